Context: an optimization exercise on an open-source flow, tuned for small area. The choices shown serve that exercise and are no tape-out recipe.
At most, simulation tests tie the RTL to the original design; equivalence was not proved.
Runs are listed by start time; runs that overlapped did not see each other's results, and the first one shown may already differ from the original design.
Some runs may be left out. An edit can pass the tests and still lose a function that they never use.
For runs 16, 20, 29 and 30, only the layout was checked, not whether the RTL still works.
Power is estimated from default activity; no workload was simulated.

File: flow/config.mk
export PLATFORM = sky130hd
export DESIGN_NAME = alu_6_bit
export DESIGN_NICKNAME = alu_6_bit
export VERILOG_FILES = /design/flow/design.v
export SDC_FILE = /design/flow/constraint.sdc
export NUM_CORES = 4
export LEC_CHECK = 0
export CAP_MARGIN = 20
export CORE_MARGIN = 2
export CORE_UTILIZATION = 40
export SLEW_MARGIN = 20
File: flow/constraint.sdc
create_clock -name core_clock -period 10.0 [get_ports {CLK_I}]
set_input_delay 2.0000 -clock core_clock [delete_from_list [all_inputs] [get_ports {CLK_I}]]
set_output_delay 2.0000 -clock core_clock [all_outputs]
set_load 0.01 [all_outputs]
File: flow/design.v
`timescale 1ns / 1ps
module alu_6_bit(            input          CLK_I                                   ,
                             input          RST_N_I                                 ,
                             input  [5:0]   DATA_IN_1_I                             ,
                             input  [5:0]   DATA_IN_2_I                             ,
                             input  [5:0]   CONTROL_I                               ,
                             input          EN_I                                    ,
                             output [11:0]  DATA_OUT_O                              ,
                             output         DONE_O                                  ,
                             output         BUSY_O                                 );
reg   [3:0]                                 alu_state_machine                       ;
reg   [5:0]                                 reg_a_r                                 ;
reg   [5:0]                                 reg_b_r                                 ;
reg   [5:0]                                 control_r                               ;
reg   [11:0]                                data_out_r                              ;
reg                                         busy_r                                  ;
reg                                         done_r                                  ;
reg                                         pre_en_r                                ;
localparam                   IDLE_S                   = 6'd0                        ,
                             ADDITION_S               = 6'd1                        ,
                             SUBSTRUCTION_S           = 6'd2                        ,
                             MULTIPLICATION_S         = 6'd3                        ,
                             DIVISION_S               = 6'd4                        ,
                             AND_S                    = 6'd5                        ,
                             OR_S                     = 6'd6                        ,
                             NOT_S                    = 6'd7                        ,
                             XOR_S                    = 6'd8                        ,
                             SHIFT_LEFT_S             = 6'd9                        ,
                             SHIFT_RIGHT_S            = 6'd10                       ,
                             ROTATE_RIGHT_S           = 6'd11                       ,
                             ROTATE_LEFT_S            = 6'd12                       ,
                             SELECT_OPERATION_S       = 6'd13                       ;
wire                                        en_w                                    ;
wire  [2:0]                                 rot_amt_w                               ;
wire  [11:0]                                rot_r_ext_w                             ;
wire  [11:0]                                rot_l_ext_w                             ;
wire  [5:0]                                 rot_right_w                             ;
wire  [5:0]                                 rot_left_w                              ;
assign   en_w                                         = EN_I                        ;
assign   rot_amt_w                                    = reg_b_r % 6'd6              ;
assign   rot_r_ext_w                                  = {reg_a_r,reg_a_r} >> rot_amt_w;
assign   rot_l_ext_w                                  = {reg_a_r,reg_a_r} << rot_amt_w;
assign   rot_right_w                                  = rot_r_ext_w[5:0]            ;
assign   rot_left_w                                   = rot_l_ext_w[11:6]           ;
assign   BUSY_O                                       = busy_r                      ;
assign   DONE_O                                       = done_r                      ;
assign   DATA_OUT_O                                   = data_out_r                  ;
always @(posedge CLK_I) begin
  if(!RST_N_I) begin
    reg_a_r                                           <= 0                          ;
    reg_b_r                                           <= 0                          ;
    control_r                                         <= 0                          ;
    busy_r                                            <= 0                          ;
    done_r                                            <= 0                          ;
    pre_en_r                                          <= 0                          ;
    data_out_r                                        <= 0                          ;
    alu_state_machine                                 <= IDLE_S                     ;
  end
  else begin
    pre_en_r                                          <= EN_I                       ;
    case(alu_state_machine)
    IDLE_S : begin
      if(!pre_en_r && en_w) begin
        reg_a_r                                       <= DATA_IN_1_I                ;
        reg_b_r                                       <= DATA_IN_2_I                ;
        control_r                                     <= CONTROL_I                  ;
        done_r                                        <= 0                          ;
        busy_r                                        <= 1                          ;
        alu_state_machine                             <= SELECT_OPERATION_S         ;
      end
      else begin
        reg_a_r                                       <= 0                          ;
        reg_b_r                                       <= 0                          ;
        control_r                                     <= 0                          ;
        done_r                                        <= 1                          ;
        data_out_r                                    <= 0                          ;
        busy_r                                        <= 0                          ;
        alu_state_machine                             <= IDLE_S                     ;
      end
    end
    SELECT_OPERATION_S : begin
      case(control_r) 
      ADDITION_S             : alu_state_machine      <= ADDITION_S                 ;
      SUBSTRUCTION_S         : alu_state_machine      <= SUBSTRUCTION_S             ;
      MULTIPLICATION_S       : alu_state_machine      <= MULTIPLICATION_S           ;
      DIVISION_S             : alu_state_machine      <= DIVISION_S                 ;
      AND_S                  : alu_state_machine      <= AND_S                      ;
      OR_S                   : alu_state_machine      <= OR_S                       ;
      NOT_S                  : alu_state_machine      <= NOT_S                      ;
      XOR_S                  : alu_state_machine      <= XOR_S                      ;
      SHIFT_LEFT_S           : begin
        reg_a_r                                       <= reg_a_r << reg_b_r         ;
        alu_state_machine                             <= SHIFT_LEFT_S               ;
      end
      SHIFT_RIGHT_S          : begin
        reg_a_r                                       <= reg_a_r >> reg_b_r         ;
        alu_state_machine                             <= SHIFT_RIGHT_S              ;
      end
      ROTATE_RIGHT_S         : begin
        reg_a_r                                       <= rot_right_w                ;
        alu_state_machine                             <= ROTATE_RIGHT_S             ;
      end
      ROTATE_LEFT_S          : begin
        reg_a_r                                       <= rot_left_w                 ;
        alu_state_machine                             <= ROTATE_LEFT_S              ;
      end
      default                : alu_state_machine      <= IDLE_S                     ;
      endcase
    end
    ADDITION_S : begin
      data_out_r                                      <= reg_a_r + reg_b_r          ;
      done_r                                          <= 1                          ;
      busy_r                                          <= 0                          ;
      alu_state_machine                               <= IDLE_S                     ;
    end
    SUBSTRUCTION_S : begin
      data_out_r                                      <= reg_a_r - reg_b_r          ;
      done_r                                          <= 1                          ;
      busy_r                                          <= 0                          ;
      alu_state_machine                               <= IDLE_S                     ;
    end
    MULTIPLICATION_S : begin
      data_out_r                                      <= reg_a_r * reg_b_r          ;
      done_r                                          <= 1                          ;
      busy_r                                          <= 0                          ;
      alu_state_machine                               <= IDLE_S                     ;
    end
    DIVISION_S : begin
      data_out_r                                      <= (reg_b_r == 6'd0) ? 12'd63 : {6'd0, reg_a_r / reg_b_r};
      done_r                                          <= 1                          ;
      busy_r                                          <= 0                          ;
      alu_state_machine                               <= IDLE_S                     ;
    end
    AND_S : begin
      data_out_r                                      <= reg_a_r & reg_b_r          ;
      done_r                                          <= 1                          ;
      busy_r                                          <= 0                          ;
      alu_state_machine                               <= IDLE_S                     ;
    end
    OR_S : begin
      data_out_r                                      <= reg_a_r | reg_b_r          ;
      done_r                                          <= 1                          ;
      busy_r                                          <= 0                          ;
      alu_state_machine                               <= IDLE_S                     ;
    end
    NOT_S : begin
      data_out_r                                      <= ~ reg_a_r                  ;
      done_r                                          <= 1                          ;
      busy_r                                          <= 0                          ;
      alu_state_machine                               <= IDLE_S                     ;
    end
    XOR_S : begin
      data_out_r                                      <= reg_a_r ^ reg_b_r          ;
      done_r                                          <= 1                          ;
      busy_r                                          <= 0                          ;
      alu_state_machine                               <= IDLE_S                     ;
    end
    SHIFT_LEFT_S : begin
      data_out_r                                      <= reg_a_r                    ;
      done_r                                          <= 1                          ;
      busy_r                                          <= 0                          ;
      alu_state_machine                               <= IDLE_S                     ;
    end
    SHIFT_RIGHT_S : begin
      data_out_r                                      <= reg_a_r                    ;
      done_r                                          <= 1                          ;
      busy_r                                          <= 0                          ;
      alu_state_machine                               <= IDLE_S                     ;
    end
    ROTATE_LEFT_S : begin
      data_out_r                                      <= reg_a_r                    ;
      done_r                                          <= 1                          ;
      busy_r                                          <= 0                          ;
      alu_state_machine                               <= IDLE_S                     ;
    end
    ROTATE_RIGHT_S : begin
      data_out_r                                      <= reg_a_r                    ;
      done_r                                          <= 1                          ;
      busy_r                                          <= 0                          ;
      alu_state_machine                               <= IDLE_S                     ;
    end
    default : alu_state_machine                       <= IDLE_S                     ; 
    endcase
  end
end
endmodule
File: flow/run.sh
#!/bin/bash
# synth_recipe.tcl (not shown) runs the flow's synth.tcl, then flattens the netlist and writes it again
# the make line also repeats each setting of config.mk as NAME=value (left out here)
make -C /OpenROAD-flow-scripts/flow DESIGN_CONFIG=/design/flow/config.mk WORK_HOME=/design/flow/orfs CLKGATE_MAP_FILE= SYNTH_SCRIPT=/design/flow/synth_recipe.tcl finish
==> results of run 1 <==
worst max-delay path by stage:
stage / slack (ps) / endpoint / depth (start not counted)
after floorplan: 2710 / data_out_r[0]$_SDFFE_PN0P_ / 35
after CTS: 2390 / data_out_r[0]$_SDFFE_PN0P_ / 33
after detailed placement: 2410 / data_out_r[0]$_SDFFE_PN0P_ / 33
after global placement: 2640 / data_out_r[0]$_SDFFE_PN0P_ / 33
after global routing: 1730 / data_out_r[0]$_SDFFE_PN0P_ / 33
final: 2330 / data_out_r[0]$_SDFFE_PN0P_ / 33
area by class of cell:
cell class / count / area (um2)
fill: 1320 / 7231
timing repair buffer: 42 / 400.4
clock inverter: 2 / 37.54
tap: 176 / 220.2
inverter: 54 / 202.7
sequential: 37 / 740.7
multi-input combinational: 558 / 4219
clock buffer: 6 / 138.9
registers in the layout, summed over array words and instances, names as in the netlist:
signal	flops
control_r	6
data_out_r	12
busy_r	1
alu_state_machine	4
pre_en_r	1
reg_a_r	6
reg_b_r	6
done_r	1
stage by stage:
step                      util (%)  setup slack, ps  total power (uW)  hold slack, ps  std cells
after floorplan                  -             2709             537.5           480.4        691
after global placement       43.84             2640             632.7           446.1        867
after detailed placement     43.84             2411             644.0           456.3        867
after CTS                    45.18             2392             848.9           470.8        875
after global routing         45.18             1734             915.8           495.1        875
final                        45.18             2334             850.5           467.2        875
kinds of logic (layout without fill, tap and decap cells):
| logic type | count (synthesis) | count (layout) | synth area share, % |
|---|---|---|---|
| buffers and inverters | 96 | 104 | 7.706 |
| DFF | 37 | 37 | 13.78 |
| and+or+nand+nor | 225 | 225 | 22.10 |
| adders and majority gates | 82 | 82 | 21.75 |
| xor gates and xnor gates | 10 | 10 | 1.630 |
| AOI/OAI and AO/OA | 214 | 214 | 27.36 |
| muxes | 27 | 27 | 5.681 |
synth_stat cells, types with 5 or more instances:
library cell and n:
xnor2_1 6, nand2b_1 10, and3_1 7, a221oi_1 6, nand3b_1 5, a2111oi_0 5, inv_1 51, fa_1 19
nor3_1 17, mux2_2 6, ha_1 63, clkbuf_1 25, a22o_1 11, nor2b_1 9, o211ai_1 10, nand2_1 61
a21oi_1 52, o21a_1 16, a22oi_1 5, nor2_1 45, a211oi_1 8, dfxtp_1 37, mux2i_1 17, a21o_1 8
buf_6 5, nand4_1 6, buf_2 7, o31ai_1 7, nand3_1 21, o21ai_0 35, a31oi_1 12, or3_1 7
metal layers:
metal  vias to the layer above  track usage, %
met1                      2600           31.47
met5                         -               0
met2                       240           41.30
met3                        36           4.183
li1                       2549               -
met4                         0           10.15
power by group:
group	internal, uW	total (uW)	switching, uW
clock network	125	203	77.7
logic	222	469	247
registers	158	179	21.6
total	504	850	346
layout by cell type, fill, tap and decap left out, types with 5 or more instances in the layout:
cell	instances
a2111oi_0	5
a211oi_1	8
a21o_1	8
a21oi_1	52
a221oi_1	6
a22o_1	11
a22oi_1	5
a31oi_1	12
and3_1	7
buf_4	8
clkbuf_16	5
clkdlybuf4s50_1	34
dfxtp_1	37
fa_1	19
ha_1	63
inv_1	51
mux2_2	6
mux2i_1	17
nand2_1	61
nand2b_1	10
nand3_1	21
nand3b_1	5
nand4_1	6
nor2_1	45
nor2b_1	9
nor3_1	17
o211ai_1	10
o21a_1	16
o21ai_0	35
o31ai_1	7
or3_1	7
xnor2_1	6
critical path, delay by kind of cell, from the launching register on:
kind / cells / cell delay [ps]
AO/OA/AOI/OAI: 21 / 4060
adder cells (fa/ha/maj): 5 / 1290
multiplexers: 4 / 1180
flip-flops: 1 / 680
AND/OR/NAND/NOR: 2 / 290
buffers and inverters: 1 / 60
==> out/qor.yml, run 1 <==
wl_um: 17400
first_pass_iters: 6
wl_met2_um: 8074
setup_viol: 0
antenna_left: 0
period_needed_ps: 7666
cts_tree: "built"
crit_path_max_fanout: 16
drt-wirelength-per-cell_um: 19.89
max_slew_margin_pct: 32.03
gr-usage-all-layers_pct: 24.70
cts_buffers: 5
worst_slew_pin_slew_ps: 1005
die_x_um: 119.9
avgSynthCellArea_um2: 7.777
crit_path_end_kind: "flop"
grt_pass1_wl_um: 27960
ys.flop_type: "dfxtp_1"
fp.dieH_um: 119.9
arrival_ps: 7860
vias: 5425
hold_viol: 0
holdPathStages: 2
rr_endpoint: "data_out_r[0]$_SDFFE_PN0P_"
cts_sinks: 37
r2r_cells: 33
gp_congestion: 0.9660
p_leak_uw: 0.002365
die-area_um2: 14380
met1Wirelength_um: 7526
cp_common_cell: "o21a_1"
startpoint_type: "flop"
maxCapViolations: 0
grt_max_degree: 30
clk_pin_slew_worst_paths_ps: 70
crit_type: "reg -> reg"
synthArstFlopShare_pct: 0
nNetsFinal: 801
top_layer_used: "met4"
r2r_start: "reg_b_r[3]$_SDFFE_PN0P_"
netlist.area_leader.share_pct: 14.67
power.density_nw_per_um2: 142.7
r2r_setup_slack_ps: 2330
h-tree-depth: 2
synth_edf_count: 0
stdcell_area_um2: 5959
fin_skew_ps: 7.847
min-delay-start: "done_r$_SDFFE_PN0P_"
drc: 0
ys_seq_area_share_pct: 13.78
cp-startpoint: "reg_b_r[3]$_SDFFE_PN0P_"
rsz0062_at_grt: "no"
syn_inst: 691
vdd_drop_max_mv: 0.07682
ctsLongestPathBuffers: 2
yosysTopAreaCell: "ha_1"
overflow: 0
antenna_found_initial: 0
syn_to_final_growth_pct: 10.90
slowest_delay_ps: 680
portBuffers: 34
slowest_stage: "dfxtp_1"
maxSlewViolCount: 0
post_cts_resized: 0
insertion_delay_ps: 300
clock.fmax_mhz: 130.4
holdCritPathClass: "reg -> reg"
ys_seq_elements: 37
synth.top_cells.by_area: "ha_1, dfxtp_1, fa_1"
synth_cell_types: 76
grt_pass1_vias: 5360
via_per_inst: 6.200
drive_gt1_share_pct: 6.009
syn_nets: 794
synth_area_um2: 5374
fin_crit_sh_pct: 76.66
hold_buffers: 0
placed_area_um2: 5783
final.setup.tns_ps: 0
cts-root-buf: "clkbuf_16"
coreArea_um2: 13190
row_count: 42
diodes: 0
ios: 35
cp.required_ps: 10200
hold_end: "done_r$_SDFFE_PN0P_"
status: "complete, no violations"
post-cts-setup-buffer-count: 0
routed-wl-met3_um: 1196
start_util_pct: 40.74
drt_iter0_markers: 365
yosys_warnings: 1
hpwlAfterDp_um: 13150
==> run 2: changes to the inputs <==
==> flow/design.v (replaced) <==
module alu_6_bit(
  input         CLK_I,
  input         RST_N_I,
  input  [5:0]  DATA_IN_1_I,
  input  [5:0]  DATA_IN_2_I,
  input  [5:0]  CONTROL_I,
  input         EN_I,
  output [11:0] DATA_OUT_O,
  output        DONE_O,
  output        BUSY_O
);
reg  [2:0]  st_r;
reg         pre_en_r;
reg  [11:0] res_r;
reg  [11:0] data_out_r;
wire [5:0] a = DATA_IN_1_I;
wire [5:0] b = DATA_IN_2_I;
wire [5:0] c = CONTROL_I;
wire idle  = ~st_r[2] | (st_r[1] & st_r[0]);
wire sel   = st_r[2] & ~st_r[1];
wire exec  = st_r[2] & st_r[1] & ~st_r[0];
wire start = idle & EN_I & ~pre_en_r;
wire valid = (c[5:4] == 2'b00) && (c[3:0] != 4'd0) && (c[3:0] <= 4'd12);
wire op_add = c[3:0] == 4'd1;
wire op_sub = c[3:0] == 4'd2;
wire op_mul = c[3:0] == 4'd3;
wire op_div = c[3:0] == 4'd4;
wire op_and = c[3:0] == 4'd5;
wire op_or  = c[3:0] == 4'd6;
wire op_not = c[3:0] == 4'd7;
wire op_xor = c[3:0] == 4'd8;
wire op_shl = c[3:0] == 4'd9;
wire op_shr = c[3:0] == 4'd10;
wire op_rr  = c[3:0] == 4'd11;
wire op_rl  = c[3:0] == 4'd12;
wire op_sh  = op_shl | op_shr | op_rr | op_rl;
wire [2:0] bm6 = b % 6'd6;
wire       left = op_shl | op_rl;
wire [2:0] ramt = op_sh & ~op_rr & ~op_rl & (b >= 6'd6) ? 3'd7 : (op_shl | op_shr) ? b[2:0] : bm6;
wire [2:0] damt = left ? ramt : ((ramt == 3'd0) ? 3'd0 : 3'd6 - ramt);
wire [5:0] onehot = (ramt == 3'd7) ? 6'd0 : (6'd1 << damt);
wire [5:0] m = op_sh ? onehot : b;
wire [5:0] pp [0:5];
wire [5:0] s  [0:5];
wire [5:0] cc [0:5];
wire [11:0] p;
genvar i, j;
generate
  for (i = 0; i < 6; i = i + 1) begin : g_pp
    for (j = 0; j < 6; j = j + 1) begin : g_pj
      assign pp[i][j] = a[j] & m[i];
    end
  end
  assign s[0]  = pp[0];
  assign cc[0] = 6'd0;
  for (i = 1; i < 6; i = i + 1) begin : g_row
    for (j = 0; j < 6; j = j + 1) begin : g_col
      wire x = pp[i][j];
      wire y = (j < 5) ? s[i-1][j+1] : 1'b0;
      wire z = cc[i-1][j];
      assign s[i][j]  = x ^ y ^ z;
      assign cc[i][j] = (x & y) | (z & (x ^ y));
    end
  end
  for (i = 0; i < 6; i = i + 1) begin : g_lo
    assign p[i] = s[i][0];
  end
endgenerate
wire [5:0] fc;
assign fc[0] = 1'b0;
generate
  for (j = 0; j < 5; j = j + 1) begin : g_fin
    wire x = s[5][j+1];
    wire z = cc[5][j];
    assign p[6+j]  = x ^ z ^ fc[j];
    assign fc[j+1] = (x & z) | (fc[j] & (x ^ z));
  end
endgenerate
assign p[11] = fc[5] ^ cc[5][5];
wire [5:0] q;
wire [5:0] bz;    
assign bz[0] = 1'b1;
generate
  for (i = 1; i < 6; i = i + 1) begin : g_bz
    assign bz[i] = bz[i-1] & ~b[6-i];
  end
endgenerate
wire [5:0] rm [0:6];
assign rm[6] = 6'd0;
generate
  for (i = 5; i >= 0; i = i - 1) begin : g_div
    localparam integer W = 6 - i;           
    wire [W-1:0] r = {rm[i+1][W-2 >= 0 ? W-2 : 0:0], a[i]};
    wire [W:0]   bw;                       
    wire [W-1:0] d;
    assign bw[0] = 1'b0;
    for (j = 0; j < W; j = j + 1) begin : g_b
      assign d[j]    = r[j] ^ b[j] ^ bw[j];
      assign bw[j+1] = (~r[j] & b[j]) | (bw[j] & ~(r[j] ^ b[j]));
    end
    assign q[i] = bz[W-1 < 5 ? 6 - W : 0] & ~bw[W];
    if (W < 6) begin : g_r
      wire [W-1:0] nr = q[i] ? d : r;
      assign rm[i] = {{(6-W){1'b0}}, nr};
    end else begin : g_r0
      assign rm[i] = 6'd0;
    end
  end
endgenerate
wire [5:0] bx = b ^ {6{op_sub}};
wire [6:0] ac;
wire [5:0] as;
assign ac[0] = op_sub;
generate
  for (j = 0; j < 6; j = j + 1) begin : g_add
    assign as[j]   = a[j] ^ bx[j] ^ ac[j];
    assign ac[j+1] = (a[j] & bx[j]) | (ac[j] & (a[j] ^ bx[j]));
  end
endgenerate
wire [5:0] logic_r = op_and ? (a & b) : op_or ? (a | b) : op_xor ? (a ^ b) : ~a;
wire use_hi = op_shr | op_rr | op_rl;
wire use_lo = op_shl | op_rr | op_rl | (op_shr & (b == 6'd0));
wire [5:0] sh_r = (p[5:0] & {6{use_lo}}) | (p[11:6] & {6{use_hi}});
reg [11:0] alu;
always @* begin
  if (op_mul)      alu = p;
  else if (op_div) alu = {6'd0, q};
  else if (op_add) alu = {5'd0, ac[6], as};
  else if (op_sub) alu = {{6{~ac[6]}}, as};
  else if (op_sh)  alu = {6'd0, sh_r};
  else if (op_not) alu = {6'h3f, ~a};
  else             alu = {6'd0, logic_r};
end
always @(posedge CLK_I) begin
  pre_en_r <= RST_N_I & EN_I;
  if (~sel) res_r <= alu;
  if (~RST_N_I)
    st_r <= 3'b000;
  else if (start)
    st_r <= {2'b10, ~valid};
  else if (sel)
    st_r <= {2'b11, st_r[0]};
  else
    st_r <= 3'b001;
  if (~RST_N_I | (idle & ~start))
    data_out_r <= 12'd0;
  else if (exec)
    data_out_r <= res_r;
end
assign DATA_OUT_O = data_out_r;
assign BUSY_O     = st_r[2];
assign DONE_O     = ~st_r[2] & st_r[0];
endmodule
--- a/flow/config.mk
+++ b/flow/config.mk
@@ -5,6 +5,7 @@
 export SDC_FILE = /design/flow/constraint.sdc
 export NUM_CORES = 4
 export LEC_CHECK = 0
+export ABC_AREA = 1
 export CAP_MARGIN = 20
 export CORE_MARGIN = 2
 export CORE_UTILIZATION = 40
==> run 2 against run 1 <==
Net effect: first-iteration DRC count fell by 58%; sequential power fell by 22%; sequential share of layout area rose by 3.3 points; non-clock buffer count rose by 7; design area fell by 28%; routed wire length fell by 47%; still clean.
==> out/qor.yml, run 2 <==
final.setup.tns_ps: 0  # unchanged
period_needed_ps: 9377  # +1711 ps
ys.flop_type: "dfxtp_1"
grt_pass1_vias: 3304  # -38%
slowest_delay_ps: 490  # -190 ps
slowest_stage: "clkdlybuf4s50_1"
clkPwrFrac_pct: 15.1  # -8.7 points
most-common-layout-cells: "nand2_1, nor2_1, inv_1"
gr-usage-all-layers_pct: 19.88  # -4.8 points
clk_pin_slew_worst_paths_ps: 90  # +20 ps
hpwlAfterDp_um: 7846  # -40%
drc: 0  # unchanged
cp.required_ps: 10040  # -160 ps
synthArstFlopShare_pct: 0  # unchanged
antenna_found_initial: 0  # unchanged
seq_power_share_pct: 30.7  # +9.6 points
ys_seq_area_share_pct: 18.40  # +4.6 points
r2r_cells: 9  # -73%
dp_cells: 640  # -26%
cts_tree: "built"
crit_type: "in -> reg"
synth.top_cells.by_area: "fa_1, nand2_1, edfxtp_1"
crit_path_end_kind: "flop"
cp_common_cell: "fa_1"
synth_area_um2: 3699  # -31%
placed_area_um2: 4253  # -26%
avgSynthCellArea_um2: 7.563  # -2.7%
setup_viol: 0  # unchanged
holdCritPathClass: "reg -> reg"
vias: 3299  # -39%
coreArea_um2: 9109  # -31%
drt-wirelength-per-cell_um: 14.40  # -28%
fin_crit_sh_pct: 93.77  # +17 points
cts_sinks: 28  # -24%
clock.fmax_mhz: 106.6  # -18%
antenna_left: 0  # unchanged
arrival_ps: 9410  # +1550 ps
rsz0062_at_grt: "no"
largestRegisters: "data_out_r (12), res_r (12), st_r (3)"
ios: 35  # unchanged
ctsLongestPathBuffers: 2  # unchanged
holdPathStages: 2  # unchanged
status: "complete, no violations"
worst_slew_pin_slew_ps: 869.8  # -135.6 ps
crit_path_max_fanout: 6  # -10
fin_skew_ps: 3.779  # -4.068 ps
syn_inst: 489  # -29%
diodes: 0  # unchanged
max_slew_margin_pct: 42.02  # +10 points
drive_gt1_share_pct: 15.20  # +9.2 points
switching_power_uw: 184.2  # -47%
wl_um: 9271  # -47%
portBuffers: 34  # unchanged
h-tree-depth: 1  # -1
yosysTopAreaCell: "fa_1"
synth_common_cells: "nand2_1, nor2_1, inv_1"
grt_max_degree: 16  # -47%
p_int_uw: 267.1  # -47%
die_x_um: 100.2  # -16%
row_count: 35  # -17%
fp.dieH_um: 100.2  # -16%
die-area_um2: 10030  # -30%
netlist.area_leader.share_pct: 21.11  # +6.4 points
maxSlewViolCount: 0  # unchanged
hold_viol: 0  # unchanged
power.density_nw_per_um2: 104.5  # -27%
post-cts-setup-buffer-count: 0  # unchanged
syn_to_final_growth_pct: 16.81
gp_congestion: 0.8903  # -7.8%
stdcell_area_um2: 4320  # -28%
p_leak_uw: 0.001959  # -17%
final_cells: 644  # -26%
ys_seq_elements: 28  # -24%
netSwitchingFraction_pct: 40.82  # +0.087 points
final_common_cell: "nand2_1"
vdd_drop_max_mv: 0.04463  # -42%
grt_pass1_wl_um: 15980  # -43%
whs_ps: 464.6  # -2.599 ps
syn_nets: 577  # -27%
yosys_warnings: 1  # unchanged
drt_iter0_markers: 154  # -58%
first_pass_iters: 4  # -2
synth_cell_types: 38  # -50%
nNetsFinal: 622  # -22%
combPwrFrac_pct: 54.2  # -0.9 points
cts-root-buf: "clkbuf_8"
overflow: 0  # unchanged
startpoint_type: "primary input"
synth_edf_count: 12  # +12
start_util_pct: 40.60  # -0.14 points
cts_buffers: 3  # -2
final_core_util_pct: 47.43  # +2.3 points
yosysMostFrequentCell: "nand2_1"
maxCapViolations: 0  # unchanged
insertion_delay_ps: 270  # -30 ps
via_per_inst: 5.123  # -17%
## run 2: changes by cell type in the layout (fill, tap and decap cells not counted), sizes merged, moves of 12 or more
cell | previous run | this run
nand2 | 61 | 116
ha | 63 | 28
nor2 | 46 | 73
a21oi | 52 | 31
dfxtp | 37 | 16
fa | 19 | 39
mux2i | 17 | 0
nor3 | 18 | 2
o21a | 16 | 0
edfxtp | 0 | 12
inv | 52 | 64
## run 2: path summary, 6_finish.rpt
kind                                                  from                         end  slack, ps
worst max-delay path                        DATA_IN_2_I[4]          res_r[0]$_DFFE_PN_        620
worst min-delay path            data_out_r[2]$_SDFFE_PP0P_  data_out_r[2]$_SDFFE_PP0P_        460
worst max register to register          st_r[2]$_SDFF_PN0_  data_out_r[8]$_SDFFE_PP0P_       7630
worst min register to register  data_out_r[2]$_SDFFE_PP0P_  data_out_r[2]$_SDFFE_PP0P_        460
## run 2: power groups by stage
stage	clock network [uW]	logic, uW	registers [uW]
2_1_floorplan	0	169	140
3_3_place_gp	0	241	141
3_5_place_dp	0	246	141
4_1_cts	70.4	247	139
5_1_grt	74.5	279	140
6_report	68.2	244	139
## run 2: what timing repair did
item / 4_1_cts / 5_1_grt
endpoints found under the setup margin: 0 / 1
hold buffers: 0 / 0
resized for setup: 0 / 5
## run 2: worst max-delay path, delay by kind of cell
| kind | cells | cell delay (ps) |
|---|---|---|
| fa+ha+maj | 11 | 4390 |
| buf+inv | 5 | 810 |
| simple gates | 16 | 1480 |
| compound gates | 7 | 750 |
## run 2: per-layer routing
layer | track usage [%] | up-vias | wire (um)
li1 | - | 1677 | -
met1 | 26.00 | 1534 | 4087
met4 | 4.320 | 0 | 131
met3 | 1.253 | 11 | 384
met2 | 36.14 | 77 | 4667
met5 | 0 | - | 0
## run 2: final cells by class
class / count / area, um2
Multi-Input combinational cell: 388 / 2750
Sequential cell: 28 / 680.7
Inverter: 64 / 242.7
Fill cell: 947 / 4788
Clock buffer: 4 / 55.05
Tap cell: 111 / 138.9
Timing Repair Buffer: 49 / 452.9
## run 2: stage by stage
| stage | setup slack [ps] | total power (uW) |
|---|---|---|
| 2_1_floorplan | 820.1 | 308.7 |
| 3_3_place_gp | 292.8 | 382.3 |
| 3_5_place_dp | 4.676 | 387.3 |
| 4_1_cts | 284.9 | 456.3 |
| 5_1_grt | 17.32 | 493.8 |
| 6_report | 623.0 | 451.4 |
## run 2: kinds of logic (layout without fill, tap and decap cells)
| logic type | count (synthesis) | after routing | synth area share, % |
|---|---|---|---|
| and+or+nand+nor | 227 | 227 | 28.01 |
| AOI/OAI and AO/OA | 89 | 89 | 14.24 |
| buffers and inverters | 73 | 117 | 7.578 |
| adders and majority gates | 67 | 67 | 30.58 |
| DFF | 28 | 28 | 18.40 |
| xor gates and xnor gates | 5 | 5 | 1.184 |
==> run 3: changes to the inputs <==
--- a/flow/config.mk
+++ b/flow/config.mk
@@ -8,5 +8,5 @@
 export ABC_AREA = 1
 export CAP_MARGIN = 20
 export CORE_MARGIN = 2
-export CORE_UTILIZATION = 40
+export CORE_UTILIZATION = 75
 export SLEW_MARGIN = 20
==> run 3 against run 2 <==
Net effect: via count grew 11%; area after synthesis is the same; critical path type unchanged; final cell count shrank 6.8%; critical endpoint unchanged; synthesized cell count is the same; combinational power grew 4%; clock skew is essentially flat; sequential share of layout area grew 0.15 points; hold slack gained 8.9 ps; global-route usage grew 17 points; routed wire length grew 7.4%; largest cell class unchanged; maximum frequency shrank 1.9%.
==> out/qor.yml, run 3 <==
largestRegisters: "data_out_r (12), res_r (12), st_r (3)"
syn_nets: 577  # unchanged
drt_iter0_markers: 397  # +160%
insertion_delay_ps: 280  # about the same
vdd_drop_max_mv: 0.07454  # +67%
synthAdderAreaFrac_pct: 30.58  # unchanged
fin_crit_sh_pct: 95.55  # +1.8 points
status: "complete, no violations"
synth_mux_area_share_pct: 0  # unchanged
portBuffers: 34  # unchanged
ys_seq_area_share_pct: 18.40  # unchanged
fin_skew_ps: 4.275  # +0.4965 ps
drive_gt1_share_pct: 15.38  # +0.19 points
start_util_pct: 77.79  # +37 points
avgSynthCellArea_um2: 7.563  # unchanged
via_per_inst: 6.097  # +19%
die-area_um2: 5509  # -45%
maxCapViolations: 0  # unchanged
overflow: 0  # unchanged
synth_edf_count: 12  # unchanged
die_x_um: 74.23  # -26%
slowest_delay_ps: 450  # -40 ps
clk_pin_slew_worst_paths_ps: 100  # about the same
h-tree-depth: 1  # unchanged
fp.dieH_um: 74.23  # -26%
yosys_warnings: 1  # unchanged
synth-xor-area-share_pct: 1.184  # unchanged
yosysMostFrequentCell: "nand2_1"
final_common_cell: "nand2_1"
hold_viol: 0  # unchanged
cp.required_ps: 10150  # +110 ps
setup_viol: 0  # unchanged
worst_slew_pin_slew_ps: 932.2  # +62.42 ps
synthArstFlopShare_pct: 0  # unchanged
holdCritPathClass: "reg -> reg"
ctsLongestPathBuffers: 2  # unchanged
startpoint_type: "primary input"
vias: 3658  # +11%
row_count: 25  # -29%
ios: 35  # unchanged
final.setup.tns_ps: 0  # unchanged
r2r_setup_slack_ps: 7530  # -100 ps
yosysTopAreaCell: "fa_1"
min-delay-start: "data_out_r[10]$_SDFFE_PP0P_"
nNetsFinal: 622  # unchanged
wl_um: 9959  # +7.4%
synth_common_cells: "nand2_1, nor2_1, inv_1"
grt_pass1_wl_um: 15780  # -1.3%
nFillCells: 238  # -75%
p_leak_uw: 0.001965  # +0.29%
gp_congestion: 1.023  # +15%
synth_top_family_by_area: "adder cells"
cts_tree: "built"
cts-root-buf: "clkbuf_8"
gr-usage-all-layers_pct: 37.38  # +17 points
synthSimpleGateAreaFrac_pct: 28.01  # unchanged
first_pass_iters: 5  # +1
most-common-layout-cells: "nand2_1, nor2_1, inv_1"
power.density_nw_per_um2: 112.8  # +8.0%
crit_type: "in -> reg"
max_slew_margin_pct: 37.62  # -4.4 points
crit_path_end_kind: "flop"
antenna_found_initial: 0  # unchanged
grt_max_degree: 17  # +1
synth_cell_types: 38  # unchanged
syn_inst: 489  # unchanged
hold_buffers: 0  # unchanged
synth_area_um2: 3699  # unchanged
cp-startpoint: "DATA_IN_2_I[5]"
synth_compound_area_share_pct: 14.24  # unchanged
diodes: 0  # unchanged
synth.top_cells.by_area: "fa_1, nand2_1, edfxtp_1"
syn_to_final_growth_pct: 15.70
stdcell_area_um2: 4279  # -0.96%
slowest_stage: "clkdlybuf4s50_1"
antenna_left: 0  # unchanged
crit_path_max_fanout: 6  # unchanged
coreArea_um2: 4755  # -48%
placed_area_um2: 4183  # -1.6%
r2r_start: "st_r[2]$_SDFF_PN0_"
hpwlAfterDp_um: 7755  # -1.2%
cp_common_cell: "fa_1"
clock.fmax_mhz: 104.7  # -1.9%
ys.flop_type: "dfxtp_1"
drc: 0  # unchanged
cts_buffers: 3  # unchanged
ys_seq_elements: 28  # unchanged
arrival_ps: 9710  # +300 ps
cts_sinks: 28  # unchanged
maxSlewViolCount: 0  # unchanged
period_needed_ps: 9555  # +178.1 ps
netlist.area_leader.share_pct: 21.11  # unchanged
drt-wirelength-per-cell_um: 16.60  # +15%
grt_pass1_vias: 3483  # +5.4%
## run 3: cell counts after synthesis
Identical to the previous run, type by type.
## run 3: cells by family (layout without fill, tap and decap cells)
family          count (synthesis)  in the layout
buf+inv                        73            117
compound gates                 89             89
fa+ha+maj                      67             67
simple gates                  227            227
flops                          28             28
xor+xnor                        5              5
## run 3: final timing paths
kind | endpoint | cells past startpoint
max | res_r[0]$_DFFE_PN_ | 39
max reg2reg | data_out_r[7]$_SDFFE_PP0P_ | 9
min reg2reg | data_out_r[10]$_SDFFE_PP0P_ | 2
min | data_out_r[10]$_SDFFE_PP0P_ | 2
## run 3: worst max-delay path, delay by kind of cell
kind | cells | cell delay, ps
AOI/OAI and AO/OA | 9 | 1030
adders and majority gates | 11 | 4380
buffers and inverters | 2 | 540
and+or+nand+nor | 17 | 1760
## run 3: per-stage QoR
step	total power (uW)	cells	setup WS, ps	utilization [%]	hold slack [ps]
CTS	469.7	598	246.3	89.47	473.0
global placement	369.6	594	303.8	87.97	447.9
detailed placement	381.8	594	-38.36	87.97	453.0
global route	513.0	600	-30.25	90.00	488.4
floorplan	308.7	489	820.1	-	462.6
finish	482.9	600	444.9	90.00	473.5
## run 3: power by group
group | leakage [uW] | switching, uW | internal [uW]
combinational | 0.00167 | 154 | 99.6
sequential | 0.000260 | 5.06 | 134
clock | 0.0000357 | 35.8 | 53.6
## run 3: timing repair
action | CTS | global route
endpoints found under the setup margin | 0 | 1
resized for setup | 0 | 6
setup buffers | 0 | 2
## run 3: area by class of cell
type                    count  area, um2  share of cell area [%]
multi-input cells         388       2748                   64.21
well taps                  67      83.83                   1.959
repair buffers             49      452.9                   10.58
clock inverters             1      30.03                  0.7018
flip-flops and latches     28      680.7                   15.91
inverters                  64      242.7                   5.673
clock buffers               3      41.29                  0.9649
## run 3: metal layers
layer  routed length (um)  track usage (%)  vias to the layer above
met1                 3612            44.57                     1694
met2                 5139            70.04                      239
li1                     -                -                     1677
met4                  412            14.29                        0
met3                  795            2.981                       48
met5                    0                0                        -
==> run 4: changes to the inputs <==
--- a/flow/design.v
+++ b/flow/design.v
@@ -117,20 +117,17 @@
     assign ac[j+1] = (a[j] & bx[j]) | (ac[j] & (a[j] ^ bx[j]));
   end
 endgenerate
-wire [5:0] logic_r = op_and ? (a & b) : op_or ? (a | b) : op_xor ? (a ^ b) : ~a;
+wire k_and = op_and | op_or;
+wire k_xor = op_or | op_xor;
+wire [5:0] logic_r = (a & b & {6{k_and}}) | ((a ^ b) & {6{k_xor}}) | (~a & {6{op_not}});
 wire use_hi = op_shr | op_rr | op_rl;
 wire use_lo = op_shl | op_rr | op_rl | (op_shr & (b == 6'd0));
-wire [5:0] sh_r = (p[5:0] & {6{use_lo}}) | (p[11:6] & {6{use_hi}});
-reg [11:0] alu;
-always @* begin
-  if (op_mul)      alu = p;
-  else if (op_div) alu = {6'd0, q};
-  else if (op_add) alu = {5'd0, ac[6], as};
-  else if (op_sub) alu = {{6{~ac[6]}}, as};
-  else if (op_sh)  alu = {6'd0, sh_r};
-  else if (op_not) alu = {6'h3f, ~a};
-  else             alu = {6'd0, logic_r};
-end
+wire fill   = op_not | (op_sub & ~ac[6]);
+wire [11:0] alu;
+assign alu[5:0]  = (p[5:0] & {6{op_mul | use_lo}}) | (p[11:6] & {6{use_hi}}) |
+                   (q & {6{op_div}}) | (as & {6{op_add | op_sub}}) | logic_r;
+assign alu[6]    = (p[6] & op_mul) | (ac[6] & op_add) | fill;
+assign alu[11:7] = (p[11:7] & {5{op_mul}}) | {5{fill}};
 always @(posedge CLK_I) begin
   pre_en_r <= RST_N_I & EN_I;
   if (~sel) res_r <= alu;
==> flow/flow/run.sh (new file) <==
#!/bin/bash
# The standard layout, with plain buffers (buf_1) on the ports instead of
# the delay cells the standard flow picks. The full output of the flow goes to
# standard.log in this folder.
export BUFFER_PORTS_ARGS="-buffer_cell sky130_fd_sc_hd__buf_1"
bash standard.sh > standard.log 2>&1
==> flow/standard.sh (new file) <==
#!/bin/bash
# synth_recipe.tcl (not shown) runs the flow's synth.tcl, then flattens the netlist and writes it again
# the make line also repeats each setting of config.mk as NAME=value (left out here)
make -C /OpenROAD-flow-scripts/flow DESIGN_CONFIG=/design/flow/config.mk WORK_HOME=/design/flow/orfs CLKGATE_MAP_FILE= SYNTH_SCRIPT=/design/flow/synth_recipe.tcl "${@:-finish}"
--- a/flow/config.mk
+++ b/flow/config.mk
@@ -8,5 +8,5 @@
 export ABC_AREA = 1
 export CAP_MARGIN = 20
 export CORE_MARGIN = 2
-export CORE_UTILIZATION = 75
+export CORE_UTILIZATION = 40
 export SLEW_MARGIN = 20
removed: flow/run.sh
==> run 4 against run 3 <==
Net effect: maximum frequency up 1.8%; area after synthesis is 9.0% lower; flip-flop and latch count unchanged; critical endpoint unchanged.
==> out/qor.yml, run 4 <==
status: "complete, no violations"
fin_skew_ps: 4.030  # -0.2448 ps
holdCritPathClass: "reg -> reg"
slowest_delay_ps: 460  # about the same
h-tree-depth: 1  # unchanged
maxSlewViolCount: 0  # unchanged
vdd_drop_max_mv: 0.04482  # -40%
max_slew_margin_pct: 41.55  # +3.9 points
crit_path_end_kind: "flop"
yosys_warnings: 1  # unchanged
avgSynthCellArea_um2: 7.717  # +2.0%
ys_seq_elements: 28  # unchanged
cp.required_ps: 10030  # -120 ps
cp_common_cell: "fa_1"
clock.fmax_mhz: 106.5  # +1.8%
synth_area_um2: 3364  # -9.0%
diodes: 0  # unchanged
die_x_um: 95.71  # +29%
syn_inst: 436  # -11%
drive_gt1_share_pct: 6.709  # -8.7 points
yosysTopAreaCell: "fa_1"
synth_cell_types: 44  # +16%
cts-root-buf: "clkbuf_8"
wl_um: 8534  # -14%
syn_nets: 518  # -10%
ios: 35  # unchanged
final_core_util_pct: 45.36  # -45 points
post-cts-setup-buffer-count: 0  # unchanged
stdcell_area_um2: 3709  # -13%
synth.top_cells.by_area: "fa_1, nand2_1, edfxtp_1"
vias: 3015  # -18%
worst_slew_pin_slew_ps: 876.8  # -55.37 ps
synthArstFlopShare_pct: 0  # unchanged
cts_buffers: 3  # unchanged
hpwlAfterDp_um: 7120  # -8.2%
rsz0062_at_grt: "no"
synth_common_cells: "nand2_1, inv_1, nor2_1"
nFillCells: 873  # +270%
grt_pass1_wl_um: 14060  # -11%
cts_tree: "built"
hold_viol: 0  # unchanged
ys.flop_type: "dfxtp_1"
drt_iter0_markers: 152  # -62%
ys_seq_area_share_pct: 20.23  # +1.8 points
portBuffers: 34  # unchanged
finalPower_uw: 428.4  # -11%
first_pass_iters: 4  # -1
largestRegisters: "data_out_r (12), res_r (12), st_r (3)"
cts_sinks: 28  # unchanged
overflow: 0  # unchanged
die-area_um2: 9160  # +66%
slowest_stage: "fa_1"
final.setup.tns_ps: 0  # unchanged
via_per_inst: 5.180  # -15%
synth_edf_count: 12  # unchanged
clk_pin_slew_worst_paths_ps: 90  # about the same
nNetsFinal: 560  # -10%
antenna_left: 0  # unchanged
fp.dieH_um: 95.71  # +29%
p_leak_uw: 0.001701  # -13%
most-common-layout-cells: "nand2_1, inv_1, nor2_1"
ctsLongestPathBuffers: 2  # unchanged
crit_path_max_fanout: 6  # unchanged
drt-wirelength-per-cell_um: 14.66  # -12%
fin_crit_sh_pct: 93.87  # -1.7 points
start_util_pct: 41.15  # -37 points
insertion_delay_ps: 270  # about the same
grt_pass1_vias: 2987  # -14%
power.density_nw_per_um2: 115.5  # +2.4%
gp_congestion: 0.8950  # -13%
netlist.area_leader.share_pct: 23.21  # +2.1 points
coreArea_um2: 8175  # +72%
row_count: 33  # +32%
gr-usage-all-layers_pct: 19.71  # -18 points
yosysMostFrequentCell: "nand2_1"
startpoint_type: "primary input"
setup_viol: 0  # unchanged
final_common_cell: "nand2_1"
arrival_ps: 9420  # -290 ps
syn_to_final_growth_pct: 10.23
antenna_found_initial: 0  # unchanged
period_needed_ps: 9387  # -167.8 ps
maxCapViolations: 0  # unchanged
drc: 0  # unchanged
whs_ps: 463.1  # -10.41 ps
placed_area_um2: 3661  # -12%
crit_type: "in -> reg"
grt_max_degree: 16  # -1
-- run 4: changes by cell type after synthesis, moves of 7 or more --
cell,change
a21oi_1,+7
inv_1,+9
inv_2,-12
nand2_2,-13
nor2_1,-7
nor2_2,-10
o21ai_0,-17
-- run 4: final timing paths --
check                              from                    endpoint  slack (ps)  cells past startpoint
max                      DATA_IN_2_I[5]          res_r[0]$_DFFE_PN_         610                     39
min          data_out_r[2]$_SDFFE_PP0P_  data_out_r[2]$_SDFFE_PP0P_         460                      2
max reg2reg          st_r[2]$_SDFF_PN0_  data_out_r[4]$_SDFFE_PP0P_        7680                      9
min reg2reg  data_out_r[2]$_SDFFE_PP0P_  data_out_r[2]$_SDFFE_PP0P_         460                      2
-- run 4: kinds of logic after synthesis --
family	Yosys count	synth area share, %
and+or+nand+nor	194	24.40
AOI/OAI and AO/OA	79	14.54
buffers and inverters	68	7.810
adders and majority gates	61	31.39
DFF	28	20.23
xor gates and xnor gates	5	1.302
muxes	1	0.3347
-- run 4: final cells by class --
cell class	instances	area, um2	area share [%]
repair buffers	43	195.2	5.263
multi-input cells	340	2424	65.35
well taps	105	131.4	3.543
flip-flops and latches	28	680.7	18.35
clock buffers	4	45.04	1.215
inverters	62	232.7	6.275
-- run 4: worst max-delay path, delay by kind of cell --
kind	cells	cell delay, ps
buf+inv	5	480
simple gates	14	1700
fa+ha+maj	11	4370
compound gates	9	890
-- run 4: repair_timing --
action | 4_1_cts | 5_1_grt
hold buffers | 0 | 0
endpoints found under the setup margin | 0 | 1
gates resized for setup | 0 | 1
-- run 4: metal layers --
metal	vias up	track usage, %	wire (um)
li1	1508	-	-
met2	91	33.62	3914
met4	0	6.548	210
met3	17	1.958	552
met1	1399	26.23	3857
met5	-	0	0
-- run 4: power by group --
part | total [uW] | switching, uW | leakage, uW | internal (uW)
clock | 61.4 | 32.9 | 0.0000228 | 28.5
sequential | 141 | 4.71 | 0.000263 | 136
combinational | 226 | 140 | 0.00142 | 86.3
total | 428 | 177 | 0.00170 | 251
-- run 4: stage by stage --
stage / cells / setup slack, ps
2_1_floorplan: 436 / 864.8
3_3_place_gp: 578 / 636.2
3_5_place_dp: 578 / 300.4
4_1_cts: 582 / 575.3
5_1_grt: 582 / 81.97
6_report: 582 / 612.7
==> run 5: changes to the inputs <==
==> flow/flow/run.sh (replaced) <==
#!/bin/bash
# Layout flow: the standard synthesis, then the combinational cells are
# re-mapped for area with yosys/abc (registers and adder cells are kept with
# their names and cell types), then the standard layout from floorplan on,
# with plain buffers (buf_1) on the ports. Each tool's output goes to its own
# log file in this folder.
set -euo pipefail
here=$(pwd)
export BUFFER_PORTS_ARGS="-buffer_cell sky130_fd_sc_hd__buf_1"
bash standard.sh synth > log_synth.txt 2>&1

res=$(ls -d "$here"/orfs/results/*/alu_6_bit/base)
lib=$FLOW_HOME/platforms/$FLOW_PLATFORM/lib/sky130_fd_sc_hd__tt_025C_1v80.lib
cp "$res/1_2_yosys.v" "$here/std_1_2_yosys.v"
python3 "$here/flow/mkmap.py" "$lib" "$here/comb_map.v" > log_mkmap.txt 2>&1
dontuse=$(sed -n '/DONT_USE_CELLS/,/^$/p' "$FLOW_HOME/platforms/$FLOW_PLATFORM/config.mk" | grep -o 'sky130_fd_sc_hd__[a-z0-9_]*' | sed 's/^/-dont_use /' | tr '\n' ' ')
sed -e "s|{LIB}|$lib|g" -e "s|{NET}|$here/std_1_2_yosys.v|" -e "s|{TOP}|$FLOW_TOP|" \
    -e "s|{MAP}|$here/comb_map.v|" -e "s|{DONTUSE}|$dontuse|" -e "s|{ABC}|$here/flow/resyn.abc|" \
    -e "s|{STAT}|$here/resyn_stat.txt|" -e "s|{OUT}|$here/resyn_1_2_yosys.v|" \
    "$here/flow/resyn.ys" > "$here/resyn_run.ys"
if yosys -s "$here/resyn_run.ys" > log_resyn.txt 2>&1 && [[ -s "$here/resyn_1_2_yosys.v" ]]; then
  cp "$here/resyn_1_2_yosys.v" "$res/1_2_yosys.v"
  rm -f "$res/1_synth.odb" "$res/1_synth.sdc"
else
  echo "re-mapping failed, keeping the standard netlist" >> log_resyn.txt
fi
bash standard.sh > log_layout.txt 2>&1
==> flow/flow/mkmap.py (new file) <==
# Writes a yosys techmap file that turns each single-output combinational cell
# of the liberty file (except the adder cells) back into its boolean function.
import re, sys
lib, out = sys.argv[1], sys.argv[2]
t = open(lib).read()
starts = [(m.group(1), m.end()) for m in re.finditer(r'\n\s*cell\s*\(\s*"?(\w+)"?\s*\)\s*\{', t)]
mods = []
for i, (name, st) in enumerate(starts):
    en = starts[i + 1][1] if i + 1 < len(starts) else len(t)
    body = t[st:en]
    if re.search(r'\b(ff|latch|statetable)\s*\(', body) or '__fa_' in name or '__ha_' in name:
        continue
    ins, outs = [], []
    for pn, pb in re.findall(r'pin\s*\(\s*"?(\w+)"?\s*\)\s*\{(.*?)\n\s{8}\}', body, re.S):
        d = re.search(r'direction\s*:\s*"?(\w+)"?', pb)
        if not d:
            continue
        if d.group(1) == 'input':
            ins.append(pn)
        elif d.group(1) == 'output':
            f = re.search(r'function\s*:\s*"([^"]*)"', pb)
            if f:
                outs.append((pn, f.group(1)))
    if len(outs) != 1:
        continue
    o, f = outs[0]
    f = f.replace('!', '~').replace('*', '&').replace('+', '|')
    mods.append('(* techmap_celltype = "%s" *)\nmodule _tm_%s(%s);\n%s\noutput %s;\nassign %s = %s;\nendmodule\n'
                % (name, name, ', '.join(ins + [o]), '\n'.join('input %s;' % x for x in ins), o, o, f))
open(out, 'w').write('\n'.join(mods))
==> flow/flow/resyn.abc (new file) <==
strash
&get -n
&deepsyn -T 60
&put
dch
map -a
mfs2
strash
dch
map -a
topo
==> flow/flow/resyn.ys (new file) <==
# Re-maps the combinational cells of the standard synthesis for area. The
# flip-flops and the adder cells stay as they are, with their names.
read_liberty -lib {LIB}
read_verilog -defer {NET}
hierarchy -top {TOP}
techmap -map {MAP}
techmap
opt
abc -liberty {LIB} {DONTUSE} -script {ABC}
opt_clean -purge
hilomap -singleton -hicell sky130_fd_sc_hd__conb_1 HI -locell sky130_fd_sc_hd__conb_1 LO
rename -enumerate -pattern _rs%_
tee -o {STAT} stat -liberty {LIB}
write_verilog -noattr -nohex -nodec {OUT}
==> run 5 against run 4 <==
Net effect: still clean on timing, DRC and antenna; die area down 8.7%; area after synthesis down 9.1%; non-clock buffer count rose by 5; global-route usage down 0.89 points; core utilization grew 2.6 points; clock-buffer cell count fell by 1; hold slack improved by 1.4 ps; sequential power barely moved; maximum frequency is 0.75% lower; clock skew up 2.9 ps; largest power group unchanged; highest routed layer unchanged.
==> out/qor.yml, run 5 <==
status: "complete, no violations"
slowest_delay_ps: 430  # -30 ps
drt-wirelength-per-cell_um: 14.01  # -4.4%
portBuffers: 34  # unchanged
coreArea_um2: 7331  # -10%
overflow: 0  # unchanged
period_needed_ps: 9459  # +71.42 ps
row_count: 31  # -6.1%
h-tree-depth: 1  # unchanged
cts_buffers: 3  # unchanged
setup_viol: 0  # unchanged
insertion_delay_ps: 260  # about the same
worst_slew_pin_slew_ps: 901.8  # +24.96 ps
nFillCells: 747  # -14%
syn_to_final_growth_pct: 15.06
crit_path_end_kind: "flop"
final_common_cell: "clkinv_1"
cp.required_ps: 10000  # -30 ps
power.density_nw_per_um2: 109.1  # -5.6%
antenna_left: 0  # unchanged
hold_viol: 0  # unchanged
vdd_drop_max_mv: 0.04832  # +7.8%
dp_cells: 524  # -9.3%
grt_max_degree: 16  # unchanged
largestRegisters: "data_out_r (12), res_r (12), st_r (3)"
via_per_inst: 5.008  # -3.3%
ios: 35  # unchanged
cts_tree: "built"
most-common-layout-cells: "clkinv_1, nor2_1, nand2_1"
arrival_ps: 9460  # +40 ps
whs_ps: 464.5  # +1.382 ps
drive_gt1_share_pct: 7.907  # +1.2 points
start_util_pct: 41.71  # +0.56 points
maxSlewViolCount: 0  # unchanged
gr-usage-all-layers_pct: 18.82  # -0.89 points
clk_pin_slew_worst_paths_ps: 90  # about the same
vias: 2649  # -12%
crit_type: "in -> reg"
cp_common_cell: "fa_1"
crit_path_max_fanout: 6  # unchanged
cts-root-buf: "clkbuf_8"
syn_nets: 460  # -11%
startpoint_type: "primary input"
first_pass_iters: 4  # unchanged
yosys_warnings: 1  # unchanged
gp_congestion: 0.9047  # +1.1%
diodes: 0  # unchanged
avgSynthCellArea_um2: 8.090  # +4.8%
ff_latch_area_um2: 680.7  # unchanged
final_cells: 529  # -9.1%
nNetsFinal: 513  # -8.4%
drc: 0  # unchanged
stdcell_area_um2: 3518  # -5.1%
grt_pass1_wl_um: 12710  # -9.6%
slowest_stage: "fa_1"
syn_inst: 378  # -13%
fin_crit_sh_pct: 94.59  # +0.71 points
antenna_found_initial: 0  # unchanged
wl_um: 7412  # -13%
ctsLongestPathBuffers: 2  # unchanged
clock.fmax_mhz: 105.7  # -0.75%
placed_area_um2: 3407  # -6.9%
fin_skew_ps: 6.907  # +2.877 ps
finalPower_uw: 383.8  # -10%
synth_area_um2: 3058  # -9.1%
hpwlAfterDp_um: 6343  # -11%
maxCapViolations: 0  # unchanged
holdCritPathClass: "reg -> reg"
die_x_um: 91.44  # -4.5%
die-area_um2: 8360  # -8.7%
cts_sinks: 28  # unchanged
max_slew_margin_pct: 39.88  # -1.7 points
drt_iter0_markers: 121  # -20%
fp.dieH_um: 91.44  # -4.5%
grt_pass1_vias: 2754  # -7.8%
p_leak_uw: 0.001402  # -18%
multi_input_comb_area_um2: 2170  # -10%
[run 5: final cells by class]
class / count / area share [%]
Clock buffer: 3 / 1.174
Clock inverter: 1 / 0.1067
Timing Repair Buffer: 48 / 6.615
Inverter: 70 / 7.575
Tap cell: 99 / 3.521
Multi-Input combinational cell: 280 / 61.66
Sequential cell: 28 / 19.35
[run 5: through the flow]
stage | util, % | setup TNS, ps | setup WS, ps
finish | 47.99 | 0 | 541.3
global route | 47.99 | -44.00 | -44.00
CTS | 47.09 | 0 | 157.7
detailed placement | 46.48 | -115.2 | -115.2
global placement | 46.48 | 0 | 206.7
floorplan | - | 0 | 352.6
[run 5: final timing paths]
| path | end | cells past startpoint | slack (ps) | from |
|---|---|---|---|---|
| max | res_r[0]$_DFFE_PN_ | 40 | 540 | DATA_IN_2_I[4] |
| min | data_out_r[5]$_SDFFE_PP0P_ | 2 | 460 | data_out_r[5]$_SDFFE_PP0P_ |
| max reg2reg | data_out_r[3]$_SDFFE_PP0P_ | 6 | 7760 | st_r[2]$_SDFF_PN0_ |
| min reg2reg | data_out_r[5]$_SDFFE_PP0P_ | 2 | 460 | data_out_r[5]$_SDFFE_PP0P_ |
[run 5: per-layer routing]
metal	wire length, um	GRT usage, %
met2	3442	31.56
met5	0	0
met1	3457	25.84
met4	159	5.429
met3	352	1.743
[run 5: critical path: cells and delay by family]
kind	cells	cell delay (ps)
adders and majority gates	11	4180
and+or+nand+nor	10	1070
buffers and inverters	6	620
AOI/OAI and AO/OA	13	1580
[run 5: power breakdown]
part | internal (uW) | total, uW | switching (uW)
combinational | 73.7 | 186 | 113
sequential | 135 | 139 | 4.27
clock | 27.4 | 58.1 | 30.6
[run 5: timing repair]
action,CTS,global route
setup endpoints to repair,0,1
resized for setup,0,18
buffers inserted,0,1
hold buffers,0,0
==> run 6: changes to the inputs <==
==> flow/flow/run.sh (replaced) <==
#!/bin/bash
# Layout flow: the standard synthesis, then the combinational cells are
# re-mapped for area with yosys/abc (registers and adder cells are kept with
# their names and cell types) and the result is proven equivalent to the
# standard netlist, then the standard layout from floorplan on, with plain
# buffers (buf_1) on the ports. Each tool's output goes to its own log file in
# this folder.
set -euo pipefail
here=$(pwd)
export BUFFER_PORTS_ARGS="-buffer_cell sky130_fd_sc_hd__buf_1"
bash standard.sh synth > log_synth.txt 2>&1

res=$(ls -d "$here"/orfs/results/*/alu_6_bit/base)
lib=$FLOW_HOME/platforms/$FLOW_PLATFORM/lib/sky130_fd_sc_hd__tt_025C_1v80.lib
cp "$res/1_2_yosys.v" "$here/std_1_2_yosys.v"
python3 "$here/flow/mkmap.py" "$lib" "$here/comb_map.v" > log_mkmap.txt 2>&1
dontuse=$(sed -n '/DONT_USE_CELLS/,/^$/p' "$FLOW_HOME/platforms/$FLOW_PLATFORM/config.mk" | grep -o 'sky130_fd_sc_hd__[a-z0-9_]*' | sed 's/^/-dont_use /' | tr '\n' ' ')
for f in resyn equiv; do
  sed -e "s|{LIB}|$lib|g" -e "s|{NET}|$here/std_1_2_yosys.v|" -e "s|{TOP}|$FLOW_TOP|g" \
      -e "s|{MAP}|$here/comb_map.v|" -e "s|{SEQ}|$here/flow/cells_seq.v|" -e "s|{DONTUSE}|$dontuse|" \
      -e "s|{ABC}|$here/flow/resyn.abc|" -e "s|{STAT}|$here/resyn_stat.txt|" \
      -e "s|{OUT}|$here/resyn_1_2_yosys.v|" "$here/flow/$f.ys" > "$here/${f}_run.ys"
done
if yosys -s "$here/resyn_run.ys" > log_resyn.txt 2>&1 && [[ -s "$here/resyn_1_2_yosys.v" ]] &&
   timeout 1200 yosys -s "$here/equiv_run.ys" > log_equiv.txt 2>&1; then
  cp "$here/resyn_1_2_yosys.v" "$res/1_2_yosys.v"
  rm -f "$res/1_synth.odb" "$res/1_synth.sdc"
  echo "re-mapped netlist proven equivalent and used" > log_choice.txt
else
  echo "re-mapping failed or not proven, keeping the standard netlist" > log_choice.txt
fi
bash standard.sh > log_layout.txt 2>&1
==> flow/flow/cells_seq.v (new file) <==
(* techmap_celltype = "sky130_fd_sc_hd__fa_1" *)
module _tm_fa(A, B, CIN, COUT, SUM); input A, B, CIN; output COUT, SUM;
assign SUM = A ^ B ^ CIN; assign COUT = (A & B) | (CIN & (A ^ B)); endmodule
(* techmap_celltype = "sky130_fd_sc_hd__ha_1" *)
module _tm_ha(A, B, COUT, SUM); input A, B; output COUT, SUM;
assign SUM = A ^ B; assign COUT = A & B; endmodule
(* techmap_celltype = "sky130_fd_sc_hd__conb_1" *)
module _tm_conb(HI, LO); output HI, LO; assign HI = 1'b1; assign LO = 1'b0; endmodule
(* techmap_celltype = "sky130_fd_sc_hd__dfxtp_1" *)
module _tm_dfxtp(CLK, D, Q); input CLK, D; output reg Q; always @(posedge CLK) Q <= D; endmodule
(* techmap_celltype = "sky130_fd_sc_hd__edfxtp_1" *)
module _tm_edfxtp(CLK, D, DE, Q); input CLK, D, DE; output reg Q; always @(posedge CLK) if (DE) Q <= D; endmodule
==> flow/flow/equiv.ys (new file) <==
# Proves the re-mapped netlist equivalent to the standard synthesis's netlist,
# with the registers paired by name.
read_liberty -lib {LIB}
read_verilog {NET}
rename {TOP} gold
read_verilog {OUT}
rename {TOP} gate
techmap -autoproc -map {MAP} -map {SEQ}
opt_clean
techmap
opt_clean
equiv_make gold gate equiv
hierarchy -top equiv
equiv_simple -seq 2
equiv_induct
equiv_status -assert
--- a/flow/flow/resyn.ys
+++ b/flow/flow/resyn.ys
@@ -10,5 +10,6 @@
 opt_clean -purge
 hilomap -singleton -hicell sky130_fd_sc_hd__conb_1 HI -locell sky130_fd_sc_hd__conb_1 LO
 rename -enumerate -pattern _rs%_
+check -assert -mapped
 tee -o {STAT} stat -liberty {LIB}
 write_verilog -noattr -nohex -nodec {OUT}
--- a/flow/config.mk
+++ b/flow/config.mk
@@ -8,5 +8,5 @@
 export ABC_AREA = 1
 export CAP_MARGIN = 20
 export CORE_MARGIN = 2
-export CORE_UTILIZATION = 40
+export CORE_UTILIZATION = 55
 export SLEW_MARGIN = 20
==> run 6 against run 5 <==
Net effect: still clean on timing, DRC and antenna; maximum frequency increased by 0.48%; flip-flop and latch count unchanged; register-to-register slack improved by 20 ps; critical path depth decreased by 1; clock power increased by 2%; clock skew decreased by 4.5 ps; design area decreased by 0.96%; highest routed layer unchanged.
==> out/qor.yml, run 6 <==
drt_iter0_markers: 125  # +3.3%
setup_viol: 0  # unchanged
arrival_ps: 9420  # -40 ps
die-area_um2: 6172  # -26%
crit_path_max_fanout: 7  # +1
cts_buffers: 3  # unchanged
fin_crit_sh_pct: 94.13  # -0.46 points
antenna_found_initial: 0  # unchanged
drive_gt1_share_pct: 9.070  # +1.2 points
met1Wirelength_um: 3359  # -2.8%
diodes: 0  # unchanged
syn_inst: 378  # unchanged
most-common-layout-cells: "clkinv_1, nor2_1, nand2_1"
via_per_inst: 5.357  # +7.0%
grt_pass1_vias: 2691  # -2.3%
crit_type: "in -> reg"
coreArea_um2: 5439  # -26%
cp.required_ps: 10010  # about the same
largestRegisters: "data_out_r (12), res_r (12), st_r (3)"
first_pass_iters: 4  # unchanged
worst_slew_pin_slew_ps: 919.6  # +17.80 ps
maxSlewViolCount: 0  # unchanged
final_core_util_pct: 64.07  # +16 points
avgSynthCellArea_um2: 8.090  # unchanged
h-tree-depth: 1  # unchanged
grt_max_degree: 16  # unchanged
drc: 0  # unchanged
ctsLongestPathBuffers: 2  # unchanged
period_needed_ps: 9413  # -45.53 ps
clk_pin_slew_worst_paths_ps: 90  # about the same
syn_nets: 460  # unchanged
drt-wirelength-per-cell_um: 14.33  # +2.3%
cts-root-buf: "clkbuf_8"
nFillCells: 519  # -31%
setup_slack_ps: 586.8  # +45.53 ps
gr-usage-all-layers_pct: 25.86  # +7.0 points
top_layer_used: "met4"
overflow: 0  # unchanged
antenna_left: 0  # unchanged
die_x_um: 78.57  # -14%
start_util_pct: 56.22  # +15 points
maxCapViolations: 0  # unchanged
routed-wl-met3_um: 267  # -24%
p_leak_uw: 0.001407  # +0.35%
nNetsFinal: 513  # unchanged
hold_buffers: 0  # unchanged
power.density_nw_per_um2: 110.7  # +1.5%
cts_tree: "built"
syn_to_final_growth_pct: 13.95
status: "complete, no violations"
gp_congestion: 0.9619  # +6.3%
slowest_stage: "fa_1"
startpoint_type: "primary input"
synth_area_um2: 3058  # unchanged
row_count: 27  # -13%
grt_pass1_wl_um: 12650  # -0.49%
hpwlAfterDp_um: 6059  # -4.5%
portBuffers: 34  # unchanged
holdCritPathClass: "reg -> reg"
hold_viol: 0  # unchanged
fp.dieH_um: 78.57  # -14%
ios: 35  # unchanged
yosys_warnings: 1  # unchanged
vias: 2689  # +1.5%
clock.fmax_mhz: 106.2  # +0.48%
cts_sinks: 28  # unchanged
wl_um: 7195  # -2.9%
max_slew_margin_pct: 38.69  # -1.2 points
final_common_cell: "clkinv_1"
crit_path_end_kind: "flop"
dpl_worst_slack_ps: -317.4  # -202.2 ps
insertion_delay_ps: 270  # about the same
fin_skew_ps: 2.443  # -4.464 ps
vdd_drop_max_mv: 0.07927  # +64%
slowest_delay_ps: 410  # -20 ps
wl_met2_um: 3348  # -2.7%
cp_common_cell: "fa_1"
==> run 6: what timing repair did <==
item / in CTS / in global routing
buffers inserted: 0 / 2
setup endpoints to repair: 1 / 1
pin swaps: 0 / 6
gates resized for setup: 1 / 25
==> run 6: worst paths after layout <==
| path | from | endpoint | slack, ps | depth (start not counted) |
|---|---|---|---|---|
| min reg2reg | data_out_r[1]$_SDFFE_PP0P_ | data_out_r[1]$_SDFFE_PP0P_ | 460 | 2 |
| max | DATA_IN_2_I[5] | res_r[0]$_DFFE_PN_ | 590 | 39 |
| max reg2reg | st_r[2]$_SDFF_PN0_ | data_out_r[5]$_SDFFE_PP0P_ | 7780 | 6 |
| min | data_out_r[1]$_SDFFE_PP0P_ | data_out_r[1]$_SDFFE_PP0P_ | 460 | 2 |
==> run 6: through the flow <==
step	TNS, ps	hold WS (ps)	power (uW)	instance area, um2	std cells
global placement	-19.98	435.8	320.2	3366	496
detailed placement	-317.4	443.7	323.7	3366	496
floorplan	0	449.5	265.4	3058	378
finish	0	458.4	385.8	3485	502
CTS	0	466.1	382.7	3413	500
global route	-10.87	479.1	420.9	3485	502
==> run 6: critical path, delay by kind of cell <==
kind	cells	cell delay, ps
adder cells (fa/ha/maj)	11	4130
AO/OA/AOI/OAI	14	1720
AND/OR/NAND/NOR	10	1140
buffers and inverters	4	410
==> run 6: per-layer routing <==
| layer | vias to the layer above | track usage [%] |
|---|---|---|
| met5 | - | 0 |
| met4 | 0 | 6.316 |
| met3 | 16 | 1.494 |
| met2 | 71 | 44.62 |
| met1 | 1259 | 35.78 |
| li1 | 1343 | - |
==> run 6: cell type report <==
| type | instances | area, um2 | share of cell area [%] |
|---|---|---|---|
| clock inverters | 1 | 3.754 | 0.1077 |
| well taps | 72 | 90.09 | 2.585 |
| multi-input cells | 280 | 2172 | 62.33 |
| clock buffers | 3 | 41.29 | 1.185 |
| inverters | 70 | 262.8 | 7.540 |
| repair buffers | 48 | 234.0 | 6.715 |
| flip-flops and latches | 28 | 680.7 | 19.53 |
==> run 6: power by group <==
group / leakage (uW) / total (uW) / switching, uW / internal, uW
registers: 0.000261 / 139 / 4.03 / 135
clock network: 0.0000231 / 59.0 / 31.5 / 27.5
logic: 0.00112 / 188 / 113 / 74.6
==> run 7: changes to the inputs <==
--- a/flow/config.mk
+++ b/flow/config.mk
@@ -8,5 +8,5 @@
 export ABC_AREA = 1
 export CAP_MARGIN = 20
 export CORE_MARGIN = 2
-export CORE_UTILIZATION = 55
+export CORE_UTILIZATION = 70
 export SLEW_MARGIN = 20
==> run 7 against run 6 <==
Net effect: combinational power is 3% higher; design area increased by 0.50%; core utilization up 17 points; via count is 3.9% higher; clock skew is essentially flat; critical endpoint unchanged; largest cell class unchanged; largest power group unchanged; highest routed layer unchanged.
==> out/qor.yml, run 7 <==
wl_um: 7501  # +4.3%
ctsLongestPathBuffers: 2  # unchanged
antenna_left: 0  # unchanged
die-area_um2: 4913  # -20%
startpoint_type: "primary input"
clk_pin_slew_worst_paths_ps: 90  # about the same
cts_sinks: 28  # unchanged
drive_gt1_share_pct: 10.00  # +0.93 points
grt_pass1_vias: 2827  # +5.1%
antenna_found_initial: 0  # unchanged
final.setup.tns_ps: 0  # unchanged
largestRegisters: "data_out_r (12), res_r (12), st_r (3)"
cts-root-buf: "clkbuf_8"
worst_slew_pin_slew_ps: 860.2  # -59.35 ps
grt_pass1_wl_um: 12580  # -0.55%
arrival_ps: 9470  # +50 ps
coreArea_um2: 4294  # -21%
syn_to_final_growth_pct: 14.53
avgSynthCellArea_um2: 8.090  # unchanged
ios: 35  # unchanged
syn_inst: 378  # unchanged
hpwlAfterDp_um: 6024  # -0.57%
row_count: 24  # -11%
hold_viol: 0  # unchanged
synth_area_um2: 3058  # unchanged
vdd_drop_max_mv: 0.05124  # -35%
vias: 2793  # +3.9%
diodes: 0  # unchanged
cts_tree: "built"
overflow: 0  # unchanged
yosys_warnings: 1  # unchanged
hold_buffers: 0  # unchanged
grt_max_degree: 17  # +1
status: "complete, no violations"
max_slew_margin_pct: 42.65  # +4.0 points
cp.required_ps: 10010  # about the same
drc: 0  # unchanged
ff_latch_area_um2: 680.7  # unchanged
setup_slack_ps: 540.5  # -46.35 ps
h-tree-depth: 1  # unchanged
crit_type: "in -> reg"
nFillCells: 296  # -43%
syn_nets: 460  # unchanged
power.density_nw_per_um2: 119.3  # +7.8%
most-common-layout-cells: "clkinv_1, nor2_1, nand2_1"
maxCapViolations: 0  # unchanged
insertion_delay_ps: 270  # about the same
fin_skew_ps: 2.128  # -0.3153 ps
fp.dieH_um: 70.10  # -11%
portBuffers: 34  # unchanged
drt-wirelength-per-cell_um: 15.56  # +8.6%
maxSlewViolCount: 0  # unchanged
start_util_pct: 71.21  # +15 points
clock.fmax_mhz: 105.7  # -0.49%
slowest_delay_ps: 420  # about the same
dpl_worst_slack_ps: -334.1  # -16.77 ps
nNetsFinal: 513  # unchanged
first_pass_iters: 5  # +1
final_common_cell: "clkinv_1"
period_needed_ps: 9460  # +46.35 ps
p_leak_uw: 0.001427  # +1.4%
cp_num_buf_inv: 5  # +1
multi_input_comb_area_um2: 2188  # +0.75%
final_core_util_pct: 81.56  # +17 points
crit_path_end_kind: "flop"
fin_crit_sh_pct: 94.60  # +0.46 points
critPathTopFamily: "adder cells"
die_x_um: 70.10  # -11%
crit_path_max_fanout: 6  # -1
drt_iter0_markers: 236  # +89%
via_per_inst: 5.795  # +8.2%
cts_buffers: 3  # unchanged
holdCritPathClass: "reg -> reg"
slowest_stage: "fa_1"
gp_congestion: 0.9317  # -3.1%
gr-usage-all-layers_pct: 32.15  # +6.3 points
setup_viol: 0  # unchanged
cp_common_cell: "fa_1"
==> run 7: repair_timing <==
item / in CTS / in global routing
resized for setup: 1 / 27
pin swaps: 0 / 6
setup endpoints to repair: 1 / 1
setup buffers: 0 / 3
==> run 7: final timing paths <==
path | cells after the start | endpoint | slack (ps) | from
worst max-delay path | 42 | res_r[0]$_DFFE_PN_ | 540 | DATA_IN_2_I[5]
worst min-delay path | 2 | data_out_r[9]$_SDFFE_PP0P_ | 460 | data_out_r[9]$_SDFFE_PP0P_
worst max register to register | 6 | data_out_r[0]$_SDFFE_PP0P_ | 7820 | st_r[2]$_SDFF_PN0_
worst min register to register | 2 | data_out_r[9]$_SDFFE_PP0P_ | 460 | data_out_r[9]$_SDFFE_PP0P_
==> run 7: through the flow <==
step,instance area (um2),power (uW),cells,hold slack (ps)
5_1_grt,3502,447.2,482,503.2
2_1_floorplan,3058,265.4,378,449.5
6_report,3502,417.8,482,463.0
4_1_cts,3410,408.8,479,467.1
3_3_place_gp,3333,316.0,475,435.7
3_5_place_dp,3333,324.2,475,444.9
==> run 7: power by group <==
group,switching (uW),internal (uW)
Sequential,4.07,135
Clock,31.7,53.5
Combinational,118,75.6
==> run 7: layout make-up <==
class	count	share of cell area [%]
Tap cell	52	1.858
Multi-Input combinational cell	280	62.49
Inverter	70	7.503
Clock buffer	3	1.179
Sequential cell	28	19.44
Timing Repair Buffer	48	6.681
Clock inverter	1	0.8574
==> run 7: metal layers <==
layer  GRT usage (%)  share of wire (%)  vias up
met5               0                  0        -
met4           11.97                2.9        0
met3           1.732                5.2       21
met2           56.40                 50      117
met1           42.33                 42     1309
li1                -                  -     1346
==> run 7: worst reg2reg max path, cell delays in order, from the launching register on <==
cell	delay [ps]
dfxtp_1	360
clkinv_1	90
nor2_1	190
clkinv_1	410
a21oi_1	830
nand2_1	120
o21ai_0	100
==> run 8: changes to the inputs <==
--- a/flow/design.v
+++ b/flow/design.v
@@ -39,7 +39,10 @@
 wire [2:0] ramt = op_sh & ~op_rr & ~op_rl & (b >= 6'd6) ? 3'd7 : (op_shl | op_shr) ? b[2:0] : bm6;
 wire [2:0] damt = left ? ramt : ((ramt == 3'd0) ? 3'd0 : 3'd6 - ramt);
 wire [5:0] onehot = (ramt == 3'd7) ? 6'd0 : (6'd1 << damt);
-wire [5:0] m = op_sh ? onehot : b;
+wire       op_as = op_add | op_sub;
+wire [5:0] m = op_sh ? onehot : op_as ? 6'd1 : b;
+wire [5:0] bx = b ^ {6{op_sub}};
+wire       c0 = op_as & (op_sub ? (a[0] | ~b[0]) : (a[0] & b[0]));
 wire [5:0] pp [0:5];
 wire [5:0] s  [0:5];
 wire [5:0] cc [0:5];
@@ -48,11 +51,17 @@
 generate
   for (i = 0; i < 6; i = i + 1) begin : g_pp
     for (j = 0; j < 6; j = j + 1) begin : g_pj
-      assign pp[i][j] = a[j] & m[i];
+      if (i == 1 && j < 5) begin : g_as
+        assign pp[i][j] = (a[j] & m[i]) | (bx[j+1] & op_as);
+      end else if (i == 0 && j == 0) begin : g_b0
+        assign pp[i][j] = (a[j] & m[i]) ^ (b[0] & op_as);
+      end else begin : g_mul
+        assign pp[i][j] = a[j] & m[i];
+      end
     end
   end
   assign s[0]  = pp[0];
-  assign cc[0] = 6'd0;
+  assign cc[0] = {5'd0, c0};
   for (i = 1; i < 6; i = i + 1) begin : g_row
     for (j = 0; j < 6; j = j + 1) begin : g_col
       wire x = pp[i][j];
@@ -107,30 +116,26 @@
     end
   end
 endgenerate
-wire [5:0] bx = b ^ {6{op_sub}};
-wire [6:0] ac;
-wire [5:0] as;
-assign ac[0] = op_sub;
-generate
-  for (j = 0; j < 6; j = j + 1) begin : g_add
-    assign as[j]   = a[j] ^ bx[j] ^ ac[j];
-    assign ac[j+1] = (a[j] & bx[j]) | (ac[j] & (a[j] ^ bx[j]));
-  end
-endgenerate
-wire k_and = op_and | op_or;
-wire k_xor = op_or | op_xor;
-wire [5:0] logic_r = (a & b & {6{k_and}}) | ((a ^ b) & {6{k_xor}}) | (~a & {6{op_not}});
-wire use_hi = op_shr | op_rr | op_rl;
-wire use_lo = op_shl | op_rr | op_rl | (op_shr & (b == 6'd0));
-wire fill   = op_not | (op_sub & ~ac[6]);
+wire ld = ~sel;
+wire k_and = (op_and | op_or) & ld;
+wire k_xor = (op_or | op_xor) & ld;
+wire k_not = op_not & ld;
+wire e_lo  = (op_mul | op_as | op_shl | op_rr | op_rl | (op_shr & (b == 6'd0))) & ld;
+wire e_hi  = (op_shr | op_rr | op_rl) & ld;
+wire e_div = op_div & ld;
+wire e_mul = (op_mul | op_add) & ld;
+wire e_up  = op_mul & ld;
+wire fill  = k_not | (op_sub & ld & ~p[6]);
+wire [5:0] logic_r = (a & b & {6{k_and}}) | ((a ^ b) & {6{k_xor}}) | (~a & {6{k_not}});
 wire [11:0] alu;
-assign alu[5:0]  = (p[5:0] & {6{op_mul | use_lo}}) | (p[11:6] & {6{use_hi}}) |
-                   (q & {6{op_div}}) | (as & {6{op_add | op_sub}}) | logic_r;
-assign alu[6]    = (p[6] & op_mul) | (ac[6] & op_add) | fill;
-assign alu[11:7] = (p[11:7] & {5{op_mul}}) | {5{fill}};
+wire [11:0] hold = res_r & {12{sel}};
+assign alu[5:0]  = (p[5:0] & {6{e_lo}}) | (p[11:6] & {6{e_hi}}) |
+                   (q & {6{e_div}}) | logic_r | hold[5:0];
+assign alu[6]    = (p[6] & e_mul) | fill | hold[6];
+assign alu[11:7] = (p[11:7] & {5{e_up}}) | {5{fill}} | hold[11:7];
 always @(posedge CLK_I) begin
   pre_en_r <= RST_N_I & EN_I;
-  if (~sel) res_r <= alu;
+  res_r <= alu;
   if (~RST_N_I)
     st_r <= 3'b000;
   else if (start)
--- a/flow/config.mk
+++ b/flow/config.mk
@@ -8,5 +8,5 @@
 export ABC_AREA = 1
 export CAP_MARGIN = 20
 export CORE_MARGIN = 2
-export CORE_UTILIZATION = 70
+export CORE_UTILIZATION = 40
 export SLEW_MARGIN = 20
==> run 8 against run 7 <==
Net effect: clock skew about the same; die area increased by 63%; via count increased by 1.1%; maximum frequency decreased by 0.61%; synthesized cell count increased by 1.3%; clock-buffer cell count unchanged; sequential share of layout area decreased by 2.9 points; combinational power increased by 9%; non-clock buffer count increased by 2; final cell count increased by 11%; critical endpoint is now res_r[0]$_DFF_P_.
==> out/qor.yml, run 8 <==
rr_endpoint: "data_out_r[5]$_SDFFE_PP0P_"
slowest_stage: "fa_1"
drc: 0  # unchanged
cts_buffers: 3  # unchanged
dp_cells: 528  # +11%
antenna_left: 0  # unchanged
die-area_um2: 8026  # +63%
grt_pass1_wl_um: 13540  # +7.6%
max_slew_margin_pct: 41.10  # -1.5 points
start_util_pct: 40.84  # -30 points
syn_nets: 460  # unchanged
worst_slew_pin_slew_ps: 883.4  # +23.22 ps
gp_congestion: 0.9924  # +6.5%
status: "complete, no violations"
r2r_cells: 6  # unchanged
diodes: 0  # unchanged
whs_ps: 462.0  # -0.9640 ps
setup_viol: 0  # unchanged
h-tree-depth: 1  # unchanged
maxCapViolations: 0  # unchanged
cts-root-buf: "clkbuf_8"
vias: 2823  # +1.1%
clock.fmax_mhz: 105.1  # -0.61%
gr-usage-all-layers_pct: 21.60  # -11 points
wl_um: 7988  # +6.5%
startpoint_type: "primary input"
syn_to_final_growth_pct: 15.54
placed_area_um2: 3272  # -1.8%
clk_pin_slew_worst_paths_ps: 90  # about the same
antenna_found_initial: 0  # unchanged
row_count: 31  # +29%
holdCritPathClass: "reg -> reg"
die_x_um: 89.59  # +28%
largestRegisters: "data_out_r (12), res_r (12), st_r (3)"
drive_gt1_share_pct: 6.407  # -3.6 points
cts_tree: "built"
fin_skew_ps: 2.371  # +0.2432 ps
vdd_drop_max_mv: 0.07993  # +56%
grt_max_degree: 17  # unchanged
final_core_util_pct: 47.18  # -34 points
hold_buffers: 0  # unchanged
final_cells: 536  # +11%
grt_pass1_vias: 2842  # +0.53%
r2r_start: "st_r[2]$_SDFF_PN0_"
most-common-layout-cells: "clkinv_1, nand2_1, nor2_1"
power.density_nw_per_um2: 127.5  # +6.8%
drt_iter0_markers: 245  # +3.8%
avgSynthCellArea_um2: 7.651  # -5.4%
cts_sinks: 28  # unchanged
hpwlAfterDp_um: 6782  # +13%
first_pass_iters: 6  # +1
insertion_delay_ps: 270  # about the same
arrival_ps: 9660  # +190 ps
crit_path_end_kind: "flop"
cp_common_cell: "fa_1"
p_leak_uw: 0.001358  # -4.8%
crit_path_max_fanout: 5  # -1
stdcell_area_um2: 3386  # -3.3%
endpoint: "res_r[0]$_DFF_P_"
nNetsFinal: 515  # +0.39%
ctsLongestPathBuffers: 2  # unchanged
fin_crit_sh_pct: 95.17  # +0.58 points
cp-startpoint: "DATA_IN_1_I[5]"
hold_viol: 0  # unchanged
fp.dieH_um: 89.59  # +28%
cp.required_ps: 10150  # +140 ps
synth_area_um2: 2930  # -4.2%
portBuffers: 34  # unchanged
drt-wirelength-per-cell_um: 14.90  # -4.2%
coreArea_um2: 7176  # +67%
overflow: 0  # unchanged
yosys_warnings: 1  # unchanged
syn_inst: 383  # +1.3%
r2r_setup_slack_ps: 7320  # -500 ps
via_per_inst: 5.267  # -9.1%
slowest_delay_ps: 440  # +20 ps
period_needed_ps: 9517  # +57.69 ps
final_common_cell: "clkinv_1"
ios: 35  # unchanged
crit_type: "in -> reg"
maxSlewViolCount: 0  # unchanged
==> run 8: worst min path at each step <==
stage | start | to | cells past startpoint
3_3_place_gp | data_out_r[9]$_SDFFE_PP0P_ | data_out_r[9]$_SDFFE_PP0P_ | 2
3_5_place_dp | data_out_r[1]$_SDFFE_PP0P_ | data_out_r[1]$_SDFFE_PP0P_ | 2
2_1_floorplan | res_r[0]$_DFF_P_ | data_out_r[0]$_SDFFE_PP0P_ | 2
5_1_grt | data_out_r[1]$_SDFFE_PP0P_ | data_out_r[1]$_SDFFE_PP0P_ | 2
4_1_cts | data_out_r[1]$_SDFFE_PP0P_ | data_out_r[1]$_SDFFE_PP0P_ | 2
6_report | data_out_r[11]$_SDFFE_PP0P_ | data_out_r[11]$_SDFFE_PP0P_ | 2
==> run 8: layer usage <==
layer	vias to the layer above	global-route usage (%)	share of wire [%]
met5	-	0	0
met4	0	7.463	2.8
met3	20	1.645	5.9
met2	121	37.17	48
met1	1310	28.63	43
li1	1372	-	-
==> run 8: through the flow <==
stage               total power, uW  setup WS, ps  setup TNS, ps
global route                  471.7        -30.90         -30.90
floorplan                     277.4         772.8              0
detailed placement            347.5         26.41              0
finish                        431.5         482.8              0
CTS                           434.3         288.5              0
global placement              342.7         409.4              0
==> run 8: what timing repair did <==
action / 4_1_cts / 5_1_grt
setup endpoints to repair: 0 / 1
endpoints found under the hold margin: 0 / 0
gates resized for setup: 0 / 4
buffers inserted: 0 / 4
==> run 8: final cells by class <==
| class | count | area, um2 |
|---|---|---|
| Clock buffer | 3 | 41.29 |
| Clock inverter | 1 | 30.03 |
| Fill cell | 747 | 3790 |
| Inverter | 74 | 277.8 |
| Multi-Input combinational cell | 281 | 2105 |
| Sequential cell | 28 | 560.5 |
| Tap cell | 99 | 123.9 |
| Timing Repair Buffer | 50 | 247.7 |
==> run 8: power breakdown <==
group,total [uW],internal (uW),switching (uW)
Sequential,134,128,6.38
Clock,86.5,53.5,33.0
Combinational,211,80.4,130
Total,432,262,170
==> run 8: worst max-delay path: cells and delay by family <==
family                     cells  cell delay (ps)
adders and majority gates     12             4600
buffers and inverters          4              420
and+or+nand+nor                9             1500
AOI/OAI and AO/OA             10             1130
==> run 9: changes to the inputs <==
--- a/flow/config.mk
+++ b/flow/config.mk
@@ -6,7 +6,11 @@
 export NUM_CORES = 4
 export LEC_CHECK = 0
 export ABC_AREA = 1
-export CAP_MARGIN = 20
+export CAP_MARGIN = 0
 export CORE_MARGIN = 2
 export CORE_UTILIZATION = 40
-export SLEW_MARGIN = 20
+export CTS_BUF_LIST = sky130_fd_sc_hd__clkbuf_8
+export CTS_CLUSTER_DIAMETER = 200
+export CTS_CLUSTER_SIZE = 30
+export GPL_TIMING_DRIVEN = 0
+export SLEW_MARGIN = 0
==> run 9 against run 8 <==
Net effect: largest power group unchanged; largest cell class unchanged; hold slack got worse by 1.3 ps; clock skew grew 2.3 ps; combinational power decreased by 4%.
==> out/qor.yml, run 9 <==
status: "complete, no violations"
crit_type: "in -> reg"
netSwitchingFraction_pct: 40.26  # +0.92 points
yosys_warnings: 1  # unchanged
grt_max_degree: 16  # -1
hold_buffers: 0  # unchanged
holdPathStages: 2  # unchanged
setup_slack_ps: 474.9  # -7.867 ps
cts_tree: "built"
ios: 35  # unchanged
period_needed_ps: 9525  # +7.867 ps
synth_area_um2: 2930  # unchanged
gr-usage-all-layers_pct: 20.08  # -1.5 points
fp.dieH_um: 89.59  # unchanged
cp-startpoint: "DATA_IN_1_I[5]"
maxCapViolations: 0  # unchanged
arrival_ps: 9670  # about the same
drc: 0  # unchanged
antenna_found_initial: 0  # unchanged
min-delay-start: "data_out_r[6]$_SDFFE_PP0P_"
setup_viol: 0  # unchanged
start_util_pct: 40.84  # unchanged
die_x_um: 89.59  # unchanged
vias: 2670  # -5.4%
vdd_drop_max_mv: 0.05480  # -31%
r2r_start: "st_r[2]$_SDFF_PN0_"
p_leak_uw: 0.001328  # -2.2%
switching_power_uw: 162.4  # -4.3%
final_common_cell: "clkinv_1"
crit_path_end_kind: "flop"
syn_inst: 383  # unchanged
most-common-layout-cells: "clkinv_1, nand2_1, nor2_1"
hold_viol: 0  # unchanged
antenna_left: 0  # unchanged
via_per_inst: 5.066  # -3.8%
slowest_stage: "fa_1"
die-area_um2: 8026  # unchanged
drive_gt1_share_pct: 6.776  # +0.37 points
cts_buffers: 3  # unchanged
cp.required_ps: 10140  # about the same
seq_power_share_pct: 33.2  # +2.1 points
fin_skew_ps: 4.685  # +2.313 ps
diodes: 0  # unchanged
h-tree-depth: 1  # unchanged
maxSlewViolCount: 0  # unchanged
syn_nets: 460  # unchanged
p_int_uw: 241.0  # -8.0%
power.density_nw_per_um2: 120.8  # -5.2%
dpl_worst_slack_ps: -731.8  # -758.2 ps
clk_pin_slew_worst_paths_ps: 90  # about the same
clock.fmax_mhz: 105.0  # about the same
avgSynthCellArea_um2: 7.651  # unchanged
cts-root-buf: "clkbuf_8"
hpwlAfterDp_um: 6209  # -8.5%
slowest_delay_ps: 440  # about the same
ctsLongestPathBuffers: 2  # unchanged
cts_sinks: 28  # unchanged
drt_iter0_markers: 194  # -21%
clkPwrFrac_pct: 16.8  # -3.2 points
wl_um: 7503  # -6.1%
worst_slew_pin_slew_ps: 875.8  # -7.643 ps
grt_pass1_wl_um: 12420  # -8.3%
grt_pass1_vias: 2475  # -13%
holdCritPathClass: "reg -> reg"
overflow: 0  # unchanged
startpoint_type: "primary input"
max_slew_margin_pct: 41.61  # +0.51 points
crit_path_max_fanout: 7  # +2
portBuffers: 34  # unchanged
syn_to_final_growth_pct: 13.92
gp_congestion: 0.9295  # -6.3%
combPwrFrac_pct: 50.0  # +1.1 points
drt-wirelength-per-cell_um: 14.24  # -4.5%
nNetsFinal: 506  # -1.7%
coreArea_um2: 7176  # unchanged
cp_common_cell: "fa_1"
first_pass_iters: 4  # -2
row_count: 31  # unchanged
insertion_delay_ps: 270  # about the same
fin_crit_sh_pct: 95.25  # about the same
r2r_cells: 6  # unchanged
largestRegisters: "data_out_r (12), res_r (12), st_r (3)"
final_cells: 527  # -1.7%
dp_cells: 516  # -2.3%
run 9: final cells by class:
| type | count | area, um2 |
|---|---|---|
| clock buffer | 4 | 55.05 |
| tap | 99 | 123.9 |
| sequential | 28 | 560.5 |
| timing repair buffer | 41 | 193.9 |
| fill | 766 | 3837 |
| multi-input combinational | 281 | 2123 |
| inverter | 74 | 281.5 |
run 9: critical path: cells and delay by family:
family                   cells  cell delay, ps
AND/OR/NAND/NOR             10            1670
adder cells (fa/ha/maj)     12            4480
buffers and inverters        5             650
AO/OA/AOI/OAI                8             840
run 9: power groups by stage:
stage / Sequential, uW / Combinational, uW / Clock [uW]
after detailed placement: 137 / 199 / 0
final: 134 / 202 / 67.7
after CTS: 134 / 200 / 69.5
after global placement: 137 / 196 / 0
after floorplan: 136 / 141 / 0
after global routing: 136 / 233 / 72.8
run 9: through the flow:
step                hold slack (ps)  utilization (%)  TNS (ps)  cell area [um2]  power [uW]
finish                        460.7            46.52         0             3338       403.4
global route                  486.3            46.52    -17.52             3338       441.9
CTS                           467.4            45.25         0             3247       403.9
detailed placement            444.7            44.34    -776.3             3182       336.1
global placement              438.5            44.34    -753.8             3182       332.6
floorplan                     441.7                -         0             2930       277.4
run 9: path summary, 6_finish.rpt:
| kind | end | slack (ps) |
|---|---|---|
| max | res_r[0]$_DFF_P_ | 470 |
| min | data_out_r[6]$_SDFFE_PP0P_ | 460 |
| max reg2reg | data_out_r[9]$_SDFFE_PP0P_ | 7340 |
| min reg2reg | data_out_r[6]$_SDFFE_PP0P_ | 460 |
run 9: repair_timing:
action,4_1_cts,5_1_grt
hold endpoints to repair,0,0
endpoints found under the setup margin,1,1
setup buffers,0,7
cloned,0,0
pin swaps,0,1
resized for setup,5,13
run 9: routing by layer:
metal  GRT usage, %  share of wire, %  vias up
li1               -                 -     1355
met1          29.82                48     1226
met2          31.95                45       81
met3         0.9141               5.3        8
met4          5.563               1.6        0
met5              0                 0        -
==> run 10: changes to the inputs <==
--- a/flow/config.mk
+++ b/flow/config.mk
@@ -9,8 +9,5 @@
 export CAP_MARGIN = 0
 export CORE_MARGIN = 2
 export CORE_UTILIZATION = 40
-export CTS_BUF_LIST = sky130_fd_sc_hd__clkbuf_8
-export CTS_CLUSTER_DIAMETER = 200
-export CTS_CLUSTER_SIZE = 30
 export GPL_TIMING_DRIVEN = 0
 export SLEW_MARGIN = 0
==> run 10 against run 9 <==
Net effect: highest routed layer unchanged; clock-buffer cell count is the same; area after synthesis is the same; sequential share of layout area is the same; design area is the same.
==> out/qor.yml, run 10 <==
status: "complete, no violations"
clock.fmax_mhz: 105.0  # unchanged
hold_end: "data_out_r[6]$_SDFFE_PP0P_"
insertion_delay_ps: 270  # about the same
grt_pass1_wl_um: 12420  # unchanged
wl_um: 7503  # unchanged
fin_crit_sh_pct: 95.25  # unchanged
coreArea_um2: 7176  # unchanged
most-common-layout-cells: "clkinv_1, nand2_1, nor2_1"
start_util_pct: 40.84  # unchanged
holdCritPathClass: "reg -> reg"
diodes: 0  # unchanged
row_count: 31  # unchanged
avgSynthCellArea_um2: 7.651  # unchanged
vias: 2670  # unchanged
p_leak_uw: 0.001328  # unchanged
startpoint_type: "primary input"
power.density_nw_per_um2: 120.8  # unchanged
ios: 35  # unchanged
synth_area_um2: 2930  # unchanged
yosys_warnings: 1  # unchanged
cts_tree: "built"
antenna_found_initial: 0  # unchanged
nNetsFinal: 506  # unchanged
portBuffers: 34  # unchanged
drc: 0  # unchanged
period_needed_ps: 9525  # unchanged
final_core_util_pct: 46.52  # unchanged
gr-usage-all-layers_pct: 20.08  # unchanged
via_per_inst: 5.066  # unchanged
drt-wirelength-per-cell_um: 14.24  # unchanged
cp_common_cell: "fa_1"
holdPathStages: 2  # unchanged
crit_path_end_kind: "flop"
cts_buffers: 3  # unchanged
slowest_stage: "fa_1"
largestRegisters: "data_out_r (12), res_r (12), st_r (3)"
grt_max_degree: 16  # unchanged
maxSlewViolCount: 0  # unchanged
crit_path_max_fanout: 7  # unchanged
overflow: 0  # unchanged
arrival_ps: 9670  # about the same
maxCapViolations: 0  # unchanged
fp.dieH_um: 89.59  # unchanged
hpwlAfterDp_um: 6209  # unchanged
fin_skew_ps: 4.685  # unchanged
syn_to_final_growth_pct: 13.92  # unchanged
gp_congestion: 0.9295  # unchanged
min-delay-start: "data_out_r[6]$_SDFFE_PP0P_"
h-tree-depth: 1  # unchanged
r2r_start: "st_r[2]$_SDFF_PN0_"
die-area_um2: 8026  # unchanged
vdd_drop_max_mv: 0.05480  # unchanged
crit_type: "in -> reg"
slowest_delay_ps: 440  # about the same
hold_viol: 0  # unchanged
final_common_cell: "clkinv_1"
rr_endpoint: "data_out_r[9]$_SDFFE_PP0P_"
cts_sinks: 28  # unchanged
drive_gt1_share_pct: 6.776  # unchanged
grt_pass1_vias: 2475  # unchanged
syn_nets: 460  # unchanged
r2r_cells: 6  # unchanged
cts-root-buf: "clkbuf_8"
syn_inst: 383  # unchanged
antenna_left: 0  # unchanged
r2r_setup_slack_ps: 7340  # about the same
max_slew_margin_pct: 41.61  # unchanged
dp_cells: 516  # unchanged
worst_slew_pin_slew_ps: 875.8  # unchanged
die_x_um: 89.59  # unchanged
first_pass_iters: 4  # unchanged
setup_viol: 0  # unchanged
clk_pin_slew_worst_paths_ps: 90  # about the same
final_cells: 527  # unchanged
drt_iter0_markers: 194  # unchanged
ctsLongestPathBuffers: 2  # unchanged
cp.required_ps: 10140  # about the same
## run 10: critical path: cells and delay by family
kind	cells	cell delay, ps
AND/OR/NAND/NOR	10	1670
AO/OA/AOI/OAI	8	840
buffers and inverters	5	650
adder cells (fa/ha/maj)	12	4480
## run 10: metrics by stage
step / total power (uW) / setup TNS, ps / setup WS (ps) / cell area (um2) / hold WS, ps
floorplan: 277.4 / 0 / 772.8 / 2930 / 441.7
global placement: 332.6 / -753.8 / -718.8 / 3182 / 438.5
detailed placement: 336.1 / -776.3 / -731.8 / 3182 / 444.7
CTS: 403.9 / 0 / 29.99 / 3247 / 467.4
global route: 441.9 / -17.52 / -17.52 / 3338 / 486.3
finish: 403.4 / 0 / 474.9 / 3338 / 460.7
## run 10: where the power goes
group	switching, uW	internal [uW]	leakage (uW)
Sequential	6.28	128	0.000230
Combinational	124	78.0	0.00107
Clock	32.5	35.2	0.0000288
## run 10: final cells by class
type                    instances  area, um2
repair buffers                 41      193.9
well taps                      99      123.9
flip-flops and latches         28      560.5
fillers                       766       3837
inverters                      74      281.5
multi-input cells             281       2123
clock buffers                   4      55.05
## run 10: repair_timing
action,CTS,global route
buffers inserted,0,7
hold buffers,0,0
resized for setup,5,13
hold endpoints to repair,0,0
endpoints found under the setup margin,1,1
pin swaps,0,1
## run 10: layer usage
metal,vias up,global-route usage (%),wire length (um)
li1,1355,-,-
met1,1226,29.82,3633
met2,81,31.95,3353
met3,8,0.9141,395
met4,0,5.563,121
met5,-,0,0
## run 10: how the worst max path moves through the flow
stage                         startpoint               end  slack, ps  cells after the start
after floorplan           DATA_IN_2_I[5]  res_r[0]$_DFF_P_        770                     34
after global placement    DATA_IN_1_I[5]  res_r[0]$_DFF_P_       -720                     35
after detailed placement  DATA_IN_2_I[1]  res_r[0]$_DFF_P_       -730                     35
after CTS                 DATA_IN_2_I[2]  res_r[0]$_DFF_P_         30                     33
after global routing      DATA_IN_2_I[5]  res_r[0]$_DFF_P_        -20                     36
final                     DATA_IN_1_I[5]  res_r[0]$_DFF_P_        470                     35
==> run 11: changes to the inputs <==
--- a/flow/design.v
+++ b/flow/design.v
@@ -13,14 +13,15 @@
 reg         pre_en_r;
 reg  [11:0] res_r;
 reg  [11:0] data_out_r;
-wire [5:0] a = DATA_IN_1_I;
-wire [5:0] b = DATA_IN_2_I;
-wire [5:0] c = CONTROL_I;
+reg  [3:0]  op_r;
+wire [5:0] a = res_r[11:6];
+wire [5:0] b = res_r[5:0];
+wire [3:0] c = op_r;
 wire idle  = ~st_r[2] | (st_r[1] & st_r[0]);
 wire sel   = st_r[2] & ~st_r[1];
 wire exec  = st_r[2] & st_r[1] & ~st_r[0];
 wire start = idle & EN_I & ~pre_en_r;
-wire valid = (c[5:4] == 2'b00) && (c[3:0] != 4'd0) && (c[3:0] <= 4'd12);
+wire valid = (CONTROL_I[5:4] == 2'b00) && (CONTROL_I[3:0] != 4'd0) && (CONTROL_I[3:0] <= 4'd12);
 wire op_add = c[3:0] == 4'd1;
 wire op_sub = c[3:0] == 4'd2;
 wire op_mul = c[3:0] == 4'd3;
@@ -116,7 +117,7 @@
     end
   end
 endgenerate
-wire ld = ~sel;
+wire ld = sel;
 wire k_and = (op_and | op_or) & ld;
 wire k_xor = (op_or | op_xor) & ld;
 wire k_not = op_not & ld;
@@ -128,13 +129,14 @@
 wire fill  = k_not | (op_sub & ld & ~p[6]);
 wire [5:0] logic_r = (a & b & {6{k_and}}) | ((a ^ b) & {6{k_xor}}) | (~a & {6{k_not}});
 wire [11:0] alu;
-wire [11:0] hold = res_r & {12{sel}};
+wire [11:0] hold = {DATA_IN_1_I, DATA_IN_2_I} & {12{~sel}};
 assign alu[5:0]  = (p[5:0] & {6{e_lo}}) | (p[11:6] & {6{e_hi}}) |
                    (q & {6{e_div}}) | logic_r | hold[5:0];
 assign alu[6]    = (p[6] & e_mul) | fill | hold[6];
 assign alu[11:7] = (p[11:7] & {5{e_up}}) | {5{fill}} | hold[11:7];
 always @(posedge CLK_I) begin
   pre_en_r <= RST_N_I & EN_I;
+  op_r  <= CONTROL_I[3:0];
   res_r <= alu;
   if (~RST_N_I)
     st_r <= 3'b000;
==> run 11 against run 10 <==
Net effect: register-to-register slack got worse by 6400 ps; via count increased by 3.6%; clock skew increased by 1.8 ps; non-clock buffer count decreased by 7; combinational power increased by 150%; sequential share of layout area increased by 2.3 points; design area increased by 0.45%; clock power increased by 100%; routed wire length increased by 11%; area after synthesis increased by 1.5%; sequential power increased by 31%; flip-flop and latch count increased by 4.
==> out/qor.yml, run 11 <==
vdd_drop_max_mv: 0.1132  # +110%
holdCritPathClass: "reg -> reg"
yosys_warnings: 1  # unchanged
start_util_pct: 41.24  # +0.40 points
holdPathStages: 2  # unchanged
ff_latch_area_um2: 640.6  # +14%
post-cts-setup-buffer-count: 0  # unchanged
h-tree-depth: 2  # +1
coreArea_um2: 7214  # +0.54%
slowest_delay_ps: 490  # +50 ps
ctsLongestPathBuffers: 2  # unchanged
drc: 0  # unchanged
setup_viol: 0  # unchanged
hold_buffers: 0  # unchanged
crit_path_max_fanout: 7  # unchanged
wl_um: 8300  # +11%
fp.dieH_um: 90.25  # +0.73%
arrival_ps: 9240  # -430 ps
hpwlAfterDp_um: 6628  # +6.8%
drive_gt1_share_pct: 2.552  # -4.2 points
antenna_left: 0  # unchanged
clk_pin_slew_worst_paths_ps: 70  # -20 ps
drt_iter0_markers: 253  # +30%
cts_tree: "built"
p_leak_uw: 0.001325  # -0.26%
gp_congestion: 0.9573  # +3.0%
via_per_inst: 5.217  # +3.0%
overflow: 0  # unchanged
syn_nets: 466  # +1.3%
die_x_um: 90.25  # +0.73%
die-area_um2: 8144  # +1.5%
grt_pass1_vias: 2821  # +14%
most-common-layout-cells: "nand2_1, nor2_1, clkinv_1"
cts-root-buf: "clkbuf_8"
rsz0062_at_grt: "no"
whs_ps: 455.7  # -4.960 ps
combPwrFrac_pct: 61.3  # +11 points
final_common_cell: "nand2_1"
diodes: 0  # unchanged
syn_to_final_growth_pct: 12.70
status: "complete, no violations"
max_slew_margin_pct: 28.09  # -14 points
fin_crit_sh_pct: 90.11  # -5.1 points
clock.fmax_mhz: 111.0  # +5.7%
r2r_cells: 32  # +26
worst_slew_pin_slew_ps: 1079  # +202.8 ps
multi_input_comb_area_um2: 2102  # -1.0%
grt_max_degree: 20  # +4
maxCapViolations: 0  # unchanged
insertion_delay_ps: 280  # about the same
hold_viol: 0  # unchanged
switching_power_uw: 384.5  # +140%
nNetsFinal: 507  # +0.20%
power.density_nw_per_um2: 241.3  # +100%
clkPwrFrac_pct: 17.1  # +0.3 points
crit_type: "reg -> reg"
antenna_found_initial: 0  # unchanged
gr-usage-all-layers_pct: 21.76  # +1.7 points
cts_sinks: 32  # +14%
grt_pass1_wl_um: 14060  # +13%
ios: 35  # unchanged
row_count: 31  # unchanged
cts_buffers: 5  # +2
portBuffers: 34  # unchanged
cp.required_ps: 10230  # +90 ps
avgSynthCellArea_um2: 7.649  # about the same
final.setup.tns_ps: 0  # unchanged
period_needed_ps: 9011  # -514.2 ps
largestRegisters: "data_out_r (12), res_r (12), op_r (4)"
seq_power_share_pct: 21.6  # -12 points
maxSlewViolCount: 0  # unchanged
vias: 2765  # +3.6%
synth_area_um2: 2975  # +1.5%
first_pass_iters: 5  # +1
nFillCells: 767  # +0.13%
netSwitchingFraction_pct: 47.53  # +7.3 points
fin_skew_ps: 6.505  # +1.820 ps
p_int_uw: 424.5  # +76%
post_cts_resized: 0  # -5
syn_inst: 389  # +1.6%
slowest_stage: "dfxtp_1"
startpoint_type: "flop"
drt-wirelength-per-cell_um: 15.66  # +10%
crit_path_end_kind: "flop"
cp_common_cell: "fa_1"
## run 11: layer usage
layer	track usage (%)	vias up	part of all wire, %
met5	0	-	0
met1	29.02	1327	45
li1	-	1367	-
met4	7.051	0	1.3
met3	3.101	8	4.0
met2	36.47	63	49
## run 11: worst paths after layout
kind,from,to,slack [ps]
max,res_r[11]$_DFF_P_,res_r[0]$_DFF_P_,990
min reg2reg,data_out_r[11]$_SDFFE_PP0P_,data_out_r[11]$_SDFFE_PP0P_,460
max reg2reg,res_r[11]$_DFF_P_,res_r[0]$_DFF_P_,990
min,data_out_r[11]$_SDFFE_PP0P_,data_out_r[11]$_SDFFE_PP0P_,460
## run 11: cell type report
type / count / share of cell area (%)
multi-input combinational: 295 / 62.69
sequential: 32 / 19.10
inverter: 62 / 6.940
timing repair buffer: 34 / 3.806
tap: 99 / 3.694
clock buffer: 7 / 2.873
clock inverter: 1 / 0.8955
## run 11: critical path: cells and delay by family, from the launching register on
family | cells | cell delay (ps)
adder cells (fa/ha/maj) | 12 | 4640
AO/OA/AOI/OAI | 9 | 1480
AND/OR/NAND/NOR | 9 | 1870
buffers and inverters | 2 | 440
flip-flops | 1 | 490
## run 11: power groups by stage
stage	combinational (uW)	clock (uW)	sequential (uW)
final	496	138	175
after floorplan	362	0	164
after global routing	567	146	178
after CTS	495	140	174
after detailed placement	492	0	177
after global placement	475	0	177
## run 11: through the flow
step                      utilization (%)  worst slack (ps)  cell area [um2]  cells  power [uW]
final                               46.48             989.2             3353    530       809.0
after global routing                46.48             451.8             3353    530       891.4
after CTS                           46.48              1088             3353    530       809.6
after detailed placement            44.73              1118             3227    522       669.1
after global placement              44.73              1089             3227    522       652.1
after floorplan                         -              2394             2975    389       526.6
==> run 12: changes to the inputs <==
--- a/flow/design.v
+++ b/flow/design.v
@@ -13,15 +13,14 @@
 reg         pre_en_r;
 reg  [11:0] res_r;
 reg  [11:0] data_out_r;
-reg  [3:0]  op_r;
-wire [5:0] a = res_r[11:6];
-wire [5:0] b = res_r[5:0];
-wire [3:0] c = op_r;
+wire [5:0] a = DATA_IN_1_I;
+wire [5:0] b = DATA_IN_2_I;
+wire [5:0] c = CONTROL_I;
 wire idle  = ~st_r[2] | (st_r[1] & st_r[0]);
 wire sel   = st_r[2] & ~st_r[1];
 wire exec  = st_r[2] & st_r[1] & ~st_r[0];
 wire start = idle & EN_I & ~pre_en_r;
-wire valid = (CONTROL_I[5:4] == 2'b00) && (CONTROL_I[3:0] != 4'd0) && (CONTROL_I[3:0] <= 4'd12);
+wire valid = (c[5:4] == 2'b00) && (c[3:0] != 4'd0) && (c[3:0] <= 4'd12);
 wire op_add = c[3:0] == 4'd1;
 wire op_sub = c[3:0] == 4'd2;
 wire op_mul = c[3:0] == 4'd3;
@@ -117,7 +116,7 @@
     end
   end
 endgenerate
-wire ld = sel;
+wire ld = ~sel;
 wire k_and = (op_and | op_or) & ld;
 wire k_xor = (op_or | op_xor) & ld;
 wire k_not = op_not & ld;
@@ -129,14 +128,13 @@
 wire fill  = k_not | (op_sub & ld & ~p[6]);
 wire [5:0] logic_r = (a & b & {6{k_and}}) | ((a ^ b) & {6{k_xor}}) | (~a & {6{k_not}});
 wire [11:0] alu;
-wire [11:0] hold = {DATA_IN_1_I, DATA_IN_2_I} & {12{~sel}};
+wire [11:0] hold = res_r & {12{sel}};
 assign alu[5:0]  = (p[5:0] & {6{e_lo}}) | (p[11:6] & {6{e_hi}}) |
                    (q & {6{e_div}}) | logic_r | hold[5:0];
 assign alu[6]    = (p[6] & e_mul) | fill | hold[6];
 assign alu[11:7] = (p[11:7] & {5{e_up}}) | {5{fill}} | hold[11:7];
 always @(posedge CLK_I) begin
   pre_en_r <= RST_N_I & EN_I;
-  op_r  <= CONTROL_I[3:0];
   res_r <= alu;
   if (~RST_N_I)
     st_r <= 3'b000;
--- a/flow/flow/run.sh
+++ b/flow/flow/run.sh
@@ -8,6 +8,7 @@
 set -euo pipefail
 here=$(pwd)
 export BUFFER_PORTS_ARGS="-buffer_cell sky130_fd_sc_hd__buf_1"
+export CTS_ARGS="-root_buf sky130_fd_sc_hd__clkbuf_8 -buf_list sky130_fd_sc_hd__clkbuf_8 -dont_use_dummy_load -repair_clock_nets"
 bash standard.sh synth > log_synth.txt 2>&1
 
 res=$(ls -d "$here"/orfs/results/*/alu_6_bit/base)
==> run 12 against run 11 <==
Net effect: first-iteration DRC count fell by 18%; highest routed layer unchanged; worst setup slack lost 510 ps; area after synthesis down 1.5%; combinational power fell by 59%; largest power group unchanged.
==> out/qor.yml, run 12 <==
avgSynthCellArea_um2: 7.651  # about the same
antenna_found_initial: 0  # unchanged
cts_sinks: 28  # -13%
maxCapViolations: 0  # unchanged
syn_nets: 460  # -1.3%
slowest_stage: "fa_1"
p_leak_uw: 0.001321  # -0.28%
cts_tree: "built"
ios: 35  # unchanged
cts-root-buf: "clkbuf_8"
seq_power_share_pct: 34.1  # +13 points
placed_area_um2: 3182  # -1.4%
crit_path_max_fanout: 7  # unchanged
netSwitchingFraction_pct: 40.85  # -6.7 points
drive_gt1_share_pct: 6.557  # +4.0 points
diodes: 0  # unchanged
fp.dieH_um: 89.59  # -0.73%
drc: 0  # unchanged
clock.fmax_mhz: 105.1  # -5.3%
most-common-layout-cells: "clkinv_1, nand2_1, nor2_1"
clk_pin_slew_worst_paths_ps: 90  # +20 ps
vias: 2672  # -3.4%
dpl_worst_slack_ps: -731.8  # -1850 ps
use_met1_pct: 29.71  # +0.69 points
cp.required_ps: 10140  # -90 ps
startpoint_type: "primary input"
arrival_ps: 9650  # +410 ps
grt-busiest-layer: "met2"
yosys_warnings: 1  # unchanged
gr-usage-all-layers_pct: 20.18  # -1.6 points
hold_viol: 0  # unchanged
vdd_drop_max_mv: 0.05498  # -51%
cp_num_buf_inv: 5  # +3
max_slew_margin_pct: 40.76  # +13 points
hpwlAfterDp_um: 6209  # -6.3%
first_pass_iters: 4  # -1
synth_area_um2: 2930  # -1.5%
drt-wirelength-per-cell_um: 14.25  # -9.0%
power.density_nw_per_um2: 118.4  # -51%
status: "complete, no violations"
cts_buffers: 3  # -2
setup_viol: 0  # unchanged
wl_um: 7494  # -9.7%
combPwrFrac_pct: 51.2  # -10 points
grt_max_degree: 16  # -20%
grt_pass1_vias: 2485  # -12%
insertion_delay_ps: 270  # about the same
setup_slack_ps: 482.7  # -506.5 ps
die_x_um: 89.59  # -0.73%
drt_iter0_markers: 207  # -18%
nNetsFinal: 506  # -0.20%
slowest_delay_ps: 440  # -50 ps
fin_skew_ps: 5.669  # -0.8355 ps
gp_congestion: 0.9295  # -2.9%
syn_inst: 383  # -1.5%
holdCritPathClass: "reg -> reg"
clkPwrFrac_pct: 14.7  # -2.4 points
crit_path_end_kind: "flop"
largestRegisters: "data_out_r (12), res_r (12), st_r (3)"
ctsLongestPathBuffers: 2  # unchanged
h-tree-depth: 1  # -1
final_common_cell: "clkinv_1"
hold_buffers: 0  # unchanged
syn_to_final_growth_pct: 13.45
row_count: 31  # unchanged
crit_type: "in -> reg"
grtUsageMet3_pct: 0.9141  # -2.2 points
critPathTopFamily: "adder cells"
p_int_uw: 232.8  # -45%
portBuffers: 34  # unchanged
cp_common_cell: "fa_1"
switching_power_uw: 160.7  # -58%
period_needed_ps: 9517  # +506.5 ps
overflow: 0  # unchanged
grt_util_met2_pct: 32.22  # -4.2 points
fin_crit_sh_pct: 95.17  # +5.1 points
die-area_um2: 8026  # -1.4%
via_per_inst: 5.080  # -2.6%
maxSlewViolCount: 0  # unchanged
antenna_left: 0  # unchanged
stdcell_area_um2: 3324  # -0.86%
grt_pass1_wl_um: 12440  # -12%
worst_slew_pin_slew_ps: 888.7  # -189.9 ps
start_util_pct: 40.84  # -0.40 points
coreArea_um2: 7176  # -0.54%
-- run 12: changes by cell type in the layout (fill, tap and decap cells not counted), sizes merged, moves of 3 or more --
cell,previous run,this run
a22oi,17,7
clkinv,62,73
dfxtp,32,28
mux2,0,3
nand2,71,67
nand3b,0,3
nor2,66,54
o221ai,0,7
-- run 12: worst paths after layout --
| path | slack, ps | start | depth (start not counted) | to |
|---|---|---|---|---|
| max | 480 | DATA_IN_1_I[5] | 35 | res_r[0]$_DFF_P_ |
| min | 460 | data_out_r[6]$_SDFFE_PP0P_ | 2 | data_out_r[6]$_SDFFE_PP0P_ |
| max reg2reg | 7350 | st_r[2]$_SDFF_PN0_ | 6 | data_out_r[9]$_SDFFE_PP0P_ |
| min reg2reg | 460 | data_out_r[6]$_SDFFE_PP0P_ | 2 | data_out_r[6]$_SDFFE_PP0P_ |
-- run 12: final cells by class --
class,count,area [um2]
Tap cell,99,123.9
Sequential cell,28,560.5
Multi-Input combinational cell,281,2123
Clock buffer,3,41.29
Fill cell,767,3851
Timing Repair Buffer,41,193.9
Inverter,74,281.5
-- run 12: repair_timing --
item,4_1_cts,5_1_grt
endpoints found under the setup margin,1,1
buffers inserted,0,7
pin swaps,0,1
resized for setup,5,13
-- run 12: power by group through the flow --
stage | Clock [uW] | Sequential [uW] | Combinational, uW
2_1_floorplan | 0 | 136 | 141
3_3_place_gp | 0 | 137 | 196
3_5_place_dp | 0 | 137 | 199
4_1_cts | 59.5 | 134 | 200
5_1_grt | 63.8 | 136 | 233
6_report | 57.9 | 134 | 201
-- run 12: through the flow --
step	TNS, ps	instances	utilization (%)	power, uW	hold WS, ps
after floorplan	0	383	-	277.4	441.7
after global placement	-753.8	516	44.34	332.6	438.5
after detailed placement	-776.3	516	44.34	336.1	444.7
after CTS	0	519	45.06	393.9	467.4
after global routing	-21.22	526	46.33	432.9	486.3
final	0	526	46.33	393.5	460.8
-- run 12: worst min-delay path: stages, from the launching register on --
cell and delay (ps):
dfxtp_1 330, nand2_1 50, o21ai_0 50
-- run 12: per-layer routing --
metal | vias up | wire [um]
met5 | - | 0
met4 | 0 | 137
met3 | 10 | 377
met2 | 78 | 3364
met1 | 1228 | 3615
li1 | 1356 | -
==> run 13: changes to the inputs <==
--- a/flow/flow/run.sh
+++ b/flow/flow/run.sh
@@ -8,7 +8,7 @@
 set -euo pipefail
 here=$(pwd)
 export BUFFER_PORTS_ARGS="-buffer_cell sky130_fd_sc_hd__buf_1"
-export CTS_ARGS="-root_buf sky130_fd_sc_hd__clkbuf_8 -buf_list sky130_fd_sc_hd__clkbuf_8 -dont_use_dummy_load -repair_clock_nets"
+export CTS_ARGS="-root_buf sky130_fd_sc_hd__clkbuf_16 -buf_list sky130_fd_sc_hd__clkbuf_16 -dont_use_dummy_load -sink_clustering_enable -sink_clustering_size 40 -sink_clustering_max_diameter 300 -sink_buffer_max_cap_derate 1.0 -repair_clock_nets"
 bash standard.sh synth > log_synth.txt 2>&1
 
 res=$(ls -d "$here"/orfs/results/*/alu_6_bit/base)
==> run 13 against run 12 <==
Net effect: total power grew 7.4%; global-route usage is essentially flat; sequential share of layout area down 0.17 points; non-clock buffer count did not move; critical path type unchanged; highest routed layer unchanged.
==> out/qor.yml, run 13 <==
start_util_pct: 40.84  # unchanged
overflow: 0  # unchanged
coreArea_um2: 7176  # unchanged
yosys_warnings: 1  # unchanged
wl_met2_um: 3367  # about the same
cts_sinks: 28  # unchanged
routed-wl-met3_um: 326  # -14%
crit_type: "in -> reg"
avgSynthCellArea_um2: 7.651  # unchanged
max_slew_margin_pct: 41.12  # +0.36 points
grt_pass1_wl_um: 12470  # +0.23%
drt_iter0_markers: 190  # -8.2%
setup_slack_ps: 460.4  # -22.27 ps
hold_buffers: 0  # unchanged
whs_ps: 455.1  # -5.717 ps
drt-wirelength-per-cell_um: 14.30  # +0.35%
fp.dieH_um: 89.59  # unchanged
die-area_um2: 8026  # unchanged
gp_congestion: 0.9295  # unchanged
power.density_nw_per_um2: 125.8  # +6.3%
period_needed_ps: 9540  # +22.26 ps
syn_to_final_growth_pct: 14.60
nNetsFinal: 506  # unchanged
ctsLongestPathBuffers: 2  # unchanged
grt_pass1_vias: 2483  # -0.080%
drc: 0  # unchanged
final_common_cell: "clkinv_1"
maxSlewViolCount: 0  # unchanged
grt_max_degree: 16  # unchanged
row_count: 31  # unchanged
nFillCells: 770  # +0.39%
r2r_setup_slack_ps: 7390  # +40 ps
slowest_stage: "fa_1"
maxCapViolations: 0  # unchanged
vdd_drop_max_mv: 0.05003  # -9.0%
vias: 2661  # -0.41%
cp_common_cell: "fa_1"
status: "complete, no violations"
worst_slew_pin_slew_ps: 883.3  # -5.412 ps
stdcell_area_um2: 3358  # +1.0%
fin_crit_sh_pct: 95.40  # +0.22 points
setup_viol: 0  # unchanged
via_per_inst: 5.059  # -0.41%
fin_skew_ps: 5.351  # -0.3178 ps
drive_gt1_share_pct: 6.557  # unchanged
met1Wirelength_um: 3686  # +2.0%
holdCritPathClass: "reg -> reg"
final.setup.tns_ps: 0  # unchanged
h-tree-depth: 1  # unchanged
cts-root-buf: "clkbuf_16"
hpwlAfterDp_um: 6209  # unchanged
syn_nets: 460  # unchanged
dpl_worst_slack_ps: -731.8  # unchanged
crit_path_end_kind: "flop"
antenna_found_initial: 0  # unchanged
clock.fmax_mhz: 104.8  # -0.23%
arrival_ps: 9660  # about the same
placed_area_um2: 3182  # unchanged
largestRegisters: "data_out_r (12), res_r (12), st_r (3)"
slowest_delay_ps: 440  # about the same
cts_buffers: 3  # unchanged
die_x_um: 89.59  # unchanged
ios: 35  # unchanged
top_layer_used: "met4"
cts_tree: "built"
cp.required_ps: 10120  # -20 ps
synth_area_um2: 2930  # unchanged
antenna_left: 0  # unchanged
wl_um: 7520  # +0.35%
p_leak_uw: 0.001336  # +1.2%
hold_viol: 0  # unchanged
final_core_util_pct: 46.80  # +0.47 points
insertion_delay_ps: 260  # about the same
gr-usage-all-layers_pct: 20.22  # +0.038 points
most-common-layout-cells: "clkinv_1, nand2_1, nor2_1"
portBuffers: 34  # unchanged
syn_inst: 383  # unchanged
diodes: 0  # unchanged
startpoint_type: "primary input"
clk_pin_slew_worst_paths_ps: 60  # -30 ps
first_pass_iters: 4  # unchanged
crit_path_max_fanout: 7  # unchanged
==> run 13: layout make-up <==
class                   instances  area, um2  share of cell area (%)
clock buffers                   3      75.07                   2.235
repair buffers                 41      193.9                   5.775
flip-flops and latches         28      560.5                   16.69
well taps                      99      123.9                   3.689
multi-input cells             281       2123                   63.23
inverters                      74      281.5                   8.383
==> run 13: worst paths after layout <==
check	startpoint	to	cells after the start
worst max-delay path	DATA_IN_1_I[5]	res_r[0]$_DFF_P_	35
worst max register to register	st_r[2]$_SDFF_PN0_	data_out_r[5]$_SDFFE_PP0P_	6
worst min register to register	data_out_r[6]$_SDFFE_PP0P_	data_out_r[6]$_SDFFE_PP0P_	2
worst min-delay path	data_out_r[6]$_SDFFE_PP0P_	data_out_r[6]$_SDFFE_PP0P_	2
==> run 13: stage by stage <==
| stage | cells | power, uW |
|---|---|---|
| 2_1_floorplan | 383 | 277.4 |
| 3_3_place_gp | 516 | 332.6 |
| 3_5_place_dp | 516 | 336.1 |
| 4_1_cts | 519 | 423.7 |
| 5_1_grt | 526 | 461.7 |
| 6_report | 526 | 422.5 |
==> run 13: where the power goes <==
| group | internal (uW) | switching [uW] | total (uW) |
|---|---|---|---|
| clock network | 52.9 | 33.5 | 86.5 |
| logic | 78.0 | 124 | 202 |
| registers | 128 | 6.34 | 134 |
| total | 259 | 164 | 423 |
==> run 13: repair_timing <==
| item | in CTS | in global routing |
|---|---|---|
| cloned | 0 | 0 |
| gates resized for setup | 5 | 13 |
| setup buffers | 0 | 7 |
| pin swaps | 0 | 1 |
| setup endpoints to repair | 1 | 1 |
==> run 13: per-layer routing <==
layer	global-route usage (%)	vias to the layer above
met3	0.9141	11
met1	29.88	1223
met4	5.970	0
li1	-	1354
met5	0	-
met2	32.15	73
==> run 13: worst max-delay path, delay by kind of cell <==
family | cells | cell delay, ps
buffers and inverters | 5 | 650
AOI/OAI and AO/OA | 8 | 840
adders and majority gates | 12 | 4490
and+or+nand+nor | 10 | 1660
==> run 14: changes to the inputs <==
==> flow/flow/run.sh (replaced) <==
#!/bin/bash
# Layout flow: the standard synthesis; then the combinational cells are
# re-mapped for area with yosys/abc in a few variants (registers keep their
# cells and names), the smallest variant is proven equivalent to the standard
# netlist and replaces it; then the standard layout from floorplan on,
# with plain buffers (buf_1) on the ports and a clock tree without dummy
# loads. Each tool's output goes to its own log file in this folder.
set -euo pipefail
here=$(pwd)
export BUFFER_PORTS_ARGS="-buffer_cell sky130_fd_sc_hd__buf_1"
export CTS_ARGS="-root_buf sky130_fd_sc_hd__clkbuf_8 -buf_list sky130_fd_sc_hd__clkbuf_8 -dont_use_dummy_load -repair_clock_nets"
bash standard.sh synth > log_synth.txt 2>&1

res=$(ls -d "$here"/orfs/results/*/alu_6_bit/base)
lib=$FLOW_HOME/platforms/$FLOW_PLATFORM/lib/sky130_fd_sc_hd__tt_025C_1v80.lib
cp "$res/1_2_yosys.v" "$here/std_1_2_yosys.v"
python3 "$here/flow/mkmap.py" "$lib" "$here/comb_map.v" > log_mkmap.txt 2>&1
dontuse=$(sed -n '/DONT_USE_CELLS/,/^$/p' "$FLOW_HOME/platforms/$FLOW_PLATFORM/config.mk" | grep -o 'sky130_fd_sc_hd__[a-z0-9_]*' | sed 's/^/-dont_use /' | tr '\n' ' ')
fill() {  # fill TEMPLATE OUT VARIANT EXTRAMAP
  sed -e "s|{LIB}|$lib|g" -e "s|{NET}|$here/std_1_2_yosys.v|" -e "s|{TOP}|$FLOW_TOP|g" \
      -e "s|{MAP}|$here/comb_map.v|" -e "s|{EXTRAMAP}|$4|" -e "s|{SEQ}|$here/flow/cells_seq.v|" \
      -e "s|{DONTUSE}|$dontuse|" -e "s|{ABC}|$here/flow/resyn.abc|" \
      -e "s|{STAT}|$here/resyn_$3_stat.txt|" -e "s|{OUT}|$here/resyn_$3.v|" "$1" > "$2"
}
fill "$here/flow/resyn.ys" "$here/resyn_keep.ys" keep ""
fill "$here/flow/resyn.ys" "$here/resyn_ha.ys" ha "-map $here/flow/cells_ha.v"
fill "$here/flow/resyn.ys" "$here/resyn_all.ys" all "-map $here/flow/cells_adders.v"
for v in keep ha all; do
  ( yosys -s "$here/resyn_$v.ys" > "log_resyn_$v.txt" 2>&1 || rm -f "$here/resyn_$v.v" ) &
done
wait
best=""; best_area=""
for v in keep ha all; do
  [[ -s "$here/resyn_$v.v" && -s "$here/resyn_${v}_stat.txt" ]] || continue
  a=$(grep 'Chip area' "$here/resyn_${v}_stat.txt" | awk '{print $NF}')
  echo "$v $a" >> log_choice.txt
  if [[ -z "$best" ]] || awk -v x="$a" -v y="$best_area" 'BEGIN{exit !(x<y)}'; then best=$v; best_area=$a; fi
done
if [[ -n "$best" ]]; then
  fill "$here/flow/equiv.ys" "$here/equiv_run.ys" "$best" ""
  if timeout 1200 yosys -s "$here/equiv_run.ys" > log_equiv.txt 2>&1; then
    cp "$here/resyn_$best.v" "$res/1_2_yosys.v"
    rm -f "$res/1_synth.odb" "$res/1_synth.sdc"
    echo "used $best ($best_area), proven equivalent" >> log_choice.txt
  else
    echo "$best not proven equivalent, keeping the standard netlist" >> log_choice.txt
  fi
else
  echo "re-mapping failed, keeping the standard netlist" >> log_choice.txt
fi
bash standard.sh > log_layout.txt 2>&1
==> flow/flow/cells_adders.v (new file) <==
(* techmap_celltype = "sky130_fd_sc_hd__fa_1" *)
module _tm_fa(A, B, CIN, COUT, SUM); input A, B, CIN; output COUT, SUM;
assign SUM = A ^ B ^ CIN; assign COUT = (A & B) | (CIN & (A ^ B)); endmodule
(* techmap_celltype = "sky130_fd_sc_hd__ha_1" *)
module _tm_ha(A, B, COUT, SUM); input A, B; output COUT, SUM;
assign SUM = A ^ B; assign COUT = A & B; endmodule
==> flow/flow/cells_ha.v (new file) <==
(* techmap_celltype = "sky130_fd_sc_hd__ha_1" *)
module _tm_ha(A, B, COUT, SUM); input A, B; output COUT, SUM;
assign SUM = A ^ B; assign COUT = A & B; endmodule
--- a/flow/flow/resyn.ys
+++ b/flow/flow/resyn.ys
@@ -1,9 +1,10 @@
 # Re-maps the combinational cells of the standard synthesis for area. The
-# flip-flops and the adder cells stay as they are, with their names.
+# flip-flops keep their cells and names; {EXTRAMAP} maps the adder cells
+# that are turned into plain logic too (the others are kept).
 read_liberty -lib {LIB}
 read_verilog -defer {NET}
 hierarchy -top {TOP}
-techmap -map {MAP}
+techmap -map {MAP} {EXTRAMAP}
 techmap
 opt
 abc -liberty {LIB} {DONTUSE} -script {ABC}
==> run 14 against run 13 <==
Net effect: critical path depth is 5 lower; register-to-register slack worse by 60 ps; non-clock buffer count decreased by 3; routed wire length increased by 5.9%; area after synthesis is 3.8% lower; die area shrank 3.6%; via count is 3.9% higher; first-iteration DRC count down 14%; largest power group unchanged; highest routed layer unchanged.
==> out/qor.yml, run 14 <==
row_count: 30  # -3.2%
ctsLongestPathBuffers: 2  # unchanged
rsz0062_at_grt: "no"
cts-root-buf: "clkbuf_8"
grt_max_degree: 17  # +1
worst_slew_pin_slew_ps: 728.2  # -155.0 ps
crit_path_max_fanout: 7  # unchanged
first_pass_iters: 5  # +1
final_cells: 540  # +2.7%
crit_path_end_kind: "flop"
avgSynthCellArea_um2: 6.998  # -8.5%
vias: 2765  # +3.9%
grt_pass1_wl_um: 13590  # +9.0%
ff_latch_area_um2: 560.5  # unchanged
largestRegisters: "data_out_r (12), res_r (12), st_r (3)"
insertion_delay_ps: 270  # about the same
syn_nets: 459  # -0.22%
gp_congestion: 0.9522  # +2.4%
setup_viol: 0  # unchanged
critPathTopFamily: "adder cells"
hold_buffers: 0  # unchanged
dp_cells: 533  # +3.3%
startpoint_type: "primary input"
diodes: 0  # unchanged
drc: 0  # unchanged
hold_viol: 0  # unchanged
final_core_util_pct: 46.92  # +0.12 points
slowest_stage: "fa_1"
power.density_nw_per_um2: 121.9  # -3.1%
setup_slack_ps: 395.7  # -64.74 ps
cts_sinks: 28  # unchanged
maxSlewViolCount: 0  # unchanged
drt_iter0_markers: 163  # -14%
start_util_pct: 41.51  # +0.67 points
syn_to_final_growth_pct: 13.04
multi_input_comb_area_um2: 2006  # -5.5%
period_needed_ps: 9604  # +64.74 ps
h-tree-depth: 1  # unchanged
status: "complete, no violations"
clock.fmax_mhz: 104.1  # -0.67%
die-area_um2: 7738  # -3.6%
ios: 35  # unchanged
coreArea_um2: 6794  # -5.3%
die_x_um: 87.97  # -1.8%
antenna_found_initial: 0  # unchanged
drt-wirelength-per-cell_um: 14.74  # +3.1%
stdcell_area_um2: 3188  # -5.1%
fin_skew_ps: 16.14  # +10.79 ps
maxCapViolations: 0  # unchanged
cp_common_cell: "fa_1"
vdd_drop_max_mv: 0.05651  # +13%
drive_gt1_share_pct: 4.955  # -1.6 points
gr-usage-all-layers_pct: 22.55  # +2.3 points
most-common-layout-cells: "nor2_1, clkinv_1, nand2_1"
slowest_delay_ps: 430  # about the same
synth_area_um2: 2820  # -3.8%
holdCritPathClass: "reg -> reg"
syn_inst: 403  # +5.2%
nFillCells: 749  # -2.7%
portBuffers: 34  # unchanged
nNetsFinal: 502  # -0.79%
hpwlAfterDp_um: 6728  # +8.4%
crit_type: "in -> reg"
yosys_warnings: 1  # unchanged
fp.dieH_um: 87.97  # -1.8%
p_leak_uw: 0.001180  # -12%
antenna_left: 0  # unchanged
cp_num_buf_inv: 3  # -2
final.setup.tns_ps: 0  # unchanged
cts_tree: "built"
cp.required_ps: 10180  # +60 ps
final_common_cell: "nor2_1"
grt_pass1_vias: 2770  # +12%
arrival_ps: 9780  # +120 ps
via_per_inst: 5.120  # +1.2%
overflow: 0  # unchanged
max_slew_margin_pct: 51.27  # +10 points
fin_crit_sh_pct: 96.04  # +0.65 points
dpl_worst_slack_ps: -1384  # -652.2 ps
placed_area_um2: 3068  # -3.6%
wl_um: 7960  # +5.9%
clk_pin_slew_worst_paths_ps: 90  # +30 ps
cts_buffers: 3  # unchanged
-- run 14: worst reg2reg max path, cell delays in order (launching register included) --
cell and delay [ps]:
dfxtp_1 390, clkinv_1 80, nor2_1 560, clkinv_1 520
nand2_1 300, clkinv_1 180, a221oi_1 370, o211ai_1 140
-- run 14: path summary, 6_finish.rpt --
check                                         from                          to  slack [ps]  depth (start not counted)
worst min-delay path              res_r[2]$_DFF_P_  data_out_r[2]$_SDFFE_PP0P_         450                          2
worst min register to register    res_r[2]$_DFF_P_  data_out_r[2]$_SDFFE_PP0P_         450                          2
worst max-delay path                DATA_IN_1_I[5]            res_r[0]$_DFF_P_         400                         30
worst max register to register  st_r[2]$_SDFF_PN0_            res_r[2]$_DFF_P_        7330                          7
-- run 14: timing repair --
item,in CTS,in global routing
endpoints found under the setup margin,1,1
endpoints found under the hold margin,0,0
setup buffers,1,3
gates resized for setup,11,7
pin swaps,1,1
-- run 14: metal layers --
| layer | vias to the layer above | GRT usage [%] | part of all wire (%) |
|---|---|---|---|
| met5 | - | 0 | 0 |
| met2 | 86 | 37.53 | 46 |
| met1 | 1262 | 30.69 | 46 |
| met3 | 14 | 2.451 | 5.7 |
| li1 | 1403 | - | - |
| met4 | 0 | 7.273 | 2.2 |
-- run 14: cell type report --
| cell class | instances | area share (%) |
|---|---|---|
| timing repair buffer | 38 | 5.377 |
| multi-input combinational | 298 | 62.91 |
| tap | 96 | 3.768 |
| inverter | 77 | 9.066 |
| sequential | 28 | 17.58 |
| clock buffer | 3 | 1.295 |
-- run 14: power by group --
group	switching, uW	internal [uW]	total, uW	leakage [uW]
Combinational	126	72.6	199	0.000929
Sequential	6.28	126	133	0.000230
Clock	30.3	26.9	57.3	0.0000216
Total	163	226	389	0.00118
-- run 14: per-stage QoR --
stage | hold WS, ps | total power [uW]
finish | 447.2 | 388.5
global route | 474.1 | 429.3
CTS | 456.8 | 390.3
detailed placement | 443.4 | 330.2
global placement | 435.3 | 325.0
floorplan | 441.6 | 270.6
==> run 15: changes to the inputs <==
--- a/flow/design.v
+++ b/flow/design.v
@@ -13,14 +13,15 @@
 reg         pre_en_r;
 reg  [11:0] res_r;
 reg  [11:0] data_out_r;
-wire [5:0] a = DATA_IN_1_I;
-wire [5:0] b = DATA_IN_2_I;
-wire [5:0] c = CONTROL_I;
+reg  [3:0]  op_r;
+wire [5:0] a = res_r[11:6];
+wire [5:0] b = res_r[5:0];
+wire [3:0] c = op_r;
 wire idle  = ~st_r[2] | (st_r[1] & st_r[0]);
 wire sel   = st_r[2] & ~st_r[1];
 wire exec  = st_r[2] & st_r[1] & ~st_r[0];
 wire start = idle & EN_I & ~pre_en_r;
-wire valid = (c[5:4] == 2'b00) && (c[3:0] != 4'd0) && (c[3:0] <= 4'd12);
+wire valid = (CONTROL_I[5:4] == 2'b00) && (CONTROL_I[3:0] != 4'd0) && (CONTROL_I[3:0] <= 4'd12);
 wire op_add = c[3:0] == 4'd1;
 wire op_sub = c[3:0] == 4'd2;
 wire op_mul = c[3:0] == 4'd3;
@@ -116,7 +117,7 @@
     end
   end
 endgenerate
-wire ld = ~sel;
+wire ld = sel;
 wire k_and = (op_and | op_or) & ld;
 wire k_xor = (op_or | op_xor) & ld;
 wire k_not = op_not & ld;
@@ -128,13 +129,14 @@
 wire fill  = k_not | (op_sub & ld & ~p[6]);
 wire [5:0] logic_r = (a & b & {6{k_and}}) | ((a ^ b) & {6{k_xor}}) | (~a & {6{k_not}});
 wire [11:0] alu;
-wire [11:0] hold = res_r & {12{sel}};
+wire [11:0] hold = {DATA_IN_1_I, DATA_IN_2_I} & {12{~sel}};
 assign alu[5:0]  = (p[5:0] & {6{e_lo}}) | (p[11:6] & {6{e_hi}}) |
                    (q & {6{e_div}}) | logic_r | hold[5:0];
 assign alu[6]    = (p[6] & e_mul) | fill | hold[6];
 assign alu[11:7] = (p[11:7] & {5{e_up}}) | {5{fill}} | hold[11:7];
 always @(posedge CLK_I) begin
   pre_en_r <= RST_N_I & EN_I;
+  op_r  <= CONTROL_I[3:0];
   res_r <= alu;
   if (~RST_N_I)
     st_r <= 3'b000;
==> run 15 against run 14 <==
Net effect: clock-buffer cell count increased by 2; clock power increased by 59%; final cell count decreased by 4.3%; die area increased by 0.81%; register-to-register slack got worse by 6400 ps; largest power group unchanged; highest routed layer unchanged.
==> out/qor.yml, run 15 <==
status: "complete, no violations"
syn_inst: 382  # -5.2%
syn_to_final_growth_pct: 11.13
netSwitchingFraction_pct: 49.77  # +7.9 points
fin_skew_ps: 9.274  # -6.871 ps
clock.fmax_mhz: 110.0  # +5.6%
nNetsFinal: 479  # -4.6%
fp.dieH_um: 88.32  # +0.40%
switching_power_uw: 333.6  # +110%
crit_type: "reg -> reg"
final_core_util_pct: 46.26  # -0.66 points
start_util_pct: 41.63  # +0.12 points
wl_um: 8201  # +3.0%
cts_sinks: 32  # +14%
grt_max_degree: 17  # unchanged
first_pass_iters: 5  # unchanged
critPathTopFamily: "adder cells"
p_int_uw: 336.7  # +49%
maxCapViolations: 0  # unchanged
r2r_setup_slack_ps: 910  # -6420 ps
post_cts_resized: 0  # -11
h-tree-depth: 2  # +1
die-area_um2: 7800  # +0.81%
most-common-layout-cells: "nor2_1, nand2_1, clkinv_1"
final.setup.tns_ps: 0  # unchanged
cp_common_cell: "fa_1"
setup_slack_ps: 907.9  # +512.2 ps
cts_buffers: 5  # +2
antenna_found_initial: 0  # unchanged
die_x_um: 88.32  # +0.40%
ctsLongestPathBuffers: 2  # unchanged
cp_num_buf_inv: 1  # -2
hold_end: "data_out_r[7]$_SDFFE_PP0P_"
gp_congestion: 0.9124  # -4.2%
insertion_delay_ps: 290  # +20 ps
final_common_cell: "nor2_1"
drive_gt1_share_pct: 1.425  # -3.5 points
clk_pin_slew_worst_paths_ps: 60  # -30 ps
r2r_cells: 29  # +22
ff_latch_area_um2: 640.6  # +14%
hold_viol: 0  # unchanged
hold_buffers: 0  # unchanged
nFillCells: 744  # -0.67%
vias: 2797  # +1.2%
vdd_drop_max_mv: 0.1241  # +120%
antenna_left: 0  # unchanged
slowest_delay_ps: 610  # +180 ps
seq_power_share_pct: 25.1  # -9.0 points
clkPwrFrac_pct: 13.6  # -1.1 points
ios: 35  # unchanged
avgSynthCellArea_um2: 7.445  # +6.4%
multi_input_comb_area_um2: 1986  # -1.0%
drt_iter0_markers: 232  # +42%
yosys_warnings: 1  # unchanged
crit_path_end_kind: "flop"
fin_crit_sh_pct: 90.92  # -5.1 points
hpwlAfterDp_um: 6716  # -0.17%
startpoint_type: "flop"
synth_area_um2: 2844  # +0.84%
coreArea_um2: 6832  # +0.55%
cp.required_ps: 10160  # -20 ps
grt_pass1_wl_um: 14040  # +3.3%
grt_pass1_vias: 2786  # +0.58%
worst_slew_pin_slew_ps: 851.9  # +123.6 ps
portBuffers: 34  # unchanged
power.density_nw_per_um2: 212.1  # +74%
slowest_stage: "dfxtp_1"
min-delay-start: "data_out_r[7]$_SDFFE_PP0P_"
drc: 0  # unchanged
gr-usage-all-layers_pct: 23.58  # +1.0 points
max_slew_margin_pct: 42.61  # -8.7 points
whs_ps: 454.7  # +7.562 ps
holdCritPathClass: "reg -> reg"
overflow: 0  # unchanged
cts-root-buf: "clkbuf_8"
period_needed_ps: 9092  # -512.2 ps
crit_path_max_fanout: 12  # +5
largestRegisters: "data_out_r (12), res_r (12), op_r (4)"
p_leak_uw: 0.001148  # -2.7%
combPwrFrac_pct: 61.3  # +10 points
r2r_start: "res_r[2]$_DFF_P_"
holdPathStages: 2  # unchanged
diodes: 0  # unchanged
drt-wirelength-per-cell_um: 15.86  # +7.6%
cts_tree: "built"
syn_nets: 438  # -4.6%
row_count: 30  # unchanged
via_per_inst: 5.410  # +5.7%
dpl_worst_slack_ps: 1056  # +2440 ps
rr_endpoint: "res_r[0]$_DFF_P_"
maxSlewViolCount: 0  # unchanged
setup_viol: 0  # unchanged
post-cts-setup-buffer-count: 0  # -1
arrival_ps: 9250  # -530 ps
rsz0062_at_grt: "no"
run 15: worst max path at each step:
stage | startpoint | end | cells past startpoint
6_report | res_r[2]$_DFF_P_ | res_r[0]$_DFF_P_ | 29
5_1_grt | res_r[2]$_DFF_P_ | res_r[0]$_DFF_P_ | 31
4_1_cts | res_r[2]$_DFF_P_ | res_r[0]$_DFF_P_ | 29
3_5_place_dp | res_r[2]$_DFF_P_ | res_r[0]$_DFF_P_ | 29
3_3_place_gp | res_r[2]$_DFF_P_ | res_r[0]$_DFF_P_ | 29
2_1_floorplan | res_r[2]$_DFF_P_ | res_r[0]$_DFF_P_ | 29
run 15: power groups by stage:
stage | Clock (uW) | Sequential (uW) | Combinational (uW)
floorplan | 0 | 161 | 300
CTS | 92.4 | 168 | 412
finish | 90.9 | 168 | 411
global placement | 0 | 172 | 400
global route | 98.2 | 171 | 469
detailed placement | 0 | 171 | 410
run 15: per-layer routing:
layer	GRT usage, %	wire [um]
met3	3.172	623
met1	32.36	3573
met2	39.71	3912
met4	5.510	92
met5	0	0
run 15: layout make-up:
type                    count  area share (%)
clock buffers               5           2.177
flip-flops and latches     32           20.27
well taps                  96           3.800
inverters                  58           6.888
repair buffers             34           4.038
multi-input cells         292           62.83
run 15: stage by stage:
| stage | std cells | cell area (um2) | power [uW] |
|---|---|---|---|
| 6_report | 517 | 3161 | 670.3 |
| 5_1_grt | 517 | 3161 | 738.8 |
| 4_1_cts | 517 | 3161 | 672.2 |
| 3_5_place_dp | 512 | 3092 | 581.1 |
| 3_3_place_gp | 512 | 3092 | 571.4 |
| 2_1_floorplan | 382 | 2844 | 460.9 |
run 15: worst reg2reg max path, delay by kind of cell, from the launching register on:
family	cells	cell delay [ps]
flip-flops	1	610
AND/OR/NAND/NOR	8	2100
adder cells (fa/ha/maj)	10	4100
buffers and inverters	1	500
AO/OA/AOI/OAI	10	1640
==> run 16: changes to the inputs <==
--- a/flow/design.v
+++ b/flow/design.v
@@ -13,15 +13,14 @@
 reg         pre_en_r;
 reg  [11:0] res_r;
 reg  [11:0] data_out_r;
-reg  [3:0]  op_r;
-wire [5:0] a = res_r[11:6];
-wire [5:0] b = res_r[5:0];
-wire [3:0] c = op_r;
+wire [5:0] a = DATA_IN_1_I;
+wire [5:0] b = DATA_IN_2_I;
+wire [5:0] c = CONTROL_I;
 wire idle  = ~st_r[2] | (st_r[1] & st_r[0]);
 wire sel   = st_r[2] & ~st_r[1];
 wire exec  = st_r[2] & st_r[1] & ~st_r[0];
 wire start = idle & EN_I & ~pre_en_r;
-wire valid = (CONTROL_I[5:4] == 2'b00) && (CONTROL_I[3:0] != 4'd0) && (CONTROL_I[3:0] <= 4'd12);
+wire valid = (c[5:4] == 2'b00) && (c[3:0] != 4'd0) && (c[3:0] <= 4'd12);
 wire op_add = c[3:0] == 4'd1;
 wire op_sub = c[3:0] == 4'd2;
 wire op_mul = c[3:0] == 4'd3;
@@ -41,7 +40,9 @@
 wire [2:0] damt = left ? ramt : ((ramt == 3'd0) ? 3'd0 : 3'd6 - ramt);
 wire [5:0] onehot = (ramt == 3'd7) ? 6'd0 : (6'd1 << damt);
 wire       op_as = op_add | op_sub;
-wire [5:0] m = op_sh ? onehot : op_as ? 6'd1 : b;
+wire       op_lg = op_and | op_or | op_xor;
+wire       inj   = op_as | op_lg;
+wire [5:0] m = op_sh ? onehot : inj ? 6'd1 : b;
 wire [5:0] bx = b ^ {6{op_sub}};
 wire       c0 = op_as & (op_sub ? (a[0] | ~b[0]) : (a[0] & b[0]));
 wire [5:0] pp [0:5];
@@ -53,9 +54,9 @@
   for (i = 0; i < 6; i = i + 1) begin : g_pp
     for (j = 0; j < 6; j = j + 1) begin : g_pj
       if (i == 1 && j < 5) begin : g_as
-        assign pp[i][j] = (a[j] & m[i]) | (bx[j+1] & op_as);
+        assign pp[i][j] = (a[j] & m[i]) | (bx[j+1] & inj);
       end else if (i == 0 && j == 0) begin : g_b0
-        assign pp[i][j] = (a[j] & m[i]) ^ (b[0] & op_as);
+        assign pp[i][j] = (a[j] & m[i]) ^ (b[0] & inj);
       end else begin : g_mul
         assign pp[i][j] = a[j] & m[i];
       end
@@ -117,7 +118,7 @@
     end
   end
 endgenerate
-wire ld = sel;
+wire ld = ~sel;
 wire k_and = (op_and | op_or) & ld;
 wire k_xor = (op_or | op_xor) & ld;
 wire k_not = op_not & ld;
@@ -127,16 +128,17 @@
 wire e_mul = (op_mul | op_add) & ld;
 wire e_up  = op_mul & ld;
 wire fill  = k_not | (op_sub & ld & ~p[6]);
-wire [5:0] logic_r = (a & b & {6{k_and}}) | ((a ^ b) & {6{k_xor}}) | (~a & {6{k_not}});
+wire [5:0] xor_v = {s[1][4:0], p[0]};
+wire [5:0] and_v = {cc[1][4:0], a[0] & b[0]};
+wire [5:0] logic_r = (and_v & {6{k_and}}) | (xor_v & {6{k_xor}}) | (~a & {6{k_not}});
 wire [11:0] alu;
-wire [11:0] hold = {DATA_IN_1_I, DATA_IN_2_I} & {12{~sel}};
+wire [11:0] hold = res_r & {12{sel}};
 assign alu[5:0]  = (p[5:0] & {6{e_lo}}) | (p[11:6] & {6{e_hi}}) |
                    (q & {6{e_div}}) | logic_r | hold[5:0];
 assign alu[6]    = (p[6] & e_mul) | fill | hold[6];
 assign alu[11:7] = (p[11:7] & {5{e_up}}) | {5{fill}} | hold[11:7];
 always @(posedge CLK_I) begin
   pre_en_r <= RST_N_I & EN_I;
-  op_r  <= CONTROL_I[3:0];
   res_r <= alu;
   if (~RST_N_I)
     st_r <= 3'b000;
==> run 16 against run 15 <==
Net effect: non-clock buffer count grew 8; global-route usage shrank 4.2 points; sequential share of layout area shrank 2.4 points; final cell count shrank 2.3%; area after synthesis shrank 3.7%; critical path type is now in -> reg; highest routed layer unchanged.
==> out/qor.yml, run 16 <==
status: "complete, no violations"
nNetsFinal: 483  # +0.84%
antenna_found_initial: 0  # unchanged
gr-usage-all-layers_pct: 19.33  # -4.2 points
cts_buffers: 3  # -2
portBuffers: 34  # unchanged
fin_crit_sh_pct: 96.14  # +5.2 points
drive_gt1_share_pct: 6.588  # +5.2 points
ctsLongestPathBuffers: 2  # unchanged
cp_common_cell: "fa_1"
switching_power_uw: 155.6  # -53%
via_per_inst: 5.212  # -3.7%
startpoint_type: "primary input"
cp_num_buf_inv: 4  # +3
seq_power_share_pct: 34.9  # +9.8 points
cp.depth: 36  # +24%
fin_skew_ps: 12.07  # +2.797 ps
cts_tree: "built"
diodes: 0  # unchanged
syn_to_final_growth_pct: 14.39
critPathTopFamily: "adder cells"
r2r_cells: 9  # -69%
maxCapViolations: 0  # unchanged
h-tree-depth: 1  # -1
cts_sinks: 28  # -13%
cts-root-buf: "clkbuf_8"
slowest_stage: "fa_1"
dpl_worst_slack_ps: -1290  # -2346 ps
yosys_warnings: 1  # unchanged
row_count: 30  # unchanged
placed_area_um2: 2967  # -4.0%
maxSlewViolCount: 0  # unchanged
largestRegisters: "data_out_r (12), res_r (12), st_r (3)"
overflow: 0  # unchanged
wl_met2_um: 3130  # -20%
holdCritPathClass: "reg -> reg"
max_slew_margin_pct: 51.32  # +8.7 points
drt-wirelength-per-cell_um: 13.44  # -15%
most-common-layout-cells: "clkinv_1, nor2_1, nand2_1"
cp.required_ps: 10130  # -30 ps
clock.fmax_mhz: 104.0  # -5.4%
routed-wl-met3_um: 426  # -32%
stdcell_area_um2: 3133  # -0.87%
hold_viol: 0  # unchanged
antenna_left: 0  # unchanged
first_pass_iters: 4  # -1
whs_ps: 457.5  # +2.719 ps
crit_path_end_kind: "flop"
crit_path_max_fanout: 6  # -6
drc: 0  # unchanged
crit_type: "in -> reg"
period_needed_ps: 9614  # +521.9 ps
grt_pass1_wl_um: 11420  # -19%
final_core_util_pct: 46.63  # +0.37 points
p_leak_uw: 0.001149  # about the same
syn_nets: 436  # -0.46%
wl_um: 6787  # -17%
drt_iter0_markers: 164  # -29%
insertion_delay_ps: 270  # -20 ps
clk_pin_slew_worst_paths_ps: 70  # about the same
start_util_pct: 40.76  # -0.87 points
final.setup.tns_ps: 0  # unchanged
arrival_ps: 9750  # +500 ps
avgSynthCellArea_um2: 7.208  # -3.2%
hold_buffers: 0  # unchanged
die_x_um: 86.75  # -1.8%
p_int_uw: 224.8  # -33%
synth_area_um2: 2739  # -3.7%
worst_slew_pin_slew_ps: 722.6  # -129.3 ps
nFillCells: 707  # -5.0%
vdd_drop_max_mv: 0.05010  # -60%
fp.dieH_um: 86.75  # -1.8%
clkPwrFrac_pct: 15.0  # +1.4 points
power.density_nw_per_um2: 121.4  # -43%
grt_pass1_vias: 2485  # -11%
gp_congestion: 0.9079  # -0.49%
holdPathStages: 2  # unchanged
grt_max_degree: 17  # unchanged
die-area_um2: 7525  # -3.5%
slowest_delay_ps: 430  # -180 ps
netSwitchingFraction_pct: 40.91  # -8.9 points
setup_viol: 0  # unchanged
setup_slack_ps: 386.0  # -521.9 ps
final_common_cell: "clkinv_1"
top_layer_used: "met4"
hpwlAfterDp_um: 5770  # -14%
syn_inst: 380  # -0.52%
met1Wirelength_um: 2957  # -17%
ios: 35  # unchanged
combPwrFrac_pct: 50.0  # -11 points
vias: 2632  # -5.9%
coreArea_um2: 6719  # -1.6%
[run 16: area by class of cell]
type / instances / area (um2) / area share [%]
clock buffers: 3 / 41.29 / 1.318
inverters: 75 / 285.3 / 9.105
flip-flops and latches: 28 / 560.5 / 17.89
multi-input cells: 277 / 1947 / 62.14
repair buffers: 42 / 198.9 / 6.350
well taps: 80 / 100.1 / 3.195
[run 16: worst reg2reg max path, delay by kind of cell, from the launching register on]
| family | cells | cell delay [ps] |
|---|---|---|
| and+or+nand+nor | 3 | 980 |
| buffers and inverters | 3 | 670 |
| AOI/OAI and AO/OA | 3 | 500 |
| DFF | 1 | 400 |
[run 16: per-layer routing]
layer	track usage, %	vias to the layer above
li1	-	1336
met4	9.091	0
met5	0	-
met2	31.47	85
met3	1.619	17
met1	26.03	1194
[run 16: path summary, 6_finish.rpt]
check	end	slack, ps	from
max	res_r[0]$_DFF_P_	390	DATA_IN_2_I[3]
min	data_out_r[6]$_SDFFE_PP0P_	460	data_out_r[6]$_SDFFE_PP0P_
max reg2reg	res_r[0]$_DFF_P_	7330	st_r[2]$_SDFF_PN0_
min reg2reg	data_out_r[6]$_SDFFE_PP0P_	460	data_out_r[6]$_SDFFE_PP0P_
[run 16: what timing repair did]
action | 4_1_cts | 5_1_grt
gates resized for setup | 11 | 11
endpoints found under the hold margin | 0 | 0
buffers inserted | 1 | 7
setup endpoints to repair | 1 | 1
gates cloned | 0 | 0
pin swaps | 1 | 6
[run 16: stage by stage]
stage                     total power (uW)  instances
after floorplan                      269.4        380
after global placement               316.1        494
after detailed placement             320.2        494
after CTS                            381.1        498
after global routing                 420.0        505
final                                380.3        505
[run 16: power groups by stage]
| stage | sequential [uW] | combinational [uW] | clock, uW |
|---|---|---|---|
| after floorplan | 135 | 135 | 0 |
| after global placement | 135 | 181 | 0 |
| final | 133 | 190 | 57.2 |
| after detailed placement | 136 | 185 | 0 |
| after CTS | 133 | 189 | 59.5 |
| after global routing | 135 | 220 | 65.7 |
==> run 17: changes to the inputs <==
--- a/flow/design.v
+++ b/flow/design.v
@@ -13,14 +13,15 @@
 reg         pre_en_r;
 reg  [11:0] res_r;
 reg  [11:0] data_out_r;
-wire [5:0] a = DATA_IN_1_I;
-wire [5:0] b = DATA_IN_2_I;
-wire [5:0] c = CONTROL_I;
+reg  [3:0]  op_r;
+wire [5:0] a = res_r[11:6];
+wire [5:0] b = res_r[5:0];
+wire [3:0] c = op_r;
 wire idle  = ~st_r[2] | (st_r[1] & st_r[0]);
 wire sel   = st_r[2] & ~st_r[1];
 wire exec  = st_r[2] & st_r[1] & ~st_r[0];
 wire start = idle & EN_I & ~pre_en_r;
-wire valid = (c[5:4] == 2'b00) && (c[3:0] != 4'd0) && (c[3:0] <= 4'd12);
+wire valid = (CONTROL_I[5:4] == 2'b00) && (CONTROL_I[3:0] != 4'd0) && (CONTROL_I[3:0] <= 4'd12);
 wire op_add = c[3:0] == 4'd1;
 wire op_sub = c[3:0] == 4'd2;
 wire op_mul = c[3:0] == 4'd3;
@@ -118,7 +119,7 @@
     end
   end
 endgenerate
-wire ld = ~sel;
+wire ld = sel;
 wire k_and = (op_and | op_or) & ld;
 wire k_xor = (op_or | op_xor) & ld;
 wire k_not = op_not & ld;
@@ -132,13 +133,14 @@
 wire [5:0] and_v = {cc[1][4:0], a[0] & b[0]};
 wire [5:0] logic_r = (and_v & {6{k_and}}) | (xor_v & {6{k_xor}}) | (~a & {6{k_not}});
 wire [11:0] alu;
-wire [11:0] hold = res_r & {12{sel}};
+wire [11:0] hold = {DATA_IN_1_I, DATA_IN_2_I} & {12{~sel}};
 assign alu[5:0]  = (p[5:0] & {6{e_lo}}) | (p[11:6] & {6{e_hi}}) |
                    (q & {6{e_div}}) | logic_r | hold[5:0];
 assign alu[6]    = (p[6] & e_mul) | fill | hold[6];
 assign alu[11:7] = (p[11:7] & {5{e_up}}) | {5{fill}} | hold[11:7];
 always @(posedge CLK_I) begin
   pre_en_r <= RST_N_I & EN_I;
+  op_r  <= CONTROL_I[3:0];
   res_r <= alu;
   if (~RST_N_I)
     st_r <= 3'b000;
==> run 17 against run 16 <==
Net effect: still clean on timing, DRC and antenna; clock power is 58% higher; non-clock buffer count is 8 lower; maximum frequency is 3.6% higher; combinational power is 110% higher; synthesized cell count is 2.4% lower; hold slack worse by 5.1 ps; sequential share of layout area is 2.8 points higher; core utilization is 0.65 points lower; global-route usage is 4.6 points higher; worst setup slack better by 330 ps.
==> out/qor.yml, run 17 <==
status: "complete, no violations"
grt_pass1_vias: 2700  # +8.7%
fp.dieH_um: 87.54  # +0.91%
crit_path_max_fanout: 9  # +3
overflow: 0  # unchanged
combPwrFrac_pct: 60.1  # +10 points
maxSlewViolCount: 0  # unchanged
rr_endpoint: "res_r[0]$_DFF_P_"
setup_slack_ps: 718.0  # +332.0 ps
cts_sinks: 32  # +14%
largestRegisters: "data_out_r (12), res_r (12), op_r (4)"
vias: 2753  # +4.6%
r2r_cells: 36  # +27
crit_path_end_kind: "flop"
synth_area_um2: 2791  # +1.9%
r2r_setup_slack_ps: 720  # -6610 ps
syn_inst: 371  # -2.4%
hold_end: "data_out_r[8]$_SDFFE_PP0P_"
vdd_drop_max_mv: 0.1871  # +270%
final_common_cell: "nand2_1"
power.density_nw_per_um2: 215.8  # +78%
fin_crit_sh_pct: 92.82  # -3.3 points
grt_pass1_wl_um: 14070  # +23%
r2r_start: "res_r[2]$_DFF_P_"
hpwlAfterDp_um: 6662  # +15%
drt-wirelength-per-cell_um: 16.73  # +24%
rsz0062_at_grt: "no"
clkPwrFrac_pct: 13.5  # -1.5 points
clock.fmax_mhz: 107.7  # +3.6%
die-area_um2: 7662  # +1.8%
h-tree-depth: 2  # +1
cts_tree: "built"
antenna_left: 0  # unchanged
grt_max_degree: 18  # +1
cp_common_cell: "fa_1"
switching_power_uw: 332.4  # +110%
whs_ps: 452.4  # -5.095 ps
insertion_delay_ps: 290  # +20 ps
cts-root-buf: "clkbuf_8"
min-delay-start: "data_out_r[8]$_SDFFE_PP0P_"
start_util_pct: 41.31  # +0.55 points
startpoint_type: "flop"
post_cts_resized: 1  # -10
gr-usage-all-layers_pct: 23.96  # +4.6 points
syn_nets: 427  # -2.1%
clk_pin_slew_worst_paths_ps: 50  # -20 ps
finalPower_uw: 670.4  # +76%
seq_power_share_pct: 26.4  # -8.5 points
syn_to_final_growth_pct: 11.30
period_needed_ps: 9282  # -332.0 ps
worst_slew_pin_slew_ps: 969.6  # +247.0 ps
cts_buffers: 5  # +2
drc: 0  # unchanged
row_count: 30  # unchanged
final_cells: 490  # -3.0%
p_leak_uw: 0.001148  # about the same
drt_iter0_markers: 208  # +27%
via_per_inst: 5.618  # +7.8%
slowest_delay_ps: 440  # about the same
crit_type: "reg -> reg"
p_int_uw: 338.0  # +50%
post-cts-setup-buffer-count: 0  # -1
ios: 35  # unchanged
fin_skew_ps: 22.13  # +10.06 ps
gp_congestion: 0.9228  # +1.6%
max_slew_margin_pct: 35.36  # -16 points
antenna_found_initial: 0  # unchanged
slowest_stage: "fa_1"
arrival_ps: 9490  # -260 ps
maxCapViolations: 0  # unchanged
avgSynthCellArea_um2: 7.524  # +4.4%
holdPathStages: 2  # unchanged
final_core_util_pct: 45.98  # -0.65 points
ctsLongestPathBuffers: 2  # unchanged
diodes: 0  # unchanged
holdCritPathClass: "reg -> reg"
netSwitchingFraction_pct: 49.58  # +8.7 points
dp_cells: 485  # -1.8%
cp.required_ps: 10210  # +80 ps
drive_gt1_share_pct: 4.634  # -2.0 points
nNetsFinal: 468  # -3.1%
setup_viol: 0  # unchanged
yosys_warnings: 1  # unchanged
first_pass_iters: 5  # +1
dpl_worst_slack_ps: -24.48  # +1265 ps
coreArea_um2: 6756  # +0.56%
wl_um: 8197  # +21%
nFillCells: 734  # +3.8%
portBuffers: 34  # unchanged
die_x_um: 87.54  # +0.91%
hold_buffers: 0  # unchanged
most-common-layout-cells: "nand2_1, nor2_1, clkinv_1"
hold_viol: 0  # unchanged
run 17: worst max-delay path by stage:
stage               depth (start not counted)          endpoint  slack (ps)             start
floorplan                                  35  res_r[0]$_DFF_P_        1190  res_r[2]$_DFF_P_
global placement                           35  res_r[0]$_DFF_P_          60  res_r[2]$_DFF_P_
detailed placement                         35  res_r[0]$_DFF_P_         -20  res_r[2]$_DFF_P_
CTS                                        35  res_r[0]$_DFF_P_         130  res_r[2]$_DFF_P_
global route                               36  res_r[0]$_DFF_P_          50  res_r[2]$_DFF_P_
finish                                     36  res_r[0]$_DFF_P_         720  res_r[2]$_DFF_P_
run 17: final cells by class:
class	count	area, um2	share of cell area, %
inverters	58	217.7	7.008
multi-input cells	281	1948	62.71
flip-flops and latches	32	644.4	20.74
repair buffers	34	127.6	4.108
clock buffers	5	68.82	2.215
well taps	80	100.1	3.222
run 17: per-layer routing:
layer | GRT usage (%) | part of all wire, % | vias up
met5 | 0 | 0 | -
met4 | 6.713 | 1.7 | 0
met3 | 2.733 | 4.6 | 14
met2 | 39.33 | 48 | 100
met1 | 33.57 | 45 | 1312
li1 | - | - | 1327
run 17: worst max-delay path: cells and delay by family (launching register included):
kind,cells,cell delay (ps)
fa+ha+maj,13,5140
simple gates,14,2100
compound gates,6,1020
buf+inv,3,560
flops,1,400
run 17: power by group through the flow:
stage | logic, uW | registers, uW | clock network, uW
6_report | 403 | 177 | 90.4
3_5_place_dp | 397 | 178 | 0
4_1_cts | 404 | 175 | 92.7
5_1_grt | 468 | 180 | 97.6
3_3_place_gp | 391 | 178 | 0
2_1_floorplan | 298 | 166 | 0
run 17: metrics by stage:
step	area (um2)	TNS, ps
6_report	3107	0
2_1_floorplan	2791	0
3_3_place_gp	3019	0
4_1_cts	3093	0
5_1_grt	3107	0
3_5_place_dp	3019	-24.48
==> run 18: changes to the inputs <==
--- a/flow/flow/run.sh
+++ b/flow/flow/run.sh
@@ -8,7 +8,7 @@
 set -euo pipefail
 here=$(pwd)
 export BUFFER_PORTS_ARGS="-buffer_cell sky130_fd_sc_hd__buf_1"
-export CTS_ARGS="-root_buf sky130_fd_sc_hd__clkbuf_8 -buf_list sky130_fd_sc_hd__clkbuf_8 -dont_use_dummy_load -repair_clock_nets"
+export CTS_ARGS="-root_buf sky130_fd_sc_hd__clkbuf_4 -buf_list sky130_fd_sc_hd__clkbuf_4 -dont_use_dummy_load -repair_clock_nets"
 bash standard.sh synth > log_synth.txt 2>&1
 
 res=$(ls -d "$here"/orfs/results/*/alu_6_bit/base)
--- a/flow/config.mk
+++ b/flow/config.mk
@@ -8,6 +8,6 @@
 export ABC_AREA = 1
 export CAP_MARGIN = 0
 export CORE_MARGIN = 2
-export CORE_UTILIZATION = 40
+export CORE_UTILIZATION = 55
 export GPL_TIMING_DRIVEN = 0
 export SLEW_MARGIN = 0
==> run 18 against run 17 <==
Net effect: still clean on timing, DRC and antenna; sequential share of layout area is 0.34 points higher; clock power is 28% lower; combinational power is 1% higher; total power is 3.3% lower; area after synthesis stayed put; synthesized cell count stayed put; final cell count is 2.7% lower; maximum frequency is 1.7% lower; core utilization is 17 points higher; clock skew is 12 ps higher; worst setup slack worse by 160 ps; register-to-register slack worse by 160 ps.
==> out/qor.yml, run 18 <==
die-area_um2: 5661  # -26%
coreArea_um2: 4817  # -29%
cts-root-buf: "clkbuf_4"
avgSynthCellArea_um2: 7.524  # unchanged
via_per_inst: 5.904  # +5.1%
clock.fmax_mhz: 105.9  # -1.7%
row_count: 25  # -17%
grt_pass1_vias: 2616  # -3.1%
ff_latch_area_um2: 644.4  # unchanged
multi_input_comb_area_um2: 1946  # -0.13%
fp.dieH_um: 75.24  # -14%
cp_common_cell: "fa_1"
hpwlAfterDp_um: 6211  # -6.8%
arrival_ps: 9730  # +240 ps
antenna_left: 0  # unchanged
power.density_nw_per_um2: 212.0  # -1.7%
h-tree-depth: 2  # unchanged
fin_skew_ps: 33.69  # +11.56 ps
cts_sinks: 32  # unchanged
final_core_util_pct: 63.45  # +17 points
cts_tree: "built"
antenna_found_initial: 0  # unchanged
crit_path_end_kind: "flop"
startpoint_type: "flop"
nNetsFinal: 468  # unchanged
post-cts-setup-buffer-count: 0  # unchanged
crit_path_max_fanout: 9  # unchanged
first_pass_iters: 5  # unchanged
whs_ps: 464.9  # +12.59 ps
maxCapViolations: 0  # unchanged
period_needed_ps: 9440  # +157.6 ps
crit_type: "reg -> reg"
grt_max_degree: 18  # unchanged
grt_pass1_wl_um: 12560  # -11%
slowest_stage: "fa_1"
diodes: 0  # unchanged
nFillCells: 496  # -32%
overflow: 0  # unchanged
most-common-layout-cells: "nand2_1, nor2_1, clkinv_1"
holdCritPathClass: "reg -> reg"
fin_crit_sh_pct: 94.40  # +1.6 points
setup_slack_ps: 560.4  # -157.6 ps
maxSlewViolCount: 0  # unchanged
gp_congestion: 0.9617  # +4.2%
wl_um: 7717  # -5.9%
largestRegisters: "data_out_r (12), res_r (12), op_r (4)"
status: "complete, no violations"
drc: 0  # unchanged
p_leak_uw: 0.001135  # -1.2%
yosys_warnings: 1  # unchanged
gr-usage-all-layers_pct: 30.26  # +6.3 points
start_util_pct: 57.95  # +17 points
stdcell_area_um2: 3057  # -1.6%
syn_inst: 371  # unchanged
die_x_um: 75.24  # -14%
dpl_worst_slack_ps: -97.69  # -73.20 ps
slowest_delay_ps: 460  # +20 ps
drt-wirelength-per-cell_um: 16.18  # -3.3%
hold_viol: 0  # unchanged
setup_viol: 0  # unchanged
cts_buffers: 5  # unchanged
vdd_drop_max_mv: 0.1354  # -28%
final_common_cell: "nand2_1"
ctsLongestPathBuffers: 2  # unchanged
syn_to_final_growth_pct: 9.502
vias: 2816  # +2.3%
holdPathStages: 2  # unchanged
max_slew_margin_pct: 30.75  # -4.6 points
final.setup.tns_ps: 0  # unchanged
syn_nets: 427  # unchanged
rsz0062_at_grt: "no"
portBuffers: 34  # unchanged
cp.required_ps: 10290  # +80 ps
synth_area_um2: 2791  # unchanged
ios: 35  # unchanged
worst_slew_pin_slew_ps: 1039  # +69.12 ps
r2r_cells: 36  # unchanged
clk_pin_slew_worst_paths_ps: 110  # +60 ps
insertion_delay_ps: 350  # +60 ps
drt_iter0_markers: 276  # +33%
placed_area_um2: 3003  # -0.54%
drive_gt1_share_pct: 4.634  # unchanged
[run 18: critical path, delay by kind of cell, from the launching register on]
family / cells / cell delay, ps
adders and majority gates: 13 / 5190
and+or+nand+nor: 13 / 2050
AOI/OAI and AO/OA: 8 / 1330
buffers and inverters: 2 / 410
DFF: 1 / 410
[run 18: final timing paths]
path	from	end	slack, ps
worst max-delay path	res_r[4]$_DFF_P_	res_r[0]$_DFF_P_	560
worst min-delay path	data_out_r[6]$_SDFFE_PP0P_	data_out_r[6]$_SDFFE_PP0P_	460
worst max register to register	res_r[4]$_DFF_P_	res_r[0]$_DFF_P_	560
worst min register to register	data_out_r[6]$_SDFFE_PP0P_	data_out_r[6]$_SDFFE_PP0P_	460
[run 18: layout make-up]
| class | count | share of cell area [%] |
|---|---|---|
| Timing Repair Buffer | 34 | 4.175 |
| Sequential cell | 32 | 21.08 |
| Multi-Input combinational cell | 281 | 63.65 |
| Inverter | 58 | 7.122 |
| Tap cell | 67 | 2.743 |
| Clock buffer | 5 | 1.228 |
[run 18: per-stage QoR]
stage	total power [uW]	instances
after global routing	709.5	477
after detailed placement	575.3	472
final	648.1	477
after CTS	644.3	477
after global placement	560.5	472
after floorplan	463.9	371
[run 18: repair_timing]
action / CTS / global route
setup endpoints to repair: 1 / 1
gates resized for setup: 1 / 6
hold buffers: 0 / 0
[run 18: power breakdown]
group | switching [uW] | internal (uW)
combinational | 256 | 152
clock | 41.7 | 23.4
sequential | 33.4 | 142
total | 331 | 318
[run 18: metal layers]
metal / vias to the layer above / track usage [%] / part of all wire, %
li1: 1326 / - / -
met1: 1336 / 38.21 / 41
met2: 124 / 50.88 / 48
met3: 30 / 6.961 / 7.8
met4: 0 / 11.11 / 3.0
met5: - / 0 / 0
==> run 19: changes to the inputs <==
--- a/flow/design.v
+++ b/flow/design.v
@@ -112,7 +112,7 @@
     end
     assign q[i] = bz[W-1 < 5 ? 6 - W : 0] & ~bw[W];
     if (W < 6) begin : g_r
-      wire [W-1:0] nr = q[i] ? d : r;
+      wire [W-1:0] nr = r ^ ({W{q[i]}} & (b[W-1:0] ^ bw[W-1:0]));
       assign rm[i] = {{(6-W){1'b0}}, nr};
     end else begin : g_r0
       assign rm[i] = 6'd0;
==> run 19 against run 18 <==
Net effect: die area decreased by 2.0%; routed wire length shrank 4.0%; register-to-register slack better by 1900 ps; clock power is 0.6% lower; critical path depth is 4 lower; largest power group unchanged; total power fell by 29%; critical endpoint is now res_r[4]$_DFF_P_.
==> out/qor.yml, run 19 <==
die-area_um2: 5546  # -2.0%
avgSynthCellArea_um2: 6.880  # -8.6%
post-cts-setup-buffer-count: 0  # unchanged
rsz0062_at_grt: "no"
row_count: 25  # unchanged
antenna_left: 0  # unchanged
synth_area_um2: 2731  # -2.2%
nFillCells: 500  # +0.81%
die_x_um: 74.47  # -1.0%
combPwrFrac_pct: 51.6  # -11 points
slowest_stage: "dfxtp_1"
first_pass_iters: 5  # unchanged
post_cts_resized: 0  # -1
cts_sinks: 32  # unchanged
final_core_util_pct: 62.68  # -0.77 points
nNetsFinal: 484  # +3.4%
slowest_delay_ps: 570  # +110 ps
netSwitchingFraction_pct: 47.05  # -4.0 points
stdcell_area_um2: 2980  # -2.5%
insertion_delay_ps: 350  # about the same
clk_pin_slew_worst_paths_ps: 110  # about the same
gr-usage-all-layers_pct: 28.90  # -1.4 points
most-common-layout-cells: "nor2_1, nand2_1, clkinv_1"
p_int_uw: 244.9  # -23%
min-delay-start: "data_out_r[7]$_SDFFE_PP0P_"
syn_nets: 443  # +3.7%
fp.dieH_um: 74.47  # -1.0%
start_util_pct: 57.45  # -0.50 points
crit_path_max_fanout: 11  # +2
cts_buffers: 5  # unchanged
rr_endpoint: "res_r[4]$_DFF_P_"
clkPwrFrac_pct: 14.0  # +4.0 points
ios: 35  # unchanged
final.setup.tns_ps: 0  # unchanged
via_per_inst: 5.720  # -3.1%
maxSlewViolCount: 0  # unchanged
hold_buffers: 0  # unchanged
setup_slack_ps: 2421  # +1861 ps
cp.required_ps: 10200  # -90 ps
crit_path_end_kind: "flop"
arrival_ps: 7770  # -1960 ps
crit_type: "reg -> reg"
diodes: 0  # unchanged
coreArea_um2: 4755  # -1.3%
p_leak_uw: 0.001116  # -1.6%
hpwlAfterDp_um: 5907  # -4.9%
gp_congestion: 0.9479  # -1.4%
cts_tree: "built"
fin_crit_sh_pct: 75.79  # -19 points
wl_um: 7411  # -4.0%
worst_slew_pin_slew_ps: 904.7  # -134.1 ps
portBuffers: 34  # unchanged
h-tree-depth: 2  # unchanged
setup_viol: 0  # unchanged
holdCritPathClass: "reg -> reg"
switching_power_uw: 217.6  # -34%
grt_pass1_wl_um: 12030  # -4.3%
syn_inst: 397  # +7.0%
r2r_cells: 32  # -11%
clock.fmax_mhz: 131.9  # +25%
ctsLongestPathBuffers: 2  # unchanged
grt_pass1_vias: 2520  # -3.7%
status: "complete, no violations"
holdPathStages: 2  # unchanged
dpl_worst_slack_ps: 2524  # +2622 ps
maxCapViolations: 0  # unchanged
syn_to_final_growth_pct: 9.116
largestRegisters: "data_out_r (12), res_r (12), op_r (4)"
r2r_start: "res_r[1]$_DFF_P_"
overflow: 0  # unchanged
power.density_nw_per_um2: 155.2  # -27%
fin_skew_ps: 30.81  # -2.877 ps
max_slew_margin_pct: 39.69  # +8.9 points
antenna_found_initial: 0  # unchanged
vdd_drop_max_mv: 0.07876  # -42%
drt_iter0_markers: 279  # +1.1%
vias: 2877  # +2.2%
cts-root-buf: "clkbuf_4"
yosys_warnings: 1  # unchanged
grt_max_degree: 19  # +1
whs_ps: 466.7  # +1.757 ps
drt-wirelength-per-cell_um: 14.73  # -8.9%
seq_power_share_pct: 34.4  # +7.3 points
placed_area_um2: 2943  # -2.0%
period_needed_ps: 7579  # -1861 ps
startpoint_type: "flop"
r2r_setup_slack_ps: 2420  # +1860 ps
drive_gt1_share_pct: 1.606  # -3.0 points
hold_viol: 0  # unchanged
drc: 0  # unchanged
hold_end: "data_out_r[7]$_SDFFE_PP0P_"
[run 19: worst max-delay path by stage]
stage                startpoint          endpoint  slack [ps]  cells after the start
3_5_place_dp   res_r[1]$_DFF_P_  res_r[4]$_DFF_P_        2520                     32
5_1_grt        res_r[1]$_DFF_P_  res_r[4]$_DFF_P_        1890                     32
2_1_floorplan  res_r[1]$_DFF_P_  res_r[4]$_DFF_P_        3530                     32
4_1_cts        res_r[1]$_DFF_P_  res_r[4]$_DFF_P_        2470                     32
3_3_place_gp   res_r[1]$_DFF_P_  res_r[4]$_DFF_P_        2600                     32
6_report       res_r[1]$_DFF_P_  res_r[4]$_DFF_P_        2420                     32
[run 19: area by class of cell]
class	instances	area, um2	area share [%]
Sequential cell	32	640.6	21.49
Tap cell	67	83.83	2.813
Timing Repair Buffer	34	127.6	4.282
Multi-Input combinational cell	301	1851	62.09
Clock buffer	5	37.54	1.259
Inverter	64	240.2	8.060
[run 19: critical path: cells and delay by family (launching register included)]
family / cells / cell delay [ps]
flip-flops: 1 / 570
AND/OR/NAND/NOR: 6 / 710
buffers and inverters: 8 / 910
adder cells (fa/ha/maj): 8 / 3250
AO/OA/AOI/OAI: 10 / 2010
[run 19: power by group through the flow]
stage,Clock [uW],Sequential (uW),Combinational (uW)
2_1_floorplan,0,154,179
3_3_place_gp,0,161,231
3_5_place_dp,0,161,235
4_1_cts,64.4,158,237
5_1_grt,70.4,161,270
6_report,64.7,159,239
[run 19: layer usage]
metal  global-route usage (%)  part of all wire [%]  up-vias
met5                        0                     0        -
met4                    10.32                   2.8        0
met3                    5.285                   7.4       24
met2                    42.97                    44      132
met1                    42.10                    46     1314
li1                         -                     -     1407
[run 19: through the flow]
step                power (uW)  std cells
floorplan                332.9        397
global placement         391.8        498
detailed placement       396.1        498
CTS                      459.9        503
global route             501.3        503
finish                   462.5        503
==> run 20: changes to the inputs <==
--- a/flow/design.v
+++ b/flow/design.v
@@ -13,15 +13,14 @@
 reg         pre_en_r;
 reg  [11:0] res_r;
 reg  [11:0] data_out_r;
-reg  [3:0]  op_r;
-wire [5:0] a = res_r[11:6];
-wire [5:0] b = res_r[5:0];
-wire [3:0] c = op_r;
+wire [5:0] a = DATA_IN_1_I;
+wire [5:0] b = DATA_IN_2_I;
+wire [5:0] c = CONTROL_I;
 wire idle  = ~st_r[2] | (st_r[1] & st_r[0]);
 wire sel   = st_r[2] & ~st_r[1];
 wire exec  = st_r[2] & st_r[1] & ~st_r[0];
 wire start = idle & EN_I & ~pre_en_r;
-wire valid = (CONTROL_I[5:4] == 2'b00) && (CONTROL_I[3:0] != 4'd0) && (CONTROL_I[3:0] <= 4'd12);
+wire valid = (c[5:4] == 2'b00) && (c[3:0] != 4'd0) && (c[3:0] <= 4'd12);
 wire op_add = c[3:0] == 4'd1;
 wire op_sub = c[3:0] == 4'd2;
 wire op_mul = c[3:0] == 4'd3;
@@ -119,7 +118,7 @@
     end
   end
 endgenerate
-wire ld = sel;
+wire ld = ~sel;
 wire k_and = (op_and | op_or) & ld;
 wire k_xor = (op_or | op_xor) & ld;
 wire k_not = op_not & ld;
@@ -133,14 +132,13 @@
 wire [5:0] and_v = {cc[1][4:0], a[0] & b[0]};
 wire [5:0] logic_r = (and_v & {6{k_and}}) | (xor_v & {6{k_xor}}) | (~a & {6{k_not}});
 wire [11:0] alu;
-wire [11:0] hold = {DATA_IN_1_I, DATA_IN_2_I} & {12{~sel}};
+wire [11:0] hold = res_r & {12{sel}};
 assign alu[5:0]  = (p[5:0] & {6{e_lo}}) | (p[11:6] & {6{e_hi}}) |
                    (q & {6{e_div}}) | logic_r | hold[5:0];
 assign alu[6]    = (p[6] & e_mul) | fill | hold[6];
 assign alu[11:7] = (p[11:7] & {5{e_up}}) | {5{fill}} | hold[11:7];
 always @(posedge CLK_I) begin
   pre_en_r <= RST_N_I & EN_I;
-  op_r  <= CONTROL_I[3:0];
   res_r <= alu;
   if (~RST_N_I)
     st_r <= 3'b000;
--- a/flow/flow/run.sh
+++ b/flow/flow/run.sh
@@ -8,7 +8,7 @@
 set -euo pipefail
 here=$(pwd)
 export BUFFER_PORTS_ARGS="-buffer_cell sky130_fd_sc_hd__buf_1"
-export CTS_ARGS="-root_buf sky130_fd_sc_hd__clkbuf_4 -buf_list sky130_fd_sc_hd__clkbuf_4 -dont_use_dummy_load -repair_clock_nets"
+export CTS_ARGS="-root_buf sky130_fd_sc_hd__clkbuf_8 -buf_list sky130_fd_sc_hd__clkbuf_8 -dont_use_dummy_load -repair_clock_nets"
 bash standard.sh synth > log_synth.txt 2>&1
 
 res=$(ls -d "$here"/orfs/results/*/alu_6_bit/base)
==> run 20 against run 19 <==
Net effect: routed wire length down 6.7%; hold slack worse by 8.5 ps; synthesized cell count shrank 0.25%; first-iteration DRC count decreased by 42%; area after synthesis fell by 1.6%; non-clock buffer count is the same; maximum frequency is 14% lower; critical path depth fell by 7; clock skew decreased by 18 ps; design area is 1.3% lower; critical path type is now in -> reg.
==> out/qor.yml, run 20 <==
status: "complete, no violations"
drt-wirelength-per-cell_um: 13.84  # -6.1%
power.density_nw_per_um2: 125.6  # -19%
critPathTopFamily: "adder cells"
clk_pin_slew_worst_paths_ps: 90  # -20 ps
yosys_warnings: 1  # unchanged
p_int_uw: 218.8  # -11%
antenna_left: 0  # unchanged
p_leak_uw: 0.001068  # -4.4%
grt_pass1_vias: 2636  # +4.6%
hold_viol: 0  # unchanged
rsz0062_at_grt: "no"
via_per_inst: 5.600  # -2.1%
drc: 0  # unchanged
cp_common_cell: "fa_1"
fin_crit_sh_pct: 87.96  # +12 points
slowest_delay_ps: 520  # -50 ps
grt_max_degree: 17  # -2
ios: 35  # unchanged
crit_path_max_fanout: 10  # -1
h-tree-depth: 1  # -1
arrival_ps: 8920  # +1150 ps
syn_inst: 396  # -0.25%
largestRegisters: "data_out_r (12), res_r (12), st_r (3)"
ctsLongestPathBuffers: 2  # unchanged
drt_iter0_markers: 162  # -42%
cts_buffers: 3  # -2
clock.fmax_mhz: 113.7  # -14%
avgSynthCellArea_um2: 6.787  # -1.4%
holdCritPathClass: "reg -> reg"
post-cts-setup-buffer-count: 0  # unchanged
hold_buffers: 0  # unchanged
insertion_delay_ps: 270  # -80 ps
wl_um: 6918  # -6.7%
crit_path_end_kind: "flop"
crit_type: "in -> reg"
period_needed_ps: 8796  # +1217 ps
r2r_setup_slack_ps: 7380  # +4960 ps
seq_power_share_pct: 35.9  # +1.5 points
dp_cells: 497  # -0.20%
overflow: 0  # unchanged
switching_power_uw: 150.5  # -31%
gp_congestion: 0.8903  # -6.1%
cp.required_ps: 10120  # -80 ps
antenna_found_initial: 0  # unchanged
start_util_pct: 56.90  # -0.55 points
fp.dieH_um: 73.91  # -0.76%
syn_to_final_growth_pct: 9.404
grt_pass1_wl_um: 12050  # +0.23%
synth_area_um2: 2688  # -1.6%
max_slew_margin_pct: 43.06  # +3.4 points
combPwrFrac_pct: 48.5  # -3.1 points
portBuffers: 34  # unchanged
post_cts_resized: 0  # unchanged
final_common_cell: "clkinv_1"
die_x_um: 73.91  # -0.76%
vdd_drop_max_mv: 0.05441  # -31%
worst_slew_pin_slew_ps: 854.0  # -50.60 ps
finalPower_uw: 369.3  # -20%
startpoint_type: "primary input"
nNetsFinal: 481  # -0.62%
die-area_um2: 5462  # -1.5%
drive_gt1_share_pct: 1.617  # +0.011 points
hpwlAfterDp_um: 5733  # -2.9%
diodes: 0  # unchanged
cp_num_buf_inv: 6  # -2
netSwitchingFraction_pct: 40.75  # -6.3 points
vias: 2800  # -2.7%
cts-root-buf: "clkbuf_8"
first_pass_iters: 4  # -1
most-common-layout-cells: "clkinv_1, nor2_1, nand2_1"
cts_sinks: 28  # -13%
fin_skew_ps: 13.17  # -17.64 ps
syn_nets: 442  # -0.23%
setup_viol: 0  # unchanged
maxSlewViolCount: 0  # unchanged
final.setup.tns_ps: 0  # unchanged
row_count: 25  # unchanged
clkPwrFrac_pct: 15.5  # +1.5 points
cts_tree: "built"
gr-usage-all-layers_pct: 28.28  # -0.62 points
coreArea_um2: 4723  # -0.66%
slowest_stage: "fa_1"
maxCapViolations: 0  # unchanged
final_cells: 500  # -0.60%
run 20: per-layer routing:
metal  vias to the layer above  routed length [um]  GRT usage, %
li1                       1398                   -             -
met1                      1270                2901         36.29
met2                       114                3330         48.71
met3                        18                 479         3.155
met4                         0                 206         10.91
met5                         -                   0             0
run 20: power groups by stage:
stage	logic (uW)	clock network (uW)	registers (uW)
5_1_grt	205	63.8	135
4_1_cts	180	59.2	133
6_report	179	57.4	133
3_5_place_dp	179	0	135
3_3_place_gp	177	0	135
2_1_floorplan	129	0	134
run 20: path summary, 6_finish.rpt:
| check | start | endpoint | depth (start not counted) |
|---|---|---|---|
| setup / recovery | DATA_IN_2_I[1] | res_r[5]$_DFF_P_ | 25 |
| hold reg to reg | data_out_r[4]$_SDFFE_PP0P_ | data_out_r[4]$_SDFFE_PP0P_ | 2 |
| hold / removal | data_out_r[4]$_SDFFE_PP0P_ | data_out_r[4]$_SDFFE_PP0P_ | 2 |
| setup reg to reg | st_r[2]$_SDFF_PN0_ | data_out_r[6]$_SDFFE_PP0P_ | 6 |
run 20: layout make-up:
type | instances | area, um2
Sequential cell | 28 | 560.5
Multi-Input combinational cell | 292 | 1842
Clock buffer | 3 | 41.29
Timing Repair Buffer | 34 | 127.6
Inverter | 76 | 285.3
Tap cell | 67 | 83.83
Fill cell | 487 | 1783
run 20: metrics by stage:
stage	utilization [%]	area (um2)	setup slack [ps]	hold slack, ps
global placement	61.38	2899	1057	436.4
floorplan	-	2688	2336	441.6
CTS	62.25	2940	1306	465.1
global route	62.25	2940	752.4	498.6
detailed placement	61.38	2899	1015	442.8
finish	62.25	2940	1204	458.2
run 20: tightest hold or removal path, stage by stage (launching register included):
cell,delay [ps]
dfxtp_1,330
nand2_1,50
o21ai_0,50
==> run 21: changes to the inputs <==
--- a/flow/design.v
+++ b/flow/design.v
@@ -148,10 +148,7 @@
     st_r <= {2'b11, st_r[0]};
   else
     st_r <= 3'b001;
-  if (~RST_N_I | (idle & ~start))
-    data_out_r <= 12'd0;
-  else if (exec)
-    data_out_r <= res_r;
+  data_out_r <= (res_r & {12{RST_N_I & exec}}) | (data_out_r & {12{RST_N_I & (sel | start)}});
 end
 assign DATA_OUT_O = data_out_r;
 assign BUSY_O     = st_r[2];
==> run 21 against run 20 <==
Net effect: still clean on timing, DRC and antenna; hold slack about the same; clock-buffer cell count unchanged; synthesized cell count decreased by 1.5%; clock skew decreased by 0.68 ps; combinational power increased by 11%; area after synthesis decreased by 1.4%; first-iteration DRC count unchanged; routed wire length decreased by 2.5%; die area decreased by 1.3%; critical path depth increased by 7; worst setup slack got worse by 55 ps; register-to-register slack about the same; critical endpoint is now res_r[4]$_DFF_P_.
==> out/qor.yml, run 21 <==
netSwitchingFraction_pct: 41.80  # +1.1 points
diodes: 0  # unchanged
p_leak_uw: 0.001056  # -1.0%
nNetsFinal: 475  # -1.2%
h-tree-depth: 1  # unchanged
worst_slew_pin_slew_ps: 963.2  # +109.1 ps
avgSynthCellArea_um2: 6.798  # +0.17%
slowest_stage: "fa_1"
coreArea_um2: 4692  # -0.66%
grt_pass1_wl_um: 11250  # -6.7%
portBuffers: 34  # unchanged
clock.fmax_mhz: 113.0  # -0.62%
combPwrFrac_pct: 50.7  # +2.2 points
period_needed_ps: 8851  # +54.57 ps
max_slew_margin_pct: 35.24  # -7.8 points
overflow: 0  # unchanged
ctsLongestPathBuffers: 2  # unchanged
gr-usage-all-layers_pct: 26.78  # -1.5 points
largestRegisters: "data_out_r (12), res_r (12), st_r (3)"
final_cells: 481  # -3.8%
drive_gt1_share_pct: 0.9368  # -0.68 points
hold_viol: 0  # unchanged
seq_power_share_pct: 34.7  # -1.2 points
arrival_ps: 8990  # +70 ps
grt_max_degree: 17  # unchanged
final.setup.tns_ps: 0  # unchanged
post-cts-setup-buffer-count: 0  # unchanged
die_x_um: 73.43  # -0.64%
grt_util_met2_pct: 46.05  # -2.7 points
wl_um: 6747  # -2.5%
status: "complete, no violations"
ios: 35  # unchanged
antenna_left: 0  # unchanged
most-common-layout-cells: "clkinv_1, nor2_1, nand2_1"
slowest_delay_ps: 540  # +20 ps
cp_common_cell: "fa_1"
cts_sinks: 28  # unchanged
rsz0062_at_grt: "no"
use_met1_pct: 36.54  # +0.24 points
post_cts_resized: 0  # unchanged
antenna_found_initial: 0  # unchanged
fin_skew_ps: 12.49  # -0.6785 ps
crit_type: "in -> reg"
p_int_uw: 226.8  # +3.7%
hpwlAfterDp_um: 5689  # -0.77%
dp_cells: 478  # -3.8%
switching_power_uw: 162.9  # +8.3%
crit_path_end_kind: "flop"
grt-busiest-layer: "met2"
syn_to_final_growth_pct: 8.919
clk_pin_slew_worst_paths_ps: 90  # about the same
hold_buffers: 0  # unchanged
setup_viol: 0  # unchanged
holdCritPathClass: "reg -> reg"
drt-wirelength-per-cell_um: 14.03  # +1.4%
startpoint_type: "primary input"
insertion_delay_ps: 270  # about the same
fp.dieH_um: 73.43  # -0.64%
vias: 2678  # -4.4%
syn_nets: 436  # -1.4%
drt_iter0_markers: 162  # unchanged
maxSlewViolCount: 0  # unchanged
syn_inst: 390  # -1.5%
maxCapViolations: 0  # unchanged
row_count: 25  # unchanged
synth_area_um2: 2651  # -1.4%
clkPwrFrac_pct: 14.6  # -0.9 points
cts_buffers: 3  # unchanged
start_util_pct: 56.51  # -0.39 points
gp_congestion: 0.9167  # +3.0%
fin_crit_sh_pct: 88.51  # +0.55 points
power.density_nw_per_um2: 134.9  # +7.5%
grt_pass1_vias: 2408  # -8.6%
yosys_warnings: 1  # unchanged
cts-root-buf: "clkbuf_8"
final_common_cell: "clkinv_1"
cts_tree: "built"
whs_ps: 458.1  # -0.1000 ps
vdd_drop_max_mv: 0.07312  # +34%
cp.required_ps: 10140  # +20 ps
die-area_um2: 5392  # -1.3%
first_pass_iters: 5  # +1
drc: 0  # unchanged
grtUsageMet3_pct: 1.509  # -1.6 points
via_per_inst: 5.568  # -0.58%
crit_path_max_fanout: 10  # unchanged
-- run 21: power by group through the flow --
| stage | Clock (uW) | Combinational, uW | Sequential (uW) |
|---|---|---|---|
| after floorplan | 0 | 141 | 136 |
| after global placement | 0 | 190 | 137 |
| after detailed placement | 0 | 196 | 138 |
| after CTS | 58.6 | 196 | 135 |
| after global routing | 63.1 | 221 | 136 |
| final | 57.0 | 198 | 135 |
-- run 21: worst paths after layout --
kind                         start                     to  slack, ps  cells past startpoint
max reg2reg     st_r[2]$_SDFF_PN0_  data_out_r[0]$_DFF_P_       7370                      6
max                 DATA_IN_2_I[1]       res_r[4]$_DFF_P_       1150                     32
min reg2reg  data_out_r[6]$_DFF_P_  data_out_r[6]$_DFF_P_        460                      2
min          data_out_r[6]$_DFF_P_  data_out_r[6]$_DFF_P_        460                      2
-- run 21: stage by stage --
step                power, uW  setup slack, ps  utilization (%)  instance area [um2]
finish                  389.7             1149            61.55                 2888
global route            420.4            622.1            61.55                 2888
CTS                     389.6             1193            61.55                 2888
detailed placement      333.2            916.1            60.67                 2846
global placement        327.2            957.2            60.67                 2846
floorplan               276.8             2034                -                 2651
-- run 21: final cells by class --
class | count | area [um2]
clock buffer | 3 | 41.29
tap | 54 | 67.56
multi-input combinational | 289 | 1817
inverter | 73 | 274.0
fill | 490 | 1804
sequential | 28 | 560.5
timing repair buffer | 34 | 127.6
-- run 21: worst max-delay path, delay by kind of cell --
family	cells	cell delay, ps
AO/OA/AOI/OAI	7	1110
XOR/XNOR	3	730
adder cells (fa/ha/maj)	8	3360
buffers and inverters	8	1220
AND/OR/NAND/NOR	6	550
-- run 21: per-layer routing --
| metal | vias to the layer above | share of wire [%] |
|---|---|---|
| met3 | 11 | 5.0 |
| met5 | - | 0 |
| met4 | 0 | 1.8 |
| li1 | 1369 | - |
| met2 | 88 | 48 |
| met1 | 1210 | 45 |
==> run 22: changes to the inputs <==
--- a/flow/config.mk
+++ b/flow/config.mk
@@ -8,6 +8,6 @@
 export ABC_AREA = 1
 export CAP_MARGIN = 0
 export CORE_MARGIN = 2
-export CORE_UTILIZATION = 55
+export CORE_UTILIZATION = 65
 export GPL_TIMING_DRIVEN = 0
 export SLEW_MARGIN = 0
==> run 22 against run 21 <==
Net effect: highest routed layer unchanged; worst setup slack got worse by 27 ps; still clean; die area decreased by 15%; first-iteration DRC count is 21% higher; clock skew is 0.85 ps higher; maximum frequency is 0.30% lower; flip-flop and latch count stayed put; total power is 0.52% lower; via count rose by 2.5%; combinational power hardly changed; final cell count down 0.83%.
==> out/qor.yml, run 22 <==
coreArea_um2: 3971  # -15%
overflow: 0  # unchanged
maxCapViolations: 0  # unchanged
avgSynthCellArea_um2: 6.798  # unchanged
max_slew_margin_pct: 40.95  # +5.7 points
placed_area_um2: 2841  # -0.18%
wl_um: 6693  # -0.80%
row_count: 23  # -8.0%
vias: 2746  # +2.5%
fp.dieH_um: 67.87  # -7.6%
cp-startpoint: "CONTROL_I[1]"
final_common_cell: "clkinv_1"
antenna_left: 0  # unchanged
worst_slew_pin_slew_ps: 874.3  # -88.86 ps
slowest_delay_ps: 570  # +30 ps
syn_to_final_growth_pct: 8.730
largestRegisters: "data_out_r (12), res_r (12), st_r (3)"
setup_slack_ps: 1123  # -26.56 ps
grt_pass1_wl_um: 11350  # +0.92%
die_x_um: 67.87  # -7.6%
via_per_inst: 5.757  # +3.4%
hpwlAfterDp_um: 5599  # -1.6%
h-tree-depth: 1  # unchanged
r2r_start: "st_r[2]$_SDFF_PN0_"
rsz0062_at_grt: "no"
cts_sinks: 28  # unchanged
fin_skew_ps: 13.35  # +0.8532 ps
maxSlewViolCount: 0  # unchanged
stdcell_area_um2: 2883  # -0.17%
cp.required_ps: 10140  # about the same
nFillCells: 339  # -31%
critPathTopFamily: "adder cells"
drive_gt1_share_pct: 0.9368  # unchanged
die-area_um2: 4606  # -15%
power.density_nw_per_um2: 134.5  # -0.35%
arrival_ps: 9020  # +30 ps
insertion_delay_ps: 270  # about the same
grt_max_degree: 17  # unchanged
grt_pass1_vias: 2532  # +5.1%
portBuffers: 34  # unchanged
post-cts-setup-buffer-count: 0  # unchanged
crit_path_max_fanout: 6  # -4
drc: 0  # unchanged
ios: 35  # unchanged
hold_viol: 0  # unchanged
period_needed_ps: 8877  # +26.56 ps
ctsLongestPathBuffers: 2  # unchanged
hold_buffers: 0  # unchanged
post_cts_resized: 0  # unchanged
min-delay-start: "data_out_r[6]$_DFF_P_"
syn_nets: 436  # unchanged
start_util_pct: 66.76  # +10 points
yosys_warnings: 1  # unchanged
synth_area_um2: 2651  # unchanged
clk_pin_slew_worst_paths_ps: 90  # about the same
antenna_found_initial: 0  # unchanged
syn_inst: 390  # unchanged
crit_type: "in -> reg"
gp_congestion: 0.9601  # +4.7%
vdd_drop_max_mv: 0.07075  # -3.2%
gr-usage-all-layers_pct: 32.86  # +6.1 points
status: "complete, no violations"
cts_buffers: 3  # unchanged
holdCritPathClass: "reg -> reg"
cts_tree: "built"
nNetsFinal: 475  # unchanged
slowest_stage: "fa_1"
drt-wirelength-per-cell_um: 14.03  # about the same
final.setup.tns_ps: 0  # unchanged
first_pass_iters: 5  # unchanged
p_leak_uw: 0.001056  # unchanged
fin_crit_sh_pct: 88.77  # +0.27 points
cp_num_buf_inv: 9  # +1
drt_iter0_markers: 196  # +21%
most-common-layout-cells: "clkinv_1, nor2_1, nand2_1"
cts-root-buf: "clkbuf_8"
diodes: 0  # unchanged
startpoint_type: "primary input"
crit_path_end_kind: "flop"
clock.fmax_mhz: 112.6  # -0.30%
dpl_worst_slack_ps: 928.2  # +12.09 ps
setup_viol: 0  # unchanged
-- run 22: routing by layer --
| metal | part of all wire [%] | track usage (%) |
|---|---|---|
| met1 | 41 | 43.19 |
| met3 | 7.6 | 1.151 |
| met4 | 3.5 | 16.50 |
| met5 | 0 | 0 |
| met2 | 48 | 55.64 |
-- run 22: worst register-to-register path, stage by stage, from the launching register on --
cell	delay (ps)
dfxtp_1	350
clkinv_1	90
nor2_1	590
clkinv_1	490
a21oi_1	800
nand2_1	140
o21ai_0	130
-- run 22: layout make-up --
type                    count  area, um2  area share, %
clock buffers               3      41.29          1.432
well taps                  50      62.56          2.170
multi-input cells         289       1817          63.02
inverters                  73      274.0          9.505
repair buffers             34      127.6          4.427
flip-flops and latches     28      560.5          19.44
-- run 22: report_power, final --
group          switching, uW  leakage [uW]  total, uW  internal [uW]
sequential              7.22      0.000230        135            128
combinational            125      0.000805        196           71.3
clock                   29.9     0.0000216       56.9           26.9
total                    162       0.00106        388            226
-- run 22: final timing paths --
kind	endpoint	slack (ps)	cells past startpoint
worst min register to register	data_out_r[6]$_DFF_P_	460	2
worst min-delay path	data_out_r[6]$_DFF_P_	460	2
worst max-delay path	res_r[4]$_DFF_P_	1120	30
worst max register to register	data_out_r[3]$_DFF_P_	7340	6
-- run 22: stage by stage --
step / power [uW] / std cells / hold slack [ps] / utilization (%)
after floorplan: 276.8 / 390 / 441.7 / -
after global placement: 326.0 / 474 / 435.2 / 71.55
after detailed placement: 331.7 / 474 / 443.2 / 71.55
after CTS: 388.4 / 477 / 460.5 / 72.59
after global routing: 422.1 / 477 / 483.1 / 72.59
final: 387.7 / 477 / 455.6 / 72.59
==> run 23: changes to the inputs <==
--- a/flow/flow/run.sh
+++ b/flow/flow/run.sh
@@ -8,7 +8,7 @@
 set -euo pipefail
 here=$(pwd)
 export BUFFER_PORTS_ARGS="-buffer_cell sky130_fd_sc_hd__buf_1"
-export CTS_ARGS="-root_buf sky130_fd_sc_hd__clkbuf_8 -buf_list sky130_fd_sc_hd__clkbuf_8 -dont_use_dummy_load -repair_clock_nets"
+export CTS_ARGS="-root_buf sky130_fd_sc_hd__clkbuf_8 -buf_list sky130_fd_sc_hd__clkbuf_8 -dont_use_dummy_load -sink_buffer_max_cap_derate 3.0 -repair_clock_nets"
 bash standard.sh synth > log_synth.txt 2>&1
 
 res=$(ls -d "$here"/orfs/results/*/alu_6_bit/base)
--- a/flow/config.mk
+++ b/flow/config.mk
@@ -8,6 +8,6 @@
 export ABC_AREA = 1
 export CAP_MARGIN = 0
 export CORE_MARGIN = 2
-export CORE_UTILIZATION = 65
+export CORE_UTILIZATION = 55
 export GPL_TIMING_DRIVEN = 0
 export SLEW_MARGIN = 0
==> run 23 against run 22 <==
Net effect: the run now fails in clock tree synthesis; synthesized cell count did not move; area after synthesis unchanged.
==> out/qor.yml, run 23 <==
status: "did not finish"
haltStage: "clock tree synthesis"
error_message: "[ERROR CTS-0109] sink_buffer_max_cap_derate needs to be between 0 and 1.0."
row_count: 25  # +8.7%
synth_area_um2: 2651  # unchanged
portBuffers: 34  # unchanged
fp.dieH_um: 73.43  # +8.2%
dpl_worst_slack_ps: 916.1  # -12.09 ps
syn_inst: 390  # unchanged
syn_nets: 436  # unchanged
placed_area_um2: 2846  # +0.18%
ios: 35  # unchanged
avgSynthCellArea_um2: 6.798  # unchanged
gp_congestion: 0.9167  # -4.5%
start_util_pct: 56.51  # -10 points
die_x_um: 73.43  # +8.2%
yosys_warnings: 1  # unchanged
hpwlAfterDp_um: 5689  # +1.6%
run 23: worst max-delay path by stage:
| stage | endpoint | slack, ps | cells after the start |
|---|---|---|---|
| 3_5_place_dp | res_r[4]$_DFF_P_ | 920 | 32 |
| 3_3_place_gp | res_r[4]$_DFF_P_ | 960 | 30 |
| 2_1_floorplan | res_r[4]$_DFF_P_ | 2030 | 29 |
run 23: power by group through the flow:
stage | Clock [uW] | Sequential (uW) | Combinational [uW]
2_1_floorplan | 0 | 136 | 141
3_3_place_gp | 0 | 137 | 190
3_5_place_dp | 0 | 138 | 196
run 23: stage by stage:
stage | hold slack, ps | instances
2_1_floorplan | 441.7 | 390
3_3_place_gp | 435.1 | 478
3_5_place_dp | 443.3 | 478
==> run 24: changes to the inputs <==
--- a/flow/flow/run.sh
+++ b/flow/flow/run.sh
@@ -8,7 +8,7 @@
 set -euo pipefail
 here=$(pwd)
 export BUFFER_PORTS_ARGS="-buffer_cell sky130_fd_sc_hd__buf_1"
-export CTS_ARGS="-root_buf sky130_fd_sc_hd__clkbuf_8 -buf_list sky130_fd_sc_hd__clkbuf_8 -dont_use_dummy_load -sink_buffer_max_cap_derate 3.0 -repair_clock_nets"
+export CTS_ARGS="-root_buf sky130_fd_sc_hd__clkbuf_16 -buf_list sky130_fd_sc_hd__clkbuf_16 -dont_use_dummy_load -sink_buffer_max_cap_derate 3.0 -repair_clock_nets"
 bash standard.sh synth > log_synth.txt 2>&1
 
 res=$(ls -d "$here"/orfs/results/*/alu_6_bit/base)
==> run 24 against run 23 <==
Net effect: the run again fails in clock tree synthesis; area after synthesis is the same; synthesized cell count did not move.
==> out/qor.yml, run 24 <==
hpwlAfterDp_um: 5689  # unchanged
syn_nets: 436  # unchanged
row_count: 25  # unchanged
portBuffers: 34  # unchanged
ios: 35  # unchanged
synth_area_um2: 2651  # unchanged
avgSynthCellArea_um2: 6.798  # unchanged
gp_congestion: 0.9167  # unchanged
start_util_pct: 56.51  # unchanged
haltStage: "clock tree synthesis"
syn_inst: 390  # unchanged
status: "did not finish"
yosys_warnings: 1  # unchanged
die_x_um: 73.43  # unchanged
placed_area_um2: 2846  # unchanged
fp.dieH_um: 73.43  # unchanged
error_message: "[ERROR CTS-0109] sink_buffer_max_cap_derate needs to be between 0 and 1.0."
-- run 24: worst max path at each step --
stage	slack (ps)	end	cells past startpoint
after detailed placement	920	res_r[4]$_DFF_P_	32
after global placement	960	res_r[4]$_DFF_P_	30
after floorplan	2030	res_r[4]$_DFF_P_	29
-- run 24: power groups by stage --
stage	registers [uW]	clock network [uW]	logic, uW
floorplan	136	0	141
global placement	137	0	190
detailed placement	138	0	196
-- run 24: stage by stage --
stage / power (uW) / worst slack (ps) / util (%) / std cells
after floorplan: 276.8 / 2034 / - / 390
after global placement: 327.2 / 957.2 / 60.67 / 478
after detailed placement: 333.2 / 916.1 / 60.67 / 478
==> run 25: changes to the inputs <==
--- a/flow/design.v
+++ b/flow/design.v
@@ -11,7 +11,7 @@
 );
 reg  [2:0]  st_r;
 reg         pre_en_r;
-reg  [11:0] res_r;
+reg  [11:0] res_n;    
 reg  [11:0] data_out_r;
 wire [5:0] a = DATA_IN_1_I;
 wire [5:0] b = DATA_IN_2_I;
@@ -132,14 +132,14 @@
 wire [5:0] and_v = {cc[1][4:0], a[0] & b[0]};
 wire [5:0] logic_r = (and_v & {6{k_and}}) | (xor_v & {6{k_xor}}) | (~a & {6{k_not}});
 wire [11:0] alu;
-wire [11:0] hold = res_r & {12{sel}};
+wire [11:0] hold = ~res_n & {12{sel}};
 assign alu[5:0]  = (p[5:0] & {6{e_lo}}) | (p[11:6] & {6{e_hi}}) |
                    (q & {6{e_div}}) | logic_r | hold[5:0];
 assign alu[6]    = (p[6] & e_mul) | fill | hold[6];
 assign alu[11:7] = (p[11:7] & {5{e_up}}) | {5{fill}} | hold[11:7];
 always @(posedge CLK_I) begin
   pre_en_r <= RST_N_I & EN_I;
-  res_r <= alu;
+  res_n <= ~alu;
   if (~RST_N_I)
     st_r <= 3'b000;
   else if (start)
@@ -148,7 +148,7 @@
     st_r <= {2'b11, st_r[0]};
   else
     st_r <= 3'b001;
-  data_out_r <= (res_r & {12{RST_N_I & exec}}) | (data_out_r & {12{RST_N_I & (sel | start)}});
+  data_out_r <= (~res_n & {12{RST_N_I & exec}}) | (data_out_r & {12{RST_N_I & (sel | start)}});
 end
 assign DATA_OUT_O = data_out_r;
 assign BUSY_O     = st_r[2];
--- a/flow/flow/run.sh
+++ b/flow/flow/run.sh
@@ -8,7 +8,7 @@
 set -euo pipefail
 here=$(pwd)
 export BUFFER_PORTS_ARGS="-buffer_cell sky130_fd_sc_hd__buf_1"
-export CTS_ARGS="-root_buf sky130_fd_sc_hd__clkbuf_16 -buf_list sky130_fd_sc_hd__clkbuf_16 -dont_use_dummy_load -sink_buffer_max_cap_derate 3.0 -repair_clock_nets"
+export CTS_ARGS="-root_buf sky130_fd_sc_hd__clkbuf_8 -buf_list sky130_fd_sc_hd__clkbuf_8 -dont_use_dummy_load -repair_clock_nets"
 bash standard.sh synth > log_synth.txt 2>&1
 
 res=$(ls -d "$here"/orfs/results/*/alu_6_bit/base)
==> run 25 against run 24 <==
Net effect: the run now finishes clean; area after synthesis is 0.14% lower; synthesized cell count is 1.8% lower.
==> out/qor.yml, run 25 <==
fin_crit_sh_pct: 90.28
startpoint_type: "primary input"
gr-usage-all-layers_pct: 27.05
hold_buffers: 0
clock.fmax_mhz: 110.8
rsz0062_at_grt: "no"
diodes: 0
row_count: 25  # unchanged
vias: 2705
die-area_um2: 5385
cts_tree: "built"
cts_buffers: 3
p_leak_uw: 0.001026
post_cts_resized: 0
hold_viol: 0
hpwlAfterDp_um: 5693  # about the same
slowest_delay_ps: 560
slowest_stage: "fa_1"
grt_pass1_wl_um: 11480
r2r_setup_slack_ps: 7390
grt_pass1_vias: 2433
cp_num_buf_inv: 6
max_slew_margin_pct: 43.99
rr_endpoint: "res_n[4]$_DFF_P_"
maxSlewViolCount: 0
overflow: 0
grt-busiest-layer: "met2"
maxCapViolations: 0
post-cts-setup-buffer-count: 0
dp_cells: 471  # -1.5%
critPathTopFamily: "adder cells"
antenna_found_initial: 0
syn_inst: 383  # -1.8%
crit_path_end_kind: "flop"
cp.required_ps: 10190
coreArea_um2: 4692
wl_um: 6704
final_common_cell: "nor2_1"
avgSynthCellArea_um2: 6.913  # +1.7%
setup_slack_ps: 972.1
yosys_warnings: 1  # unchanged
drt-wirelength-per-cell_um: 14.14
drive_gt1_share_pct: 1.667
min-delay-start: "res_n[7]$_DFF_P_"
final.setup.tns_ps: 0
setup_viol: 0
grt_max_degree: 17
cts-root-buf: "clkbuf_8"
ios: 35  # unchanged
period_needed_ps: 9028
cts_sinks: 28
crit_type: "in -> reg"
cp_common_cell: "fa_1"
ctsLongestPathBuffers: 2
syn_nets: 429  # -1.6%
holdPathStages: 1
final_cells: 474
nNetsFinal: 468
use_met1_pct: 37.76
largestRegisters: "data_out_r (12), res_n (12), st_r (3)"
synth_area_um2: 2648  # -0.14%
drt_iter0_markers: 210
start_util_pct: 56.43  # -0.080 points
grt_util_met2_pct: 46.05
drc: 0
via_per_inst: 5.707
dpl_worst_slack_ps: 734.4  # -181.7 ps
insertion_delay_ps: 270
first_pass_iters: 4
antenna_left: 0
r2r_start: "st_r[2]$_SDFF_PN0_"
status: "complete, no violations"
holdCritPathClass: "reg -> reg"
fp.dieH_um: 73.38  # about the same
grtUsageMet3_pct: 1.372
gp_congestion: 0.9458  # +3.2%
die_x_um: 73.38  # about the same
syn_to_final_growth_pct: 8.932
vdd_drop_max_mv: 0.06827
hold_end: "data_out_r[7]$_DFF_P_"
fin_skew_ps: 16.74
power.density_nw_per_um2: 125.6
clk_pin_slew_worst_paths_ps: 90
most-common-layout-cells: "nor2_1, clkinv_1, nand2_1"
arrival_ps: 9220
portBuffers: 34  # unchanged
h-tree-depth: 1
r2r_cells: 9
crit_path_max_fanout: 10
worst_slew_pin_slew_ps: 831.4
-- run 25: stage by stage --
| stage | utilization, % | power (uW) | hold slack (ps) | cell area [um2] |
|---|---|---|---|---|
| after floorplan | - | 256.9 | 421.2 | 2648 |
| after global placement | 60.59 | 304.5 | 435.6 | 2843 |
| after detailed placement | 60.59 | 307.7 | 442.9 | 2843 |
| after CTS | 61.47 | 363.7 | 462.2 | 2884 |
| after global routing | 61.47 | 394.1 | 480.2 | 2884 |
| final | 61.47 | 362.3 | 449.2 | 2884 |
-- run 25: how the worst max path moves through the flow --
| stage | from | endpoint | depth (start not counted) |
|---|---|---|---|
| after floorplan | DATA_IN_2_I[4] | res_n[4]$_DFF_P_ | 27 |
| after global placement | DATA_IN_2_I[1] | res_n[4]$_DFF_P_ | 27 |
| after detailed placement | DATA_IN_2_I[1] | res_n[4]$_DFF_P_ | 27 |
| after CTS | DATA_IN_2_I[1] | res_n[4]$_DFF_P_ | 27 |
| after global routing | DATA_IN_2_I[1] | res_n[4]$_DFF_P_ | 27 |
| final | DATA_IN_2_I[1] | res_n[4]$_DFF_P_ | 27 |
-- run 25: area by class of cell --
type / instances / area [um2]
repair buffers: 34 / 127.6
flip-flops and latches: 28 / 560.5
inverters: 64 / 240.2
well taps: 54 / 67.56
fillers: 470 / 1808
multi-input cells: 291 / 1847
clock buffers: 3 / 41.29
-- run 25: routing by layer --
| metal | wire length [um] | vias to the layer above |
|---|---|---|
| met5 | 0 | - |
| met4 | 111 | 0 |
| met3 | 391 | 8 |
| met2 | 3223 | 102 |
| met1 | 2977 | 1233 |
| li1 | - | 1362 |
-- run 25: power by group --
part	internal, uW	leakage, uW	total (uW)	switching [uW]
Combinational	63.7	0.000775	173	109
Sequential	127	0.000230	134	7.35
Clock	26.9	0.0000216	55.8	28.9
Total	217	0.00103	362	145
-- run 25: worst register-to-register path, stage by stage, from the launching register on --
cell	delay, ps
dfxtp_1	400
clkinv_1	80
nor2_1	370
clkinv_1	490
nand2_1	260
clkinv_1	190
a21oi_1	160
o21ai_0	130
a221o_2	310
a21oi_1	160
==> run 26: changes to the inputs <==
--- a/flow/flow/run.sh
+++ b/flow/flow/run.sh
@@ -28,9 +28,12 @@
 for v in keep ha all; do
   ( yosys -s "$here/resyn_$v.ys" > "log_resyn_$v.txt" 2>&1 || rm -f "$here/resyn_$v.v" ) &
 done
+( python3 "$here/flow/flip.py" "$here/std_1_2_yosys.v" "$lib" "$here/comb_map.v" "$here/flow/cells_ha.v" \
+    "$dontuse" "$here/flow" "$here/resyn_flip.v" "$here/resyn_flip_stat.txt" "$here" \
+    > log_flip_run.txt 2>&1 || rm -f "$here/resyn_flip.v" ) &
 wait
 best=""; best_area=""
-for v in keep ha all; do
+for v in keep ha all flip; do
   [[ -s "$here/resyn_$v.v" && -s "$here/resyn_${v}_stat.txt" ]] || continue
   a=$(grep 'Chip area' "$here/resyn_${v}_stat.txt" | awk '{print $NF}')
   echo "$v $a" >> log_choice.txt
==> flow/flow/cells_fa_flip.v (new file) <==
(* techmap_celltype = "sky130_fd_sc_hd__fa_1" *)
module _tm_fa_flip(A, B, CIN, COUT, SUM); input A, B, CIN; output COUT, SUM;
wire ns, nc;
FA_FLIP _TECHMAP_REPLACE_ (.A(~A), .B(~B), .CIN(~CIN), .COUT(nc), .SUM(ns));
assign SUM = ~ns; assign COUT = ~nc;
endmodule
==> flow/flow/cells_fa_flip_bb.v (new file) <==
(* blackbox *)
module FA_FLIP(A, B, CIN, COUT, SUM); input A, B, CIN; output COUT, SUM; endmodule
==> flow/flow/fast.abc (new file) <==
strash
dch
map -a
mfs2
strash
dch
map -a
topo
==> flow/flow/flip.py (new file) <==
# Picks which full-adder cells to use with all inputs and outputs inverted (a
# full adder gives inverted outputs for inverted inputs), so that fewer
# inverters are needed around them: a greedy search with a quick abc script,
# then the final re-mapping with the full script. Writes OUT and STAT.
import os, re, subprocess, sys
net, lib, cmap, hamap, dontuse, flow, out, stat, work = sys.argv[1:10]
names = re.findall(r'sky130_fd_sc_hd__fa_1\s+(\S+)\s*\(', open(net).read())
log = open(os.path.join(work, 'log_flip.txt'), 'w')

def run(flip, script, outfile=None):
    sel = ' '.join('c:' + n.replace('\\', '\\\\') for n in sorted(flip))
    fl = ('techmap -map %s/cells_fa_flip.v %s; ' % (flow, sel)) if flip else ''
    st = os.path.join(work, 'flip_tmp.stat')
    if os.path.exists(st):
        os.remove(st)
    cmd = ('read_liberty -lib %s; read_verilog %s; read_verilog -lib %s/cells_fa_flip_bb.v; '
           'hierarchy -top %s; %stechmap -map %s -map %s; techmap; opt; '
           'abc -liberty %s %s -script %s; opt_clean -purge; '
           'chtype -map FA_FLIP sky130_fd_sc_hd__fa_1; '
           'hilomap -singleton -hicell sky130_fd_sc_hd__conb_1 HI -locell sky130_fd_sc_hd__conb_1 LO; '
           'rename -enumerate -pattern _rs%%_; check -assert -mapped; tee -o %s stat -liberty %s'
           % (lib, net, flow, os.environ['FLOW_TOP'], fl, cmap, hamap, lib, dontuse, script, st, lib))
    if outfile:
        cmd += '; write_verilog -noattr -nohex -nodec %s' % outfile
    r = subprocess.run(['yosys', '-q', '-p', cmd], stdout=subprocess.PIPE, stderr=subprocess.STDOUT, text=True)
    log.write(r.stdout[-2000:])
    if r.returncode != 0 or not os.path.exists(st):
        return None
    return float(re.search(r'Chip area.*?([\d.]+)\s*$', open(st).read(), re.M).group(1))

fast = os.path.join(flow, 'fast.abc')
flip = set()
best = run(flip, fast)
log.write('base %s, %d full adders\n' % (best, len(names)))
for _ in range(2):
    better = False
    for n in names:
        a = run(flip ^ {n}, fast)
        if a is not None and best is not None and a < best - 0.01:
            best, flip, better = a, flip ^ {n}, True
            log.write('flip %s -> %s\n' % (n, a))
    if not better:
        break
log.write('flipped: %s\n' % ' '.join(sorted(flip)))
a = run(flip, os.path.join(flow, 'resyn.abc'), out)
if a is not None:
    open(stat, 'w').write("   Chip area for module '\\%s': %s\n" % (os.environ['FLOW_TOP'], a))
==> run 26 against run 25 <==
Net effect: still clean on timing, DRC and antenna; core utilization grew 2.2 points; routed wire length increased by 1.6%; total power is 7.5% higher; first-iteration DRC count down 14%; register-to-register slack lost 160 ps; global-route usage grew 1.1 points; final cell count down 1.5%; hold slack better by 2.3 ps; non-clock buffer count stayed put; highest routed layer unchanged.
==> out/qor.yml, run 26 <==
status: "complete, no violations"
final_common_cell: "nor2_1"
seq_power_share_pct: 36.8  # -0.2 points
switching_power_uw: 161.1  # +11%
row_count: 24  # -4.0%
worst_slew_pin_slew_ps: 825.3  # -6.072 ps
r2r_setup_slack_ps: 7230  # -160 ps
crit_path_end_kind: "flop"
antenna_left: 0  # unchanged
rsz0062_at_grt: "no"
cts-root-buf: "clkbuf_8"
yosys_warnings: 1  # unchanged
post_cts_resized: 0  # unchanged
ff_latch_area_um2: 560.5  # unchanged
syn_to_final_growth_pct: 9.016  # about the same
fin_skew_ps: 0.8227  # -15.92 ps
drive_gt1_share_pct: 0.7229  # -0.94 points
cts_buffers: 3  # unchanged
grt_pass1_vias: 2465  # +1.3%
final.setup.tns_ps: 0  # unchanged
first_pass_iters: 5  # +1
via_per_inst: 5.835  # +2.2%
min-delay-start: "res_n[7]$_DFF_P_"
most-common-layout-cells: "nor2_1, nand2_1, clkinv_1"
startpoint_type: "primary input"
wl_um: 6813  # +1.6%
power.density_nw_per_um2: 137.6  # +9.6%
die-area_um2: 5284  # -1.9%
start_util_pct: 58.39  # +2.0 points
crit_path_max_fanout: 10  # unchanged
die_x_um: 72.69  # -0.94%
p_leak_uw: 0.001020  # -0.61%
syn_inst: 378  # -1.3%
gr-usage-all-layers_pct: 28.20  # +1.1 points
vdd_drop_max_mv: 0.05347  # -22%
drt_iter0_markers: 180  # -14%
p_int_uw: 228.3  # +5.1%
hpwlAfterDp_um: 5706  # +0.23%
nNetsFinal: 463  # -1.1%
holdPathStages: 1  # unchanged
clkPwrFrac_pct: 14.8  # -0.6 points
multi_input_comb_area_um2: 1809  # -2.0%
nFillCells: 454  # -3.4%
drt-wirelength-per-cell_um: 14.59  # +3.1%
final_cells: 467  # -1.5%
largestRegisters: "data_out_r (12), res_n (12), st_r (3)"
insertion_delay_ps: 270  # about the same
crit_type: "in -> reg"
diodes: 0  # unchanged
combPwrFrac_pct: 48.4  # +0.8 points
dp_cells: 464  # -1.5%
stdcell_area_um2: 2829  # -1.9%
hold_end: "data_out_r[7]$_DFF_P_"
overflow: 0  # unchanged
max_slew_margin_pct: 44.51  # +0.52 points
maxSlewViolCount: 0  # unchanged
hold_viol: 0  # unchanged
syn_nets: 424  # -1.2%
arrival_ps: 9140  # -80 ps
slowest_delay_ps: 550  # about the same
drc: 0  # unchanged
clk_pin_slew_worst_paths_ps: 80  # about the same
cts_sinks: 28  # unchanged
r2r_start: "st_r[2]$_SDFF_PN0_"
synth_area_um2: 2595  # -2.0%
holdCritPathClass: "reg -> reg"
fp.dieH_um: 72.69  # -0.94%
fin_crit_sh_pct: 89.82  # -0.46 points
gp_congestion: 0.9879  # +4.5%
setup_viol: 0  # unchanged
clock.fmax_mhz: 111.3  # +0.51%
hold_buffers: 0  # unchanged
netSwitchingFraction_pct: 41.37  # +1.3 points
cp.required_ps: 10160  # -30 ps
period_needed_ps: 8982  # -46.05 ps
maxCapViolations: 0  # unchanged
slowest_stage: "fa_1"
vias: 2725  # +0.74%
h-tree-depth: 1  # unchanged
grt_pass1_wl_um: 11610  # +1.1%
rr_endpoint: "res_n[1]$_DFF_P_"
portBuffers: 34  # unchanged
post-cts-setup-buffer-count: 0  # unchanged
coreArea_um2: 4444  # -5.3%
antenna_found_initial: 0  # unchanged
ctsLongestPathBuffers: 2  # unchanged
cts_tree: "built"
grt_max_degree: 16  # -1
ios: 35  # unchanged
cp_common_cell: "fa_1"
avgSynthCellArea_um2: 6.865  # -0.69%
final_core_util_pct: 63.65  # +2.2 points
r2r_cells: 10  # +1
placed_area_um2: 2788  # -1.9%
==> run 26: cell type report <==
type                            instances  area share, %
Inverter                               60          7.961
Multi-Input combinational cell        290          63.95
Tap cell                               52          2.300
Timing Repair Buffer                   34          4.511
Clock buffer                            3          1.460
Sequential cell                        28          19.81
==> run 26: critical path: cells and delay by family <==
| family | cells | cell delay (ps) |
|---|---|---|
| fa+ha+maj | 8 | 3320 |
| compound gates | 6 | 1190 |
| simple gates | 10 | 1500 |
| buf+inv | 6 | 1110 |
==> run 26: how the worst max path moves through the flow <==
stage,cells after the start,endpoint,slack [ps],startpoint
after global placement,30,res_n[4]$_DFF_P_,990,DATA_IN_2_I[2]
after floorplan,30,res_n[4]$_DFF_P_,2150,DATA_IN_2_I[3]
after global routing,30,res_n[4]$_DFF_P_,410,DATA_IN_2_I[2]
after detailed placement,30,res_n[4]$_DFF_P_,810,DATA_IN_2_I[2]
final,30,res_n[4]$_DFF_P_,1020,DATA_IN_2_I[2]
after CTS,30,res_n[4]$_DFF_P_,1060,DATA_IN_2_I[2]
==> run 26: stage by stage <==
| stage | total power (uW) | worst slack, ps | hold slack, ps |
|---|---|---|---|
| after global placement | 328.4 | 987.5 | 435.7 |
| final | 389.3 | 1018 | 451.5 |
| after floorplan | 277.5 | 2151 | 421.2 |
| after CTS | 391.3 | 1060 | 455.7 |
| after global routing | 423.9 | 412.1 | 473.5 |
| after detailed placement | 334.5 | 805.3 | 443.2 |
==> run 26: power groups by stage <==
stage	logic, uW	clock network, uW	registers (uW)
after floorplan	135	0	142
after global placement	183	0	145
after detailed placement	189	0	146
after CTS	189	59.1	143
after global routing	216	62.7	145
final	189	57.5	143
==> run 26: metal layers <==
layer	track usage, %	routed length, um
met4	9.053	136
met1	38.12	3076
met2	48.28	3204
met3	1.796	394
met5	0	0
==> run 27: changes to the inputs <==
--- a/flow/flow/run.sh
+++ b/flow/flow/run.sh
@@ -14,26 +14,32 @@
 res=$(ls -d "$here"/orfs/results/*/alu_6_bit/base)
 lib=$FLOW_HOME/platforms/$FLOW_PLATFORM/lib/sky130_fd_sc_hd__tt_025C_1v80.lib
 cp "$res/1_2_yosys.v" "$here/std_1_2_yosys.v"
+mkdir -p "$here/flip8"
 python3 "$here/flow/mkmap.py" "$lib" "$here/comb_map.v" > log_mkmap.txt 2>&1
 dontuse=$(sed -n '/DONT_USE_CELLS/,/^$/p' "$FLOW_HOME/platforms/$FLOW_PLATFORM/config.mk" | grep -o 'sky130_fd_sc_hd__[a-z0-9_]*' | sed 's/^/-dont_use /' | tr '\n' ' ')
-fill() {  # fill TEMPLATE OUT VARIANT EXTRAMAP
+fill() {  # fill TEMPLATE OUT VARIANT EXTRAMAP [ABC_SCRIPT]
   sed -e "s|{LIB}|$lib|g" -e "s|{NET}|$here/std_1_2_yosys.v|" -e "s|{TOP}|$FLOW_TOP|g" \
       -e "s|{MAP}|$here/comb_map.v|" -e "s|{EXTRAMAP}|$4|" -e "s|{SEQ}|$here/flow/cells_seq.v|" \
-      -e "s|{DONTUSE}|$dontuse|" -e "s|{ABC}|$here/flow/resyn.abc|" \
+      -e "s|{DONTUSE}|$dontuse|" -e "s|{ABC}|$here/flow/${5:-resyn.abc}|" \
       -e "s|{STAT}|$here/resyn_$3_stat.txt|" -e "s|{OUT}|$here/resyn_$3.v|" "$1" > "$2"
 }
 fill "$here/flow/resyn.ys" "$here/resyn_keep.ys" keep ""
 fill "$here/flow/resyn.ys" "$here/resyn_ha.ys" ha "-map $here/flow/cells_ha.v"
 fill "$here/flow/resyn.ys" "$here/resyn_all.ys" all "-map $here/flow/cells_adders.v"
-for v in keep ha all; do
+fill "$here/flow/resyn.ys" "$here/resyn_ha8.ys" ha8 "-map $here/flow/cells_ha.v" resyn_t8.abc
+fill "$here/flow/resyn.ys" "$here/resyn_ha20.ys" ha20 "-map $here/flow/cells_ha.v" resyn_t20.abc
+for v in keep ha all ha8 ha20; do
   ( yosys -s "$here/resyn_$v.ys" > "log_resyn_$v.txt" 2>&1 || rm -f "$here/resyn_$v.v" ) &
 done
 ( python3 "$here/flow/flip.py" "$here/std_1_2_yosys.v" "$lib" "$here/comb_map.v" "$here/flow/cells_ha.v" \
     "$dontuse" "$here/flow" "$here/resyn_flip.v" "$here/resyn_flip_stat.txt" "$here" \
     > log_flip_run.txt 2>&1 || rm -f "$here/resyn_flip.v" ) &
+( FLIP_ABC=resyn_t8.abc python3 "$here/flow/flip.py" "$here/std_1_2_yosys.v" "$lib" "$here/comb_map.v" "$here/flow/cells_ha.v" \
+    "$dontuse" "$here/flow" "$here/resyn_flip8.v" "$here/resyn_flip8_stat.txt" "$here/flip8" \
+    > log_flip8_run.txt 2>&1 || rm -f "$here/resyn_flip8.v" ) &
 wait
 best=""; best_area=""
-for v in keep ha all flip; do
+for v in keep ha all ha8 ha20 flip flip8; do
   [[ -s "$here/resyn_$v.v" && -s "$here/resyn_${v}_stat.txt" ]] || continue
   a=$(grep 'Chip area' "$here/resyn_${v}_stat.txt" | awk '{print $NF}')
   echo "$v $a" >> log_choice.txt
--- a/flow/flow/flip.py
+++ b/flow/flow/flip.py
@@ -42,6 +42,6 @@
     if not better:
         break
 log.write('flipped: %s\n' % ' '.join(sorted(flip)))
-a = run(flip, os.path.join(flow, 'resyn.abc'), out)
+a = run(flip, os.path.join(flow, os.environ.get('FLIP_ABC', 'resyn.abc')), out)
 if a is not None:
     open(stat, 'w').write("   Chip area for module '\\%s': %s\n" % (os.environ['FLOW_TOP'], a))
==> flow/flow/resyn_t20.abc (new file) <==
strash
&get -n
&deepsyn -T 20
&put
dch
map -a
mfs2
strash
dch
map -a
topo
==> flow/flow/resyn_t8.abc (new file) <==
strash
&get -n
&deepsyn -T 8
&put
dch
map -a
mfs2
strash
dch
map -a
topo
==> run 27 against run 26 <==
Net effect: clock-buffer cell count unchanged; clock skew unchanged; register-to-register slack about the same; first-iteration DRC count stayed put; design area stayed put; critical path type unchanged.
==> out/qor.yml, run 27 <==
status: "complete, no violations"
holdCritPathClass: "reg -> reg"
cp_num_buf_inv: 6  # unchanged
grt_pass1_vias: 2465  # unchanged
worst_slew_pin_slew_ps: 825.3  # unchanged
overflow: 0  # unchanged
largestRegisters: "data_out_r (12), res_n (12), st_r (3)"
post_cts_resized: 0  # unchanged
coreArea_um2: 4444  # unchanged
portBuffers: 34  # unchanged
syn_nets: 424  # unchanged
syn_to_final_growth_pct: 9.016  # unchanged
final_common_cell: "nor2_1"
rsz0062_at_grt: "no"
hold_buffers: 0  # unchanged
stdcell_area_um2: 2829  # unchanged
gr-usage-all-layers_pct: 28.20  # unchanged
row_count: 24  # unchanged
first_pass_iters: 5  # unchanged
whs_ps: 451.5  # unchanged
crit_type: "in -> reg"
period_needed_ps: 8982  # unchanged
maxCapViolations: 0  # unchanged
p_leak_uw: 0.001020  # unchanged
antenna_left: 0  # unchanged
nNetsFinal: 463  # unchanged
maxSlewViolCount: 0  # unchanged
drt-wirelength-per-cell_um: 14.59  # unchanged
cts_sinks: 28  # unchanged
die_x_um: 72.69  # unchanged
ios: 35  # unchanged
diodes: 0  # unchanged
avgSynthCellArea_um2: 6.865  # unchanged
yosys_warnings: 1  # unchanged
fp.dieH_um: 72.69  # unchanged
crit_path_max_fanout: 10  # unchanged
fin_crit_sh_pct: 89.82  # unchanged
synth_area_um2: 2595  # unchanged
placed_area_um2: 2788  # unchanged
grt_max_degree: 16  # unchanged
die-area_um2: 5284  # unchanged
vias: 2725  # unchanged
most-common-layout-cells: "nor2_1, nand2_1, clkinv_1"
h-tree-depth: 1  # unchanged
antenna_found_initial: 0  # unchanged
nFillCells: 454  # unchanged
slowest_stage: "fa_1"
clock.fmax_mhz: 111.3  # unchanged
critPathTopFamily: "adder cells"
syn_inst: 378  # unchanged
hold_viol: 0  # unchanged
finalPower_uw: 389.3  # unchanged
grt_pass1_wl_um: 11610  # unchanged
drt_iter0_markers: 180  # unchanged
insertion_delay_ps: 270  # about the same
fin_skew_ps: 0.8227  # unchanged
power.density_nw_per_um2: 137.6  # unchanged
via_per_inst: 5.835  # unchanged
vdd_drop_max_mv: 0.05347  # unchanged
cts-root-buf: "clkbuf_8"
post-cts-setup-buffer-count: 0  # unchanged
gp_congestion: 0.9879  # unchanged
start_util_pct: 58.39  # unchanged
startpoint_type: "primary input"
slowest_delay_ps: 550  # about the same
hpwlAfterDp_um: 5706  # unchanged
cts_tree: "built"
ctsLongestPathBuffers: 2  # unchanged
crit_path_end_kind: "flop"
wl_um: 6813  # unchanged
cts_buffers: 3  # unchanged
drive_gt1_share_pct: 0.7229  # unchanged
max_slew_margin_pct: 44.51  # unchanged
final.setup.tns_ps: 0  # unchanged
clk_pin_slew_worst_paths_ps: 80  # about the same
arrival_ps: 9140  # about the same
cp.required_ps: 10160  # about the same
drc: 0  # unchanged
setup_viol: 0  # unchanged
cp_common_cell: "fa_1"
run 27: worst paths after layout:
check | from | end | slack [ps] | depth (start not counted)
setup reg to reg | st_r[2]$_SDFF_PN0_ | res_n[1]$_DFF_P_ | 7230 | 10
hold / removal | res_n[7]$_DFF_P_ | data_out_r[7]$_DFF_P_ | 450 | 1
hold reg to reg | res_n[7]$_DFF_P_ | data_out_r[7]$_DFF_P_ | 450 | 1
setup / recovery | DATA_IN_2_I[2] | res_n[4]$_DFF_P_ | 1020 | 30
run 27: power by group:
group	internal, uW	switching (uW)
combinational	68.9	120
clock	27.0	30.5
sequential	132	10.9
total	228	161
run 27: area by class of cell:
type | instances | area, um2 | area share (%)
clock buffer | 3 | 41.29 | 1.460
inverter | 60 | 225.2 | 7.961
multi-input combinational | 290 | 1809 | 63.95
sequential | 28 | 560.5 | 19.81
tap | 52 | 65.06 | 2.300
timing repair buffer | 34 | 127.6 | 4.511
run 27: worst register-to-register path: cells and delay by family (launching register included):
| family | cells | cell delay (ps) |
|---|---|---|
| simple gates | 4 | 680 |
| compound gates | 4 | 1280 |
| flops | 1 | 400 |
| buf+inv | 2 | 300 |
run 27: stage by stage:
step	utilization (%)	worst slack, ps	instances
3_3_place_gp	62.73	987.5	464
3_5_place_dp	62.73	805.3	464
6_report	63.65	1018	467
2_1_floorplan	-	2151	378
4_1_cts	63.65	1060	467
5_1_grt	63.65	412.1	467
run 27: routing by layer:
| metal | vias up | wire, um | part of all wire (%) | GRT usage, % |
|---|---|---|---|---|
| met5 | - | 0 | 0 | 0 |
| met4 | 0 | 136 | 2.0 | 9.053 |
| met3 | 9 | 394 | 5.8 | 1.796 |
| met2 | 98 | 3204 | 47 | 48.28 |
| met1 | 1258 | 3076 | 45 | 38.12 |
| li1 | 1360 | - | - | - |
==> run 28: changes to the inputs <==
--- a/flow/design.v
+++ b/flow/design.v
@@ -11,7 +11,7 @@
 );
 reg  [2:0]  st_r;
 reg         pre_en_r;
-reg  [11:0] res_n;    
+reg  [11:0] res_r;
 reg  [11:0] data_out_r;
 wire [5:0] a = DATA_IN_1_I;
 wire [5:0] b = DATA_IN_2_I;
@@ -132,14 +132,14 @@
 wire [5:0] and_v = {cc[1][4:0], a[0] & b[0]};
 wire [5:0] logic_r = (and_v & {6{k_and}}) | (xor_v & {6{k_xor}}) | (~a & {6{k_not}});
 wire [11:0] alu;
-wire [11:0] hold = ~res_n & {12{sel}};
+wire [11:0] hold = res_r & {12{sel}};
 assign alu[5:0]  = (p[5:0] & {6{e_lo}}) | (p[11:6] & {6{e_hi}}) |
                    (q & {6{e_div}}) | logic_r | hold[5:0];
 assign alu[6]    = (p[6] & e_mul) | fill | hold[6];
 assign alu[11:7] = (p[11:7] & {5{e_up}}) | {5{fill}} | hold[11:7];
 always @(posedge CLK_I) begin
   pre_en_r <= RST_N_I & EN_I;
-  res_n <= ~alu;
+  res_r <= alu;
   if (~RST_N_I)
     st_r <= 3'b000;
   else if (start)
@@ -148,7 +148,7 @@
     st_r <= {2'b11, st_r[0]};
   else
     st_r <= 3'b001;
-  data_out_r <= (~res_n & {12{RST_N_I & exec}}) | (data_out_r & {12{RST_N_I & (sel | start)}});
+  data_out_r <= (res_r & {12{RST_N_I & exec}}) | (data_out_r & {12{RST_N_I & (sel | start)}});
 end
 assign DATA_OUT_O = data_out_r;
 assign BUSY_O     = st_r[2];
==> run 28 against run 27 <==
Net effect: first-iteration DRC count grew 8.3%; synthesized cell count grew 1.6%; clock power increased by 2%; final cell count is 1.7% higher; worst setup slack better by 500 ps; clock-buffer cell count unchanged; via count is 0.26% lower; die area up 1.4%; clock skew grew 18 ps; design area is 1.5% higher; flip-flop and latch count did not move; total power fell by 3.4%; critical path type unchanged; highest routed layer unchanged.
==> out/qor.yml, run 28 <==
grt_pass1_wl_um: 11410  # -1.8%
h-tree-depth: 1  # unchanged
cp.depth: 27  # -10%
coreArea_um2: 4661  # +4.9%
final.setup.tns_ps: 0  # unchanged
most-common-layout-cells: "nor2_1, clkinv_1, nand2_1"
cts-root-buf: "clkbuf_8"
final_common_cell: "nor2_1"
cts_tree: "built"
arrival_ps: 8630  # -510 ps
stdcell_area_um2: 2870  # +1.5%
synth_area_um2: 2634  # +1.5%
p_leak_uw: 0.001004  # -1.6%
r2r_start: "st_r[2]$_SDFF_PN0_"
gr-usage-all-layers_pct: 27.36  # -0.83 points
placed_area_um2: 2829  # +1.5%
drive_gt1_share_pct: 0.9501  # +0.23 points
syn_inst: 384  # +1.6%
portBuffers: 34  # unchanged
cp_num_buf_inv: 6  # unchanged
row_count: 25  # +4.2%
antenna_found_initial: 0  # unchanged
crit_path_end_kind: "flop"
post-cts-setup-buffer-count: 0  # unchanged
final_cells: 475  # +1.7%
antenna_left: 0  # unchanged
vdd_drop_max_mv: 0.04964  # -7.2%
cts_buffers: 3  # unchanged
r2r_cells: 7  # -3
die-area_um2: 5358  # +1.4%
dp_cells: 472  # +1.7%
r2r_setup_slack_ps: 7810  # +580 ps
finalPower_uw: 376.0  # -3.4%
grt_pass1_vias: 2437  # -1.1%
syn_nets: 430  # +1.4%
largestRegisters: "data_out_r (12), res_r (12), st_r (3)"
wl_met2_um: 3160  # -1.4%
nNetsFinal: 469  # +1.3%
rsz0062_at_grt: "no"
rr_endpoint: "res_r[8]$_DFF_P_"
crit_type: "in -> reg"
ios: 35  # unchanged
slowest_stage: "a221oi_1"
period_needed_ps: 8480  # -502.3 ps
holdPathStages: 2  # +1
fp.dieH_um: 73.20  # +0.70%
wl_um: 6666  # -2.2%
cp.required_ps: 10150  # about the same
gp_congestion: 0.9279  # -6.1%
syn_to_final_growth_pct: 8.979  # about the same
fin_crit_sh_pct: 84.80  # -5.0 points
drt_iter0_markers: 195  # +8.3%
clock.fmax_mhz: 117.9  # +5.9%
yosys_warnings: 1  # unchanged
hpwlAfterDp_um: 5561  # -2.5%
power.density_nw_per_um2: 131.0  # -4.8%
via_per_inst: 5.722  # -1.9%
start_util_pct: 56.51  # -1.9 points
cp-startpoint: "DATA_IN_2_I[1]"
ctsLongestPathBuffers: 2  # unchanged
critPathTopFamily: "adder cells"
top_layer_used: "met4"
die_x_um: 73.20  # +0.70%
post_cts_resized: 0  # unchanged
vias: 2718  # -0.26%
min-delay-start: "data_out_r[6]$_DFF_P_"
clk_pin_slew_worst_paths_ps: 100  # +20 ps
hold_viol: 0  # unchanged
cp_common_cell: "fa_1"
drt-wirelength-per-cell_um: 14.03  # -3.8%
diodes: 0  # unchanged
hold_end: "data_out_r[6]$_DFF_P_"
worst_slew_pin_slew_ps: 805.6  # -19.70 ps
insertion_delay_ps: 280  # about the same
maxSlewViolCount: 0  # unchanged
first_pass_iters: 5  # unchanged
maxCapViolations: 0  # unchanged
overflow: 0  # unchanged
met1Wirelength_um: 2991  # -2.8%
setup_slack_ps: 1520  # +502.3 ps
status: "complete, no violations"
setup_viol: 0  # unchanged
startpoint_type: "primary input"
max_slew_margin_pct: 45.72  # +1.2 points
slowest_delay_ps: 500  # -50 ps
routed-wl-met3_um: 355  # -9.9%
drc: 0  # unchanged
holdCritPathClass: "reg -> reg"
crit_path_max_fanout: 13  # +3
fin_skew_ps: 19.28  # +18.45 ps
hold_buffers: 0  # unchanged
cts_sinks: 28  # unchanged
dpl_worst_slack_ps: 1240  # +434.5 ps
grt_max_degree: 17  # +1
avgSynthCellArea_um2: 6.859  # about the same
## run 28: worst max-delay path by stage
stage,end
after CTS,res_r[5]$_DFF_P_
after floorplan,res_r[5]$_DFF_P_
final,res_r[5]$_DFF_P_
after global placement,res_r[5]$_DFF_P_
after global routing,res_r[5]$_DFF_P_
after detailed placement,res_r[5]$_DFF_P_
## run 28: final cells by class
class / count / area [um2]
Fill cell: 477 / 1790
Timing Repair Buffer: 34 / 127.6
Sequential cell: 28 / 560.5
Tap cell: 54 / 67.56
Clock buffer: 3 / 41.29
Multi-Input combinational cell: 286 / 1810
Inverter: 70 / 262.8
## run 28: power by group
| part | total (uW) | switching (uW) | internal (uW) |
|---|---|---|---|
| sequential | 135 | 6.69 | 128 |
| clock | 58.4 | 31.4 | 27.0 |
| combinational | 183 | 117 | 65.7 |
## run 28: stage by stage
step	hold slack [ps]	utilization (%)
finish	457.5	61.58
global route	488.9	61.58
CTS	464.8	61.58
detailed placement	443.0	60.70
global placement	435.0	60.70
floorplan	441.5	-
## run 28: routing by layer
metal / GRT usage [%] / vias up
met5: 0 / -
met4: 8.436 / 0
met3: 1.796 / 12
li1: - / 1359
met2: 46.05 / 100
met1: 37.60 / 1247
## run 28: worst reg2reg max path, cell delays in order, from the launching register on
cell and delay, ps:
dfxtp_1 390, clkinv_1 80, nor2_1 500, nor2_1 220, nand2_1 200, nor2_1 120
nor2_1 370, o221ai_1 200
==> run 29: changes to the inputs <==
--- a/flow/design.v
+++ b/flow/design.v
@@ -104,14 +104,14 @@
     wire [W-1:0] r = {rm[i+1][W-2 >= 0 ? W-2 : 0:0], a[i]};
     wire [W:0]   bw;                       
     wire [W-1:0] d;
-    assign bw[0] = 1'b0;
+    assign bw[0] = 1'b1;    
     for (j = 0; j < W; j = j + 1) begin : g_b
-      assign d[j]    = r[j] ^ b[j] ^ bw[j];
-      assign bw[j+1] = (~r[j] & b[j]) | (bw[j] & ~(r[j] ^ b[j]));
+      assign d[j]    = r[j] ^ ~b[j] ^ bw[j];
+      assign bw[j+1] = (r[j] & ~b[j]) | (bw[j] & (r[j] ^ ~b[j]));
     end
-    assign q[i] = bz[W-1 < 5 ? 6 - W : 0] & ~bw[W];
+    assign q[i] = bz[W-1 < 5 ? 6 - W : 0] & bw[W];
     if (W < 6) begin : g_r
-      wire [W-1:0] nr = r ^ ({W{q[i]}} & (b[W-1:0] ^ bw[W-1:0]));
+      wire [W-1:0] nr = r ^ ({W{q[i]}} & ~(b[W-1:0] ^ bw[W-1:0]));
       assign rm[i] = {{(6-W){1'b0}}, nr};
     end else begin : g_r0
       assign rm[i] = 6'd0;
==> run 29 against run 28 <==
Net effect: clock power down 3.8%; core utilization down 0.064 points; clock skew down 5.5 ps; combinational power down 3%; non-clock buffer count unchanged; final cell count up 0.84%; first-iteration DRC count down 29%; flip-flop and latch count unchanged; total power down 1.9%; via count up 0.55%; critical endpoint unchanged.
==> out/qor.yml, run 29 <==
cts_buffers: 3  # unchanged
cp.required_ps: 10150  # about the same
gp_congestion: 0.9345  # +0.71%
post-cts-setup-buffer-count: 0  # unchanged
period_needed_ps: 8886  # +406.8 ps
diodes: 0  # unchanged
setup_viol: 0  # unchanged
die-area_um2: 5390  # +0.59%
final_core_util_pct: 61.52  # -0.064 points
vdd_drop_max_mv: 0.05552  # +12%
switching_power_uw: 149.2  # -3.9%
portBuffers: 34  # unchanged
rsz0062_at_grt: "no"
final_common_cell: "clkinv_1"
grt_max_degree: 17  # unchanged
drt-wirelength-per-cell_um: 14.28  # +1.8%
avgSynthCellArea_um2: 6.830  # -0.42%
drc: 0  # unchanged
arrival_ps: 9030  # +400 ps
p_int_uw: 219.6  # -0.53%
drive_gt1_share_pct: 0.9412  # -0.0089 points
synth_area_um2: 2650  # +0.62%
hpwlAfterDp_um: 5805  # +4.4%
grt_pass1_vias: 2514  # +3.2%
final.setup.tns_ps: 0  # unchanged
grt_pass1_wl_um: 11700  # +2.5%
fin_crit_sh_pct: 88.86  # +4.1 points
overflow: 0  # unchanged
crit_path_end_kind: "flop"
most-common-layout-cells: "clkinv_1, nor2_1, nand2_1"
first_pass_iters: 4  # -1
insertion_delay_ps: 270  # about the same
combPwrFrac_pct: 48.2  # -0.4 points
yosys_warnings: 1  # unchanged
antenna_left: 0  # unchanged
use_met1_pct: 36.96  # -0.64 points
status: "complete, no violations"
cts_sinks: 28  # unchanged
wl_um: 6842  # +2.6%
via_per_inst: 5.706  # -0.29%
gr-usage-all-layers_pct: 27.61  # +0.25 points
drt_iter0_markers: 139  # -29%
nNetsFinal: 473  # +0.85%
post_cts_resized: 0  # unchanged
holdCritPathClass: "reg -> reg"
cts_tree: "built"
hold_viol: 0  # unchanged
fp.dieH_um: 73.42  # +0.29%
max_slew_margin_pct: 39.53  # -6.2 points
startpoint_type: "primary input"
ctsLongestPathBuffers: 2  # unchanged
syn_to_final_growth_pct: 8.924  # about the same
h-tree-depth: 1  # unchanged
netSwitchingFraction_pct: 40.45  # -0.82 points
maxCapViolations: 0  # unchanged
vias: 2733  # +0.55%
clkPwrFrac_pct: 15.2  # -0.3 points
finalPower_uw: 368.8  # -1.9%
ios: 35  # unchanged
clk_pin_slew_worst_paths_ps: 90  # about the same
seq_power_share_pct: 36.6  # +0.7 points
die_x_um: 73.42  # +0.29%
coreArea_um2: 4692  # +0.67%
clock.fmax_mhz: 112.5  # -4.6%
cts-root-buf: "clkbuf_8"
row_count: 25  # unchanged
grt_util_met2_pct: 46.55  # +0.50 points
nFillCells: 474  # -0.63%
maxSlewViolCount: 0  # unchanged
fin_skew_ps: 13.78  # -5.501 ps
grt-busiest-layer: "met2"
syn_inst: 388  # +1.0%
p_leak_uw: 0.001052  # +4.8%
crit_type: "in -> reg"
crit_path_max_fanout: 12  # -1
power.density_nw_per_um2: 127.8  # -2.5%
antenna_found_initial: 0  # unchanged
syn_nets: 434  # +0.93%
grtUsageMet3_pct: 2.195  # +0.40 points
worst_slew_pin_slew_ps: 900.2  # +94.53 ps
largestRegisters: "data_out_r (12), res_r (12), st_r (3)"
hold_buffers: 0  # unchanged
start_util_pct: 56.48  # about the same
[run 29: path summary, 6_finish.rpt]
kind / depth (start not counted) / slack, ps / to / from
hold reg to reg: 2 / 450 / data_out_r[11]$_DFF_P_ / data_out_r[11]$_DFF_P_
hold / removal: 2 / 450 / data_out_r[11]$_DFF_P_ / data_out_r[11]$_DFF_P_
setup reg to reg: 8 / 7250 / res_r[4]$_DFF_P_ / st_r[2]$_SDFF_PN0_
setup / recovery: 27 / 1110 / res_r[5]$_DFF_P_ / DATA_IN_2_I[1]
[run 29: stage by stage]
| step | hold slack [ps] | cell area [um2] | instances | setup slack, ps |
|---|---|---|---|---|
| detailed placement | 442.9 | 2845 | 476 | 811.1 |
| CTS | 463.2 | 2887 | 479 | 1097 |
| floorplan | 441.5 | 2650 | 388 | 2266 |
| global placement | 435.3 | 2845 | 476 | 843.2 |
| finish | 454.7 | 2887 | 479 | 1114 |
| global route | 480.5 | 2887 | 479 | 476.0 |
[run 29: layout make-up]
type | count | area [um2] | area share (%)
Inverter | 70 | 262.8 | 9.103
Sequential cell | 28 | 560.5 | 19.42
Multi-Input combinational cell | 290 | 1827 | 63.29
Tap cell | 54 | 67.56 | 2.341
Clock buffer | 3 | 41.29 | 1.430
Timing Repair Buffer | 34 | 127.6 | 4.421
[run 29: worst max-delay path, cell delays in order]
cell	delay, ps
buf_1	250
nor3_1	620
a21oi_1	190
a21oi_1	140
nand3_1	130
o21bai_1	170
clkinv_1	110
nor3_1	700
clkinv_1	320
nor2_1	280
nor2_1	110
fa_1	540
fa_1	450
fa_1	420
fa_1	480
clkinv_1	60
nor2_1	40
fa_1	380
fa_1	370
clkinv_1	60
fa_1	160
clkinv_1	70
fa_1	370
clkinv_1	110
o22ai_1	90
a221oi_1	260
o211ai_1	130
[run 29: layer usage]
| layer | part of all wire, % | wire (um) | vias up |
|---|---|---|---|
| met5 | 0 | 0 | - |
| met4 | 3.1 | 211 | 0 |
| met3 | 6.4 | 437 | 15 |
| met2 | 48 | 3265 | 103 |
| met1 | 43 | 2928 | 1244 |
| li1 | - | - | 1371 |
[run 29: power by group through the flow]
stage	clock, uW	combinational, uW	sequential, uW
floorplan	0	128	136
global placement	0	173	137
detailed placement	0	177	138
CTS	58.7	178	135
global route	63.7	202	137
finish	56.2	178	135
==> run 30: changes to the inputs <==
--- a/flow/design.v
+++ b/flow/design.v
@@ -11,7 +11,7 @@
 );
 reg  [2:0]  st_r;
 reg         pre_en_r;
-reg  [11:0] res_r;
+reg  [11:0] res_n;    
 reg  [11:0] data_out_r;
 wire [5:0] a = DATA_IN_1_I;
 wire [5:0] b = DATA_IN_2_I;
@@ -132,14 +132,14 @@
 wire [5:0] and_v = {cc[1][4:0], a[0] & b[0]};
 wire [5:0] logic_r = (and_v & {6{k_and}}) | (xor_v & {6{k_xor}}) | (~a & {6{k_not}});
 wire [11:0] alu;
-wire [11:0] hold = res_r & {12{sel}};
+wire [11:0] hold = ~res_n & {12{sel}};
 assign alu[5:0]  = (p[5:0] & {6{e_lo}}) | (p[11:6] & {6{e_hi}}) |
                    (q & {6{e_div}}) | logic_r | hold[5:0];
 assign alu[6]    = (p[6] & e_mul) | fill | hold[6];
 assign alu[11:7] = (p[11:7] & {5{e_up}}) | {5{fill}} | hold[11:7];
 always @(posedge CLK_I) begin
   pre_en_r <= RST_N_I & EN_I;
-  res_r <= alu;
+  res_n <= ~alu;
   if (~RST_N_I)
     st_r <= 3'b000;
   else if (start)
@@ -148,7 +148,7 @@
     st_r <= {2'b11, st_r[0]};
   else
     st_r <= 3'b001;
-  data_out_r <= (res_r & {12{RST_N_I & exec}}) | (data_out_r & {12{RST_N_I & (sel | start)}});
+  data_out_r <= (~res_n & {12{RST_N_I & exec}}) | (data_out_r & {12{RST_N_I & (sel | start)}});
 end
 assign DATA_OUT_O = data_out_r;
 assign BUSY_O     = st_r[2];
==> run 30 against run 29 <==
Net effect: sequential share of layout area rose by 0.21 points; synthesized cell count down 1.8%; clock-buffer cell count stayed put; largest cell class unchanged; critical path depth grew 1; die area decreased by 1.1%; area after synthesis fell by 1.2%.
==> out/qor.yml, run 30 <==
diodes: 0  # unchanged
yosys_warnings: 1  # unchanged
nFillCells: 481  # +1.5%
worst_slew_pin_slew_ps: 804.3  # -95.83 ps
synth_area_um2: 2619  # -1.2%
startpoint_type: "primary input"
cp.required_ps: 10160  # about the same
grt-busiest-layer: "met2"
syn_to_final_growth_pct: 9.030  # about the same
cts_sinks: 28  # unchanged
first_pass_iters: 5  # +1
drt-wirelength-per-cell_um: 14.30  # +0.13%
p_leak_uw: 0.001012  # -3.8%
portBuffers: 34  # unchanged
use_met1_pct: 38.16  # +1.2 points
cts_tree: "built"
arrival_ps: 9140  # +110 ps
power.density_nw_per_um2: 136.2  # +6.6%
via_per_inst: 5.612  # -1.6%
cts-root-buf: "clkbuf_8"
start_util_pct: 56.19  # -0.29 points
setup_viol: 0  # unchanged
fin_skew_ps: 3.045  # -10.73 ps
antenna_found_initial: 0  # unchanged
grt_pass1_wl_um: 11550  # -1.2%
syn_nets: 427  # -1.6%
drive_gt1_share_pct: 1.914  # +0.97 points
hold_buffers: 0  # unchanged
crit_path_max_fanout: 10  # -2
maxCapViolations: 0  # unchanged
antenna_left: 0  # unchanged
avgSynthCellArea_um2: 6.873  # +0.64%
post_cts_resized: 0  # unchanged
crit_type: "in -> reg"
stdcell_area_um2: 2855  # -1.1%
grtUsageMet3_pct: 0.8287  # -1.4 points
clk_pin_slew_worst_paths_ps: 80  # about the same
grt_util_met2_pct: 47.15  # +0.60 points
coreArea_um2: 4661  # -0.67%
hpwlAfterDp_um: 5725  # -1.4%
grt_pass1_vias: 2413  # -4.0%
maxSlewViolCount: 0  # unchanged
vias: 2649  # -3.1%
max_slew_margin_pct: 45.81  # +6.3 points
period_needed_ps: 8981  # +94.29 ps
status: "complete, no violations"
largestRegisters: "data_out_r (12), res_n (12), st_r (3)"
cts_buffers: 3  # unchanged
vdd_drop_max_mv: 0.06285  # +13%
rsz0062_at_grt: "no"
die-area_um2: 5329  # -1.1%
crit_path_end_kind: "flop"
clock.fmax_mhz: 111.4  # -1.1%
final_core_util_pct: 61.26  # -0.26 points
post-cts-setup-buffer-count: 0  # unchanged
ctsLongestPathBuffers: 2  # unchanged
ios: 35  # unchanged
h-tree-depth: 1  # unchanged
die_x_um: 73  # -0.57%
gr-usage-all-layers_pct: 27.74  # +0.12 points
gp_congestion: 0.9360  # +0.16%
syn_inst: 381  # -1.8%
drc: 0  # unchanged
nNetsFinal: 466  # -1.5%
final.setup.tns_ps: 0  # unchanged
row_count: 25  # unchanged
holdCritPathClass: "reg -> reg"
fp.dieH_um: 73  # -0.57%
wl_um: 6751  # -1.3%
setup_slack_ps: 1019  # -94.29 ps
hold_viol: 0  # unchanged
placed_area_um2: 2814  # -1.1%
dpl_worst_slack_ps: 751.4  # -59.68 ps
grt_max_degree: 16  # -1
drt_iter0_markers: 164  # +18%
overflow: 0  # unchanged
insertion_delay_ps: 260  # about the same
fin_crit_sh_pct: 89.81  # +0.94 points
most-common-layout-cells: "nor2_1, clkinv_1, nand2_1"
final_common_cell: "nor2_1"
==> run 30: changes by cell type in the layout (fill, tap and decap cells not counted), moves of 5 or more <==
cell      delta
a21oi_1      +5
a22oi_1      -7
nand2_1     -16
nor2_1       +9
o221ai_1     -7
==> run 30: critical path: stages <==
cell and delay [ps]:
buf_1 220, clkinv_1 330, a21oi_1 320, clkinv_1 90
o21ai_0 290, nor2_1 90, xor2_1 230, xor2_1 260
clkinv_1 120, nand2_1 70, o21ai_0 260, a221oi_1 450
xor2_1 330, fa_1 490, fa_1 490, fa_1 520
clkinv_1 80, fa_1 430, nor2_1 160, fa_1 200
fa_1 170, clkinv_1 70, fa_1 430, fa_1 530
o22ai_1 90, a21oi_1 120, o211ai_1 100, a221oi_1 230
==> run 30: layer usage <==
layer / wire (um) / share of wire (%)
met2: 3198 / 47
met1: 3083 / 46
met4: 130 / 1.9
met3: 339 / 5.0
met5: 0 / 0
==> run 30: path summary, 6_finish.rpt <==
path              slack, ps                    end  depth (start not counted)          startpoint
setup / recovery       1020       res_n[4]$_DFF_P_                         28      DATA_IN_2_I[1]
hold / removal          460  data_out_r[4]$_DFF_P_                          1    res_n[4]$_DFF_P_
hold reg to reg         460  data_out_r[4]$_DFF_P_                          1    res_n[4]$_DFF_P_
setup reg to reg       7490       res_n[2]$_DFF_P_                          9  st_r[2]$_SDFF_PN0_
==> run 30: layout make-up <==
cell class                 instances  area, um2  area share (%)
multi-input combinational        287       1810           63.41
sequential                        28      560.5           19.63
inverter                          66      247.7           8.677
timing repair buffer              34      127.6           4.470
tap                               54      67.56           2.366
clock buffer                       3      41.29           1.446
==> run 30: stage by stage <==
step                      power (uW)  cells  hold slack [ps]
after floorplan                281.6    381            421.2
after global placement         332.6    469            433.1
after detailed placement       335.8    469            443.4
after CTS                      392.0    472            458.3
after global routing           426.2    472            472.1
final                          388.9    472            455.7
==> run 30: report_power, final <==
part	switching [uW]	internal, uW	total, uW
sequential	9.13	130	139
combinational	121	72.2	193
clock	29.5	26.9	56.4
==> run 31: changes to the inputs <==
--- a/flow/design.v
+++ b/flow/design.v
@@ -104,14 +104,14 @@
     wire [W-1:0] r = {rm[i+1][W-2 >= 0 ? W-2 : 0:0], a[i]};
     wire [W:0]   bw;                       
     wire [W-1:0] d;
-    assign bw[0] = 1'b1;    
+    assign bw[0] = 1'b0;
     for (j = 0; j < W; j = j + 1) begin : g_b
-      assign d[j]    = r[j] ^ ~b[j] ^ bw[j];
-      assign bw[j+1] = (r[j] & ~b[j]) | (bw[j] & (r[j] ^ ~b[j]));
+      assign d[j]    = r[j] ^ b[j] ^ bw[j];
+      assign bw[j+1] = (~r[j] & b[j]) | (bw[j] & ~(r[j] ^ b[j]));
     end
-    assign q[i] = bz[W-1 < 5 ? 6 - W : 0] & bw[W];
+    assign q[i] = bz[W-1 < 5 ? 6 - W : 0] & ~bw[W];
     if (W < 6) begin : g_r
-      wire [W-1:0] nr = r ^ ({W{q[i]}} & ~(b[W-1:0] ^ bw[W-1:0]));
+      wire [W-1:0] nr = r ^ ({W{q[i]}} & (b[W-1:0] ^ bw[W-1:0]));
       assign rm[i] = {{(6-W){1'b0}}, nr};
     end else begin : g_r0
       assign rm[i] = 6'd0;
--- a/flow/flow/run.sh
+++ b/flow/flow/run.sh
@@ -8,7 +8,7 @@
 set -euo pipefail
 here=$(pwd)
 export BUFFER_PORTS_ARGS="-buffer_cell sky130_fd_sc_hd__buf_1"
-export CTS_ARGS="-root_buf sky130_fd_sc_hd__clkbuf_8 -buf_list sky130_fd_sc_hd__clkbuf_8 -dont_use_dummy_load -repair_clock_nets"
+export CTS_ARGS="-root_buf sky130_fd_sc_hd__clkbuf_8 -buf_list sky130_fd_sc_hd__clkbuf_4 -dont_use_dummy_load -repair_clock_nets"
 bash standard.sh synth > log_synth.txt 2>&1
 
 res=$(ls -d "$here"/orfs/results/*/alu_6_bit/base)
==> run 31 against run 30 <==
Net effect: still clean; non-clock buffer count did not move; hold slack got worse by 4.2 ps; global-route usage rose by 0.46 points; critical endpoint unchanged; largest cell class unchanged.
==> out/qor.yml, run 31 <==
drc: 0  # unchanged
syn_inst: 378  # -0.79%
portBuffers: 34  # unchanged
clock.fmax_mhz: 111.3  # about the same
r2r_setup_slack_ps: 7230  # -260 ps
maxSlewViolCount: 0  # unchanged
p_leak_uw: 0.001020  # +0.82%
ctsLongestPathBuffers: 2  # unchanged
largestRegisters: "data_out_r (12), res_n (12), st_r (3)"
clk_pin_slew_worst_paths_ps: 80  # about the same
cts_buffers: 3  # unchanged
first_pass_iters: 5  # unchanged
drive_gt1_share_pct: 0.7229  # -1.2 points
wl_um: 6813  # +0.92%
crit_path_end_kind: "flop"
multi_input_comb_area_um2: 1809  # about the same
antenna_found_initial: 0  # unchanged
grt_pass1_wl_um: 11610  # +0.54%
drt-wirelength-per-cell_um: 14.59  # +2.0%
ios: 35  # unchanged
overflow: 0  # unchanged
final.setup.tns_ps: 0  # unchanged
synth_area_um2: 2595  # -0.91%
worst_slew_pin_slew_ps: 825.3  # +21.00 ps
avgSynthCellArea_um2: 6.865  # -0.12%
max_slew_margin_pct: 44.51  # -1.3 points
cp_common_cell: "fa_1"
post-cts-setup-buffer-count: 0  # unchanged
hpwlAfterDp_um: 5706  # -0.34%
most-common-layout-cells: "nor2_1, nand2_1, clkinv_1"
critPathTopFamily: "adder cells"
dpl_worst_slack_ps: 805.3  # +53.88 ps
hold_buffers: 0  # unchanged
diodes: 0  # unchanged
fin_skew_ps: 0.8227  # -2.222 ps
cp_num_buf_inv: 6  # unchanged
grt_max_degree: 16  # unchanged
insertion_delay_ps: 270  # about the same
die_x_um: 72.69  # -0.42%
start_util_pct: 58.39  # +2.2 points
h-tree-depth: 1  # unchanged
crit_type: "in -> reg"
arrival_ps: 9140  # about the same
dp_cells: 464  # -1.1%
holdCritPathClass: "reg -> reg"
vdd_drop_max_mv: 0.05347  # -15%
cp.required_ps: 10160  # about the same
final_common_cell: "nor2_1"
nFillCells: 454  # -5.6%
power.density_nw_per_um2: 137.6  # +1.0%
antenna_left: 0  # unchanged
final_cells: 467  # -1.1%
period_needed_ps: 8982  # +1.190 ps
hold_viol: 0  # unchanged
crit_path_max_fanout: 10  # unchanged
row_count: 24  # -4.0%
syn_nets: 424  # -0.70%
startpoint_type: "primary input"
finalPower_uw: 389.3  # +0.12%
maxCapViolations: 0  # unchanged
nNetsFinal: 463  # -0.64%
status: "complete, no violations"
setup_slack_ps: 1018  # -1.190 ps
fp.dieH_um: 72.69  # -0.42%
cts-root-buf: "clkbuf_8"
slowest_stage: "fa_1"
setup_viol: 0  # unchanged
final_core_util_pct: 63.65  # +2.4 points
post_cts_resized: 0  # unchanged
fin_crit_sh_pct: 89.82  # about the same
rsz0062_at_grt: "no"
cts_sinks: 28  # unchanged
cts_tree: "built"
slowest_delay_ps: 550  # +20 ps
via_per_inst: 5.835  # +4.0%
vias: 2725  # +2.9%
yosys_warnings: 1  # unchanged
die-area_um2: 5284  # -0.85%
coreArea_um2: 4444  # -4.6%
gp_congestion: 0.9879  # +5.5%
gr-usage-all-layers_pct: 28.20  # +0.46 points
grt_pass1_vias: 2465  # +2.2%
syn_to_final_growth_pct: 9.016  # about the same
ff_latch_area_um2: 560.5  # unchanged
drt_iter0_markers: 180  # +9.8%
[run 31: area by class of cell]
class	instances	area share, %
repair buffers	34	4.511
clock buffers	3	1.460
multi-input cells	290	63.95
inverters	60	7.961
flip-flops and latches	28	19.81
well taps	52	2.300
[run 31: metal layers]
metal  global-route usage, %  wire [um]  up-vias
met4                   9.053        136        0
met5                       0          0        -
met2                   48.28       3204       98
li1                        -          -     1360
met1                   38.12       3076     1258
met3                   1.796        394        9
[run 31: path summary, 6_finish.rpt]
kind         depth (start not counted)                    end               start
min                                  1  data_out_r[7]$_DFF_P_    res_n[7]$_DFF_P_
min reg2reg                          1  data_out_r[7]$_DFF_P_    res_n[7]$_DFF_P_
max                                 30       res_n[4]$_DFF_P_      DATA_IN_2_I[2]
max reg2reg                         10       res_n[1]$_DFF_P_  st_r[2]$_SDFF_PN0_
[run 31: power by group]
part	switching, uW	internal, uW
clock network	30.5	27.0
registers	10.9	132
logic	120	68.9
[run 31: through the flow]
stage / hold WS [ps] / cell area (um2)
2_1_floorplan: 421.2 / 2595
3_3_place_gp: 435.7 / 2788
3_5_place_dp: 443.2 / 2788
4_1_cts: 455.7 / 2829
5_1_grt: 473.5 / 2829
6_report: 451.5 / 2829

==> afterwards: timing with drivers on the ports <==
The results above use ideal ports. As a check the final layouts listed here were re-extracted and re-timed, cells and wires unchanged. Step 1 sets driving cells, clkbuf_16 on the clock port and buf_2 on the other inputs (assumed; they add their load-dependent delay and slew). Step 2 adds t to the input delays and takes it off the output delays; t is the mean of the earliest and latest rising clock arrival at the registers after step 1. Input paths then give back, and output paths get back, about the clock's delay inside the block. a / b / c = no drivers / after step 1 / after step 2; a / b = the first two.
run | t (ns) | setup WS [ns] | worst data-port slew with drivers (ns)
run 1 | 0.338 | 2.334 / 2.334 / 2.334 | 0.04
run 2 | 0.291 | 0.623 / 0.625 / 0.334 | 0.04
run 3 | 0.298 | 0.445 / 0.448 / 0.150 | 0.04
run 4 | 0.292 | 0.613 / 0.607 / 0.315 | 0.04
run 5 | 0.284 | 0.541 / 0.542 / 0.258 | 0.04
run 6 | 0.289 | 0.587 / 0.591 / 0.302 | 0.04
run 7 | 0.288 | 0.540 / 0.544 / 0.256 | 0.03
run 8 | 0.289 | 0.483 / 0.480 / 0.190 | 0.04
run 9 | 0.290 | 0.475 / 0.473 / 0.182 | 0.04
run 10 | 0.290 | 0.475 / 0.473 / 0.182 | 0.04
run 11 | 0.310 | 0.989 / 0.989 / 0.989 | 0.03
run 12 | 0.288 | 0.483 / 0.481 / 0.193 | 0.04
run 13 | 0.283 | 0.460 / 0.462 / 0.178 | 0.04
run 14 | 0.284 | 0.396 / 0.400 / 0.115 | 0.04
run 15 | 0.310 | 0.908 / 0.908 / 0.908 | 0.03
run 16 | 0.288 | 0.386 / 0.387 / 0.099 | 0.03
run 17 | 0.310 | 0.718 / 0.718 / 0.718 | 0.03
run 18 | 0.356 | 0.560 / 0.560 / 0.560 | 0.03
run 19 | 0.356 | 2.421 / 2.421 / 2.421 | 0.03
run 20 | 0.288 | 1.204 / 1.205 / 0.917 | 0.03
run 21 | 0.284 | 1.149 / 1.153 / 0.868 | 0.03
run 22 | 0.285 | 1.123 / 1.121 / 0.836 | 0.03
run 25 | 0.280 | 0.972 / 0.972 / 0.692 | 0.03
run 26 | 0.291 | 1.018 / 1.018 / 0.727 | 0.03
run 27 | 0.291 | 1.018 / 1.018 / 0.727 | 0.03
run 28 | 0.293 | 1.520 / 1.523 / 1.230 | 0.03
run 29 | 0.283 | 1.114 / 1.118 / 0.835 | 0.03
run 30 | 0.284 | 1.019 / 1.025 / 0.740 | 0.03
run 31 | 0.291 | 1.018 / 1.018 / 0.727 | 0.03
After both steps setup and hold are still met in every run listed. The setup slack of run 4, which loses most, moves by -0.006 ns with the drivers and by -0.298 ns with both steps.
